This design comes from an exercise in tuning for small area, a short achievable clock period and few clock cycles per item on the open sky130 flow, not from production work. RTL that was checked went through simulation tests only; none was proved equivalent to the original. Runs are listed by start time; runs that overlapped did not see each other's results, and the first one shown may already differ from the original design. The series may have gaps, and a smaller design here may also do less where the tests do not look. The RTL of run 2 was laid out without a check of its function. Power figures rest on the tool's default switching activity, not on a simulated workload.

<file path="flow/config.mk">
export PLATFORM = sky130hd
export DESIGN_NAME = axi_lite_dut
export DESIGN_NICKNAME = axi_lite_dut
export VERILOG_FILES = /design/flow/design.v
export SDC_FILE = /design/flow/constraint.sdc
export NUM_CORES = 8
export LEC_CHECK = 0
export CAP_MARGIN = 20
export CORE_MARGIN = 2
export CORE_UTILIZATION = 40
export SLEW_MARGIN = 20
export SYNTH_MEMORY_MAX_BITS = 8192
</file>
<file path="flow/constraint.sdc">
create_clock -name core_clock -period 4.5 [get_ports {clk}]
set_input_delay 0.9000 -clock core_clock [delete_from_list [all_inputs] [get_ports {clk}]]
set_output_delay 0.9000 -clock core_clock [all_outputs]
set_load 0.01 [all_outputs]
</file>
<file path="flow/design.v">
module axi_lite_dut (
  input logic         clk,
  input logic         reset_n,
  input logic [31:0]  awaddr,
  input logic         awvalid,
  output logic        awready,
  input logic [31:0]  wdata,
  input logic         wvalid,
  output logic        wready,
  output logic        bvalid,
  input logic         bready,
  input logic [31:0]  araddr,
  input logic         arvalid,
  output logic        arready,
  output logic [31:0] rdata,
  output logic        rvalid,
  input logic         rready
);
  logic [31:0] mem [0:255];
  always_ff @(posedge clk or negedge reset_n) begin
    if (!reset_n) begin
      awready <= 0;
      wready  <= 0;
      bvalid  <= 0;
    end else begin
      awready <= !awready && awvalid && wvalid && !(bvalid && !bready);
      wready  <= !wready && awvalid && wvalid && !(bvalid && !bready);
      if (awvalid && awready && wvalid && wready)
        bvalid <= 1;
      if (bvalid && bready)
        bvalid <= 0;
    end
  end
  always_ff @(posedge clk) begin
    if (awvalid && awready && wvalid && wready)
      mem[awaddr[7:0]] <= wdata;
  end
  always_ff @(posedge clk or negedge reset_n) begin
    if (!reset_n) begin
      arready <= 0;
      rvalid  <= 0;
    end else begin
      arready <= !arready && arvalid && !(rvalid && !rready);
      if (arvalid && arready)
        rvalid <= 1;
      if (rvalid && rready)
        rvalid <= 0;
    end
  end
  always_ff @(posedge clk) begin
    if (arvalid && arready)
      rdata <= mem[araddr[7:0]];
  end
endmodule
</file>
<file path="flow/run.sh">
#!/bin/bash
# synth_recipe.tcl (not shown) runs the flow's synth.tcl, then flattens the netlist and writes it again
# the make line also repeats each setting of config.mk as NAME=value (left out here)
make -C /OpenROAD-flow-scripts/flow DESIGN_CONFIG=/design/flow/config.mk WORK_HOME=/design/flow/orfs CLKGATE_MAP_FILE= SYNTH_SCRIPT=/design/flow/synth_recipe.tcl finish
</file>
==> results list, run 1 <==
- Leading area contributor after synthesis: sky130_fd_sc_hd__edfxtp_1
- Post-Synth Adder-Cell Area: 0%
- Post-synthesis share of cell area spent on xor and xnor gates: 0%
* Post-layout minimum cycle time: 3797 ps
- In the post-synthesis netlist, the biggest area contributors are sky130_fd_sc_hd__edfxtp_1, sky130_fd_sc_hd__mux4_2, sky130_fd_sc_hd__mux2i_1.
- Standard cell area after detailed placement: 343700 um2
* Count of cells along the worst register-to-register path: 8
- Fin nets: 16310
* Number of maximum-capacitance constraint violations: 0
- Drt wl/cell: 34.45 um
- The worst setup path is of the primary input to flip-flop kind.
* HPWL after detailed placement: 585000 um
- The area growth from synthesis to layout is 17.12%.
- Switching Share: 21.95%
* Min-delay worst type: primary input to flip-flop
* Core Area: 787600 um2
* R2R Setup Slk: 1200 ps
- In this run the worst setup path begins at araddr[0].
- Once the floorplan was initialized, standard cells occupied 40.10% of the core.
* Kind of launch point of the worst setup path: primary input
- Capture point of the worst path: rdata[7]$_DFFE_PP_
- Global-route wire length before repair: 1296000 um
* Synth Area in Compound Gates: 3.516%
- Unrepaired setup endpoints after global routing: false
* Final standard cell area without fillers: 370000 um2
* Die extent in x: 892.6 um
- Gr usage total: 23.07%
* Routed via count divided by cell count: 5.954
* Leakage power total: 117.4 nW
- TritonCTS built the clock tree.
- Final antenna-violating net count: 0
* Multi-input gate area: 65620 um2
- Timing would allow up to 0.2634 GHz.
- In this run the critical register-to-register path is launched from mem[171][11]$_DFFE_PP_.
- Share of cell area taken by muxes after synthesis: 14.44%
- The worst hold path begins at wdata[22].
- The worst register-to-register path ends at rdata[11]$_DFFE_PP_.
- Most common cell after layout, fill and taps aside: sky130_fd_sc_hd__edfxtp_1
- During I/O placement, the number of pins put on the boundary was 140.
* Maximum vdd ir drop: 0.4667 mV
* Critical path fanouts, max: 35
- Power per cell area: 431.9 nW/um2
* Crit path max-delay family: buffers and inverters
- The critical path runs through a total of 12 cells.
- Mean instance size in the synthesized netlist: 21.48 um2
- Number of endpoints with negative hold slack in the final report: 0
- Entering global routing, the biggest net connects 128 pins.
* Syn_nets: 14810
* Iteration-0 DRC count of the detailed router: 23930
- Register area: 247100 um2
* Critical Path, Cell by Cell: buf_16, buf_12, buf_12, buf_12, mux2i_1, o221ai_1, a21oi_1, nor4_2, buf_4, nand4_1, buf_4, nor4_2
* Clock latency of the later-clocked register in the worst-skew pair: 1210 ps
* Post-Synthesis Cells: 14700
- After synthesis, the largest family of logic cells by area is multiplexers.
* Critical path arrival: 4840 ps
- Count of input and output buffers: 91
- Total setup violations reported at the end of the flow: 0
* Antenna violations before repair: 69
- Share of layout cells above drive strength 1: 26.89%
- For the worst setup path, the data required time is 5540 ps.
* Seq/Total Area, Yosys: 78.22%
- Final routed DRC violation total: 0
* Simple-gate portion of the synthesized area: 2.007%
* Fillers: 64170
- Standard cell with the maximum stage delay on the critical path: sky130_fd_sc_hd__nor4_2
- YS warnings: 1
- Vert. Die Dim: 892.6 um
* Cell internal power dissipation: 124.7 mW
- Registers are responsible for 52.8% of the overall power.
* Clock Root Buffer: sky130_fd_sc_hd__clkbuf_16
- Vias in the first global route: 157700
- Clock buffer count from CTS: 815
- For this design, the sink count on the clock tree is 8229.
* Pwr Total: 159.8 mW
- Routed via count: 163200
* Post-CTS repair timing setup buffer count: 0
- Die area: 796800 um2
- Number of library cell types mapped by synthesis: 76
- Worst Skew: 171.3 ps
* Post-synthesis sequential element count: 8229
- Among all flip-flop cells after synthesis, the most frequent one is sky130_fd_sc_hd__edfxtp_1.
- For this run, asynchronously set or reset flops after synthesis account for 0.06076%.
- Count of pins over their slew limit: 0
- Post-cts sizing count: 0
- GP Congestion: 0.8743
* Global route overflow: 0
- Number of buffers and inverters on the critical path: 6
- Slew headroom: 18.32%
- Transition time at the pin with the least slew margin: 1225 ps
* Commonest non-fill, non-tap cells in the layout: sky130_fd_sc_hd__edfxtp_1, sky130_fd_sc_hd__mux4_2, sky130_fd_sc_hd__mux2i_1
- The routed design has 944000 um of wire.
* Critical Path Max Stage Delay: 1010 ps
- Crit end category: flip-flop
- Clock-pin slew was measured on the worst setup and hold paths at 60 ps.
- Critical Path Most Common Cell: sky130_fd_sc_hd__buf_12
* Net Switching: 35.08 mW
- Yosys mapped a number of flops with a built-in enable equal to 8224.
* Part of the cycle the worst path needs: 84.38%
- First-pass detailed-route iteration total: 9
- Area share of the largest cell type after synthesis: 78.18%
- The clock network accounts for 41.9% of the total power.
* Std-Cell Rows: 326
- Of the total power, combinational logic draws 5.3%.
* Netlist Area Pre-Place: 315900 um2
- Counting along the longest clock path gives a buffer depth of 4.
- Result of the run: no timing/DRC/antenna violations
* Number of H-tree levels: 6
* Quantity of hold-fixing buffers added after cts: 1
-- worst min-delay path by stage --
stage | endpoint | slack [ps] | cells after the start
finish | mem[60][22]$_DFFE_PP_ | 100 | 1
global route | mem[51][25]$_DFFE_PP_ | 120 | 1
CTS | mem[59][25]$_DFFE_PP_ | 70 | 1
detailed placement | wready$_DFF_PN0_ | 440 | 1
global placement | awready$_DFF_PN0_ | 440 | 1
floorplan | awready$_DFF_PN0_ | 480 | 1
-- power groups by stage --
| stage | logic, mW | clock network (mW) | registers, mW |
|---|---|---|---|
| detailed placement | 8.37 | 0 | 86.1 |
| finish | 8.40 | 67.0 | 84.4 |
| global route | 8.69 | 70.7 | 84.4 |
| CTS | 8.39 | 67.7 | 84.4 |
| floorplan | 3.76 | 0 | 86.0 |
| global placement | 8.27 | 0 | 86.1 |
-- synthesized netlist by cell type, types with 74 or more instances --
cell type	instances
sky130_fd_sc_hd__a21oi_1	186
sky130_fd_sc_hd__a221oi_1	135
sky130_fd_sc_hd__a22oi_1	301
sky130_fd_sc_hd__buf_2	201
sky130_fd_sc_hd__buf_4	118
sky130_fd_sc_hd__buf_6	89
sky130_fd_sc_hd__clkbuf_1	364
sky130_fd_sc_hd__edfxtp_1	8224
sky130_fd_sc_hd__mux2i_1	1216
sky130_fd_sc_hd__mux4_2	1444
sky130_fd_sc_hd__nand2_1	198
sky130_fd_sc_hd__nand3_1	74
sky130_fd_sc_hd__nand4_1	77
sky130_fd_sc_hd__nor2_1	451
sky130_fd_sc_hd__nor3_1	192
sky130_fd_sc_hd__nor4_1	176
sky130_fd_sc_hd__o211ai_1	105
sky130_fd_sc_hd__o21ai_0	113
sky130_fd_sc_hd__o221ai_1	161
sky130_fd_sc_hd__o22ai_1	329
-- worst reg2reg max path: stages (launching register included) --
cell                       delay [ps]
sky130_fd_sc_hd__edfxtp_1         360
sky130_fd_sc_hd__mux4_2           480
sky130_fd_sc_hd__a22o_1           240
sky130_fd_sc_hd__a221oi_1         760
sky130_fd_sc_hd__a221oi_1         260
sky130_fd_sc_hd__buf_4            230
sky130_fd_sc_hd__nor4_2           520
sky130_fd_sc_hd__buf_4            210
sky130_fd_sc_hd__nor4_2            40
-- flip-flops by register name (all words and copies together) (netlist names) --
| register | count |
|---|---|
| mem | 8192 |
| arready | 1 |
| bvalid | 1 |
| rvalid | 1 |
| awready | 1 |
| rdata | 32 |
| wready | 1 |
-- kinds of logic (layout without fill, tap and decap cells) --
family / after synthesis / count (layout)
buf+inv: 899 / 3079
flops: 8229 / 8229
compound gates: 1560 / 1560
other cells: 0 / 27
simple gates: 1293 / 1293
mux: 2722 / 2722
-- per-stage QoR --
stage | TNS (ps) | hold slack [ps] | instances | setup WS (ps) | utilization (%)
after floorplan | 0 | 477.8 | 14700 | 675.1 | -
after global placement | -4155 | 435.0 | 25880 | -795.3 | 43.63
after detailed placement | -465.3 | 444.2 | 25880 | -296.0 | 43.64
final | 0 | 101.2 | 27410 | 702.8 | 46.97
after global routing | 0 | 124.3 | 27390 | 689.1 | 46.97
after CTS | 0 | 72.91 | 27380 | 884.2 | 46.95
-- routing by layer --
layer  up-vias  track usage, %  share of wire (%)
met4        14           8.145                4.2
met5         -               0             0.0089
met3      1336           4.590                 10
li1      65540               -                  -
met1     87800           32.48                 39
met2      8487           36.11                 46
-- layout make-up --
type | instances | share of cell area (%)
sequential | 8229 | 66.79
multi-input combinational | 5575 | 17.74
clock buffer | 998 | 5.727
timing repair buffer | 1583 | 4.851
tap | 10500 | 3.550
clock inverter | 493 | 1.321
antenna | 27 | 0.01826
inverter | 5 | 0.008793
Testbench counts, summed over its fixed seeds: cycles 24,645, items 16,000.
==> run 2, diff against run 1 <==
==> flow/design.v (replaced) <==
module axi_lite_dut (
  input logic         clk,
  input logic         reset_n,
  input logic [31:0]  awaddr,
  input logic         awvalid,
  output logic        awready,
  input logic [31:0]  wdata,
  input logic         wvalid,
  output logic        wready,
  output logic        bvalid,
  input logic         bready,
  input logic [31:0]  araddr,
  input logic         arvalid,
  output logic        arready,
  output logic [31:0] rdata,
  output logic        rvalid,
  input logic         rready
);
  logic [7:0]  wb_a;
  logic [31:0] wb_d;
  logic        wb_av, wb_dv;
  logic [3:0]  bcnt;             
  logic        aw_in, w_in, commit, complete, b_take;
  logic        av_n, dv_n;
  logic [3:0]  bcnt_n;
  assign aw_in    = awvalid && awready;
  assign w_in     = wvalid && wready;
  assign commit   = wb_av && wb_dv;
  assign av_n     = aw_in || (wb_av && !commit);
  assign dv_n     = w_in  || (wb_dv && !commit);
  assign complete = av_n && dv_n;
  assign b_take   = bvalid && bready;
  assign bcnt_n   = bcnt + {3'b0, complete} - {3'b0, b_take};
  always_ff @(posedge clk or negedge reset_n) begin
    if (!reset_n) begin
      wb_av   <= 1'b0;
      wb_dv   <= 1'b0;
      bcnt    <= 4'd0;
      bvalid  <= 1'b0;
      awready <= 1'b0;
      wready  <= 1'b0;
    end else begin
      wb_av   <= av_n;
      wb_dv   <= dv_n;
      bcnt    <= bcnt_n;
      bvalid  <= bcnt_n != 4'd0;
      awready <= !(av_n && !dv_n) && bcnt_n < 4'd8;
      wready  <= !(dv_n && !av_n) && bcnt_n < 4'd8;
    end
  end
  always_ff @(posedge clk) begin
    if (aw_in) wb_a <= awaddr[7:0];
    if (w_in)  wb_d <= wdata;
  end
  logic [15:0] wh, wl;           
  logic [15:0] rh, rl;           
  logic [31:0] mem [0:255];
  logic [31:0] rsel [0:255];
  always_comb begin
    for (int i = 0; i < 16; i++) begin
      wh[i] = commit && wb_a[7:4] == i[3:0];
      wl[i] = wb_a[3:0] == i[3:0];
    end
  end
  for (genvar w = 0; w < 256; w++) begin : g_word
    always_ff @(posedge clk)
      if (wh[w/16] && wl[w%16]) mem[w] <= wb_d;
    assign rsel[w] = mem[w] & {32{rh[w/16] && rl[w%16]}};
  end
  logic [7:0]  sk_a;
  logic        sk_v;
  logic        ar_in, r_free, load;
  logic [7:0]  ra;
  logic [31:0] rword;
  assign ar_in  = arvalid && arready;
  assign r_free = !rvalid || rready;
  assign load   = r_free && (sk_v || ar_in);
  assign ra     = sk_v ? sk_a : araddr[7:0];
  always_comb begin
    for (int i = 0; i < 16; i++) begin
      rh[i] = ra[7:4] == i[3:0];
      rl[i] = ra[3:0] == i[3:0];
    end
    rword = '0;
    for (int w = 0; w < 256; w++) rword = rword | rsel[w];
  end
  always_ff @(posedge clk or negedge reset_n) begin
    if (!reset_n) begin
      rvalid  <= 1'b0;
      sk_v    <= 1'b0;
      arready <= 1'b0;
    end else begin
      if (r_free) begin
        rvalid <= sk_v || ar_in;
        sk_v   <= 1'b0;
        arready <= 1'b1;
      end else begin
        if (ar_in) sk_v <= 1'b1;
        arready <= !(sk_v || ar_in);
      end
    end
  end
  always_ff @(posedge clk) begin
    if (!r_free && ar_in) sk_a <= araddr[7:0];
    if (load) rdata <= rword;
  end
endmodule
==> run 2 against run 1 <==
Effect of this change:
- the layout now fails its checks (setup timing)
- synthesized cell count up 13%
- first-iteration DRC count is 47% higher
- global-route usage up 5.2 points
- utilization grew 2.0 points
- worst hold slack improved by 130 ps
- critical path depth is 4 higher
- sequential cell count rose by 55
- combinational power rose by 13%
- power up 2.2%
- area after synthesis is 4.6% lower
- design area fell by 0.77%
- final cell count increased by 8.7%
- critical endpoint unchanged
- highest routed layer unchanged
==> results list, run 2 <==
* Result of the run: finished with violations (was no timing/DRC/antenna violations)
* SO Faults: setup timing
- The number of nets still failing antenna checks after routing came to 0 (unchanged).
- The share of cells above drive strength 1 came to 22.49% (was 26.89%).
* Number of maximum-capacitance constraint violations: 0 (unchanged)
- Most numerous cell in the Yosys netlist: sky130_fd_sc_hd__edfxtp_1 (unchanged)
- Gr usage total: 28.29% (was 23.07%)
* Vias in the first global route: 176900 (was 157700)
* HPWL after detailed placement: 732200 um (was 585000 um)
- The fraction of the yosys area taken by sequential cells was 82.57% (was 78.22%).
* Final setup margin: -243.6 ps (was 702.8 ps)
- The cell taking the most area after synthesis is sky130_fd_sc_hd__edfxtp_1 (unchanged).
- The pin count of the biggest net entering global routing was 170 (was 128).
- Maximum frequency from static timing analysis: 0.2108 GHz (was 0.2634 GHz)
- YS warnings: 3 (was 1)
- The initial antenna violation count came to 128 (was 69).
- The number of enable flip-flop cells after synthesis is 8272 (was 8224).
- Share of cell area taken by muxes after synthesis: 0% (was 14.44%)
- Syn_nets: 16650 (was 14810)
* Critical path arrival: 5590 ps (was 4840 ps)
* Final standard cell area without fillers: 367100 um2 (was 370000 um2)
* Worst-path clk slew: 60 ps (about the same)
* Final core utilization: 48.95% (was 46.97%)
- The total setup violations reported at the end of the flow is 11 (was 0).
* GP Congestion: 0.9728 (was 0.8743)
- Most common cell after layout, fill and taps aside: sky130_fd_sc_hd__edfxtp_1 (unchanged)
- Clock tree from TritonCTS: yes (unchanged)
* Main combinational cell family by area after synthesis: compound AO/OA/AOI/OAI gates (was multiplexers)
- Post-Synth Adder-Cell Area: 0.02326% (was 0%)
- The die area is 760000 um2 (was 796800 um2).
- Global route overflow: 0 (unchanged)
* Number of H-tree levels: 6 (unchanged)
- The count of unresolved DRC violations after routing is 0 (unchanged).
- The cell count after synthesis is 16540 (was 14700).
- Main synth FF type: sky130_fd_sc_hd__edfxtp_1 (unchanged)
- The worst ir drop on vdd is 0.4630 mV (was 0.4667 mV).
- The number of hold-slack violations in the final timing report is 0 (unchanged).
* Total length of routed met3 wires: 155900 um (was 95870 um)
- Post-synthesis share of cell area spent on xor and xnor gates: 0.008723% (was 0%)
- Worst Skew: 124.4 ps (was 171.3 ps)
* Top Metal Used: met5 (unchanged)
- Final sum of negative setup slack: -999.4 ps (was 0 ps)
- Commonest cells post-synth: sky130_fd_sc_hd__edfxtp_1, sky130_fd_sc_hd__a22oi_1, sky130_fd_sc_hd__clkbuf_1, sky130_fd_sc_hd__and3_1, sky130_fd_sc_hd__nand3_1 (was sky130_fd_sc_hd__edfxtp_1, sky130_fd_sc_hd__mux4_2, sky130_fd_sc_hd__mux2i_1, sky130_fd_sc_hd__nor2_1, sky130_fd_sc_hd__clkbuf_1).
* Leakage power total: 121.5 nW (was 117.4 nW)
- Clock Root Buffer: sky130_fd_sc_hd__clkbuf_16 (unchanged)
- The fraction of the mapped netlist area in compound gates is 9.649% (was 3.516%).
- Max FFs per register: 8192 (unchanged)
- The CTS sink count is 8284 (was 8229).
- The number of CTS-inserted buffers is 801 (was 815).
- The time the worst path needs with I/O delays and setup came to 4744 ps (was 3797 ps).
* Drt wl/cell: 37.38 um (was 34.45 um)
* Fillers: 61330 (was 64170)
* Global-route wire length before repair: 1496000 um (was 1296000 um)
- The part of the cycle the worst path needs came to 105.4% (was 84.38%).
- Required time of the critical path: 5350 ps (was 5540 ps)
- Die extent in x: 871.8 um (was 892.6 um)
- Routed via count: 188500 (was 163200)
- Count of pins over their slew limit: 0 (unchanged)
* IO Pins: 140 (unchanged)
- The type of destination of the critical path was a flip-flop (unchanged).
- Power per cell area: 445.0 nW/um2 (was 431.9 nW/um2)
- Maximum buffer depth of the clock tree: 4 (unchanged)
- Number of library cell types mapped by synthesis: 57 (was 76)
- The effective utilization at floorplan was 40.16% (was 40.10%).
- Iteration-0 DRC count of the detailed router: 35170 (was 23930)
- Core Area: 750000 um2 (was 787600 um2)
- Count of input and output buffers: 91 (unchanged)
- Routed via count divided by cell count: 6.331 (was 5.954)
- The category of the critical setup timing path was flip-flop to flip-flop (was primary input to flip-flop).
* Area share of the largest cell type after synthesis: 82.47% (was 78.18%)
* Kind of launch point of the worst setup path: flip-flop (was primary input)
- The transition at the pin with the smallest max-transition slack came to 1410 ps (was 1225 ps).
- Fin nets: 19240 (was 16310)
- Post-synthesis sequential element count: 8284 (was 8229)
- The type of the tightest min-delay check was primary input to flip-flop (unchanged).
- The clock latency on the worst-skew pair was 1220 ps (was 1210 ps).
- The post-detailed-placement cell area is 340800 um2 (was 343700 um2).
- Std-Cell Rows: 318 (was 326)
- The wire length the detailed router placed on met1 came to 398600 um (was 370700 um).
* Top cells by area in the synthesized netlist: sky130_fd_sc_hd__edfxtp_1, sky130_fd_sc_hd__a22oi_1, sky130_fd_sc_hd__and3_1 (was sky130_fd_sc_hd__edfxtp_1, sky130_fd_sc_hd__mux4_2, sky130_fd_sc_hd__mux2i_1)
- Unrepaired setup endpoints after global routing: true (was false).
- First-pass detailed-route iteration total: 10 (was 9)
* Simple-gate portion of the synthesized area: 6.256% (was 2.007%)
- The highest net fanout along the worst path is 33 (was 35).
- Async SR Flop Fraction: 0.1449% (was 0.06076%)
- Mean instance size in the synthesized netlist: 18.21 um2 (was 21.48 um2)
- The netlist area before placement came to 301200 um2 (was 315900 um2).
* Commonest non-fill, non-tap cells in the layout: sky130_fd_sc_hd__edfxtp_1, sky130_fd_sc_hd__a22oi_1, sky130_fd_sc_hd__buf_4 (was sky130_fd_sc_hd__edfxtp_1, sky130_fd_sc_hd__mux4_2, sky130_fd_sc_hd__mux2i_1)
- The layout-stage area growth over the synthesis result was 21.89% (was 17.12%).
- Slew headroom: 6.002% (was 18.32%)
- WL final: 1113000 um (was 944000 um)
- Vert. Die Dim: 871.8 um (was 892.6 um)
- The length of routed met2 wiring is 483400 um (was 437900 um).
* Count of cells along the worst register-to-register path: 16 (was 8)
* Worst hold path cell count: 1 (unchanged)
run 2: critical path, cell delays in order (launching register included):
cell and delay, ps:
sky130_fd_sc_hd__dfrtp_1 370, sky130_fd_sc_hd__buf_12 200, sky130_fd_sc_hd__or3_1 220, sky130_fd_sc_hd__buf_4 140, sky130_fd_sc_hd__buf_4 100, sky130_fd_sc_hd__a22oi_2 110, sky130_fd_sc_hd__buf_4 280, sky130_fd_sc_hd__buf_4 220
sky130_fd_sc_hd__and3_1 170, sky130_fd_sc_hd__a2111oi_0 670, sky130_fd_sc_hd__nand4_1 180, sky130_fd_sc_hd__buf_4 220, sky130_fd_sc_hd__nor4_1 700, sky130_fd_sc_hd__buf_4 250, sky130_fd_sc_hd__and4_1 220, sky130_fd_sc_hd__buf_12 150
sky130_fd_sc_hd__nand4_1 90
run 2: stage by stage:
step | power [mW] | instances | worst slack [ps] | hold WS (ps)
3_3_place_gp | 98.67 | 28220 | -2029 | 481.9
5_1_grt | 166.3 | 29740 | -174.0 | 231.0
4_1_cts | 163.1 | 29680 | -71.83 | 181.3
3_5_place_dp | 98.90 | 28220 | -1844 | 499.3
2_1_floorplan | 92.80 | 16540 | 454.3 | 472.1
6_report | 163.4 | 29780 | -243.6 | 230.3
run 2: repair_timing:
action | 4_1_cts | 5_1_grt
pin swaps | 15 | 17
resized for setup | 78 | 89
hold endpoints to repair | 12 | 0
hold buffers | 1 | 0
endpoints found under the setup margin | 27 | 26
setup buffers | 6 | 16
run 2: cell families after synthesis:
logic type	after synthesis
flops	8284
compound gates	3716
buf+inv	1131
fa+ha+maj	5
simple gates	3404
xor+xnor	3
run 2: final cells by class:
| cell class | instances | area [um2] | area share [%] |
|---|---|---|---|
| Antenna cell | 84 | 210.2 | 0.05726 |
| Sequential cell | 8284 | 248700 | 67.74 |
| Tap cell | 9920 | 12410 | 3.381 |
| Clock buffer | 972 | 20810 | 5.669 |
| Multi-Input combinational cell | 7128 | 51560 | 14.04 |
| Clock inverter | 479 | 4451 | 1.212 |
| Inverter | 11 | 41.29 | 0.01125 |
| Timing Repair Buffer | 2903 | 28940 | 7.882 |
run 2: worst paths after layout:
kind	slack (ps)	from	to
max	-240	sk_v$_DFFE_PN0P_	rdata[7]$_DFFE_PP_
min	230	wdata[30]	wb_d[30]$_DFFE_PP_
max reg2reg	-240	sk_v$_DFFE_PN0P_	rdata[7]$_DFFE_PP_
min reg2reg	500	bcnt[0]$_DFF_PN0_	bcnt[0]$_DFF_PN0_
max in group asynchronous	3480	reset_n	wb_dv$_DFF_PN0_
min in group asynchronous	440	reset_n	rvalid$_DFFE_PN0N_
run 2: routing by layer:
metal  up-vias  global-route usage [%]
met5         -                  0.1625
met4        38                   15.45
met3      2510                   8.241
met2     14390                   41.92
met1     96900                   37.71
li1      74710                       -
run 2: power breakdown:
group / total [mW] / internal (mW) / switching [mW] / leakage [nW]
clock: 65.6 / 35.9 / 29.7 / 12.3
combinational: 9.53 / 2.09 / 7.45 / 34.7
sequential: 88.2 / 87.6 / 0.616 / 74.5
total: 163 / 126 / 37.8 / 121
==> run 3, diff against run 2 <==
--- a/flow/design.v
+++ b/flow/design.v
@@ -52,56 +52,86 @@
     if (aw_in) wb_a <= awaddr[7:0];
     if (w_in)  wb_d <= wdata;
   end
-  logic [15:0] wh, wl;           
-  logic [15:0] rh, rl;           
-  logic [31:0] mem [0:255];
-  logic [31:0] rsel [0:255];
+  logic r_free;
+  assign r_free  = !rvalid || rready;
+  assign arready = r_free;
+  always_ff @(posedge clk or negedge reset_n) begin
+    if (!reset_n)
+      rvalid <= 1'b0;
+    else if (r_free)
+      rvalid <= arvalid;
+  end
+  logic [15:0]  wh, wl;          
+  logic [15:0]  rh, rl;          
+  logic [255:0] we, nwe, rs;     
   always_comb begin
     for (int i = 0; i < 16; i++) begin
       wh[i] = commit && wb_a[7:4] == i[3:0];
       wl[i] = wb_a[3:0] == i[3:0];
+      rh[i] = araddr[7:4] == i[3:0];
+      rl[i] = araddr[3:0] == i[3:0];
     end
   end
-  for (genvar w = 0; w < 256; w++) begin : g_word
-    always_ff @(posedge clk)
-      if (wh[w/16] && wl[w%16]) mem[w] <= wb_d;
-    assign rsel[w] = mem[w] & {32{rh[w/16] && rl[w%16]}};
+  logic [31:0][31:0] hit8;       
+  logic [255:0][31:0] mem;       
+  logic [255:0][31:0] mem_n;     
+  for (genvar g = 0; g < 32; g++) begin : g_grp
+    for (genvar k = 0; k < 8; k++) begin : g_w
+      localparam int W = 8 * g + k;
+      dut_and2  u_we  (.a(wh[W / 16]), .b(wl[W % 16]), .y(we[W]));
+      dut_nand2 u_nwe (.a(wh[W / 16]), .b(wl[W % 16]), .y(nwe[W]));
+      dut_and2  u_rs  (.a(rh[W / 16]), .b(rl[W % 16]), .y(rs[W]));
+      dut_ao22  u_n   (.a({32{we[W]}}), .b(wb_d), .c({32{nwe[W]}}), .d(mem[W]), .y(mem_n[W]));
+    end
+    dut_or8 u_rd (.s(rs[8*g +: 8]), .q(mem[8*g +: 8]), .y(hit8[g]));
   end
-  logic [7:0]  sk_a;
-  logic        sk_v;
-  logic        ar_in, r_free, load;
-  logic [7:0]  ra;
-  logic [31:0] rword;
-  assign ar_in  = arvalid && arready;
-  assign r_free = !rvalid || rready;
-  assign load   = r_free && (sk_v || ar_in);
-  assign ra     = sk_v ? sk_a : araddr[7:0];
-  always_comb begin
-    for (int i = 0; i < 16; i++) begin
-      rh[i] = ra[7:4] == i[3:0];
-      rl[i] = ra[3:0] == i[3:0];
-    end
-    rword = '0;
-    for (int w = 0; w < 256; w++) rword = rword | rsel[w];
+  always_ff @(posedge clk)
+    mem <= mem_n;
+  logic [15:0][31:0] l3;         
+  logic [7:0][31:0]  l4;         
+  logic [3:0][31:0]  l5;         
+  logic [1:0][31:0]  l6;         
+  logic [31:0]       rword_n;    
+  logic [31:0]       rnext;
+  for (genvar i = 0; i < 16; i++) begin : g_l3
+    dut_nor2w u (.a(hit8[2*i]), .b(hit8[2*i+1]), .y(l3[i]));
   end
-  always_ff @(posedge clk or negedge reset_n) begin
-    if (!reset_n) begin
-      rvalid  <= 1'b0;
-      sk_v    <= 1'b0;
-      arready <= 1'b0;
-    end else begin
-      if (r_free) begin
-        rvalid <= sk_v || ar_in;
-        sk_v   <= 1'b0;
-        arready <= 1'b1;
-      end else begin
-        if (ar_in) sk_v <= 1'b1;
-        arready <= !(sk_v || ar_in);
-      end
-    end
+  for (genvar i = 0; i < 8; i++) begin : g_l4
+    dut_nand2w u (.a(l3[2*i]), .b(l3[2*i+1]), .y(l4[i]));
   end
-  always_ff @(posedge clk) begin
-    if (!r_free && ar_in) sk_a <= araddr[7:0];
-    if (load) rdata <= rword;
+  for (genvar i = 0; i < 4; i++) begin : g_l5
+    dut_nor2w u (.a(l4[2*i]), .b(l4[2*i+1]), .y(l5[i]));
   end
+  for (genvar i = 0; i < 2; i++) begin : g_l6
+    dut_nand2w u (.a(l5[2*i]), .b(l5[2*i+1]), .y(l6[i]));
+  end
+  dut_nor2w u_l7 (.a(l6[0]), .b(l6[1]), .y(rword_n));
+  dut_load u_ld (.s({32{r_free}}), .wn(rword_n), .q(rdata), .y(rnext));
+  always_ff @(posedge clk)
+    rdata <= rnext;
 endmodule
+module dut_and2 (input logic a, b, output logic y);
+  assign y = a & b;
+endmodule
+module dut_nand2 (input logic a, b, output logic y);
+  assign y = ~(a & b);
+endmodule
+module dut_nor2w (input logic [31:0] a, b, output logic [31:0] y);
+  assign y = ~(a | b);
+endmodule
+module dut_nand2w (input logic [31:0] a, b, output logic [31:0] y);
+  assign y = ~(a & b);
+endmodule
+module dut_ao22 (input logic [31:0] a, b, c, d, output logic [31:0] y);
+  assign y = (a & b) | (c & d);
+endmodule
+module dut_or8 (input logic [7:0] s, input logic [7:0][31:0] q, output logic [31:0] y);
+  logic [3:0][31:0] p;
+  for (genvar i = 0; i < 4; i++) begin : g_p
+    assign p[i] = ~(({32{s[2*i]}} & q[2*i]) | ({32{s[2*i+1]}} & q[2*i+1]));
+  end
+  assign y = ~(p[0] & p[1] & p[2] & p[3]);
+endmodule
+module dut_load (input logic [31:0] s, wn, q, output logic [31:0] y);
+  assign y = (s & ~wn) | (~s & q);
+endmodule
--- a/flow/config.mk
+++ b/flow/config.mk
@@ -7,6 +7,11 @@
 export LEC_CHECK = 0
 export CAP_MARGIN = 20
 export CORE_MARGIN = 2
-export CORE_UTILIZATION = 40
+export CORE_UTILIZATION = 60
+export CTS_CLUSTER_DIAMETER = 80
+export CTS_CLUSTER_SIZE = 25
+export PLACE_DENSITY = 0.7
+export SETUP_SLACK_MARGIN = 1.8
 export SLEW_MARGIN = 20
+export SYNTH_HIERARCHICAL = 1
 export SYNTH_MEMORY_MAX_BITS = 8192
==> run 3 against run 2 <==
Effect of this change:
- now clean on timing, DRC and antenna
- utilization grew 21 points
- synthesized cell count grew 47%
- die area shrank 36%
- via count grew 33%
- critical path depth grew 4
- worst hold slack lost 80 ps
- largest cell class unchanged
==> results list, run 3 <==
- The count of cell types in the netlist came to 28 (was 57).
- The number of hold-slack violations in the final timing report came to 0 (unchanged).
- The peak clock frequency supported by timing was 0.3363 GHz (was 0.2108 GHz).
- The number of filler instances in the final layout was 35260 (was 61330).
- Cell internal power dissipation: 98.45 mW (was 125.6 mW)
* Area added between synthesis and finish: 16.57% (was 21.89%)
- Antenna violations before repair: 58 (was 128)
* Area share of the largest cell type after synthesis: 56.96% (was 82.47%)
- The number of synthesis warnings came to 7 (was 3).
- Net Switching: 33.73 mW (was 37.75 mW)
* Final antenna-violating net count: 0 (unchanged)
- The share of total power in combinational logic is 8.5% (was 5.8%).
* Clock tree from TritonCTS: yes (unchanged)
* Post-layout minimum cycle time: 2974 ps (was 4744 ps)
- Global-route wire length before repair: 1635000 um (was 1496000 um)
- Result of the run: no timing/DRC/antenna violations (was finished with violations)
- The netlist area before placement came to 289000 um2 (was 301200 um2).
- The cts-stage hold buffer count is 0 (was 1).
- The count of TritonRoute iterations in the first routing pass came to 7 (was 10).
* Kind of launch point of the worst setup path: primary input (was flip-flop)
* Transition time at the pin with the least slew margin: 1295 ps (was 1410 ps)
- Unrepaired setup endpoints after global routing: true (unchanged)
* Top cells by area in the synthesized netlist: sky130_fd_sc_hd__dfxtp_1, sky130_fd_sc_hd__a22o_1, sky130_fd_sc_hd__a22oi_1 (was sky130_fd_sc_hd__edfxtp_1, sky130_fd_sc_hd__a22oi_1, sky130_fd_sc_hd__and3_1)
- The cell leakage power was 129.1 nW (was 121.5 nW).
- The cell count after synthesis is 24300 (was 16540).
* Worst-path clk slew: 100 ps (was 60 ps)
- The final worst slack is 1526 ps (was -243.6 ps).
* HPWL after detailed placement: 675700 um (was 732200 um)
* Gr usage total: 44.20% (was 28.29%)
- The arrival time at the worst endpoint was 3910 ps (was 5590 ps).
- Max FFs per register: 8192 (unchanged)
- Final routed DRC violation total: 0 (unchanged)
- Part of the cycle the worst path needs: 66.08% (was 105.4%)
* Standard cell area after detailed placement: 315400 um2 (was 340800 um2)
* Type of the worst setup path: primary input to flip-flop (was flip-flop to flip-flop)
* R2R Setup Slk: 1700 ps (was -240 ps)
- Core Area: 479300 um2 (was 750000 um2)
- Routed via count: 250700 (was 188500)
- The final-report max-slew violation count came to 0 (unchanged).
* Initial core utilization: 60.31% (was 40.16%)
- The fraction of registers with async set or reset after synthesis came to 0.1209% (was 0.1449%).
- The number of CTS-inserted buffers came to 379 (was 801).
- Slew headroom: 13.67% (was 6.002%)
- The final estimated routing congestion in global placement came to 0.9415 (was 0.9728).
* Final worst hold slack: 150.5 ps (was 230.3 ps)
* Iteration-0 DRC count of the detailed router: 36610 (was 35170)
- The count of input and output buffers is 91 (unchanged).
- Commonest cells post-synth: sky130_fd_sc_hd__dfxtp_1, sky130_fd_sc_hd__a22o_1, sky130_fd_sc_hd__a22oi_1, sky130_fd_sc_hd__nand4_1, sky130_fd_sc_hd__nor2_1 (was sky130_fd_sc_hd__edfxtp_1, sky130_fd_sc_hd__a22oi_1, sky130_fd_sc_hd__clkbuf_1, sky130_fd_sc_hd__and3_1, sky130_fd_sc_hd__nand3_1).
- Number of maximum-capacitance constraint violations: 0 (unchanged)
* Die extent in x: 698.1 um (was 871.8 um)
- Global route overflow: 0 (unchanged)
- The number of enable flip-flop cells after synthesis was 40 (was 8272).
* Maximum number of pins on one net before global-route repair: 136 (was 170)
* IO Pins: 140 (unchanged)
* Total setup violations reported at the end of the flow: 0 (was 11)
- The synthesized area per cell came to 11.89 um2 (was 18.21 um2).
- # clock sinks: 8274 (was 8284)
* Fin nets: 26480 (was 19240)
- The share of cells above drive strength 1 came to 15.48% (was 22.49%).
- Routed via count divided by cell count: 7.613 (was 6.331)
- Commonest non-fill, non-tap cells in the layout: sky130_fd_sc_hd__dfxtp_1, sky130_fd_sc_hd__a22o_1, sky130_fd_sc_hd__a22oi_1 (was sky130_fd_sc_hd__edfxtp_1, sky130_fd_sc_hd__a22oi_1, sky130_fd_sc_hd__buf_4).
- Final standard cell area without fillers: 336900 um2 (was 367100 um2)
* Crit end category: flip-flop (unchanged)
- Required time of the critical path: 5440 ps (was 5350 ps)
* Syn_nets: 24410 (was 16650)
* Clock share of power: 30.3% (was 40.2%)
- The most instantiated library cell after synthesis is sky130_fd_sc_hd__dfxtp_1 (was sky130_fd_sc_hd__edfxtp_1).
- The cell area power density came to 392.3 nW/um2 (was 445.0 nW/um2).
- Multi-input gate area: 123600 um2 (was 51560 um2)
* WL final: 1144000 um (was 1113000 um)
- Vias in the first global route: 235700 (was 176900)
* Most common cell after layout, fill and taps aside: sky130_fd_sc_hd__dfxtp_1 (was sky130_fd_sc_hd__edfxtp_1)
* Leading area contributor after synthesis: sky130_fd_sc_hd__dfxtp_1 (was sky130_fd_sc_hd__edfxtp_1)
- The die area was 487300 um2 (was 760000 um2).
- The switching fraction of total power came to 25.52% (was 23.11%).
* Reg power frac: 61.1% (was 54.0%)
- Worst Skew: 38.10 ps (was 124.4 ps)
* Critical path fanouts, max: 8 (was 33)
- The leading register cell type out of synthesis was sky130_fd_sc_hd__dfxtp_1 (was sky130_fd_sc_hd__edfxtp_1).
- Min-delay worst type: primary input to async pin (was primary input to flip-flop)
- The count of placed standard cells including taps is 32110 (was 28220).
* Clock Root Buffer: sky130_fd_sc_hd__clkbuf_16 (unchanged)
- Post-synthesis sequential element count: 8274 (was 8284)
- Number of H-tree levels: 5 (was 6)
- Seq/Total Area, Yosys: 57.46% (was 82.57%)
- The area taken by flip-flops and latches was 166200 um2 (was 248700 um2).
- Clock latency of the later-clocked register in the worst-skew pair: 1080 ps (was 1220 ps)
- Vert. Die Dim: 698.1 um (was 871.8 um)
- The final cell count without fillers was 32930 (was 29780).
- The detail-routed net length per standard cell came to 34.75 um (was 37.38 um).
* Std-Cell Rows: 254 (was 318)
* Worst Setup Slack post-DPL: -820.2 ps (was -1844 ps)
- The number of buffers on the longest clock path is 4 (unchanged).
- Maximum vdd ir drop: 0.4295 mV (was 0.4630 mV)
## run 3: cell types whose count changed in the layout (fill, tap and decap cells not counted), moves of 185 or more
cell                        delta
sky130_fd_sc_hd__a2111oi_0   -185
sky130_fd_sc_hd__a22o_1     +8100
sky130_fd_sc_hd__a22oi_1     +985
sky130_fd_sc_hd__a22oi_2     +220
sky130_fd_sc_hd__and3_1      -752
sky130_fd_sc_hd__buf_4       -751
sky130_fd_sc_hd__buf_6       +197
sky130_fd_sc_hd__clkbuf_16   -394
sky130_fd_sc_hd__clkinv_1    -201
sky130_fd_sc_hd__dfxtp_1    +8193
sky130_fd_sc_hd__edfxtp_1   -8232
sky130_fd_sc_hd__nand3_1     -695
sky130_fd_sc_hd__nand4_1     +513
sky130_fd_sc_hd__nor2_1      +266
## run 3: cell families (layout without fill, tap and decap cells)
kind of cell	count (synthesis)	in the layout	share of synthesized area, %
simple gates	2887	2889	5.119
other cells	0	70	0
flops	8274	8274	57.46
xor+xnor	2	2	0.006062
mux	32	32	0.1108
compound gates	12290	12290	35.48
buf+inv	808	2961	1.797
fa+ha+maj	5	5	0.02424
## run 3: worst paths after layout
path | startpoint | end | cells after the start
setup reg to reg | wb_av$_DFF_PN0_ | mem[6440]$_DFF_P_ | 7
max in group asynchronous | reset_n | wb_dv$_DFF_PN0_ | 1
hold reg to reg | rdata[30]$_DFF_P_ | rdata[30]$_DFF_P_ | 2
hold / removal | reset_n | bcnt[2]$_DFF_PN0_ | 1
min in group core_clock | wdata[21] | wb_d[21]$_DFFE_PP_ | 1
setup / recovery | araddr[0] | rdata[4]$_DFF_P_ | 20
## run 3: layout make-up
type / count / share of cell area [%]
multi-input cells: 15220 / 36.70
flip-flops and latches: 8274 / 49.33
repair buffers: 2455 / 8.354
inverters: 40 / 0.04456
well taps: 6400 / 2.377
clock inverters: 47 / 0.1608
diodes: 70 / 0.05199
clock buffers: 419 / 2.981
## run 3: timing repair
action,4_1_cts,5_1_grt
resized for setup,1574,562
pin swaps,526,434
buffers inserted,155,60
setup endpoints to repair,7110,3451
cloned,49,17
endpoints found under the hold margin,0,0
## run 3: stage by stage
stage | setup TNS [ps] | util [%] | power (mW)
global placement | -17790 | 65.75 | 92.08
finish | 0 | 70.30 | 132.2
floorplan | -1429310 | - | 87.28
detailed placement | -16680 | 65.80 | 92.54
global route | 0 | 70.28 | 135.2
CTS | 0 | 69.61 | 131.2
## run 3: modules after synthesis, one instance, submodules excluded
module        flip-flops and latches  copies in the design  area (um2)
axi_lite_dut                    8274                     1      166800
dut_ao22                           0                   256       280.3
dut_nand2                          0                   256       3.754
dut_nor2w                          0                    21       120.1
dut_and2                           0                   512       6.256
dut_or8                            0                    32        1319
dut_nand2w                         0                    10       120.1
dut_load                           0                     1       440.4
## run 3: power groups by stage
stage	clock [mW]	combinational [mW]	sequential (mW)
2_1_floorplan	0	4.19	83.1
3_3_place_gp	0	9.97	82.1
3_5_place_dp	0	10.3	82.2
4_1_cts	39.9	10.7	80.6
5_1_grt	42.4	11.5	81.2
6_report	40.1	11.3	80.8
## run 3: layer usage
layer,global-route usage (%),vias to the layer above,share of wire [%]
met5,0.4216,-,0.047
met4,26.84,26,6.8
met3,14.56,3267,14
met2,62.05,18310,41
met1,58.89,125100,38
li1,-,103900,-
## run 3: critical path: stages
cell and delay (ps):
sky130_fd_sc_hd__buf_6 70, sky130_fd_sc_hd__buf_12 120, sky130_fd_sc_hd__nand2b_4 190, sky130_fd_sc_hd__buf_8 160
sky130_fd_sc_hd__nor2_4 60, sky130_fd_sc_hd__buf_12 160, sky130_fd_sc_hd__and2_4 200, sky130_fd_sc_hd__buf_12 140
sky130_fd_sc_hd__buf_8 120, sky130_fd_sc_hd__a22oi_2 170, sky130_fd_sc_hd__nand4_1 240, sky130_fd_sc_hd__nor2_4 310
sky130_fd_sc_hd__buf_6 140, sky130_fd_sc_hd__nand2_4 50, sky130_fd_sc_hd__buf_6 140, sky130_fd_sc_hd__nor2_4 250
sky130_fd_sc_hd__nand2_2 110, sky130_fd_sc_hd__buf_12 150, sky130_fd_sc_hd__nor2_4 70, sky130_fd_sc_hd__mux2i_1 60
Testbench counts for the RTL of run 3, summed over its fixed seeds: cycles 14,228, items 16,000.
==> run 4, diff against run 3 <==
--- a/flow/design.v
+++ b/flow/design.v
@@ -48,9 +48,16 @@
       wready  <= !(dv_n && !av_n) && bcnt_n < 4'd8;
     end
   end
+  logic [7:0]  a_n;
+  logic [15:0] wh, wl;           
+  assign a_n = aw_in ? awaddr[7:0] : wb_a;
   always_ff @(posedge clk) begin
     if (aw_in) wb_a <= awaddr[7:0];
     if (w_in)  wb_d <= wdata;
+    for (int i = 0; i < 16; i++) begin
+      wh[i] <= complete && a_n[7:4] == i[3:0];
+      wl[i] <= a_n[3:0] == i[3:0];
+    end
   end
   logic r_free;
   assign r_free  = !rvalid || rready;
@@ -61,51 +68,46 @@
     else if (r_free)
       rvalid <= arvalid;
   end
-  logic [15:0]  wh, wl;          
-  logic [15:0]  rh, rl;          
-  logic [255:0] we, nwe, rs;     
+  logic [15:0]  rh_n;            
+  logic [255:0] we, nwe;         
   always_comb begin
-    for (int i = 0; i < 16; i++) begin
-      wh[i] = commit && wb_a[7:4] == i[3:0];
-      wl[i] = wb_a[3:0] == i[3:0];
-      rh[i] = araddr[7:4] == i[3:0];
-      rl[i] = araddr[3:0] == i[3:0];
-    end
+    for (int i = 0; i < 16; i++)
+      rh_n[i] = araddr[7:4] != i[3:0];
   end
-  logic [31:0][31:0] hit8;       
   logic [255:0][31:0] mem;       
   logic [255:0][31:0] mem_n;     
-  for (genvar g = 0; g < 32; g++) begin : g_grp
-    for (genvar k = 0; k < 8; k++) begin : g_w
-      localparam int W = 8 * g + k;
-      dut_and2  u_we  (.a(wh[W / 16]), .b(wl[W % 16]), .y(we[W]));
-      dut_nand2 u_nwe (.a(wh[W / 16]), .b(wl[W % 16]), .y(nwe[W]));
-      dut_and2  u_rs  (.a(rh[W / 16]), .b(rl[W % 16]), .y(rs[W]));
+  logic [15:0][31:0]  cand_n;    
+  for (genvar h = 0; h < 16; h++) begin : g_grp
+    for (genvar l = 0; l < 16; l++) begin : g_w
+      localparam int W = 16 * h + l;
+      dut_and2  u_we  (.a(wh[h]), .b(wl[l]), .y(we[W]));
+      dut_nand2 u_nwe (.a(wh[h]), .b(wl[l]), .y(nwe[W]));
       dut_ao22  u_n   (.a({32{we[W]}}), .b(wb_d), .c({32{nwe[W]}}), .d(mem[W]), .y(mem_n[W]));
     end
-    dut_or8 u_rd (.s(rs[8*g +: 8]), .q(mem[8*g +: 8]), .y(hit8[g]));
+    logic [1:0][31:0] o8;        
+    logic [15:0]      rl;        
+    dut_dec4  u_rl (.a(araddr[3:0]), .y(rl));
+    dut_or8   u_r0 (.s(rl[7:0]),  .q(mem[16*h +: 8]),     .y(o8[0]));
+    dut_or8   u_r1 (.s(rl[15:8]), .q(mem[16*h + 8 +: 8]), .y(o8[1]));
+    dut_nor2w u_r2 (.a(o8[0]), .b(o8[1]), .y(cand_n[h]));
   end
   always_ff @(posedge clk)
     mem <= mem_n;
-  logic [15:0][31:0] l3;         
-  logic [7:0][31:0]  l4;         
-  logic [3:0][31:0]  l5;         
-  logic [1:0][31:0]  l6;         
-  logic [31:0]       rword_n;    
-  logic [31:0]       rnext;
-  for (genvar i = 0; i < 16; i++) begin : g_l3
-    dut_nor2w u (.a(hit8[2*i]), .b(hit8[2*i+1]), .y(l3[i]));
+  logic [7:0][31:0] m1;          
+  logic [3:0][31:0] m2;          
+  logic [1:0][31:0] m3;          
+  logic [31:0]      rword_n;     
+  logic [31:0]      rnext;
+  for (genvar i = 0; i < 8; i++) begin : g_m1
+    dut_oai22 u (.a({32{rh_n[2*i]}}), .b(cand_n[2*i]), .c({32{rh_n[2*i+1]}}), .d(cand_n[2*i+1]), .y(m1[i]));
   end
-  for (genvar i = 0; i < 8; i++) begin : g_l4
-    dut_nand2w u (.a(l3[2*i]), .b(l3[2*i+1]), .y(l4[i]));
+  for (genvar i = 0; i < 4; i++) begin : g_m2
+    dut_nor2w u (.a(m1[2*i]), .b(m1[2*i+1]), .y(m2[i]));
   end
-  for (genvar i = 0; i < 4; i++) begin : g_l5
-    dut_nor2w u (.a(l4[2*i]), .b(l4[2*i+1]), .y(l5[i]));
+  for (genvar i = 0; i < 2; i++) begin : g_m3
+    dut_nand2w u (.a(m2[2*i]), .b(m2[2*i+1]), .y(m3[i]));
   end
-  for (genvar i = 0; i < 2; i++) begin : g_l6
-    dut_nand2w u (.a(l5[2*i]), .b(l5[2*i+1]), .y(l6[i]));
-  end
-  dut_nor2w u_l7 (.a(l6[0]), .b(l6[1]), .y(rword_n));
+  dut_nor2w u_m4 (.a(m3[0]), .b(m3[1]), .y(rword_n));
   dut_load u_ld (.s({32{r_free}}), .wn(rword_n), .q(rdata), .y(rnext));
   always_ff @(posedge clk)
     rdata <= rnext;
@@ -125,6 +127,13 @@
 module dut_ao22 (input logic [31:0] a, b, c, d, output logic [31:0] y);
   assign y = (a & b) | (c & d);
 endmodule
+module dut_oai22 (input logic [31:0] a, b, c, d, output logic [31:0] y);
+  assign y = ~((a | b) & (c | d));
+endmodule
+module dut_dec4 (input logic [3:0] a, output logic [15:0] y);
+  always_comb
+    for (int i = 0; i < 16; i++) y[i] = a == i[3:0];
+endmodule
 module dut_or8 (input logic [7:0] s, input logic [7:0][31:0] q, output logic [31:0] y);
   logic [3:0][31:0] p;
   for (genvar i = 0; i < 4; i++) begin : g_p
--- a/flow/config.mk
+++ b/flow/config.mk
@@ -7,11 +7,11 @@
 export LEC_CHECK = 0
 export CAP_MARGIN = 20
 export CORE_MARGIN = 2
-export CORE_UTILIZATION = 60
+export CORE_UTILIZATION = 78
 export CTS_CLUSTER_DIAMETER = 80
 export CTS_CLUSTER_SIZE = 25
-export PLACE_DENSITY = 0.7
-export SETUP_SLACK_MARGIN = 1.8
+export PLACE_DENSITY = 0.86
+export SETUP_SLACK_MARGIN = 1.85
 export SLEW_MARGIN = 20
 export SYNTH_HIERARCHICAL = 1
 export SYNTH_MEMORY_MAX_BITS = 8192
==> run 4 against run 3 <==
Effect of this change:
- the layout now fails its checks (slew limit)
- synthesized cell count rose by 0.54%
- critical path depth fell by 5
- sequential cell count rose by 32
- sequential share of layout area rose by 2.1 points
- register-to-register slack improved by 40 ps
- first-iteration DRC count rose by 38%
- largest power group unchanged
==> results list, run 4 <==
- Final standard cell area without fillers: 324400 um2 (was 336900 um2)
- Leakage power total: 120.7 nW (was 129.1 nW)
- The number of top-level pins was 140 (unchanged).
- The post-detailed-placement cell area was 306200 um2 (was 315400 um2).
- The final cell count without fillers came to 30720 (was 32930).
- Power per cell area: 430.7 nW/um2 (was 392.3 nW/um2)
- The clock tree root buffer cell was sky130_fd_sc_hd__clkbuf_16 (unchanged).
* Post-synth EDFFs: 32 (was 40)
* Maximum buffer depth of the clock tree: 4 (unchanged)
* Clock latency of the later-clocked register in the worst-skew pair: 1070 ps (was 1080 ps)
* Count of input and output buffers: 91 (unchanged)
* Maximum frequency from static timing analysis: 0.2938 GHz (was 0.3363 GHz)
- Critical path fanouts, max: 9 (was 8)
- Final sum of negative setup slack: 0 ps (unchanged)
* Final setup margin: 1097 ps (was 1526 ps)
- Maximum vdd ir drop: 0.4384 mV (was 0.4295 mV)
- Area added between synthesis and finish: 10.58% (was 16.57%)
- Std-Cell Rows: 225 (was 254)
- Async SR Flop Fraction: 0.1204% (was 0.1209%)
- Drt wl/cell: 36.98 um (was 34.75 um)
- The overall overflow remaining after global route was 0 (unchanged).
- The launch instance of the worst register-to-register path is wl[11]$_DFF_P_ (was wb_av$_DFF_PN0_).
- GP Congestion: 0.9773 (was 0.9415)
- Core Area: 375000 um2 (was 479300 um2)
- Top cells by area in the synthesized netlist: sky130_fd_sc_hd__dfxtp_1, sky130_fd_sc_hd__a22o_1, sky130_fd_sc_hd__a22oi_1 (unchanged)
- Initial core utilization: 78.23% (was 60.31%)
* Iteration-0 DRC count of the detailed router: 50420 (was 36610)
* Worst-path clk slew: 100 ps (about the same)
* Critical path arrival: 4320 ps (was 3910 ps)
* Part of the cycle the worst path needs: 75.63% (was 66.08%)
* Count of cells along the worst register-to-register path: 4 (was 7)
- HPWL after detailed placement: 619700 um (was 675700 um)
- The most instantiated library cell after synthesis is sky130_fd_sc_hd__dfxtp_1 (unchanged).
* Count of pins over their slew limit: 37 (was 0)
- Number of library cell types mapped by synthesis: 42 (was 28)
* # clock sinks: 8306 (was 8274)
- Unrepaired setup endpoints after global routing: true (unchanged).
* Share of layout cells above drive strength 1: 10.92% (was 15.48%)
- The count of unresolved DRC violations after routing came to 0 (unchanged).
- The fraction of post-synthesis cell area in the top cell type by area is 56.40% (was 56.96%).
- The total setup violations reported at the end of the flow was 0 (unchanged).
* Max FFs per register: 8192 (unchanged)
* Post-layout minimum cycle time: 3403 ps (was 2974 ps)
- The aggregate global-route resource usage came to 55.43% (was 44.20%).
- The worst slack at placement was -440.6 ps (was -820.2 ps).
- The netlist area before placement came to 293300 um2 (was 289000 um2).
- First-pass detailed-route iteration total: 13 (was 7)
- Clock tree from TritonCTS: yes (unchanged)
- The pin count of the biggest net entering global routing is 160 (was 136).
* Vert. Die Dim: 617.3 um (was 698.1 um)
- Quantity of hold-fixing buffers added after cts: 0 (unchanged)
* Final core utilization: 86.50% (was 70.30%)
- The net count after synthesis came to 24540 (was 24410).
- Required time of the critical path: 5410 ps (was 5440 ps)
- The cell taking the most area after synthesis is sky130_fd_sc_hd__dfxtp_1 (unchanged).
* Seq/Total Area, Yosys: 56.81% (was 57.46%)
- The synthesized area per cell came to 12.01 um2 (was 11.89 um2).
- YS warnings: 8 (was 7)
- Type of the worst setup path: primary input to flip-flop (unchanged)
* Post-synthesis sequential element count: 8306 (was 8274)
* Antenna violations before repair: 78 (was 58)
* Transition time at the pin with the least slew margin: 1543 ps (was 1295 ps)
- The x dimension of the die came to 617.3 um (was 698.1 um).
- Routed via count divided by cell count: 8.572 (was 7.613)
- The cell count after synthesis was 24430 (was 24300).
- Global-route wire length before repair: 1614000 um (was 1635000 um)
- The capture instance of the worst register-to-register path is mem[3961]$_DFF_P_ (was mem[6440]$_DFF_P_).
* Crit end category: flip-flop (unchanged)
- Commonest cells post-synth: sky130_fd_sc_hd__dfxtp_1, sky130_fd_sc_hd__a22o_1, sky130_fd_sc_hd__a22oi_1, sky130_fd_sc_hd__nand4_1, sky130_fd_sc_hd__nor2_1 (unchanged)
- WL final: 1136000 um (was 1144000 um)
- Number of endpoints with negative hold slack in the final report: 0 (unchanged)
- Worst Skew: 32.82 ps (was 38.10 ps)
- Result of the run: finished with violations (was no timing/DRC/antenna violations).
- The die area is 381000 um2 (was 487300 um2).
- The number of nets still failing antenna checks after routing is 0 (unchanged).
* SO Faults: slew limit
- The total power draw was 139.7 mW (was 132.2 mW).
- Vias in the first global route: 246800 (was 235700)
- Slew headroom: -2.880% (was 13.67%)
* Kind of launch point of the worst setup path: primary input (unchanged)
* Routed via count: 263300 (was 250700)
- Clock buffer count from CTS: 370 (was 379)
- R2R Setup Slk: 1740 ps (was 1700 ps)
- The worst hold slack across all endpoints came to 151.9 ps (was 150.5 ps).
* Fin nets: 25640 (was 26480)
- The level count of the clock H-tree was 5 (unchanged).
- The count of placed standard cells including taps came to 29920 (was 32110).
- The number of filler instances in the final layout was 19020 (was 35260).
* Number of maximum-capacitance constraint violations: 0 (unchanged)
- The leading cell type in the layout, fill and taps excluded is sky130_fd_sc_hd__dfxtp_1 (unchanged).
* Min-delay worst type: primary input to async pin (unchanged)
* Main synth FF type: sky130_fd_sc_hd__dfxtp_1 (unchanged)
* Commonest non-fill, non-tap cells in the layout: sky130_fd_sc_hd__dfxtp_1, sky130_fd_sc_hd__a22o_1, sky130_fd_sc_hd__a22oi_1 (unchanged)
## run 4: worst max-delay path by stage
stage | from | endpoint | slack [ps] | cells after the start
3_5_place_dp | araddr[0] | rdata[17]$_DFF_P_ | -440 | 13
5_1_grt | araddr[0] | rdata[10]$_DFF_P_ | 1200 | 16
2_1_floorplan | wb_d[0]$_DFFE_PP_ | mem[0]$_DFF_P_ | -170 | 1
3_3_place_gp | araddr[0] | rdata[17]$_DFF_P_ | -400 | 13
4_1_cts | araddr[3] | rdata[6]$_DFF_P_ | 1590 | 15
6_report | araddr[0] | rdata[5]$_DFF_P_ | 1100 | 15
## run 4: power by group
group / total, mW / switching, mW / internal, mW / leakage [nW]
Clock: 38.4 / 23.1 / 15.3 / 4.78
Combinational: 16.6 / 10.4 / 6.19 / 48.9
Sequential: 84.8 / 4.83 / 79.9 / 67.1
Total: 140 / 38.3 / 101 / 121
## run 4: critical path, cell delays in order
cell	delay, ps
sky130_fd_sc_hd__buf_16	200
sky130_fd_sc_hd__buf_12	200
sky130_fd_sc_hd__buf_16	220
sky130_fd_sc_hd__buf_16	180
sky130_fd_sc_hd__buf_12	110
sky130_fd_sc_hd__and4bb_4	280
sky130_fd_sc_hd__buf_4	160
sky130_fd_sc_hd__a22oi_1	210
sky130_fd_sc_hd__nand4_1	700
sky130_fd_sc_hd__nor2_4	420
sky130_fd_sc_hd__o22ai_4	130
sky130_fd_sc_hd__nor2_4	270
sky130_fd_sc_hd__nand2_1	100
sky130_fd_sc_hd__nor2_1	90
sky130_fd_sc_hd__mux2i_1	80
## run 4: per-module statistics from Yosys (local to each module, per instance), excerpt
module | times used | cells inside | cell area (um2) | flip-flops and latches
dut_oai22 | 8 | 32 | 200.2 | 0
dut_load | 1 | 64 | 440.4 | 0
dut_nand2 | 256 | 1 | 3.754 | 0
axi_lite_dut | 1 | 8465 | 167600 | 8306
dut_ao22 | 256 | 32 | 280.3 | 0
dut_nor2w | 21 | 32 | 120.1 | 0
dut_nand2w | 2 | 32 | 120.1 | 0
dut_or8 | 32 | 184 | 1319 | 0
## run 4: kinds of logic (layout without fill, tap and decap cells)
family                   count (synthesis)  count (layout)  share of synthesized area, %
AO/OA/AOI/OAI                        12590           12590                         35.60
XOR/XNOR                                 2               2                      0.005972
adder cells (fa/ha/maj)                  7               7                       0.03071
buffers and inverters                  884            1999                         2.035
flip-flops                            8306            8306                         56.81
multiplexers                            32              32                        0.1092
other                                    0             162                             0
AND/OR/NAND/NOR                       2610            2626                         5.407
## run 4: cell type report
| type | instances | area (um2) | area share (%) |
|---|---|---|---|
| flip-flops and latches | 8306 | 166800 | 51.43 |
| multi-input cells | 15260 | 125000 | 38.54 |
| repair buffers | 1553 | 16020 | 4.939 |
| clock buffers | 390 | 9590 | 2.957 |
| well taps | 4994 | 6248 | 1.926 |
| diodes | 162 | 405.4 | 0.1250 |
| inverters | 44 | 165.2 | 0.05092 |
| clock inverters | 12 | 133.9 | 0.04127 |
## run 4: timing repair
| item | 4_1_cts | 5_1_grt |
|---|---|---|
| endpoints found under the hold margin | 0 | 0 |
| gates resized for setup | 923 | 479 |
| setup endpoints to repair | 141 | 461 |
| pin swaps | 189 | 297 |
| cloned | 33 | 26 |
| setup buffers | 98 | 80 |
## run 4: routing by layer
layer  track usage, %  vias to the layer above  part of all wire, %
met5           0.3157                        -                0.083
met1            66.85                   126300                   32
met2            75.18                    26680                   39
met3            22.63                     6755                   17
met4            50.59                       56                   11
li1                 -                   103500                    -
Testbench counts for the RTL of run 4, summed over its fixed seeds: cycles 14,228, items 16,000.
==> run 5, diff against run 4 <==
--- a/flow/design.v
+++ b/flow/design.v
@@ -31,7 +31,7 @@
   assign complete = av_n && dv_n;
   assign b_take   = bvalid && bready;
   assign bcnt_n   = bcnt + {3'b0, complete} - {3'b0, b_take};
-  always_ff @(posedge clk or negedge reset_n) begin
+  always_ff @(posedge clk) begin
     if (!reset_n) begin
       wb_av   <= 1'b0;
       wb_dv   <= 1'b0;
@@ -62,7 +62,7 @@
   logic r_free;
   assign r_free  = !rvalid || rready;
   assign arready = r_free;
-  always_ff @(posedge clk or negedge reset_n) begin
+  always_ff @(posedge clk) begin
     if (!reset_n)
       rvalid <= 1'b0;
     else if (r_free)
--- a/flow/config.mk
+++ b/flow/config.mk
@@ -7,11 +7,11 @@
 export LEC_CHECK = 0
 export CAP_MARGIN = 20
 export CORE_MARGIN = 2
-export CORE_UTILIZATION = 78
+export CORE_UTILIZATION = 64
 export CTS_CLUSTER_DIAMETER = 80
 export CTS_CLUSTER_SIZE = 25
-export PLACE_DENSITY = 0.86
-export SETUP_SLACK_MARGIN = 1.85
+export PLACE_DENSITY = 0.74
+export SETUP_SLACK_MARGIN = 2.0
 export SLEW_MARGIN = 20
 export SYNTH_HIERARCHICAL = 1
 export SYNTH_MEMORY_MAX_BITS = 8192
==> run 5 against run 4 <==
Effect of this change:
- now clean on timing, DRC and antenna
- sequential cell count unchanged
- critical path depth unchanged
- design area rose by 0.89%
==> results list, run 5 <==
* Iteration-0 DRC count of the detailed router: 38290 (was 50420)
- Top cells by area in the synthesized netlist: sky130_fd_sc_hd__dfxtp_1, sky130_fd_sc_hd__a22o_1, sky130_fd_sc_hd__a22oi_1 (unchanged)
- The count of unresolved DRC violations after routing was 0 (unchanged).
- The cell area power density came to 390.5 nW/um2 (was 430.7 nW/um2).
* Die extent in x: 680.9 um (was 617.3 um)
- Initial core utilization: 64.29% (was 78.23%)
- Total setup violations reported at the end of the flow: 0 (unchanged)
* Number of maximum-capacitance constraint violations: 0 (unchanged)
- Clock share of power: 31.0% (was 27.5%)
* Register area: 166800 um2 (about the same)
* Critical Path Max Stage Delay: 500 ps (was 700 ps)
- The worst ir drop on vdd is 0.4258 mV (was 0.4384 mV).
- Critical Path Most Common Cell: sky130_fd_sc_hd__buf_16 (unchanged)
- Mean instance size in the synthesized netlist: 12.00 um2 (was 12.01 um2)
* Gr usage total: 46.81% (was 55.43%)
* Capture point of the worst path: rdata[9]$_DFF_P_ (was rdata[5]$_DFF_P_)
- The data required time at the worst endpoint is 5440 ps (was 5410 ps).
* Multi-input gate area: 124600 um2 (was 125000 um2)
* Crit end category: flip-flop (unchanged)
* Pwr Total: 127.8 mW (was 139.7 mW)
* Clock Root Buffer: sky130_fd_sc_hd__clkbuf_16 (unchanged)
- The post-route clock skew is 38.64 ps (was 32.82 ps).
- Leakage power total: 121.2 nW (was 120.7 nW)
* # clock sinks: 8306 (unchanged)
- The part of the power in registers is 60.8% (was 60.7%).
- Most common cell after layout, fill and taps aside: sky130_fd_sc_hd__dfxtp_1 (unchanged)
- The final layout net count is 25650 (was 25640).
- The worst path buffer plus inverter count is 6 (unchanged).
- Max FFs per register: 8192 (unchanged)
- The number of top-level pins is 140 (unchanged).
- The level count of the clock H-tree was 5 (unchanged).
* Critical path arrival: 3980 ps (was 4320 ps)
- The headroom to the max-slew limit is 6.100% (was -2.880%).
* WL final: 1148000 um (was 1136000 um)
- Count of cells along the worst register-to-register path: 3 (was 4)
- Most numerous cell in the Yosys netlist: sky130_fd_sc_hd__dfxtp_1 (unchanged)
- The half-perimeter wire length after detailed placement is 643400 um (was 619700 um).
- The slowest cell on the critical path is sky130_fd_sc_hd__nand4_1 (unchanged).
* Critical path fanouts, max: 8 (was 9)
* Area added between synthesis and finish: 11.60% (was 10.58%)
- The die area was 463700 um2 (was 381000 um2).
- Worst-path clk slew: 100 ps (about the same)
* Number of endpoints with negative hold slack in the final report: 0 (unchanged)
- Critical Path, Cell by Cell: buf_16, buf_16, buf_16, buf_12, buf_16, and4bb_4, clkbuf_16, a22oi_1, nand4_1, nor2_4, o22ai_2, nor2_2, nand2_1, nor2_1, mux2i_1 (was buf_16, buf_12, buf_16, buf_16, buf_12, and4bb_4, buf_4, a22oi_1, nand4_1, nor2_4, o22ai_4, nor2_4, nand2_1, nor2_1, mux2i_1).
- The cell taking the most area after synthesis was sky130_fd_sc_hd__dfxtp_1 (unchanged).
- The type of the tightest min-delay check is primary input to flip-flop (was primary input to async pin).
* Part of the cycle the worst path needs: 67.48% (was 75.63%)
- The time the worst path needs with I/O delays and setup was 3037 ps (was 3403 ps).
* Clock buffer count from CTS: 377 (was 370)
- The category of the worst setup path launch point is a primary input (unchanged).
* R2R Setup Slk: 1820 ps (was 1740 ps)
- Routed via count: 250900 (was 263300)
* Final worst hold slack: 347.7 ps (was 151.9 ps)
- Count of input and output buffers: 91 (unchanged)
- Net Switching: 32.86 mW (was 38.32 mW)
- Levels on crit path: 15 (unchanged)
- Antenna violations before repair: 50 (was 78)
* Post-synthesis sequential element count: 8306 (unchanged)
- The cts-stage hold buffer count is 0 (unchanged).
- The category of the critical setup timing path was primary input to flip-flop (unchanged).
- Post-Synthesis Cells: 24440 (was 24430)
- Main synth FF type: sky130_fd_sc_hd__dfxtp_1 (unchanged)
* Vias in the first global route: 234400 (was 246800)
* Std-Cell Rows: 248 (was 225)
- Final Non-Filler Cells: 31680 (was 30720)
- Start of the worst register-to-register path: wl[15]$_DFF_P_ (was wl[11]$_DFF_P_)
- Maximum buffer depth of the clock tree: 4 (unchanged)
- Fillers: 32530 (was 19020)
* First-pass detailed-route iteration total: 9 (was 13)
- Count of pins over their slew limit: 0 (was 37)
- Global-route wire length before repair: 1635000 um (was 1614000 um)
* Cell internal power dissipation: 94.92 mW (was 101.4 mW)
* Inst Count DP: 30950 (was 29920)
- Area share of the largest cell type after synthesis: 56.48% (was 56.40%)
* YS warnings: 8 (unchanged)
- Post-synth EDFFs: 32 (unchanged)
- The capture instance of the worst register-to-register path is mem[1512]$_DFF_P_ (was mem[3961]$_DFF_P_).
- Commonest non-fill, non-tap cells in the layout: sky130_fd_sc_hd__dfxtp_1, sky130_fd_sc_hd__a22o_1, sky130_fd_sc_hd__a22oi_1 (unchanged)
* Commonest cells post-synth: sky130_fd_sc_hd__dfxtp_1, sky130_fd_sc_hd__a22o_1, sky130_fd_sc_hd__a22oi_1, sky130_fd_sc_hd__nand4_1, sky130_fd_sc_hd__nor2_1 (unchanged)
* Routed via count divided by cell count: 7.920 (was 8.572)
- The fraction of the yosys area taken by sequential cells came to 56.81% (about the same).
- Async SR Flop Fraction: 0% (was 0.1204%)
- GP Congestion: 1.089 (was 0.9773)
* Global route overflow: 0 (unchanged)
- Vert. Die Dim: 680.9 um (was 617.3 um)
* Relative contribution of combinational cells to total power: 8.2% (was 11.9%)
- Switching Share: 25.72% (was 27.42%)
- The number of nets still failing antenna checks after routing was 0 (unchanged).
- The share of cells above drive strength 1 came to 11.20% (was 10.92%).
- The count of cell types in the netlist is 45 (was 42).
- Syn_nets: 24550 (was 24540)
- Result of the run: no timing/DRC/antenna violations (was finished with violations).
- Critical Path Source: araddr[2] (was araddr[0])
* Final core utilization: 71.75% (was 86.50%)
- Maximum frequency from static timing analysis: 0.3293 GHz (was 0.2938 GHz)
- The CTS tree was yes (unchanged).
- Crit path max-delay family: simple AND/OR/NAND/NOR gates (unchanged)
* Unrepaired setup endpoints after global routing: true (unchanged)
* Clock latency of the later-clocked register in the worst-skew pair: 1100 ps (was 1070 ps)
- Transition time at the pin with the least slew margin: 1408 ps (was 1543 ps)
- Netlist Area Pre-Place: 293300 um2 (about the same)
* Core Area: 456100 um2 (was 375000 um2)
* Drt wl/cell: 36.23 um (was 36.98 um)
- The pin count of the biggest net entering global routing is 137 (was 160).
## run 5: cell count changes in the layout (fill, tap and decap cells not counted), sizes merged, moves of 19 or more
cell / previous run / this run
diode: 162 / 55
nor2: 694 / 713
buf: 1447 / 1476
clkdlybuf4s15: 20 / 0
a211oi: 20 / 0
## run 5: final cells by class
cell class / instances / share of cell area, %
Sequential cell: 8306 / 50.96
Multi-Input combinational cell: 15260 / 38.06
Timing Repair Buffer: 1561 / 5.424
Clock buffer: 417 / 3.037
Tap cell: 6000 / 2.294
Clock inverter: 37 / 0.1311
Inverter: 44 / 0.05046
Antenna cell: 55 / 0.04205
## run 5: cells by family after synthesis
group | Yosys count | share of synthesized area, %
buffers and inverters | 881 | 2.035
muxes | 32 | 0.1092
AOI/OAI and AO/OA | 12570 | 35.57
xor gates and xnor gates | 3 | 0.008961
adders and majority gates | 6 | 0.02731
and+or+nand+nor | 2639 | 5.441
DFF | 8306 | 56.81
## run 5: per-module statistics from Yosys (local to each module, per instance), excerpt
module | cells | flip-flops and latches | area, um2
axi_lite_dut | 8471 | 8306 | 167500
dut_load | 64 | 0 | 440.4
dut_ao22 | 32 | 0 | 280.3
dut_dec4 | 20 | 0 | 276.5
dut_oai22 | 32 | 0 | 200.2
dut_nand2w | 32 | 0 | 120.1
dut_and2 | 1 | 0 | 6.256
dut_nand2 | 1 | 0 | 3.754
## run 5: repair_timing
| item | CTS | global route |
|---|---|---|
| resized for setup | 1161 | 182 |
| endpoints found under the setup margin | 794 | 781 |
| hold endpoints to repair | 0 | 0 |
| buffers inserted | 98 | 47 |
| pin swaps | 341 | 238 |
| cloned | 61 | 9 |
## run 5: layer usage
| layer | part of all wire [%] | GRT usage [%] |
|---|---|---|
| met1 | 37 | 60.88 |
| met2 | 40 | 64.15 |
| met3 | 15 | 16.10 |
| met4 | 8.5 | 34.46 |
| met5 | 0.062 | 0 |
## run 5: worst min path at each step
stage / from / cells after the start / slack (ps) / endpoint
4_1_cts: wdata[0] / 1 / 350 / wb_d[0]$_DFFE_PP_
3_5_place_dp: mem[4458]$_DFF_P_ / 1 / 450 / mem[4458]$_DFF_P_
6_report: wdata[29] / 1 / 350 / wb_d[29]$_DFFE_PP_
5_1_grt: wdata[0] / 1 / 370 / wb_d[0]$_DFFE_PP_
2_1_floorplan: mem[1054]$_DFF_P_ / 1 / 440 / mem[1054]$_DFF_P_
3_3_place_gp: mem[3934]$_DFF_P_ / 1 / 450 / mem[3934]$_DFF_P_
## run 5: through the flow
stage	area [um2]	TNS, ps	setup slack [ps]
after global routing	327200	0	1557
after floorplan	293300	-1429310	-174.5
final	327300	0	1463
after detailed placement	308800	-1314	-263.3
after CTS	325600	0	1750
after global placement	308800	-1234	-244.5
## run 5: power groups by stage
stage	clock, mW	combinational (mW)	sequential (mW)
finish	39.7	10.5	77.6
global route	41.9	10.4	77.8
CTS	39.4	9.41	77.6
detailed placement	0	8.60	79.4
global placement	0	8.38	79.3
floorplan	0	3.24	79.7
Testbench counts for the RTL of run 5, summed over its fixed seeds: cycles 14,228, items 16,000.
==> run 6, diff against run 5 <==
==> flow/config.mk (replaced) <==
export PLATFORM = sky130hd
export DESIGN_NAME = axi_lite_dut
export DESIGN_NICKNAME = axi_lite_dut
export VERILOG_FILES = /design/flow/design.v
export SDC_FILE = /design/flow/constraint.sdc
export NUM_CORES = 8
export LEC_CHECK = 0
export CAP_MARGIN = 55
export CORE_MARGIN = 2
export CORE_UTILIZATION = 60
export CTS_CLUSTER_DIAMETER = 80
export CTS_CLUSTER_SIZE = 25
export PLACE_DENSITY = 0.7
export SETUP_SLACK_MARGIN = 2.0
export SLEW_MARGIN = 20
export SYNTH_HIERARCHICAL = 1
export SYNTH_MEMORY_MAX_BITS = 8192
export TNS_END_PERCENT = 10
==> run 6 against run 5 <==
Effect of this change:
- combinational power about the same
- power rose by 0.52%
- critical path depth rose by 1
- die area is 6.6% higher
- clock-buffer cell count grew 15
- utilization decreased by 4.0 points
- final cell count rose by 2.2%
- critical endpoint is now rdata[7]$_DFF_P_
==> results list, run 6 <==
- The post-detailed-route via-to-cell ratio is 7.676 (was 7.920).
- Core Area: 486500 um2 (was 456100 um2)
* Max FFs per register: 8192 (unchanged)
- Commonest cells post-synth: sky130_fd_sc_hd__dfxtp_1, sky130_fd_sc_hd__a22o_1, sky130_fd_sc_hd__a22oi_1, sky130_fd_sc_hd__nand4_1, sky130_fd_sc_hd__nor2_1 (unchanged)
- Vias in the first global route: 230600 (was 234400)
- Antenna violations before repair: 47 (was 50)
- The CTS tree was yes (unchanged).
* Power per cell area: 389.5 nW/um2 (was 390.5 nW/um2)
- The fraction of post-synthesis cell area in the top cell type by area is 56.48% (unchanged).
* Maximum frequency from static timing analysis: 0.3310 GHz (was 0.3293 GHz)
- Main synth FF type: sky130_fd_sc_hd__dfxtp_1 (unchanged)
- Drt wl/cell: 34.57 um (was 36.23 um)
* Number of library cell types mapped by synthesis: 45 (unchanged)
- Fin nets: 25880 (was 25650)
* Result of the run: no timing/DRC/antenna violations (unchanged)
- YS warnings: 8 (unchanged)
* Final routed DRC violation total: 0 (unchanged)
- Most common cell after layout, fill and taps aside: sky130_fd_sc_hd__dfxtp_1 (unchanged)
- Global-route wire length before repair: 1608000 um (was 1635000 um)
* Most numerous cell in the Yosys netlist: sky130_fd_sc_hd__dfxtp_1 (unchanged)
* Standard cell with the maximum stage delay on the critical path: sky130_fd_sc_hd__nand4_1 (unchanged)
- The half-perimeter wire length after detailed placement came to 680000 um (was 643400 um).
- Levels on crit path: 16 (was 15)
* Number of endpoints with negative hold slack in the final report: 0 (unchanged)
- Global route overflow: 0 (unchanged)
* IO Pins: 140 (unchanged)
* Critical Path Most Common Cell: sky130_fd_sc_hd__buf_16 (unchanged)
- Top cells by area in the synthesized netlist: sky130_fd_sc_hd__dfxtp_1, sky130_fd_sc_hd__a22o_1, sky130_fd_sc_hd__a22oi_1 (unchanged).
- Critical Path Max Stage Delay: 410 ps (was 500 ps)
- The switching fraction of total power came to 25.68% (was 25.72%).
- The accumulated negative setup slack is 0 ps (unchanged).
- Initial core utilization: 60.28% (was 64.29%)
* Syn_nets: 24550 (unchanged)
- Number of maximum-capacitance constraint violations: 0 (unchanged)
- The count of TritonRoute iterations in the first routing pass is 7 (was 9).
- Worst Skew: 45.03 ps (was 38.64 ps)
* Clock Root Buffer: sky130_fd_sc_hd__clkbuf_16 (unchanged)
- The number of buffers on the longest clock path came to 4 (unchanged).
- The total setup violations reported at the end of the flow came to 0 (unchanged).
- Post-layout minimum cycle time: 3021 ps (was 3037 ps)
- Gr usage total: 42.90% (was 46.81%)
- The x dimension of the die came to 703.1 um (was 680.9 um).
* Number of buffers and inverters on the critical path: 7 (was 6)
- Critical Path, Cell by Cell: buf_16, buf_16, buf_16, buf_16, nor4_4, buf_6, buf_4, a22oi_1, nand4_1, nor2_1, o22ai_1, nor2_1, buf_4, nand2_1, nor2_1, mux2i_1 (was buf_16, buf_16, buf_16, buf_12, buf_16, and4bb_4, clkbuf_16, a22oi_1, nand4_1, nor2_4, o22ai_2, nor2_2, nand2_1, nor2_1, mux2i_1).
- Pwr Total: 128.5 mW (was 127.8 mW)
- Maximum number of pins on one net before global-route repair: 129 (was 137)
* Mean instance size in the synthesized netlist: 12.00 um2 (unchanged)
- Commonest non-fill, non-tap cells in the layout: sky130_fd_sc_hd__dfxtp_1, sky130_fd_sc_hd__a22o_1, sky130_fd_sc_hd__a22oi_1 (unchanged).
- Leading area contributor after synthesis: sky130_fd_sc_hd__dfxtp_1 (unchanged)
* Critical path fanouts, max: 11 (was 8)
- The vias after detailed routing was 248500 (was 250900).
- The type of destination of the critical path is a flip-flop (unchanged).
- The part of the cycle the worst path needs was 67.14% (was 67.48%).
- # clock sinks: 8306 (unchanged)
* Post-synth EDFFs: 32 (unchanged)
- The cts-stage hold buffer count is 0 (unchanged).
- The number of flip-flops and latches in the synthesized netlist came to 8306 (unchanged).
- Count of cells along the worst register-to-register path: 10 (was 3)
- The clock transition at the registers of the reported paths came to 100 ps (about the same).
- Async SR Flop Fraction: 0% (unchanged)
- Crit path max-delay family: buffers and inverters (was simple AND/OR/NAND/NOR gates)
* Net Switching: 32.99 mW (was 32.86 mW)
* Type of the worst setup path: primary input to flip-flop (unchanged)
- The part of the power in registers is 60.3% (was 60.8%).
- Count of pins over their slew limit: 0 (unchanged)
- Transition time at the pin with the least slew margin: 1305 ps (was 1408 ps)
* Leakage power total: 122.8 nW (was 121.2 nW)
* GP Congestion: 0.9459 (was 1.089)
- The data required time at the worst endpoint came to 5440 ps (about the same).
- Number of H-tree levels: 5 (unchanged)
* Kind of launch point of the worst setup path: primary input (unchanged)
- Clock share of power: 31.6% (was 31.0%)
* Area added between synthesis and finish: 12.45% (was 11.60%)
- The fraction of the yosys area taken by sequential cells was 56.81% (unchanged).
- The cell count after synthesis came to 24440 (unchanged).
- The number of CTS-inserted buffers was 385 (was 377).
- The worst hold path depth was 1 (unchanged).
- Standard cell area after detailed placement: 313700 um2 (was 308800 um2)
- Final standard cell area without fillers: 329800 um2 (was 327300 um2)
- Cell internal power dissipation: 95.46 mW (was 94.92 mW)
- Min-delay worst type: primary input to flip-flop (unchanged)
* Share of layout cells above drive strength 1: 11.35% (was 11.20%)
- Iteration-0 DRC count of the detailed router: 36960 (was 38290)
- Maximum vdd ir drop: 0.4735 mV (was 0.4258 mV)
- Clock latency of the later-clocked register in the worst-skew pair: 1070 ps (was 1100 ps)
- Std-Cell Rows: 256 (was 248)
* Count of input and output buffers: 91 (unchanged)
- The number of nets still failing antenna checks after routing was 0 (unchanged).
- Die area: 494400 um2 (was 463700 um2)
- Unrepaired setup endpoints after global routing: true (unchanged)
* Slew headroom: 12.99% (was 6.100%)
- The arrival time at the worst endpoint is 3960 ps (was 3980 ps).
* Vert. Die Dim: 703.1 um (was 680.9 um)
- Relative contribution of combinational cells to total power: 8.1% (was 8.2%)
- WL final: 1119000 um (was 1148000 um)
* Netlist Area Pre-Place: 293300 um2 (unchanged)
[run 6: power groups by stage]
stage	combinational (mW)	clock, mW	sequential [mW]
finish	10.4	40.6	77.4
global route	10.5	42.9	77.6
CTS	9.80	40.5	77.3
detailed placement	9.48	0	79.0
global placement	8.40	0	79.5
floorplan	3.24	0	79.7
[run 6: path summary, 6_finish.rpt]
check / slack, ps / from / to
max: 1480 / araddr[1] / rdata[7]$_DFF_P_
min: 370 / wdata[31] / wb_d[31]$_DFFE_PP_
max reg2reg: 1900 / wready$_SDFF_PN0_ / bvalid$_SDFF_PN0_
min reg2reg: 480 / mem[4845]$_DFF_P_ / mem[4845]$_DFF_P_
[run 6: stage by stage]
| step | utilization (%) | std cells | hold WS, ps | setup WS [ps] |
|---|---|---|---|---|
| global placement | 63.60 | 31480 | 451.9 | -178.5 |
| detailed placement | 64.48 | 31710 | 452.8 | -121.1 |
| floorplan | - | 24440 | 439.9 | -174.5 |
| global route | 67.76 | 32340 | 379.5 | 1593 |
| finish | 67.78 | 32380 | 373.6 | 1479 |
| CTS | 67.52 | 32300 | 336.4 | 1749 |
[run 6: area by class of cell]
type	count	area [um2]
clock buffer	432	10160
timing repair buffer	1786	20310
antenna	44	110.1
clock inverter	62	703.2
tap	6450	8070
inverter	44	165.2
sequential	8306	166800
multi-input combinational	15250	123500
fill	36770	156800
[run 6: cell families after synthesis]
| group | count (synthesis) | synth area share (%) |
|---|---|---|
| xor+xnor | 3 | 0.008961 |
| flops | 8306 | 56.81 |
| buf+inv | 881 | 2.035 |
| mux | 32 | 0.1092 |
| compound gates | 12570 | 35.57 |
| simple gates | 2639 | 5.441 |
| fa+ha+maj | 6 | 0.02731 |
[run 6: timing repair]
action | 4_1_cts | 5_1_grt
cloned | 30 | 8
resized for setup | 767 | 171
pin swaps | 192 | 137
setup buffers | 61 | 24
endpoints found under the setup margin | 70 | 96
[run 6: modules after synthesis (local to each module, per instance)]
module        times used  flip-flops and latches  cells
axi_lite_dut           1                    8306   8471
dut_or8               32                       0    184
dut_load               1                       0     64
dut_ao22             256                       0     32
dut_dec4              16                       0     20
dut_oai22              8                       0     32
dut_nand2w             2                       0     32
dut_nor2w             21                       0     32
dut_and2             256                       0      1
dut_nand2            256                       0      1
[run 6: layer usage]
layer / global-route usage (%) / wire (um) / vias up
met5: 0.1068 / 307 / -
met4: 24.86 / 75210 / 37
met3: 12.60 / 152000 / 2711
met2: 59.91 / 454800 / 17390
met1: 58.87 / 437100 / 124600
li1: - / - / 103800
[run 6: worst reg2reg max path: stages (launching register included)]
cell                      delay, ps
sky130_fd_sc_hd__dfxtp_1        340
sky130_fd_sc_hd__nand2_1        140
sky130_fd_sc_hd__nor2_1         380
sky130_fd_sc_hd__nor2_1         120
sky130_fd_sc_hd__ha_1           290
sky130_fd_sc_hd__inv_1           50
sky130_fd_sc_hd__ha_1           160
sky130_fd_sc_hd__inv_1           60
sky130_fd_sc_hd__fa_1           510
sky130_fd_sc_hd__inv_1           50
sky130_fd_sc_hd__o41a_1         400
==> run 7, diff against run 6 <==
--- a/flow/design.v
+++ b/flow/design.v
@@ -95,22 +95,21 @@
     mem <= mem_n;
   logic [7:0][31:0] m1;          
   logic [3:0][31:0] m2;          
-  logic [1:0][31:0] m3;          
-  logic [31:0]      rword_n;     
-  logic [31:0]      rnext;
+  logic [3:0][31:0] quarter;     
+  logic [3:0][31:0] quarter_n;
+  logic [1:0][31:0] rd_n;
   for (genvar i = 0; i < 8; i++) begin : g_m1
     dut_oai22 u (.a({32{rh_n[2*i]}}), .b(cand_n[2*i]), .c({32{rh_n[2*i+1]}}), .d(cand_n[2*i+1]), .y(m1[i]));
   end
   for (genvar i = 0; i < 4; i++) begin : g_m2
     dut_nor2w u (.a(m1[2*i]), .b(m1[2*i+1]), .y(m2[i]));
+    dut_load  u_ld (.s({32{r_free}}), .wn(m2[i]), .q(quarter[i]), .y(quarter_n[i]));
   end
-  for (genvar i = 0; i < 2; i++) begin : g_m3
-    dut_nand2w u (.a(m2[2*i]), .b(m2[2*i+1]), .y(m3[i]));
-  end
-  dut_nor2w u_m4 (.a(m3[0]), .b(m3[1]), .y(rword_n));
-  dut_load u_ld (.s({32{r_free}}), .wn(rword_n), .q(rdata), .y(rnext));
   always_ff @(posedge clk)
-    rdata <= rnext;
+    quarter <= quarter_n;
+  dut_nor2w  u_o0 (.a(quarter[0]), .b(quarter[1]), .y(rd_n[0]));
+  dut_nor2w  u_o1 (.a(quarter[2]), .b(quarter[3]), .y(rd_n[1]));
+  dut_nand2w u_o2 (.a(rd_n[0]), .b(rd_n[1]), .y(rdata));
 endmodule
 module dut_and2 (input logic a, b, output logic y);
   assign y = a & b;
==> flow/config.mk (replaced) <==
export PLATFORM = sky130hd
export DESIGN_NAME = axi_lite_dut
export DESIGN_NICKNAME = axi_lite_dut
export VERILOG_FILES = /design/flow/design.v
export SDC_FILE = /design/flow/constraint.sdc
export NUM_CORES = 8
export LEC_CHECK = 0
export CAP_MARGIN = 20
export CORE_MARGIN = 2
export CORE_UTILIZATION = 64
export CTS_CLUSTER_DIAMETER = 80
export CTS_CLUSTER_SIZE = 25
export PLACE_DENSITY = 0.74
export SETUP_SLACK_MARGIN = 2.0
export SLEW_MARGIN = 20
export SYNTH_HIERARCHICAL = 1
export SYNTH_MEMORY_MAX_BITS = 8192
==> run 7 against run 6 <==
Effect of this change:
- still clean
- first-iteration DRC count increased by 6.4%
- clock power decreased by 2%
- clock skew increased by 9.6 ps
- largest cell class unchanged
==> results list, run 7 <==
- The count of unresolved DRC violations after routing came to 0 (unchanged).
- The cell count after synthesis is 24730 (was 24440).
- Critical path fanouts, max: 2 (was 11)
- The end-of-flow core utilization came to 71.14% (was 67.78%).
* Part of the cycle the worst path needs: 74.73% (was 67.14%)
- Max FFs per register: 8192 (unchanged)
- Number of library cell types mapped by synthesis: 45 (unchanged)
- The post-detailed-route via-to-cell ratio is 7.874 (was 7.676).
- Global route overflow: 0 (unchanged)
- Gr usage total: 44.93% (was 42.90%)
- The fraction of registers with async set or reset after synthesis is 0% (unchanged).
- The level count of the clock H-tree came to 5 (unchanged).
* Count of input and output buffers: 91 (unchanged)
- Clock tree from TritonCTS: yes (unchanged)
- The number of flip-flops and latches in the synthesized netlist was 8402 (was 8306).
- Type of the worst setup path: flip-flop to primary output (was primary input to flip-flop)
- The leading register cell type out of synthesis is sky130_fd_sc_hd__dfxtp_1 (unchanged).
* Std-Cell Rows: 249 (was 256)
- Most common cell after layout, fill and taps aside: sky130_fd_sc_hd__dfxtp_1 (unchanged)
- The total power draw is 128.8 mW (was 128.5 mW).
* Crit end category: primary output (was flip-flop)
- The number of nets still failing antenna checks after routing was 0 (unchanged).
- The fraction of post-synthesis cell area in the top cell type by area is 56.51% (was 56.48%).
* Share of layout cells above drive strength 1: 10.40% (was 11.35%)
- GP Congestion: 0.9719 (was 0.9459)
- The most instantiated library cell after synthesis was sky130_fd_sc_hd__dfxtp_1 (unchanged).
- Syn_nets: 24840 (was 24550)
* HPWL after detailed placement: 639500 um (was 680000 um)
- The pin count of the biggest net entering global routing came to 152 (was 129).
- Kind of launch point of the worst setup path: flip-flop (was primary input)
- Iteration-0 DRC count of the detailed router: 39320 (was 36960)
* Critical Path Max Stage Delay: 640 ps (was 410 ps)
* Min-delay worst type: primary input to flip-flop (unchanged)
- The netlist area before placement came to 296500 um2 (was 293300 um2).
* Final worst hold slack: 385.9 ps (was 373.6 ps)
- The via count of the first global-routing pass was 235100 (was 230600).
* Die extent in x: 684.7 um (was 703.1 um)
- Power per cell area: 392.8 nW/um2 (was 389.5 nW/um2)
- Slew headroom: 10.76% (was 12.99%)
- Mean instance size in the synthesized netlist: 11.99 um2 (was 12.00 um2)
- Commonest non-fill, non-tap cells in the layout: sky130_fd_sc_hd__dfxtp_1, sky130_fd_sc_hd__a22o_1, sky130_fd_sc_hd__a22oi_1 (unchanged)
- The time the worst path needs with I/O delays and setup came to 3363 ps (was 3021 ps).
- Top cells by area in the synthesized netlist: sky130_fd_sc_hd__dfxtp_1, sky130_fd_sc_hd__a22o_1, sky130_fd_sc_hd__a22oi_1 (unchanged).
- The number of synthesis warnings came to 8 (unchanged).
- Antenna violations before repair: 61 (was 47)
- Maximum vdd ir drop: 0.4262 mV (was 0.4735 mV)
* Initial core utilization: 64.35% (was 60.28%)
- The layout-stage area growth over the synthesis result is 10.55% (was 12.45%).
- Commonest cells post-synth: sky130_fd_sc_hd__dfxtp_1, sky130_fd_sc_hd__a22o_1, sky130_fd_sc_hd__a22oi_1, sky130_fd_sc_hd__nand4_1, sky130_fd_sc_hd__nor2_1 (unchanged)
* Post-synth EDFFs: 32 (unchanged)
- Die area: 468800 um2 (was 494400 um2)
- Final sum of negative setup slack: 0 ps (unchanged)
- The clock transition at the registers of the reported paths is 100 ps (about the same).
* Critical path arrival: 2460 ps (was 3960 ps)
- The detail-routed net length per standard cell is 35.45 um (was 34.57 um).
- WL final: 1133000 um (was 1119000 um)
* Count of pins over their slew limit: 0 (unchanged)
- The clock latency on the worst-skew pair is 1090 ps (was 1070 ps).
- Quantity of hold-fixing buffers added after cts: 0 (unchanged)
* Number of maximum-capacitance constraint violations: 0 (unchanged)
* Core Area: 460800 um2 (was 486500 um2)
* Total setup violations reported at the end of the flow: 0 (unchanged)
- The die height came to 684.7 um (was 703.1 um).
- The CTS sink count is 8402 (was 8306).
- Critical Path, Cell by Cell: nor2_4, nand2_2, buf_6 (was buf_16, buf_16, buf_16, buf_16, nor4_4, buf_6, buf_4, a22oi_1, nand4_1, nor2_1, o22ai_1, nor2_1, buf_4, nand2_1, nor2_1, mux2i_1).
* Transition time at the pin with the least slew margin: 1339 ps (was 1305 ps)
* Routed via count: 251700 (was 248500)
- Clock Root Buffer: sky130_fd_sc_hd__clkbuf_16 (unchanged)
* Fin nets: 25760 (was 25880)
* Seq/Total Area, Yosys: 56.83% (was 56.81%)
- Global-route wire length before repair: 1607000 um (was 1608000 um)
- Number of endpoints with negative hold slack in the final report: 0 (unchanged)
* Leading area contributor after synthesis: sky130_fd_sc_hd__dfxtp_1 (unchanged)
- First-pass detailed-route iteration total: 7 (unchanged)
- IO Pins: 140 (unchanged)
- Worst Skew: 54.63 ps (was 45.03 ps)
* Result of the run: no timing/DRC/antenna violations (unchanged)
* Maximum frequency from static timing analysis: 0.2974 GHz (was 0.3310 GHz)
* Required time of the critical path: 3600 ps (was 5440 ps)
- The cell leakage power came to 121.3 nW (was 122.8 nW).
- Clock buffer count from CTS: 379 (was 385)
- Unrepaired setup endpoints after global routing: true (unchanged)
- The slowest cell on the critical path is sky130_fd_sc_hd__nor2_4 (was sky130_fd_sc_hd__nand4_1).
- The number of buffers on the longest clock path is 4 (unchanged).
run 7: cell types whose count changed in the layout (fill, tap and decap cells not counted), sizes merged, moves of 15 or more:
cell,before,now
nor2,713,745
nand2,349,317
dlygate4sd2,37,0
dfxtp,8274,8370
clkinv,25,10
mux2i,32,128
buf,1674,1294
diode,44,97
inv,68,151
run 7: metrics by stage:
| stage | cells | cell area [um2] | setup WS [ps] |
|---|---|---|---|
| after floorplan | 24730 | 296500 | -174.5 |
| after global placement | 31200 | 310000 | -13.98 |
| after detailed placement | 31210 | 310100 | -9.684 |
| after CTS | 31740 | 323600 | 1424 |
| after global routing | 31890 | 327600 | 1248 |
| final | 31960 | 327800 | 1137 |
run 7: worst max-delay path: cells and delay by family (launching register included):
| family | cells | cell delay, ps |
|---|---|---|
| flops | 1 | 370 |
| buf+inv | 1 | 180 |
| simple gates | 2 | 800 |
run 7: cell families (layout without fill, tap and decap cells):
logic type               Yosys count  count (layout)  synth area share [%]
flip-flops                      8402            8402                 56.83
buffers and inverters            977            1958                 2.134
AO/OA/AOI/OAI                  12570           12570                 35.18
multiplexers                     128             128                0.4321
other                              0              97                     0
XOR/XNOR                           3               3              0.008863
AND/OR/NAND/NOR                 2639            2643                 5.381
adder cells (fa/ha/maj)            6               6               0.02701
run 7: worst paths after layout:
kind	start	to	slack, ps	cells past startpoint
max	quarter[26]$_DFF_P_	rdata[26]	1140	3
max reg2reg	wl[1]$_DFF_P_	mem[5675]$_DFF_P_	1880	3
min reg2reg	quarter[2]$_DFF_P_	quarter[2]$_DFF_P_	470	2
min	wdata[6]	wb_d[6]$_DFFE_PP_	390	1
run 7: area by class of cell:
class | instances | area (um2)
diodes | 97 | 242.7
inverters | 140 | 525.5
fillers | 33200 | 133000
clock inverters | 28 | 321.6
flip-flops and latches | 8402 | 168800
clock buffers | 417 | 10030
multi-input cells | 15350 | 125000
well taps | 6149 | 7694
repair buffers | 1373 | 15240
run 7: Yosys stat by module (local to each module, per instance):
module	flops+latches	times used	cells
dut_load	0	4	64
dut_and2	0	256	1
dut_oai22	0	8	32
dut_nor2w	0	22	32
dut_dec4	0	16	20
axi_lite_dut	8402	1	8567
dut_or8	0	32	184
dut_nand2w	0	1	32
dut_ao22	0	256	32
dut_nand2	0	256	1
run 7: routing by layer:
metal	share of wire [%]	vias to the layer above	routed length, um	global-route usage (%)
li1	-	103800	-	-
met1	37	125200	421400	59.25
met2	41	19300	462400	62.77
met3	15	3227	164600	14.16
met4	7.4	44	83760	30.72
met5	0.054	-	609	0.3163
run 7: timing repair:
item | CTS | global route
setup endpoints to repair | 584 | 1069
resized for setup | 770 | 606
cloned | 14 | 29
buffers inserted | 75 | 93
pin swaps | 128 | 264
run 7: power by group:
| group | leakage [nW] | switching [mW] | internal, mW |
|---|---|---|---|
| combinational | 48.5 | 7.32 | 3.13 |
| clock | 5.08 | 23.7 | 16.2 |
| sequential | 67.8 | 1.94 | 76.5 |
Testbench counts for the RTL of run 7, summed over its fixed seeds: cycles 14,228, items 16,000.
==> run 8, diff against run 7 <==
--- a/flow/design.v
+++ b/flow/design.v
@@ -31,7 +31,7 @@
   assign complete = av_n && dv_n;
   assign b_take   = bvalid && bready;
   assign bcnt_n   = bcnt + {3'b0, complete} - {3'b0, b_take};
-  always_ff @(posedge clk) begin
+  always_ff @(posedge clk or negedge reset_n) begin
     if (!reset_n) begin
       wb_av   <= 1'b0;
       wb_dv   <= 1'b0;
@@ -62,7 +62,7 @@
   logic r_free;
   assign r_free  = !rvalid || rready;
   assign arready = r_free;
-  always_ff @(posedge clk) begin
+  always_ff @(posedge clk or negedge reset_n) begin
     if (!reset_n)
       rvalid <= 1'b0;
     else if (r_free)
@@ -95,21 +95,22 @@
     mem <= mem_n;
   logic [7:0][31:0] m1;          
   logic [3:0][31:0] m2;          
-  logic [3:0][31:0] quarter;     
-  logic [3:0][31:0] quarter_n;
-  logic [1:0][31:0] rd_n;
+  logic [1:0][31:0] m3;          
+  logic [31:0]      rword_n;     
+  logic [31:0]      rnext;
   for (genvar i = 0; i < 8; i++) begin : g_m1
     dut_oai22 u (.a({32{rh_n[2*i]}}), .b(cand_n[2*i]), .c({32{rh_n[2*i+1]}}), .d(cand_n[2*i+1]), .y(m1[i]));
   end
   for (genvar i = 0; i < 4; i++) begin : g_m2
     dut_nor2w u (.a(m1[2*i]), .b(m1[2*i+1]), .y(m2[i]));
-    dut_load  u_ld (.s({32{r_free}}), .wn(m2[i]), .q(quarter[i]), .y(quarter_n[i]));
   end
+  for (genvar i = 0; i < 2; i++) begin : g_m3
+    dut_nand2w u (.a(m2[2*i]), .b(m2[2*i+1]), .y(m3[i]));
+  end
+  dut_nor2w u_m4 (.a(m3[0]), .b(m3[1]), .y(rword_n));
+  dut_load u_ld (.s({32{r_free}}), .wn(rword_n), .q(rdata), .y(rnext));
   always_ff @(posedge clk)
-    quarter <= quarter_n;
-  dut_nor2w  u_o0 (.a(quarter[0]), .b(quarter[1]), .y(rd_n[0]));
-  dut_nor2w  u_o1 (.a(quarter[2]), .b(quarter[3]), .y(rd_n[1]));
-  dut_nand2w u_o2 (.a(rd_n[0]), .b(rd_n[1]), .y(rdata));
+    rdata <= rnext;
 endmodule
 module dut_and2 (input logic a, b, output logic y);
   assign y = a & b;
--- a/flow/config.mk
+++ b/flow/config.mk
@@ -5,7 +5,7 @@
 export SDC_FILE = /design/flow/constraint.sdc
 export NUM_CORES = 8
 export LEC_CHECK = 0
-export CAP_MARGIN = 20
+export CAP_MARGIN = 55
 export CORE_MARGIN = 2
 export CORE_UTILIZATION = 64
 export CTS_CLUSTER_DIAMETER = 80
@@ -15,3 +15,4 @@
 export SLEW_MARGIN = 20
 export SYNTH_HIERARCHICAL = 1
 export SYNTH_MEMORY_MAX_BITS = 8192
+export TNS_END_PERCENT = 10
==> run 8 against run 7 <==
Effect of this change:
- the layout now fails its checks (slew limit)
- wire length shrank 2.1%
- maximum frequency grew 12%
- global-route usage up 0.34 points
- die area decreased by 1.1%
- sequential share of layout area decreased by 0.86 points
- register-to-register slack got worse by 100 ps
- power up 8.5%
- non-clock buffer count grew 441
- clock power fell by 2%
- sequential power is 7.0% higher
- worst setup slack better by 350 ps
- critical path type is now primary input to flip-flop
- largest cell class unchanged
- highest routed layer unchanged
==> results list, run 8 <==
- Result of the run: finished with violations (was no timing/DRC/antenna violations)
- In this run the layout check failures are slew limit.
- Area added between synthesis and finish: 12.33% (was 10.55%)
* Clock tree from TritonCTS: yes (unchanged)
- The half-perimeter wire length after detailed placement was 664300 um (was 639500 um).
- Most common cell after layout, fill and taps aside: sky130_fd_sc_hd__dfxtp_1 (unchanged)
- The final layout net count came to 25890 (was 25760).
- Register area: 166800 um2 (was 168800 um2)
* Maximum buffer depth of the clock tree: 4 (unchanged)
- The die area came to 463800 um2 (was 468800 um2).
- The time the worst path needs with I/O delays and setup came to 3015 ps (was 3363 ps).
* Commonest cells post-synth: sky130_fd_sc_hd__dfxtp_1, sky130_fd_sc_hd__a22o_1, sky130_fd_sc_hd__a22oi_1, sky130_fd_sc_hd__nand4_1, sky130_fd_sc_hd__nor2_1 (unchanged)
- The via count of the first global-routing pass came to 233200 (was 235100).
* Worst Skew: 43.23 ps (was 54.63 ps)
- Power per cell area: 424.2 nW/um2 (was 392.8 nW/um2)
- The number of flip-flops and latches in the synthesized netlist came to 8306 (was 8402).
* Number of H-tree levels: 5 (unchanged)
* Final sum of negative setup slack: 0 ps (unchanged)
* Relative contribution of combinational cells to total power: 11.9% (was 8.1%)
* GP Congestion: 0.9836 (was 0.9719)
- Unrepaired setup endpoints after global routing: true (unchanged).
* Count of pins over their slew limit: 24 (was 0)
- Post-synth EDFFs: 32 (unchanged)
- The number of hold-slack violations in the final timing report came to 0 (unchanged).
- Routed via count divided by cell count: 7.784 (was 7.874)
* Required time of the critical path: 5460 ps (was 3600 ps)
* Crit path max-delay family: simple AND/OR/NAND/NOR gates (unchanged)
- The x dimension of the die is 681.0 um (was 684.7 um).
- The effective utilization at floorplan came to 64.27% (was 64.35%).
* Clock Root Buffer: sky130_fd_sc_hd__clkbuf_16 (unchanged)
- The count of input and output buffers was 91 (unchanged).
- The number of CTS-inserted buffers is 374 (was 379).
- Maximum vdd ir drop: 0.5247 mV (was 0.4262 mV)
- The cts-stage hold buffer count came to 0 (unchanged).
* Commonest non-fill, non-tap cells in the layout: sky130_fd_sc_hd__dfxtp_1, sky130_fd_sc_hd__a22o_1, sky130_fd_sc_hd__a22oi_1 (unchanged)
- The die height was 681.0 um (was 684.7 um).
- Critical path fanouts, max: 9 (was 2)
- The most instantiated library cell after synthesis was sky130_fd_sc_hd__dfxtp_1 (unchanged).
- The clock latency on the worst-skew pair came to 1090 ps (about the same).
- The number of synthesis warnings is 8 (unchanged).
- The part of the cycle the worst path needs is 66.99% (was 74.73%).
* Leakage power total: 122.9 nW (was 121.3 nW)
- The transition at the pin with the smallest max-transition slack came to 1514 ps (was 1339 ps).
- IO Pins: 140 (unchanged)
- The cell count after synthesis was 24430 (was 24730).
- First-pass detailed-route iteration total: 7 (unchanged)
* Final routed DRC violation total: 0 (unchanged)
- The category of the worst setup path launch point was a primary input (was flip-flop).
- Global route overflow: 0 (unchanged)
- Share of layout cells above drive strength 1: 11.12% (was 10.40%)
- Gr usage total: 45.27% (was 44.93%)
- Number of maximum-capacitance constraint violations: 0 (unchanged)
- The headroom to the max-slew limit came to -0.9253% (was 10.76%).
- The part of the total power dissipated in the clock network came to 28.0% (was 30.9%).
- Worst-path clk slew: 100 ps (about the same)
* Cell internal power dissipation: 102.0 mW (was 95.84 mW)
* Max FFs per register: 8192 (unchanged)
- Std-Cell Rows: 248 (was 249)
* Seq/Total Area, Yosys: 56.81% (was 56.83%)
* Min-delay worst type: primary input to async pin (was primary input to flip-flop)
- Critical Path, Cell by Cell: buf_16, clkbuf_16, clkbuf_16, and4b_4, buf_12, a22oi_1, nand4_1, nor2_2, buf_4, o22ai_2, nor2_2, buf_6, nand2_1, nor2_1, mux2i_1 (was nor2_4, nand2_2, buf_6).
* Fillers: 32350 (was 33200)
- Crit end category: flip-flop (was primary output)
* Switching Share: 27.02% (was 25.58%)
* Main synth FF type: sky130_fd_sc_hd__dfxtp_1 (unchanged)
- The net count after synthesis was 24540 (was 24840).
- Antenna violations before repair: 48 (was 61)
* Top cells by area in the synthesized netlist: sky130_fd_sc_hd__dfxtp_1, sky130_fd_sc_hd__a22o_1, sky130_fd_sc_hd__a22oi_1 (unchanged)
* Routed via count: 249300 (was 251700)
* Net Switching: 37.77 mW (was 32.94 mW)
* Maximum frequency from static timing analysis: 0.3317 GHz (was 0.2974 GHz)
- Async SR Flop Fraction: 0.1204% (was 0%)
- Multi-input gate area: 123600 um2 (was 125000 um2)
- Type of the worst setup path: primary input to flip-flop (was flip-flop to primary output)
- WL final: 1110000 um (was 1133000 um)
- The count of cell types in the netlist was 42 (was 45).
- The total setup violations reported at the end of the flow is 0 (unchanged).
- The part of the power in registers is 60.1% (was 60.9%).
- # clock sinks: 8306 (was 8402)
* Standard cell area after detailed placement: 314200 um2 (was 310100 um2)
* Core Area: 456400 um2 (was 460800 um2)
- The slowest cell on the critical path is sky130_fd_sc_hd__nand4_1 (was sky130_fd_sc_hd__nor2_4).
* Netlist Area Pre-Place: 293300 um2 (was 296500 um2)
- The cell taking the most area after synthesis is sky130_fd_sc_hd__dfxtp_1 (unchanged).
- Drt wl/cell: 34.65 um (was 35.45 um)
* Iteration-0 DRC count of the detailed router: 37210 (was 39320)
- The pin count of the biggest net entering global routing came to 154 (was 152).
- Critical path arrival: 3970 ps (was 2460 ps)
- Final standard cell area without fillers: 329500 um2 (was 327800 um2)
- The first-pass GRT wire length came to 1598000 um (was 1607000 um).
- Mean instance size in the synthesized netlist: 12.01 um2 (was 11.99 um2)
* Area share of the largest cell type after synthesis: 56.40% (was 56.51%)
- Critical Path Max Stage Delay: 340 ps (was 640 ps)
- The number of nets still failing antenna checks after routing came to 0 (unchanged).
- Number of buffers and inverters on the critical path: 6 (was 1)
[run 8: cell types whose count changed in the layout (fill, tap and decap cells not counted), moves of 61 or more]
cell / change
sky130_fd_sc_hd__dfxtp_1: -61
sky130_fd_sc_hd__buf_4: +263
sky130_fd_sc_hd__mux2i_1: -96
sky130_fd_sc_hd__buf_16: +92
sky130_fd_sc_hd__inv_1: -95
sky130_fd_sc_hd__nand2_1: +78
[run 8: power groups by stage]
stage | logic (mW) | registers, mW | clock network (mW)
floorplan | 6.95 | 85.9 | 0
global placement | 13.9 | 85.8 | 0
detailed placement | 15.4 | 85.3 | 0
CTS | 15.7 | 83.8 | 38.9
global route | 17.0 | 84.6 | 41.4
finish | 16.6 | 84.0 | 39.1
[run 8: cells by family after synthesis]
| family | synth area share (%) |
|---|---|
| AOI/OAI and AO/OA | 35.60 |
| DFF | 56.81 |
| and+or+nand+nor | 5.407 |
| buffers and inverters | 2.035 |
| muxes | 0.1092 |
| adders and majority gates | 0.03071 |
| xor gates and xnor gates | 0.005972 |
[run 8: Yosys stat by module, one instance, submodules excluded]
module        times used  flip-flops and latches
dut_load               1                       0
dut_dec4              16                       0
axi_lite_dut           1                    8306
dut_or8               32                       0
dut_oai22              8                       0
dut_nand2w             2                       0
dut_ao22             256                       0
dut_nor2w             21                       0
dut_and2             256                       0
dut_nand2            256                       0
[run 8: worst register-to-register path: stages, from the launching register on]
cell	delay, ps
sky130_fd_sc_hd__dfrtp_2	420
sky130_fd_sc_hd__buf_4	200
sky130_fd_sc_hd__and2_1	180
sky130_fd_sc_hd__o21ai_2	70
sky130_fd_sc_hd__and2_1	170
sky130_fd_sc_hd__ha_1	220
sky130_fd_sc_hd__inv_1	60
sky130_fd_sc_hd__ha_1	260
sky130_fd_sc_hd__and3_4	170
sky130_fd_sc_hd__or3_4	400
sky130_fd_sc_hd__a2111o_1	440
[run 8: worst paths after layout]
kind / end / cells after the start / start / slack, ps
max in group asynchronous: awready$_DFF_PN0_ / 1 / reset_n / 4020
max: rdata[22]$_DFF_P_ / 15 / araddr[2] / 1490
min reg2reg: mem[3569]$_DFF_P_ / 1 / mem[3569]$_DFF_P_ / 480
min in group core_clock: wb_d[9]$_DFFE_PP_ / 1 / wdata[9] / 370
max reg2reg: bvalid$_DFF_PN0_ / 10 / awready$_DFF_PN0_ / 1780
min: rvalid$_DFFE_PN0P_ / 1 / reset_n / 140
[run 8: metal layers]
layer	part of all wire, %	track usage, %
met4	8.3	32.97
met3	13	12.85
met2	41	63.28
met5	0.013	0
met1	37	59.74
[run 8: area by class of cell]
cell class / count / area share (%)
diodes: 65 / 0.04936
repair buffers: 1814 / 6.399
flip-flops and latches: 8306 / 50.62
clock buffers: 402 / 2.943
clock inverters: 26 / 0.09227
inverters: 44 / 0.05012
multi-input cells: 15240 / 37.52
well taps: 6125 / 2.326
[run 8: metrics by stage]
step	util, %	cells	power [mW]	setup slack, ps	hold slack [ps]
floorplan	-	24430	92.90	-174.5	439.9
global route	72.17	31980	143.0	1630	171.6
detailed placement	68.83	31370	100.7	-344.1	452.8
finish	72.19	32030	139.8	1485	138.9
global placement	67.74	31100	99.61	-656.5	452.0
CTS	71.74	31900	138.4	1724	129.5
[run 8: repair_timing]
| action | CTS | global route |
|---|---|---|
| setup endpoints to repair | 73 | 73 |
| endpoints found under the hold margin | 0 | 0 |
| resized for setup | 613 | 272 |
| cloned | 21 | 17 |
| pin swaps | 161 | 170 |
| setup buffers | 82 | 35 |
Testbench counts for the RTL of run 8, summed over its fixed seeds: cycles 14,228, items 16,000.
==> run 9, diff against run 8 <==
--- a/flow/config.mk
+++ b/flow/config.mk
@@ -12,7 +12,7 @@
 export CTS_CLUSTER_SIZE = 25
 export PLACE_DENSITY = 0.74
 export SETUP_SLACK_MARGIN = 2.0
-export SLEW_MARGIN = 20
+export SLEW_MARGIN = 50
 export SYNTH_HIERARCHICAL = 1
 export SYNTH_MEMORY_MAX_BITS = 8192
 export TNS_END_PERCENT = 10
==> run 9 against run 8 <==
Effect of this change:
- now clean on timing, DRC and antenna
- utilization fell by 0.38 points
- design area down 0.53%
- via count shrank 0.21%
- combinational power about the same
- worst setup slack worse by 7.2 ps
- global-route usage is 0.26 points lower
- wire length shrank 0.35%
- clock-buffer cell count up 1
- critical path type unchanged
- critical endpoint is now rdata[16]$_DFF_P_
- largest cell class unchanged
==> results list, run 9 <==
- Result of the run: no timing/DRC/antenna violations (was finished with violations).
- The internal reg-to-reg setup slack was 1760 ps (was 1780 ps).
- The area of the core was 456400 um2 (unchanged).
- Most numerous cell in the Yosys netlist: sky130_fd_sc_hd__dfxtp_1 (unchanged)
- # clock sinks: 8306 (unchanged)
* Number of endpoints with negative hold slack in the final report: 0 (unchanged)
- Post-Synthesis Cells: 24430 (unchanged)
- The number of violations of the max-capacitance limit came to 0 (unchanged).
* Kind of launch point of the worst setup path: primary input (unchanged)
- Critical path arrival: 3970 ps (about the same)
- Critical Path Max Stage Delay: 350 ps (was 340 ps)
- Final routed DRC violation total: 0 (unchanged)
- Iteration-0 DRC count of the detailed router: 38060 (was 37210)
* IO Pins: 140 (unchanged)
* Clock tree from TritonCTS: yes (unchanged)
* Unrepaired setup endpoints after global routing: true (unchanged)
- Top cells by area in the synthesized netlist: sky130_fd_sc_hd__dfxtp_1, sky130_fd_sc_hd__a22o_1, sky130_fd_sc_hd__a22oi_1 (unchanged).
- Antenna violations before repair: 47 (was 48)
- Post-Synth Adder-Cell Area: 0.03071% (unchanged)
* Critical path fanouts, max: 8 (was 9)
- Maximum vdd ir drop: 0.4734 mV (was 0.5247 mV)
- Number of H-tree levels: 5 (unchanged)
- Required time of the critical path: 5450 ps (was 5460 ps)
* Total setup violations reported at the end of the flow: 0 (unchanged)
- The total power draw was 139.6 mW (was 139.8 mW).
* Netlist Area Pre-Place: 293300 um2 (unchanged)
- The effective utilization at floorplan is 64.27% (unchanged).
- The part of the cycle the worst path needs came to 67.15% (was 66.99%).
- Async SR Flop Fraction: 0.1204% (unchanged)
- The number of nets still failing antenna checks after routing is 0 (unchanged).
- Critical Path, Cell by Cell: buf_16, buf_16, buf_16, buf_12, and4bb_4, bufbuf_16, a22oi_1, nand4_1, nor2_4, o22ai_2, nor2_1, buf_4, nand2_1, nor2_1, mux2i_1 (was buf_16, clkbuf_16, clkbuf_16, and4b_4, buf_12, a22oi_1, nand4_1, nor2_2, buf_4, o22ai_2, nor2_2, buf_6, nand2_1, nor2_1, mux2i_1)
- Clock latency of the later-clocked register in the worst-skew pair: 1080 ps (was 1090 ps)
* Syn_nets: 24540 (unchanged)
- Count of pins over their slew limit: 0 (was 24)
* Most common cell after layout, fill and taps aside: sky130_fd_sc_hd__dfxtp_1 (unchanged)
* Vert. Die Dim: 681.0 um (unchanged)
* Seq/Total Area, Yosys: 56.81% (unchanged)
* Min-delay worst type: primary input to async pin (unchanged)
- WL final: 1106000 um (was 1110000 um)
- The slowest cell on the critical path was sky130_fd_sc_hd__nand4_1 (unchanged).
- The post-synthesis share of cell area spent on xor and xnor gates is 0.005971% (unchanged).
- The pin count of the biggest net entering global routing came to 113 (was 154).
- The number of filler instances in the final layout came to 32560 (was 32350).
* Clock Root Buffer: sky130_fd_sc_hd__clkbuf_16 (unchanged)
- The vias after detailed routing was 248700 (was 249300).
- Final standard cell area without fillers: 327800 um2 (was 329500 um2)
* Slew headroom: 46.33% (was -0.9253%)
* Share of layout cells above drive strength 1: 11.29% (was 11.12%)
* Main synth FF type: sky130_fd_sc_hd__dfxtp_1 (unchanged)
- Count of input and output buffers: 91 (unchanged)
* Drt wl/cell: 34.65 um (about the same)
- The number of flip-flops in the largest register came to 8192 (unchanged).
- The final estimated routing congestion in global placement came to 0.9836 (unchanged).
- The count of TritonRoute iterations in the first routing pass is 7 (unchanged).
- The overall overflow remaining after global route is 0 (unchanged).
- Commonest cells post-synth: sky130_fd_sc_hd__dfxtp_1, sky130_fd_sc_hd__a22o_1, sky130_fd_sc_hd__a22oi_1, sky130_fd_sc_hd__nand4_1, sky130_fd_sc_hd__nor2_1 (unchanged).
- The number of cell instances on the worst register-to-register path came to 10 (unchanged).
- Number of buffers and inverters on the critical path: 6 (unchanged)
- The half-perimeter wire length after detailed placement was 655800 um (was 664300 um).
* Die area: 463800 um2 (unchanged)
* Commonest non-fill, non-tap cells in the layout: sky130_fd_sc_hd__dfxtp_1, sky130_fd_sc_hd__a22o_1, sky130_fd_sc_hd__a22oi_1 (unchanged)
- The cell area power density is 426.0 nW/um2 (was 424.2 nW/um2).
- Worst-path clk slew: 100 ps (about the same)
- Global-route wire length before repair: 1589000 um (was 1598000 um)
- Area share of the largest cell type after synthesis: 56.40% (unchanged)
- Standard cell area after detailed placement: 311400 um2 (was 314200 um2)
- Transition time at the pin with the least slew margin: 805.1 ps (was 1514 ps)
* Routed via count divided by cell count: 7.796 (was 7.784)
* Final sum of negative setup slack: 0 ps (unchanged)
- Register area: 166800 um2 (about the same)
- Share of cell area taken by muxes after synthesis: 0.1092% (unchanged)
- Post-synthesis sequential element count: 8306 (unchanged)
- Critical Path Source: araddr[1] (was araddr[2])
- The x dimension of the die is 681.0 um (unchanged).
- Number of library cell types mapped by synthesis: 42 (unchanged)
- In this design, the critical path's most frequently occurring cell is sky130_fd_sc_hd__buf_16.
* Area added between synthesis and finish: 11.74% (was 12.33%)
* Post-synth EDFFs: 32 (unchanged)
- The largest family of logic cells by synthesized area is compound AO/OA/AOI/OAI gates (unchanged).
* Simple-gate portion of the synthesized area: 5.408% (unchanged)
- The cell leakage power came to 122.2 nW (was 122.9 nW).
- Maximum buffer depth of the clock tree: 4 (unchanged)
- Levels on crit path: 15 (unchanged)
* Crit path max-delay family: simple AND/OR/NAND/NOR gates (unchanged)
- The synthesized area per cell came to 12.01 um2 (unchanged).
- Crit end category: flip-flop (unchanged)
- Type of the worst setup path: primary input to flip-flop (unchanged)
* Clock buffer count from CTS: 373 (was 374)
- Post-layout minimum cycle time: 3022 ps (was 3015 ps)
- Gr usage total: 45.01% (was 45.27%)
* Start of the worst register-to-register path: awready$_DFF_PN0_ (unchanged)
* Maximum frequency from static timing analysis: 0.3309 GHz (was 0.3317 GHz)
* Worst Skew: 47.78 ps (was 43.23 ps)
- The placement row count was 248 (unchanged).
- The final layout net count is 25800 (was 25890).
- The multi-input logic area was 124500 um2 (was 123600 um2).
* Vias in the first global route: 232000 (was 233200)
- The fraction of the mapped netlist area in compound gates is 35.60% (unchanged).
- YS warnings: 8 (unchanged)
* Leading area contributor after synthesis: sky130_fd_sc_hd__dfxtp_1 (unchanged)
[run 9: final timing paths]
check,end
worst max-delay path,rdata[16]$_DFF_P_
worst max register to register,bvalid$_DFF_PN0_
worst min-delay path,wready$_DFF_PN0_
min in group core_clock,wb_d[29]$_DFFE_PP_
max in group asynchronous,awready$_DFF_PN0_
worst min register to register,mem[7753]$_DFF_P_
[run 9: timing repair]
item,4_1_cts,5_1_grt
endpoints found under the hold margin,0,0
resized for setup,558,467
hold buffers,0,0
pin swaps,108,262
endpoints found under the setup margin,82,93
setup buffers,70,45
gates cloned,15,15
[run 9: report_power, final]
group | internal, mW | total [mW] | switching, mW | leakage [nW]
registers | 79.9 | 84.1 | 4.13 | 67.1
logic | 6.51 | 16.8 | 10.3 | 50.2
clock network | 15.5 | 38.8 | 23.3 | 4.87
total | 102 | 140 | 37.7 | 122
[run 9: logic make-up after synthesis]
group | count (synthesis)
mux | 32
flops | 8306
compound gates | 12590
buf+inv | 884
fa+ha+maj | 7
simple gates | 2610
xor+xnor | 2
[run 9: modules after synthesis, one instance, submodules excluded]
module / flip-flops and latches / cell area [um2] / copies in the design
axi_lite_dut: 8306 / 167600 / 1
dut_or8: 0 / 1319 / 32
dut_load: 0 / 440.4 / 1
dut_ao22: 0 / 280.3 / 256
dut_dec4: 0 / 276.5 / 16
dut_oai22: 0 / 200.2 / 8
dut_nand2w: 0 / 120.1 / 2
dut_nor2w: 0 / 120.1 / 21
dut_and2: 0 / 6.256 / 256
dut_nand2: 0 / 3.754 / 256
[run 9: worst register-to-register path: stages (launching register included)]
cell and delay, ps:
sky130_fd_sc_hd__dfrtp_2 420, sky130_fd_sc_hd__buf_4 200, sky130_fd_sc_hd__and2_1 180, sky130_fd_sc_hd__o21ai_2 60, sky130_fd_sc_hd__and2_1 170, sky130_fd_sc_hd__ha_1 220, sky130_fd_sc_hd__inv_1 60, sky130_fd_sc_hd__ha_1 270
sky130_fd_sc_hd__and3_4 170, sky130_fd_sc_hd__or3_4 400, sky130_fd_sc_hd__a2111o_1 460
[run 9: per-layer routing]
layer / vias to the layer above / share of wire, % / GRT usage, %
li1: 103600 / - / -
met1: 123900 / 37 / 59.78
met2: 18210 / 41 / 63.01
met3: 3007 / 13 / 12.01
met4: 38 / 8.1 / 32.86
met5: - / 0.034 / 0.1041
[run 9: cell type report]
cell class / count / share of cell area (%)
repair buffers: 1720 / 5.671
clock inverters: 22 / 0.06375
clock buffers: 403 / 2.955
diodes: 40 / 0.03054
multi-input cells: 15250 / 37.99
well taps: 6125 / 2.338
inverters: 44 / 0.05039
flip-flops and latches: 8306 / 50.90
[run 9: through the flow]
step / instances / util (%) / setup slack (ps) / hold WS, ps
floorplan: 24430 / - / -174.5 / 439.9
global placement: 31100 / 67.74 / -656.5 / 452.0
detailed placement: 31250 / 68.23 / -380.4 / 452.9
CTS: 31760 / 71.04 / 1664 / 139.9
global route: 31880 / 71.79 / 1624 / 194.0
finish: 31910 / 71.81 / 1478 / 139.7
==> run 10, diff against run 9 <==
--- a/flow/design.v
+++ b/flow/design.v
@@ -69,10 +69,13 @@
       rvalid <= arvalid;
   end
   logic [15:0]  rh_n;            
+  logic [15:0]  rl;              
   logic [255:0] we, nwe;         
   always_comb begin
-    for (int i = 0; i < 16; i++)
+    for (int i = 0; i < 16; i++) begin
       rh_n[i] = araddr[7:4] != i[3:0];
+      rl[i]   = araddr[3:0] == i[3:0];
+    end
   end
   logic [255:0][31:0] mem;       
   logic [255:0][31:0] mem_n;     
@@ -85,8 +88,6 @@
       dut_ao22  u_n   (.a({32{we[W]}}), .b(wb_d), .c({32{nwe[W]}}), .d(mem[W]), .y(mem_n[W]));
     end
     logic [1:0][31:0] o8;        
-    logic [15:0]      rl;        
-    dut_dec4  u_rl (.a(araddr[3:0]), .y(rl));
     dut_or8   u_r0 (.s(rl[7:0]),  .q(mem[16*h +: 8]),     .y(o8[0]));
     dut_or8   u_r1 (.s(rl[15:8]), .q(mem[16*h + 8 +: 8]), .y(o8[1]));
     dut_nor2w u_r2 (.a(o8[0]), .b(o8[1]), .y(cand_n[h]));
@@ -130,10 +131,6 @@
 module dut_oai22 (input logic [31:0] a, b, c, d, output logic [31:0] y);
   assign y = ~((a | b) & (c | d));
 endmodule
-module dut_dec4 (input logic [3:0] a, output logic [15:0] y);
-  always_comb
-    for (int i = 0; i < 16; i++) y[i] = a == i[3:0];
-endmodule
 module dut_or8 (input logic [7:0] s, input logic [7:0][31:0] q, output logic [31:0] y);
   logic [3:0][31:0] p;
   for (genvar i = 0; i < 4; i++) begin : g_p
==> run 10 against run 9 <==
Effect of this change:
- still clean on timing, DRC and antenna
- worst setup slack worse by 120 ps
- clock power grew 2%
- power is 0.35% higher
- critical endpoint is now rdata[15]$_DFF_P_
- highest routed layer unchanged
==> results list, run 10 <==
- Clock buffer count from CTS: 374 (was 373)
- Final antenna-violating net count: 0 (unchanged)
* # clock sinks: 8306 (unchanged)
- Met2 GRT Util: 64.47% (was 63.01%)
- Layer with the highest usage after global routing: met2 (unchanged)
- Part of the cycle the worst path needs: 69.88% (was 67.15%)
- YS warnings: 7 (was 8)
* Net Switching: 37.83 mW (was 37.72 mW)
- The number of enable flip-flop cells after synthesis was 32 (unchanged).
- The fraction of post-synthesis cell area in the top cell type by area came to 57.24% (was 56.40%).
- Cell internal power dissipation: 102.3 mW (was 101.9 mW)
- The routing usage on met3 is 13.88% (was 12.01%).
- Clock share of power: 28.1% (was 27.8%)
* Seq/Total Area, Yosys: 57.66% (was 56.81%)
* Die extent in x: 676.0 um (was 681.0 um)
* Post-layout minimum cycle time: 3145 ps (was 3022 ps)
- The half-perimeter wire length after detailed placement was 680000 um (was 655800 um).
* Maximum frequency from static timing analysis: 0.3180 GHz (was 0.3309 GHz)
* Final routed DRC violation total: 0 (unchanged)
* Relative contribution of combinational cells to total power: 11.9% (was 12.0%)
- Commonest cells post-synth: sky130_fd_sc_hd__dfxtp_1, sky130_fd_sc_hd__a22o_1, sky130_fd_sc_hd__a22oi_1, sky130_fd_sc_hd__nand4_1, sky130_fd_sc_hd__nor2_1 (unchanged).
* Required time of the critical path: 5410 ps (was 5450 ps)
- The detail-routed net length per standard cell came to 34.89 um (was 34.65 um).
- Slew headroom: 31.95% (was 46.33%)
- The die height came to 676.0 um (was 681.0 um).
- Unrepaired setup endpoints after global routing: true (unchanged)
- Max FFs per register: 8192 (unchanged)
- Number of library cell types mapped by synthesis: 40 (was 42)
- IO Pins: 140 (unchanged)
- The area taken by flip-flops and latches came to 166800 um2 (about the same).
- The count of TritonRoute iterations in the first routing pass is 8 (was 7).
* R2R Setup Slk: 1690 ps (was 1760 ps)
* Most common cell after layout, fill and taps aside: sky130_fd_sc_hd__dfxtp_1 (unchanged)
- Count of cells along the worst register-to-register path: 5 (was 10)
* Critical path fanouts, max: 8 (unchanged)
- The accumulated negative setup slack is 0 ps (unchanged).
* Power per cell area: 426.0 nW/um2 (about the same)
- The layout-stage area growth over the synthesis result was 13.81% (was 11.74%).
* Worst R2R End: mem[4471]$_DFF_P_ (was bvalid$_DFF_PN0_)
- Core Area: 449400 um2 (was 456400 um2)
- The number of hold-slack violations in the final timing report is 0 (unchanged).
- The critical path startpoint is araddr[3] (was araddr[1]).
- The vias after detailed routing was 249700 (was 248700).
* Worst-path clk slew: 100 ps (about the same)
- Count of pins over their slew limit: 0 (unchanged)
- Worst Setup Slack post-DPL: -905.8 ps (was -380.4 ps)
- Clock Root Buffer: sky130_fd_sc_hd__clkbuf_16 (unchanged)
* Fin nets: 26020 (was 25800)
- Pwr Total: 140.1 mW (was 139.6 mW)
* Most numerous cell in the Yosys netlist: sky130_fd_sc_hd__dfxtp_1 (unchanged)
* Total setup violations reported at the end of the flow: 0 (unchanged)
- Number of maximum-capacitance constraint violations: 0 (unchanged)
- The category of the critical setup timing path is primary input to flip-flop (unchanged).
* Reg power frac: 60.0% (was 60.2%)
* Initial core utilization: 64.32% (was 64.27%)
* Critical path arrival: 4060 ps (was 3970 ps)
- Switching Share: 26.99% (was 27.01%)
* Crit end category: flip-flop (unchanged)
- Transition time at the pin with the least slew margin: 1021 ps (was 805.1 ps)
- The count of input and output buffers was 91 (unchanged).
* Kind of launch point of the worst setup path: primary input (unchanged)
- The final worst slack came to 1355 ps (was 1478 ps).
- The level count of the clock H-tree is 5 (unchanged).
- Commonest non-fill, non-tap cells in the layout: sky130_fd_sc_hd__dfxtp_1, sky130_fd_sc_hd__a22o_1, sky130_fd_sc_hd__a22oi_1 (unchanged).
- The number of buffers on the longest clock path is 4 (unchanged).
- The synthesized area per cell came to 11.98 um2 (was 12.01 um2).
* Post-Synthesis Cells: 24140 (was 24430)
- Leading area contributor after synthesis: sky130_fd_sc_hd__dfxtp_1 (unchanged)
- The clock latency on the worst-skew pair is 1060 ps (was 1080 ps).
- Multi-input gate area: 121400 um2 (was 124500 um2)
* Global route overflow: 0 (unchanged)
- Start of the worst register-to-register path: wl[11]$_DFF_P_ (was awready$_DFF_PN0_)
- Main synth FF type: sky130_fd_sc_hd__dfxtp_1 (unchanged)
- Routed via count divided by cell count: 7.809 (was 7.796)
- The first-pass GRT wire length is 1600000 um (was 1589000 um).
* Leakage power total: 123.2 nW (was 122.2 nW)
- The via count of the first global-routing pass came to 233100 (was 232000).
- The first-iteration detailed-routing DRC count came to 37900 (was 38060).
* Maximum number of pins on one net before global-route repair: 113 (unchanged)
* Met1 Use GR: 61.52% (was 59.78%)
- The placement row count was 246 (was 248).
- Result of the run: no timing/DRC/antenna violations (unchanged)
- Quantity of hold-fixing buffers added after cts: 0 (unchanged)
- Share of layout cells above drive strength 1: 12.96% (was 11.29%)
* GP Congestion: 0.9975 (was 0.9836)
- Clock tree from TritonCTS: yes (unchanged)
- The worst ir drop on vdd came to 0.3822 mV (was 0.4734 mV).
* Top cells by area in the synthesized netlist: sky130_fd_sc_hd__dfxtp_1, sky130_fd_sc_hd__a22o_1, sky130_fd_sc_hd__a22oi_1 (unchanged)
- Gr usage total: 46.21% (was 45.01%)
- The number of flip-flops and latches in the synthesized netlist came to 8306 (unchanged).
* Async SR Flop Fraction: 0.1204% (unchanged)
- The end-of-flow core utilization came to 73.20% (was 71.81%).
- The detailed-route wire length came to 1115000 um (was 1106000 um).
- Min-delay worst type: primary input to async pin (unchanged)
- Worst Skew: 40.51 ps (was 47.78 ps)
* Antenna violations before repair: 46 (was 47)
- The net count after synthesis was 24240 (was 24540).
- Fillers: 31670 (was 32560)
- Netlist Area Pre-Place: 289000 um2 (was 293300 um2)
- The die area is 457000 um2 (was 463800 um2).
-- run 10: critical path, cell delays in order --
cell and delay, ps:
sky130_fd_sc_hd__buf_6 90, sky130_fd_sc_hd__buf_8 130, sky130_fd_sc_hd__buf_12 140, sky130_fd_sc_hd__nand2_4 60, sky130_fd_sc_hd__buf_12 130, sky130_fd_sc_hd__nor2_4 40, sky130_fd_sc_hd__buf_12 160, sky130_fd_sc_hd__buf_16 190
sky130_fd_sc_hd__buf_12 170, sky130_fd_sc_hd__buf_6 150, sky130_fd_sc_hd__a22oi_2 140, sky130_fd_sc_hd__nand4_1 400, sky130_fd_sc_hd__nor2_4 370, sky130_fd_sc_hd__buf_6 150, sky130_fd_sc_hd__o22ai_4 60, sky130_fd_sc_hd__nor2_4 170
sky130_fd_sc_hd__buf_6 150, sky130_fd_sc_hd__nand2_8 80, sky130_fd_sc_hd__buf_6 150, sky130_fd_sc_hd__nor2_4 70, sky130_fd_sc_hd__mux2i_1 80
-- run 10: worst max-delay path by stage --
stage | end | slack, ps
final | rdata[15]$_DFF_P_ | 1360
after global placement | rdata[28]$_DFF_P_ | -1020
after CTS | rdata[15]$_DFF_P_ | 1630
after global routing | rdata[16]$_DFF_P_ | 1450
after floorplan | mem[0]$_DFF_P_ | -170
after detailed placement | rdata[15]$_DFF_P_ | -910
-- run 10: metal layers --
layer	vias to the layer above	wire, um
li1	103300	-
met1	124100	414600
met2	18720	453900
met3	3513	157700
met4	40	88790
met5	-	282
-- run 10: cell families (layout without fill, tap and decap cells) --
kind of cell | count (synthesis) | in the layout | share of synthesized area [%]
AO/OA/AOI/OAI | 12590 | 12590 | 36.13
adder cells (fa/ha/maj) | 7 | 7 | 0.03117
multiplexers | 32 | 32 | 0.1108
XOR/XNOR | 2 | 2 | 0.006062
flip-flops | 8306 | 8306 | 57.66
AND/OR/NAND/NOR | 2376 | 2376 | 4.242
other | 0 | 49 | 0
buffers and inverters | 820 | 2653 | 1.816
-- run 10: area by class of cell --
type,count,share of cell area [%]
well taps,5952,2.264
inverters,44,0.05021
diodes,49,0.03728
multi-input cells,15010,36.89
clock inverters,29,0.1172
flip-flops and latches,8306,50.71
clock buffers,407,2.976
repair buffers,2173,6.948
-- run 10: power by group through the flow --
stage                     sequential [mW]  combinational [mW]  clock (mW)
after floorplan                      86.0                6.77           0
after global placement               85.8                13.9           0
after detailed placement             85.4                15.4           0
after CTS                            83.9                15.7        39.1
after global routing                 84.7                17.0        41.6
final                                84.1                16.7        39.4
-- run 10: Yosys stat by module (local to each module, per instance), a selection --
module	flip-flops and latches	cell area, um2	cells inside	times used
dut_nand2	0	3.754	1	256
dut_load	0	440.4	64	1
dut_nand2w	0	120.1	32	2
axi_lite_dut	8306	167700	8487	1
dut_nor2w	0	120.1	32	21
dut_oai22	0	200.2	32	8
-- run 10: timing repair --
action | in CTS | in global routing
gates cloned | 15 | 6
buffers inserted | 78 | 22
pin swaps | 255 | 173
gates resized for setup | 768 | 220
setup endpoints to repair | 178 | 184
-- run 10: stage by stage --
stage | cells | instance area [um2] | hold WS [ps]
after global placement | 31240 | 311300 | 452.0
final | 31970 | 328900 | 160.2
after CTS | 31860 | 327000 | 139.4
after floorplan | 24140 | 290300 | 439.9
after global routing | 31930 | 328800 | 190.6
after detailed placement | 31330 | 313000 | 452.8
Testbench counts for the RTL of run 10, summed over its fixed seeds: cycles 14,228, items 16,000.
==> run 11, diff against run 10 <==
--- a/flow/design.v
+++ b/flow/design.v
@@ -69,13 +69,10 @@
       rvalid <= arvalid;
   end
   logic [15:0]  rh_n;            
-  logic [15:0]  rl;              
   logic [255:0] we, nwe;         
   always_comb begin
-    for (int i = 0; i < 16; i++) begin
+    for (int i = 0; i < 16; i++)
       rh_n[i] = araddr[7:4] != i[3:0];
-      rl[i]   = araddr[3:0] == i[3:0];
-    end
   end
   logic [255:0][31:0] mem;       
   logic [255:0][31:0] mem_n;     
@@ -88,6 +85,13 @@
       dut_ao22  u_n   (.a({32{we[W]}}), .b(wb_d), .c({32{nwe[W]}}), .d(mem[W]), .y(mem_n[W]));
     end
     logic [1:0][31:0] o8;        
+    logic [15:0]      rl;        
+    logic [3:0]       pl, ph;    
+    dut_dec2  u_pl (.a(araddr[1:0]), .y(pl));
+    dut_dec2  u_ph (.a(araddr[3:2]), .y(ph));
+    for (genvar l = 0; l < 16; l++) begin : g_rl
+      dut_and2 u (.a(ph[l / 4]), .b(pl[l % 4]), .y(rl[l]));
+    end
     dut_or8   u_r0 (.s(rl[7:0]),  .q(mem[16*h +: 8]),     .y(o8[0]));
     dut_or8   u_r1 (.s(rl[15:8]), .q(mem[16*h + 8 +: 8]), .y(o8[1]));
     dut_nor2w u_r2 (.a(o8[0]), .b(o8[1]), .y(cand_n[h]));
@@ -131,6 +135,10 @@
 module dut_oai22 (input logic [31:0] a, b, c, d, output logic [31:0] y);
   assign y = ~((a | b) & (c | d));
 endmodule
+module dut_dec2 (input logic [1:0] a, output logic [3:0] y);
+  always_comb
+    for (int i = 0; i < 4; i++) y[i] = a == i[1:0];
+endmodule
 module dut_or8 (input logic [7:0] s, input logic [7:0][31:0] q, output logic [31:0] y);
   logic [3:0][31:0] p;
   for (genvar i = 0; i < 4; i++) begin : g_p
==> run 11 against run 10 <==
Effect of this change:
- sequential power barely moved
- non-clock buffer count fell by 685
- global-route usage fell by 1.4 points
- power fell by 0.18%
- clock-buffer cell count rose by 2
- maximum frequency rose by 2.9%
- utilization fell by 1.8 points
- design area fell by 1.6%
- sequential share of layout area rose by 0.82 points
- synthesized cell count rose by 1.5%
- combinational power barely moved
- worst setup slack improved by 90 ps
- critical path type unchanged
- largest cell class unchanged
==> results list, run 11 <==
* Result of the run: no timing/DRC/antenna violations (unchanged)
* Initial core utilization: 64.31% (was 64.32%)
- Crit end category: flip-flop (unchanged)
- Critical Path, Cell by Cell: clkbuf_16, buf_12, clkbuf_16, and2_2, and2_1, buf_12, a22oi_1, nand4_1, nor2_1, o22ai_1, nor2_1, nand2_2, nor2_1, mux2i_1 (was buf_6, buf_8, buf_12, nand2_4, buf_12, nor2_4, buf_12, buf_16, buf_12, buf_6, a22oi_2, nand4_1, nor2_4, buf_6, o22ai_4, nor2_4, buf_6, nand2_8, buf_6, nor2_4, mux2i_1).
- Critical path fanouts, max: 32 (was 8)
- The most instantiated library cell after synthesis is sky130_fd_sc_hd__dfxtp_1 (unchanged).
* Clock Root Buffer: sky130_fd_sc_hd__clkbuf_16 (unchanged)
- Clock latency of the later-clocked register in the worst-skew pair: 1080 ps (was 1060 ps)
- The first-pass GRT wire length is 1578000 um (was 1600000 um).
* Vert. Die Dim: 678.7 um (was 676.0 um)
* Maximum frequency from static timing analysis: 0.3273 GHz (was 0.3180 GHz)
* Leakage power total: 120.7 nW (was 123.2 nW)
- The share of cells above drive strength 1 is 10.10% (was 12.96%).
- The number of top-level pins is 140 (unchanged).
- Post-synth EDFFs: 32 (unchanged)
- The layout-stage area growth over the synthesis result was 11.09% (was 13.81%).
- The net count after synthesis was 24610 (was 24240).
- The final estimated routing congestion in global placement came to 0.9706 (was 0.9975).
* Standard cell with the maximum stage delay on the critical path: sky130_fd_sc_hd__nor2_1 (was sky130_fd_sc_hd__nand4_1)
- Vias in the first global route: 232000 (was 233100)
* HPWL after detailed placement: 648100 um (was 680000 um)
- The first-iteration detailed-routing DRC count came to 36140 (was 37900).
- Drt wl/cell: 34.93 um (was 34.89 um)
- Slew headroom: 39.86% (was 31.95%)
* Number of endpoints with negative hold slack in the final report: 0 (unchanged)
- The number of nets still failing antenna checks after routing is 0 (unchanged).
- Netlist Area Pre-Place: 291400 um2 (was 289000 um2)
- The category of the worst setup path launch point was a primary input (unchanged).
- The type of the tightest min-delay check is primary input to async pin (unchanged).
* WL final: 1106000 um (was 1115000 um)
* Number of H-tree levels: 5 (unchanged)
- Final routed DRC violation total: 0 (unchanged)
- Final standard cell area without fillers: 323700 um2 (was 328900 um2)
* Worst-path clk slew: 100 ps (about the same)
* Maximum vdd ir drop: 0.4018 mV (was 0.3822 mV)
* Power per cell area: 432.1 nW/um2 (was 426.0 nW/um2)
- The pin count of the biggest net entering global routing came to 113 (unchanged).
* Final Non-Filler Cells: 31660 (was 31970)
* Maximum buffer depth of the clock tree: 4 (unchanged)
* Count of cells along the worst register-to-register path: 10 (was 5)
- The transition at the pin with the smallest max-transition slack is 902.2 ps (was 1021 ps).
* Count of pins over their slew limit: 0 (unchanged)
- Async SR Flop Fraction: 0.1204% (unchanged)
- Die area: 460700 um2 (was 457000 um2)
* Most common cell after layout, fill and taps aside: sky130_fd_sc_hd__dfxtp_1 (unchanged)
* YS warnings: 8 (was 7)
- The largest stage delay on the critical path is 470 ps (was 400 ps).
- Std-Cell Rows: 247 (was 246)
- The count of TritonRoute iterations in the first routing pass was 17 (was 8).
- The post-route clock skew was 50.03 ps (was 40.51 ps).
- Part of the cycle the worst path needs: 67.89% (was 69.88%)
- The fraction of the yosys area taken by sequential cells is 57.20% (was 57.66%).
- Critical path arrival: 4010 ps (was 4060 ps)
- Routed via count divided by cell count: 7.803 (was 7.809)
- The worst hold slack across all endpoints is 216.3 ps (was 160.2 ps).
* Quantity of hold-fixing buffers added after cts: 0 (unchanged)
- The kind of cell adding the most delay to the critical path was simple AND/OR/NAND/NOR gates (was buffers and inverters).
* Commonest cells post-synth: sky130_fd_sc_hd__dfxtp_1, sky130_fd_sc_hd__a22o_1, sky130_fd_sc_hd__a22oi_1, sky130_fd_sc_hd__nand4_1, sky130_fd_sc_hd__nor2_1 (unchanged)
* Levels on crit path: 14 (was 21)
- Top cells by area in the synthesized netlist: sky130_fd_sc_hd__dfxtp_1, sky130_fd_sc_hd__a22o_1, sky130_fd_sc_hd__a22oi_1 (unchanged)
* Required time of the critical path: 5450 ps (was 5410 ps)
- Global route overflow: 0 (unchanged)
- Main synth FF type: sky130_fd_sc_hd__dfxtp_1 (unchanged)
- Inst Count DP: 31080 (was 31330)
- # clock sinks: 8306 (unchanged)
- Antenna violations before repair: 52 (was 46)
* Total setup violations reported at the end of the flow: 0 (unchanged)
- The number of CTS-inserted buffers came to 373 (was 374).
* Die extent in x: 678.7 um (was 676.0 um)
* Gr usage total: 44.85% (was 46.21%)
- Standard cell area after detailed placement: 308100 um2 (was 313000 um2)
- Commonest non-fill, non-tap cells in the layout: sky130_fd_sc_hd__dfxtp_1, sky130_fd_sc_hd__a22o_1, sky130_fd_sc_hd__a22oi_1 (unchanged).
* Post-layout minimum cycle time: 3055 ps (was 3145 ps)
* Clock tree from TritonCTS: yes (unchanged)
- The number of flip-flops and latches in the synthesized netlist is 8306 (unchanged).
- The count of cell types in the netlist is 39 (was 40).
* Core Area: 453100 um2 (was 449400 um2)
- Leading area contributor after synthesis: sky130_fd_sc_hd__dfxtp_1 (unchanged)
* Post-Synthesis Cells: 24500 (was 24140)
- Number of buffers and inverters on the critical path: 4 (was 11)
- The number of flip-flops in the largest register came to 8192 (unchanged).
- Number of maximum-capacitance constraint violations: 0 (unchanged)
- The critical path's most frequent cell is sky130_fd_sc_hd__nor2_1 (was sky130_fd_sc_hd__buf_6).
- Count of input and output buffers: 91 (unchanged)
* Unrepaired setup endpoints after global routing: true (unchanged)
- The category of the critical setup timing path is primary input to flip-flop (unchanged).
- The fraction of post-synthesis cell area in the top cell type by area came to 56.78% (was 57.24%).
- Routed via count: 247000 (was 249700)
- The synthesized area per cell was 11.89 um2 (was 11.98 um2).
- Fin nets: 25690 (was 26020)
==> run 11: changes by cell type after synthesis <==
cell,before,now
sky130_fd_sc_hd__and2_1,259,515
sky130_fd_sc_hd__and2_2,1,33
sky130_fd_sc_hd__and2b_2,0,32
sky130_fd_sc_hd__nor2b_1,5,37
sky130_fd_sc_hd__nor2_1,703,726
sky130_fd_sc_hd__nor3_1,6,0
sky130_fd_sc_hd__nand2b_1,6,2
sky130_fd_sc_hd__nand2_1,349,347
sky130_fd_sc_hd__nor4_1,1,0
==> run 11: timing repair <==
| item | CTS | global route |
|---|---|---|
| gates cloned | 9 | 40 |
| resized for setup | 495 | 494 |
| pin swaps | 123 | 199 |
| setup endpoints to repair | 102 | 117 |
| buffers inserted | 11 | 9 |
==> run 11: worst paths after layout <==
check | to | slack [ps] | startpoint
worst max register to register | bvalid$_DFF_PN0_ | 1740 | wready$_DFF_PN0_
worst min-delay path | wready$_DFF_PN0_ | 220 | reset_n
min in group core_clock | wb_d[7]$_DFFE_PP_ | 370 | wdata[7]
worst max-delay path | rdata[9]$_DFF_P_ | 1440 | araddr[0]
worst min register to register | mem[6207]$_DFF_P_ | 480 | mem[6207]$_DFF_P_
max in group asynchronous | bvalid$_DFF_PN0_ | 3960 | reset_n
==> run 11: per-stage QoR <==
stage,power (mW),setup WS [ps],TNS [ps],utilization (%)
floorplan,92.73,-174.5,-1429310,-
global placement,99.53,-390.3,-2050,67.58
detailed placement,100.6,-424.6,-1421,68.00
CTS,138.3,1643,0,70.66
global route,143.1,1592,0,71.43
finish,139.9,1445,0,71.44
==> run 11: final cells by class <==
class	count	area, um2
Sequential cell	8306	166800
Fill cell	32710	129400
Multi-Input combinational cell	15370	122600
Timing Repair Buffer	1488	16410
Clock buffer	409	9766
Tap cell	5976	7477
Clock inverter	23	319.1
Inverter	44	165.2
Antenna cell	38	95.09
==> run 11: per-module statistics from Yosys (local to each module, per instance) <==
module	cells	copies in the design
axi_lite_dut	8465	1
dut_ao22	32	256
dut_load	64	1
dut_dec2	4	32
dut_nor2w	32	21
dut_oai22	32	8
dut_nand2w	32	2
dut_or8	184	32
dut_nand2	1	256
dut_and2	1	512
==> run 11: cells by family after synthesis <==
family / after synthesis / synth area share (%)
adders and majority gates: 7 / 0.03092
buffers and inverters: 820 / 1.801
muxes: 32 / 0.1099
and+or+nand+nor: 2738 / 5.011
xor gates and xnor gates: 2 / 0.006013
AOI/OAI and AO/OA: 12590 / 35.84
DFF: 8306 / 57.20
==> run 11: where the power goes <==
part           total [mW]  leakage [nW]  internal (mW)  switching, mW
Sequential           84.0          67.1           79.9           4.05
Combinational        16.7          48.6           6.35           10.3
Clock                39.2          4.95           15.8           23.4
==> run 11: metal layers <==
metal / routed length [um] / global-route usage [%] / share of wire, %
met1: 412400 / 59.24 / 37
met2: 458200 / 64.25 / 41
met3: 146300 / 11.50 / 13
met4: 88580 / 31.34 / 8.0
met5: 287 / 0 / 0.026
==> run 11: worst register-to-register path, stage by stage (launching register included) <==
cell and delay [ps]:
sky130_fd_sc_hd__dfrtp_1 400, sky130_fd_sc_hd__nand2_2 240, sky130_fd_sc_hd__inv_2 100, sky130_fd_sc_hd__o21ai_2 160, sky130_fd_sc_hd__and2_1 200, sky130_fd_sc_hd__ha_1 210, sky130_fd_sc_hd__inv_1 60, sky130_fd_sc_hd__ha_1 270
sky130_fd_sc_hd__and3_4 170, sky130_fd_sc_hd__or3_4 400, sky130_fd_sc_hd__a2111o_1 420
Testbench counts for the RTL of run 11, summed over its fixed seeds: cycles 14,228, items 16,000.
==> run 12, diff against run 11 <==
--- a/flow/design.v
+++ b/flow/design.v
@@ -86,12 +86,7 @@
     end
     logic [1:0][31:0] o8;        
     logic [15:0]      rl;        
-    logic [3:0]       pl, ph;    
-    dut_dec2  u_pl (.a(araddr[1:0]), .y(pl));
-    dut_dec2  u_ph (.a(araddr[3:2]), .y(ph));
-    for (genvar l = 0; l < 16; l++) begin : g_rl
-      dut_and2 u (.a(ph[l / 4]), .b(pl[l % 4]), .y(rl[l]));
-    end
+    dut_dec4  u_rl (.a(araddr[3:0]), .y(rl));
     dut_or8   u_r0 (.s(rl[7:0]),  .q(mem[16*h +: 8]),     .y(o8[0]));
     dut_or8   u_r1 (.s(rl[15:8]), .q(mem[16*h + 8 +: 8]), .y(o8[1]));
     dut_nor2w u_r2 (.a(o8[0]), .b(o8[1]), .y(cand_n[h]));
@@ -135,9 +130,9 @@
 module dut_oai22 (input logic [31:0] a, b, c, d, output logic [31:0] y);
   assign y = ~((a | b) & (c | d));
 endmodule
-module dut_dec2 (input logic [1:0] a, output logic [3:0] y);
+module dut_dec4 (input logic [3:0] a, output logic [15:0] y);
   always_comb
-    for (int i = 0; i < 4; i++) y[i] = a == i[1:0];
+    for (int i = 0; i < 16; i++) y[i] = a == i[3:0];
 endmodule
 module dut_or8 (input logic [7:0] s, input logic [7:0][31:0] q, output logic [31:0] y);
   logic [3:0][31:0] p;
--- a/flow/config.mk
+++ b/flow/config.mk
@@ -7,10 +7,10 @@
 export LEC_CHECK = 0
 export CAP_MARGIN = 55
 export CORE_MARGIN = 2
-export CORE_UTILIZATION = 64
+export CORE_UTILIZATION = 62
 export CTS_CLUSTER_DIAMETER = 80
 export CTS_CLUSTER_SIZE = 25
-export PLACE_DENSITY = 0.74
+export PLACE_DENSITY = 0.72
 export SETUP_SLACK_MARGIN = 2.0
 export SLEW_MARGIN = 50
 export SYNTH_HIERARCHICAL = 1
==> run 12 against run 11 <==
Effect of this change:
- first-iteration DRC count up 6.6%
- largest cell class unchanged
- register-to-register slack worse by 80 ps
- power up 0.41%
- critical path type unchanged
==> results list, run 12 <==
- Result of the run: no timing/DRC/antenna violations (unchanged)
- Number of H-tree levels: 5 (unchanged)
- Post-synthesis sequential element count: 8306 (unchanged)
- Leading area contributor after synthesis: sky130_fd_sc_hd__dfxtp_1 (unchanged)
- The count of cell types in the netlist came to 42 (was 39).
* IO Pins: 140 (unchanged)
* Std-Cell Rows: 252 (was 247)
- The number of nets still failing antenna checks after routing came to 0 (unchanged).
* Kind of launch point of the worst setup path: primary input (unchanged)
- The fraction of the yosys area taken by sequential cells came to 56.81% (was 57.20%).
* Net Switching: 37.83 mW (was 37.77 mW)
* Post-synth EDFFs: 32 (unchanged)
- Initial core utilization: 62.27% (was 64.31%)
- The leading cell type in the layout, fill and taps excluded is sky130_fd_sc_hd__dfxtp_1 (unchanged).
- Total setup violations reported at the end of the flow: 0 (unchanged)
* Leakage power total: 122.7 nW (was 120.7 nW)
* Fin nets: 25760 (was 25690)
- Reg power frac: 59.9% (was 60.0%)
- Clock Root Buffer: sky130_fd_sc_hd__clkbuf_16 (unchanged)
- The overall overflow remaining after global route was 0 (unchanged).
- Routed via count divided by cell count: 7.762 (was 7.803)
- Final routed DRC violation total: 0 (unchanged)
* Required time of the critical path: 5440 ps (was 5450 ps)
* Critical path arrival: 4080 ps (was 4010 ps)
- The share of total power in combinational logic is 11.7% (was 11.9%).
- The worst ir drop on vdd came to 0.3418 mV (was 0.4018 mV).
- First-pass detailed-route iteration total: 9 (was 17)
- Routed via count: 248300 (was 247000)
* Cell internal power dissipation: 102.6 mW (was 102.1 mW)
* Drt wl/cell: 34.65 um (was 34.93 um)
* Vert. Die Dim: 691.9 um (was 678.7 um)
- Part of the cycle the worst path needs: 69.74% (was 67.89%)
- Critical path fanouts, max: 17 (was 32)
* HPWL after detailed placement: 661600 um (was 648100 um)
* Type of the worst setup path: primary input to flip-flop (unchanged)
- Clock latency of the later-clocked register in the worst-skew pair: 1090 ps (was 1080 ps)
- The peak clock frequency supported by timing was 0.3187 GHz (was 0.3273 GHz).
* Number of endpoints with negative hold slack in the final report: 0 (unchanged)
- The CTS tree is yes (unchanged).
* Core Area: 471100 um2 (was 453100 um2)
- The net count after synthesis was 24540 (was 24610).
* Netlist Area Pre-Place: 293300 um2 (was 291400 um2)
- Area share of the largest cell type after synthesis: 56.40% (was 56.78%)
* Crit end category: flip-flop (unchanged)
- Commonest non-fill, non-tap cells in the layout: sky130_fd_sc_hd__dfxtp_1, sky130_fd_sc_hd__a22o_1, sky130_fd_sc_hd__a22oi_1 (unchanged).
* Quantity of hold-fixing buffers added after cts: 0 (unchanged)
- GP Congestion: 0.9470 (was 0.9706)
- The clock transition at the registers of the reported paths came to 100 ps (about the same).
- The CTS sink count was 8306 (unchanged).
- Power per cell area: 430.0 nW/um2 (was 432.1 nW/um2)
- The number of synthesis warnings is 8 (unchanged).
- The headroom to the max-slew limit was 35.55% (was 39.86%).
- The fraction of registers with async set or reset after synthesis was 0.1204% (unchanged).
- The post-detailed-placement cell area was 311300 um2 (was 308100 um2).
- The synthesized area per cell came to 12.01 um2 (was 11.89 um2).
* Transition time at the pin with the least slew margin: 966.7 ps (was 902.2 ps)
- Top cells by area in the synthesized netlist: sky130_fd_sc_hd__dfxtp_1, sky130_fd_sc_hd__a22o_1, sky130_fd_sc_hd__a22oi_1 (unchanged)
* Most numerous cell in the Yosys netlist: sky130_fd_sc_hd__dfxtp_1 (unchanged)
- The via count of the first global-routing pass was 233500 (was 232000).
- Pwr Total: 140.5 mW (was 139.9 mW)
- The switching fraction of total power was 26.93% (was 27.00%).
- WL final: 1108000 um (was 1106000 um)
- Area added between synthesis and finish: 11.36% (was 11.09%)
- Worst Skew: 48.15 ps (was 50.03 ps)
- Post-layout minimum cycle time: 3138 ps (was 3055 ps)
- Final worst hold slack: 141.6 ps (was 216.3 ps)
- The number of flip-flops in the largest register was 8192 (unchanged).
- Gr usage total: 43.57% (was 44.85%)
- Die area: 478700 um2 (was 460700 um2)
* Final standard cell area without fillers: 326700 um2 (was 323700 um2)
* Clock buffer count from CTS: 380 (was 373)
* Iteration-0 DRC count of the detailed router: 38520 (was 36140)
* Post-Synthesis Cells: 24430 (was 24500)
* Maximum buffer depth of the clock tree: 4 (unchanged)
- Min-delay worst type: primary input to async pin (unchanged)
- The number of violations of the max-capacitance limit is 0 (unchanged).
* Maximum number of pins on one net before global-route repair: 115 (was 113)
* Final core utilization: 69.35% (was 71.44%)
- The share of cells above drive strength 1 was 10.96% (was 10.10%).
- The part of the total power dissipated in the clock network is 28.4% (was 28.0%).
- Antenna violations before repair: 29 (was 52)
* Count of pins over their slew limit: 0 (unchanged)
* Die extent in x: 691.9 um (was 678.7 um)
- Commonest cells post-synth: sky130_fd_sc_hd__dfxtp_1, sky130_fd_sc_hd__a22o_1, sky130_fd_sc_hd__a22oi_1, sky130_fd_sc_hd__nand4_1, sky130_fd_sc_hd__nor2_1 (unchanged).
- Main synth FF type: sky130_fd_sc_hd__dfxtp_1 (unchanged)
- The count of input and output buffers is 91 (unchanged).
- Unrepaired setup endpoints after global routing: true (unchanged).
- The first-pass GRT wire length came to 1599000 um (was 1578000 um).
[run 12: cell types whose count changed after synthesis]
cell,before,now
sky130_fd_sc_hd__and2_1,515,259
sky130_fd_sc_hd__nor4b_4,0,64
sky130_fd_sc_hd__and4_1,4,20
sky130_fd_sc_hd__nor4_2,0,16
sky130_fd_sc_hd__and4b_1,4,68
sky130_fd_sc_hd__buf_6,192,256
sky130_fd_sc_hd__nor2b_1,37,5
sky130_fd_sc_hd__nor2_1,726,694
sky130_fd_sc_hd__and2_2,33,1
sky130_fd_sc_hd__and4bb_2,0,16
sky130_fd_sc_hd__and2b_2,32,0
sky130_fd_sc_hd__and4bb_1,0,80
[run 12: area by class of cell]
| class | instances | area (um2) |
|---|---|---|
| Multi-Input combinational cell | 15240 | 123600 |
| Inverter | 44 | 165.2 |
| Fill cell | 34730 | 144400 |
| Clock buffer | 421 | 10040 |
| Tap cell | 6223 | 7786 |
| Timing Repair Buffer | 1678 | 17650 |
| Clock inverter | 44 | 489.2 |
| Sequential cell | 8306 | 166800 |
| Antenna cell | 26 | 65.06 |
[run 12: critical path: stages]
cell and delay (ps):
sky130_fd_sc_hd__clkbuf_16 270, sky130_fd_sc_hd__buf_6 240, sky130_fd_sc_hd__and4bb_2 370, sky130_fd_sc_hd__buf_8 210
sky130_fd_sc_hd__a22oi_1 180, sky130_fd_sc_hd__nand4_1 190, sky130_fd_sc_hd__nor2_1 440, sky130_fd_sc_hd__o22ai_1 390
sky130_fd_sc_hd__nor2_1 310, sky130_fd_sc_hd__nand2_1 150, sky130_fd_sc_hd__buf_12 170, sky130_fd_sc_hd__nor2_1 110
sky130_fd_sc_hd__mux2i_1 80
[run 12: metrics by stage]
stage / setup TNS (ps) / setup slack (ps) / instances
2_1_floorplan: -1429310 / -174.5 / 24430
3_3_place_gp: -5784 / -453.8 / 31220
3_5_place_dp: -4298 / -507.5 / 31360
4_1_cts: 0 / 1497 / 31870
5_1_grt: 0 / 1562 / 31960
6_report: 0 / 1362 / 31990
[run 12: logic make-up after synthesis]
logic type | Yosys count | synth area share (%)
XOR/XNOR | 2 | 0.005972
adder cells (fa/ha/maj) | 7 | 0.03071
AO/OA/AOI/OAI | 12590 | 35.60
buffers and inverters | 884 | 2.035
multiplexers | 32 | 0.1092
flip-flops | 8306 | 56.81
AND/OR/NAND/NOR | 2610 | 5.407
[run 12: final timing paths]
path	start	endpoint	slack, ps	cells past startpoint
hold reg to reg	mem[942]$_DFF_P_	mem[942]$_DFF_P_	470	1
hold / removal	reset_n	rvalid$_DFFE_PN0P_	140	1
max in group asynchronous	reset_n	awready$_DFF_PN0_	4020	1
min in group core_clock	awaddr[5]	wb_a[5]$_DFF_P_	330	3
setup / recovery	araddr[1]	rdata[10]$_DFF_P_	1360	13
setup reg to reg	awready$_DFF_PN0_	bvalid$_DFF_PN0_	1660	10
[run 12: power groups by stage]
stage,clock [mW],sequential [mW],combinational [mW]
finish,39.9,84.1,16.4
global route,42.3,84.7,16.9
CTS,39.8,83.8,15.5
detailed placement,0,85.4,15.2
global placement,0,85.8,13.8
floorplan,0,85.9,6.95
[run 12: Yosys stat by module (local to each module, per instance)]
module / flops+latches / cells inside
axi_lite_dut: 8306 / 8465
dut_and2: 0 / 1
dut_ao22: 0 / 32
dut_dec4: 0 / 20
dut_load: 0 / 64
dut_nand2: 0 / 1
dut_nand2w: 0 / 32
dut_nor2w: 0 / 32
dut_oai22: 0 / 32
dut_or8: 0 / 184
[run 12: repair_timing]
item | CTS | global route
resized for setup | 446 | 419
setup buffers | 26 | 50
gates cloned | 13 | 19
pin swaps | 101 | 188
endpoints found under the setup margin | 76 | 75
[run 12: metal layers]
metal / vias to the layer above / part of all wire [%] / GRT usage, %
met4: 14 / 7.7 / 29.78
met3: 2979 / 13 / 11.54
met1: 124100 / 38 / 58.31
met5: - / 0.019 / 0
met2: 17650 / 41 / 61.51
li1: 103500 / - / -
Testbench counts for the RTL of run 12, summed over its fixed seeds: cycles 14,228, items 16,000.
==> run 13, diff against run 12 <==
--- a/flow/design.v
+++ b/flow/design.v
@@ -86,7 +86,12 @@
     end
     logic [1:0][31:0] o8;        
     logic [15:0]      rl;        
-    dut_dec4  u_rl (.a(araddr[3:0]), .y(rl));
+    logic [3:0]       pl, ph;    
+    dut_dec2  u_pl (.a(araddr[1:0]), .y(pl));
+    dut_dec2  u_ph (.a(araddr[3:2]), .y(ph));
+    for (genvar l = 0; l < 16; l++) begin : g_rl
+      dut_and2 u (.a(ph[l / 4]), .b(pl[l % 4]), .y(rl[l]));
+    end
     dut_or8   u_r0 (.s(rl[7:0]),  .q(mem[16*h +: 8]),     .y(o8[0]));
     dut_or8   u_r1 (.s(rl[15:8]), .q(mem[16*h + 8 +: 8]), .y(o8[1]));
     dut_nor2w u_r2 (.a(o8[0]), .b(o8[1]), .y(cand_n[h]));
@@ -130,9 +135,9 @@
 module dut_oai22 (input logic [31:0] a, b, c, d, output logic [31:0] y);
   assign y = ~((a | b) & (c | d));
 endmodule
-module dut_dec4 (input logic [3:0] a, output logic [15:0] y);
+module dut_dec2 (input logic [1:0] a, output logic [3:0] y);
   always_comb
-    for (int i = 0; i < 16; i++) y[i] = a == i[3:0];
+    for (int i = 0; i < 4; i++) y[i] = a == i[1:0];
 endmodule
 module dut_or8 (input logic [7:0] s, input logic [7:0][31:0] q, output logic [31:0] y);
   logic [3:0][31:0] p;
--- a/flow/config.mk
+++ b/flow/config.mk
@@ -7,10 +7,10 @@
 export LEC_CHECK = 0
 export CAP_MARGIN = 55
 export CORE_MARGIN = 2
-export CORE_UTILIZATION = 62
+export CORE_UTILIZATION = 66
 export CTS_CLUSTER_DIAMETER = 80
 export CTS_CLUSTER_SIZE = 25
-export PLACE_DENSITY = 0.72
+export PLACE_DENSITY = 0.76
 export SETUP_SLACK_MARGIN = 2.0
 export SLEW_MARGIN = 50
 export SYNTH_HIERARCHICAL = 1
==> run 13 against run 12 <==
Effect of this change:
- still clean on timing, DRC and antenna
- design area shrank 0.67%
- non-clock buffer count shrank 89
- worst setup slack worse by 30 ps
- first-iteration DRC count shrank 5.3%
- final cell count is 0.86% lower
- sequential share of layout area rose by 0.35 points
- maximum frequency decreased by 0.95%
- clock skew up 0.51 ps
- combinational power hardly changed
- power fell by 0.92%
- critical path type unchanged
- critical endpoint is now rdata[2]$_DFF_P_
- largest cell class unchanged
==> results list, run 13 <==
- Result of the run: no timing/DRC/antenna violations (unchanged).
- The count of TritonRoute iterations in the first routing pass was 7 (was 9).
- Iteration-0 DRC count of the detailed router: 36480 (was 38520)
- The number of enable flip-flop cells after synthesis was 32 (unchanged).
- The number of hold-slack violations in the final timing report was 0 (unchanged).
- The clock latency on the worst-skew pair came to 1070 ps (was 1090 ps).
* Type of the worst setup path: primary input to flip-flop (unchanged)
- The leading cell type in the layout, fill and taps excluded is sky130_fd_sc_hd__dfxtp_1 (unchanged).
- Kind of launch point of the worst setup path: primary input (unchanged)
- Relative contribution of combinational cells to total power: 11.7% (about the same)
- YS warnings: 8 (unchanged)
- The number of nets still failing antenna checks after routing is 0 (unchanged).
- Post-Synthesis Cells: 24500 (was 24430)
- Fillers: 30780 (was 34730)
* Clock share of power: 27.8% (was 28.4%)
- The final design instance area without fill came to 324500 um2 (was 326700 um2).
- The effective utilization at floorplan is 66.14% (was 62.27%).
- Leading area contributor after synthesis: sky130_fd_sc_hd__dfxtp_1 (unchanged)
- The first-pass GRT wire length came to 1572000 um (was 1599000 um).
- The count of input and output buffers was 91 (unchanged).
- The switching fraction of total power came to 26.86% (was 26.93%).
- Max FFs per register: 8192 (unchanged)
- Worst Skew: 48.66 ps (was 48.15 ps)
- Die area: 446800 um2 (was 478700 um2)
- Main synth FF type: sky130_fd_sc_hd__dfxtp_1 (unchanged)
- Crit end category: flip-flop (unchanged)
- Global route overflow: 0 (unchanged)
- The detailed-route wire length came to 1085000 um (was 1108000 um).
- The headroom to the max-slew limit was 40.20% (was 35.55%).
- Most numerous cell in the Yosys netlist: sky130_fd_sc_hd__dfxtp_1 (unchanged)
- The detail-routed net length per standard cell was 34.22 um (was 34.65 um).
* Top cells by area in the synthesized netlist: sky130_fd_sc_hd__dfxtp_1, sky130_fd_sc_hd__a22o_1, sky130_fd_sc_hd__a22oi_1 (unchanged)
* Inst Count DP: 31080 (was 31360)
- Required time of the critical path: 5410 ps (was 5440 ps)
* Transition time at the pin with the least slew margin: 897.0 ps (was 966.7 ps)
- The final-report max-slew violation count is 0 (unchanged).
- Worst Setup Slack post-DPL: -571.6 ps (was -507.5 ps)
* Area added between synthesis and finish: 11.36% (about the same)
- Min-delay worst type: primary input to async pin (unchanged)
- Commonest cells post-synth: sky130_fd_sc_hd__dfxtp_1, sky130_fd_sc_hd__a22o_1, sky130_fd_sc_hd__a22oi_1, sky130_fd_sc_hd__nand4_1, sky130_fd_sc_hd__nor2_1 (unchanged)
* Leakage power total: 121.0 nW (was 122.7 nW)
- Part of the cycle the worst path needs: 70.40% (was 69.74%)
- Unrepaired setup endpoints after global routing: true (unchanged)
- Share of layout cells above drive strength 1: 10.61% (was 10.96%)
- The count of unresolved DRC violations after routing is 0 (unchanged).
* Critical path arrival: 4080 ps (about the same)
- The initial antenna violation count was 60 (was 29).
- The clock transition at the registers of the reported paths was 100 ps (about the same).
- Final Non-Filler Cells: 31710 (was 31990)
* Post-synthesis sequential element count: 8306 (unchanged)
* GP Congestion: 0.9988 (was 0.9470)
* Die extent in x: 668.4 um (was 691.9 um)
* Routed via count: 247600 (was 248300)
* Power per cell area: 428.9 nW/um2 (was 430.0 nW/um2)
* Final setup margin: 1332 ps (was 1362 ps)
- Mean instance size in the synthesized netlist: 11.89 um2 (was 12.01 um2)
- The level count of the clock H-tree came to 5 (unchanged).
- The worst ir drop on vdd came to 0.4137 mV (was 0.3418 mV).
- The post-detailed-placement cell area is 308500 um2 (was 311300 um2).
- The post-detailed-route via-to-cell ratio is 7.807 (was 7.762).
- Total setup violations reported at the end of the flow: 0 (unchanged)
* Gr usage total: 46.18% (was 43.57%)
- The half-perimeter wire length after detailed placement came to 642900 um (was 661600 um).
* Area share of the largest cell type after synthesis: 56.78% (was 56.40%)
- Vert. Die Dim: 668.4 um (was 691.9 um)
* Net Switching: 37.37 mW (was 37.83 mW)
- The fraction of registers with async set or reset after synthesis is 0.1204% (unchanged).
- The number of top-level pins is 140 (unchanged).
- Core Area: 440500 um2 (was 471100 um2)
- # clock sinks: 8306 (unchanged)
* Clock Root Buffer: sky130_fd_sc_hd__clkbuf_16 (unchanged)
- The peak clock frequency supported by timing is 0.3156 GHz (was 0.3187 GHz).
- The number of violations of the max-capacitance limit is 0 (unchanged).
* Std-Cell Rows: 244 (was 252)
- Cell internal power dissipation: 101.8 mW (was 102.6 mW)
- The number of CTS-inserted buffers was 373 (was 380).
* Maximum buffer depth of the clock tree: 4 (unchanged)
- Fin nets: 25790 (was 25760)
- Maximum number of pins on one net before global-route repair: 119 (was 115)
* Netlist Area Pre-Place: 291400 um2 (was 293300 um2)
- Clock tree from TritonCTS: yes (unchanged)
* Critical path fanouts, max: 9 (was 17)
- Pwr Total: 139.2 mW (was 140.5 mW)
- The time the worst path needs with I/O delays and setup came to 3168 ps (was 3138 ps).
* Number of library cell types mapped by synthesis: 39 (was 42)
* Commonest non-fill, non-tap cells in the layout: sky130_fd_sc_hd__dfxtp_1, sky130_fd_sc_hd__a22o_1, sky130_fd_sc_hd__a22oi_1 (unchanged)
- Vias in the first global route: 232600 (was 233500)
* Syn_nets: 24610 (was 24540)
* Seq/Total Area, Yosys: 57.20% (was 56.81%)
* Final sum of negative setup slack: 0 ps (unchanged)
- The part of the power in registers is 60.5% (was 59.9%).
## run 13: cell types whose count changed after synthesis, moves of 64 or more
cell	before	now
sky130_fd_sc_hd__and4bb_1	80	0
sky130_fd_sc_hd__nor4b_4	64	0
sky130_fd_sc_hd__and4b_1	68	4
sky130_fd_sc_hd__and2_1	259	515
sky130_fd_sc_hd__buf_6	256	192
## run 13: final timing paths
kind / from / end / slack [ps] / cells after the start
max in group asynchronous: reset_n / awready$_DFF_PN0_ / 3940 / 1
hold reg to reg: rdata[18]$_DFF_P_ / rdata[18]$_DFF_P_ / 450 / 2
min in group core_clock: wdata[24] / wb_d[24]$_DFFE_PP_ / 390 / 1
setup / recovery: araddr[2] / rdata[2]$_DFF_P_ / 1330 / 15
hold / removal: reset_n / rvalid$_DFFE_PN0P_ / 170 / 1
setup reg to reg: wready$_DFF_PN0_ / bvalid$_DFF_PN0_ / 1670 / 11
## run 13: kinds of logic after synthesis
logic type | synth area share, %
and+or+nand+nor | 5.011
muxes | 0.1099
adders and majority gates | 0.03092
xor gates and xnor gates | 0.006013
buffers and inverters | 1.801
DFF | 57.20
AOI/OAI and AO/OA | 35.84
## run 13: worst max-delay path, stage by stage
cell and delay [ps]:
sky130_fd_sc_hd__buf_16 180, sky130_fd_sc_hd__buf_12 180, sky130_fd_sc_hd__buf_6 170, sky130_fd_sc_hd__and2b_2 260
sky130_fd_sc_hd__and2_4 230, sky130_fd_sc_hd__buf_4 180, sky130_fd_sc_hd__a22oi_1 200, sky130_fd_sc_hd__nand4_1 270
sky130_fd_sc_hd__nor2_2 250, sky130_fd_sc_hd__o22ai_2 130, sky130_fd_sc_hd__nor2_4 290, sky130_fd_sc_hd__nand2_4 120
sky130_fd_sc_hd__nor2_4 440, sky130_fd_sc_hd__buf_6 160, sky130_fd_sc_hd__mux2i_1 50
## run 13: final cells by class
cell class | instances | area [um2] | area share (%)
timing repair buffer | 1589 | 17380 | 5.355
antenna | 68 | 170.2 | 0.05244
tap | 5904 | 7387 | 2.277
clock inverter | 26 | 269.0 | 0.08291
multi-input combinational | 15370 | 122600 | 37.79
inverter | 44 | 165.2 | 0.05090
sequential | 8306 | 166800 | 51.41
clock buffer | 403 | 9668 | 2.980
## run 13: stage by stage
step | hold WS [ps] | util (%)
4_1_cts | 147.0 | 73.20
3_3_place_gp | 446.1 | 69.61
2_1_floorplan | 439.9 | -
6_report | 167.8 | 73.65
5_1_grt | 223.3 | 73.62
3_5_place_dp | 449.8 | 70.03
## run 13: modules after synthesis, one instance, submodules excluded
| module | cell area [um2] | cells inside |
|---|---|---|
| dut_and2 | 6.256 | 1 |
| dut_or8 | 1319 | 184 |
| dut_oai22 | 200.2 | 32 |
| dut_nor2w | 120.1 | 32 |
| dut_nand2w | 120.1 | 32 |
| dut_dec2 | 26.28 | 4 |
| dut_ao22 | 280.3 | 32 |
| dut_nand2 | 3.754 | 1 |
| dut_load | 440.4 | 64 |
| axi_lite_dut | 167600 | 8465 |
## run 13: routing by layer
layer | track usage [%] | vias to the layer above | part of all wire, %
li1 | - | 103200 | -
met1 | 60.21 | 122700 | 37
met2 | 65.17 | 18250 | 41
met3 | 14.31 | 3349 | 14
met4 | 32.26 | 38 | 8.0
met5 | 0 | - | 0.022
## run 13: what timing repair did
action | CTS | global route
endpoints found under the setup margin | 93 | 116
resized for setup | 835 | 193
hold buffers | 0 | 0
cloned | 31 | 5
endpoints found under the hold margin | 0 | 0
setup buffers | 31 | 18
pin swaps | 219 | 124
## run 13: power groups by stage
stage                     sequential (mW)  clock (mW)  combinational (mW)
after floorplan                      85.9           0                6.79
final                                84.1        38.8                16.3
after CTS                            83.9        38.5                15.3
after global placement               85.7           0                13.5
after global routing                 84.7        41.1                16.6
after detailed placement             85.4           0                14.8
Testbench counts for the RTL of run 13, summed over its fixed seeds: cycles 14,228, items 16,000.

[separate check: timing with driven ports]
In the flow no input, the clock included, has a driving cell. The finished layouts below were timed again as built, in two steps.
Step 1 assumes that a clkbuf_16 drives the clock port and a buf_2 every other input.
Step 2 also shifts input and output timing later by t, the mid clock arrival at the registers, as if the neighbouring blocks saw the same clock.
Three values: ideal, step 1, step 2; two values: the first two.
run | t, ns | setup slack, ns | worst setup path at the end | worst slew at a driven data input, ns | cell pins on the clock port's net
run 1 | 1.275 | 0.703 / 0.765 / -0.509 | input to register | 0.29 | 1
run 2 | 1.321 | -0.244 / -0.244 / -1.395 | input to register | 0.35 | 1
run 3 | 1.198 | 1.526 / 1.543 / 0.345 | input to register | 0.20 | 1
run 4 | 1.181 | 1.097 / 0.877 / -0.305 | input to register | 0.45 | 1
run 5 | 1.185 | 1.463 / 1.205 / 0.020 | input to register | 0.49 | 1
run 6 | 1.178 | 1.479 / 1.162 / -0.016 | input to register | 0.58 | 1
run 7 | 1.192 | 1.137 / 1.010 / 0.109 | input to register | 0.82 | 1
run 8 | 1.194 | 1.485 / 1.170 / -0.024 | input to register | 0.55 | 1
run 9 | 1.190 | 1.478 / 1.249 / 0.060 | input to register | 0.49 | 1
run 10 | 1.172 | 1.355 / 1.426 / 0.253 | input to register | 0.26 | 1
run 11 | 1.190 | 1.445 / 1.202 / 0.012 | input to register | 0.46 | 1
run 12 | 1.215 | 1.362 / 0.927 / -0.287 | input to register | 0.65 | 1
run 13 | 1.180 | 1.332 / 1.163 / -0.017 | input to register | 0.42 | 1
For run 12, which loses most, drivers alone change the setup slack by -0.435 ns; drivers and shift together by -1.649 ns.
